Context: an optimization exercise on an open-source flow, tuned for small area. The choices shown serve that exercise and are no tape-out recipe.
The RTL was checked by simulation tests, not by an equivalence proof against the original design.
Order is by start time. A run may have started before the one above it ended, and the first run may already hold edits.
Not every run is shown, and edits may drop behaviour that the tests do not exercise.
Power is estimated from default activity; no workload was simulated. The flow treats the clock pin as an ideal source, which a real chip does not have.

`constraint.sdc`:
```
create_clock -name core_clock -period 6.0 [get_ports {clk}]
set_input_delay 1.2000 -clock core_clock [delete_from_list [all_inputs] [get_ports {clk}]]
set_output_delay 1.2000 -clock core_clock [all_outputs]
set_load 0.01 [all_outputs]
```
`config.mk`:
```
export PLATFORM = sky130hd
export DESIGN_NAME = Top
export DESIGN_NICKNAME = Top
export VERILOG_FILES = /design/flow/design.v
export SDC_FILE = /design/flow/constraint.sdc
export NUM_CORES = 4
export LEC_CHECK = 0
export CAP_MARGIN = 20
export CORE_MARGIN = 2
export CORE_UTILIZATION = 40
export SLEW_MARGIN = 20
```
`run.sh`:
```
#!/bin/bash
# synth_recipe.tcl (not shown) runs the flow's synth.tcl, then flattens the netlist and writes it again
# the make line also repeats each setting of config.mk as NAME=value (left out here)
make -C /OpenROAD-flow-scripts/flow DESIGN_CONFIG=/design/flow/config.mk WORK_HOME=/design/flow/orfs CLKGATE_MAP_FILE= SYNTH_SCRIPT=/design/flow/synth_recipe.tcl finish
```
`design.v`:
```
`timescale 1ns / 1ns
module counter(
	clk,
	reset,
	counter
);
input clk, reset;
output reg [5:0] counter;
always @(posedge clk) begin
	if(reset)
		counter <= 6'd0;
	else
		counter <= counter + 6'd1;
end
endmodule
`timescale 1ns / 1ns
module sobel(
	a,
	b,
	out
);
input  [10:0] a, b;	 
output [7:0] out;
wire sat_a = a[10] ? (~&a[9:7] | ~|a[6:0]) : |a[9:7];
wire sat_b = b[10] ? (~&b[9:7] | ~|b[6:0]) : |b[9:7];
wire [6:0] mag_a = a[10] ? 7'd0 - a[6:0] : a[6:0];
wire [6:0] mag_b = b[10] ? 7'd0 - b[6:0] : b[6:0];
wire [6:0] mx = (mag_a > mag_b) ? mag_a : mag_b;
assign out = (sat_a | sat_b) ? 8'hff : {mx, 1'b0};
endmodule
`timescale 1ns / 1ns
module Top(
	clk,
	data_in,
	data_out,
	element,
	outmatrix
);
input clk, data_in, data_out;
input [7:0] element;
output reg [7:0] outmatrix;
wire [5:0] Wadr, Radr;
counter countin(
	.clk(clk),
	.reset(!data_in),
	.counter(Wadr)
);
counter countout(
	.clk(clk),
	.reset(!data_out),
	.counter(Radr)
);
reg [7:0] px [1:9];
wire [9:0] q0 = element + px[1] + px[8] + px[9];
reg [9:0] qs [1:9];
integer k;
always @(posedge clk) begin
	px[1] <= element;
	qs[1] <= q0;
	for (k = 2; k <= 9; k = k + 1) begin
		px[k] <= px[k-1];
		qs[k] <= qs[k-1];
	end
end
wire [10:0] a = {1'b0, qs[8]} - {1'b0, qs[1]};
wire [10:0] b = {1'b0, q0} - {1'b0, qs[9]};
wire [7:0] res;
sobel Sobel(
	.a(a),
	.b(b),
	.out(res)
);
wire ins = data_in & (|Wadr[5:4]) & (|Wadr[2:1]);
wire [2:0] wrow = Wadr[5:3];
reg [7:0] ring [0:35];
always @(posedge clk) begin
	ring[0] <= ring[35];
	for (k = 1; k < 36; k = k + 1)
		if (ins && k[0] == 1'b0 && k[5:1] == wrow - 3'd1)
			ring[k] <= res;
		else
			ring[k] <= ring[k-1];
end
reg [2:0] ph_hi, ph_lo;
always @(posedge clk) begin
	if (data_in) begin
		ph_hi <= 3'd1;
		ph_lo <= 3'd5;
	end else if (ph_lo >= 3'd5) begin
		ph_lo <= 3'd0;
		ph_hi <= (ph_hi >= 3'd5) ? 3'd0 : ph_hi + 3'd1;
	end else
		ph_lo <= ph_lo + 3'd1;
end
wire [2:0] rrow = Radr[5:3];
wire [2:0] rcol = Radr[2:0];
wire border = (rrow == 3'd0) | (rrow == 3'd7) | (rcol == 3'd0) | (rcol == 3'd7);
wire [3:0] lo_d = {1'b0, ph_lo} - {1'b0, rcol - 3'd1};
wire borrow = lo_d[3];
wire [2:0] pos_lo = borrow ? lo_d[2:0] + 3'd6 : lo_d[2:0];
wire [3:0] hi_d = {1'b0, ph_hi} - {1'b0, rrow - 3'd1} - {3'd0, borrow};
wire [2:0] pos_hi = hi_d[3] ? hi_d[2:0] + 3'd6 : hi_d[2:0];
reg [7:0] col_sel [0:5];
integer g;
always @(*) begin
	for (g = 0; g < 6; g = g + 1)
		case (pos_lo)
			3'd0: col_sel[g] = ring[6*g];
			3'd1: col_sel[g] = ring[6*g+1];
			3'd2: col_sel[g] = ring[6*g+2];
			3'd3: col_sel[g] = ring[6*g+3];
			3'd4: col_sel[g] = ring[6*g+4];
			default: col_sel[g] = ring[6*g+5];
		endcase
end
reg [7:0] rd;
always @(*) begin
	case (pos_hi)
		3'd0: rd = col_sel[0];
		3'd1: rd = col_sel[1];
		3'd2: rd = col_sel[2];
		3'd3: rd = col_sel[3];
		3'd4: rd = col_sel[4];
		default: rd = col_sel[5];
	endcase
end
always @(posedge clk)
	if (data_out)
		outmatrix <= border ? 8'd0 : rd;
endmodule
```
==> metrics.md, run 1 <==
| Metric | Value |
|---|---|
| Status | `finished with violations` |
| Failing Checks | `negative setup slack` |
| CP max stage delay | `0.56 ns` |
| DIE HEIGHT | `207 microns` |
| Layout Skew | `0.0277 ns` |
| Synth top area share | `57.1%` |
| CP max FO | `6` |
| Detailed Routing Iterations Pass 1 | `6` |
| Final WL | `37100 microns` |
| TritonCTS clock tree | `done` |
| Root buf cell | `clkbuf_16` |
| WL/cell | `17.4 microns` |
| Register area share after synthesis | `58.6%` |
| Yosys top cell by area | `dfxtp_1` |
| Io pins | `19` |
| Residual DRC count | `0` |
| Crit Path Class | `in2reg` |
| Num CTS Buffers | `49` |
| Largest family of logic cells by synthesized area | `compound AO/OA/AOI/OAI gates` |
| FFs w/ async S/R, synth | `0%` |
| Final hold violation count | `0` |
| Setup TNS | `-3.45 ns` |
| Yosys warns | `6` |
| Maxcap violations | `0` |
| H-tree levels | `2` |
| Max-slew violations | `0` |
| Initial Util | `40.4%` |
| Area share of fa/ha/maj cells after synthesis | `6.97%` |
| Slowest cell on crit path | `fa_1` |
| Synthesized area | `16400 sq um` |
| Core ar. | `40600 sq um` |
| Antenna Nets Post-Route | `0` |
| Post-synthesis mux area share | `3.40%` |
| Worst hold slack | `0.317 ns` |
| Critical path data required time | `6.42 ns` |
| Count of endpoints failing setup in the final report | `30` |
| First-pass GRT wire length | `60400 microns` |
| Slack of the critical path | `-0.178 ns` |
| Tightest Pin Transition | `0.997 ns` |
| Vias in the first global route | `11.4k` |
| Vias per std cell | `5.22` |
| Worst slew margin relative to its limit | `33.0%` |
| CP Depth | `28` |
| Antenna cells | `0` |
| Clock-pin slew on the worst setup and hold paths | `0.07 ns` |
| CP Capture Type | `register` |
| Share of layout cells above drive strength 1 | `15.5%` |
| Synth Area in XOR/XNOR | `2.03%` |
| # placed instances | `2038` |
| Row Count | `74` |
| Area fraction in compound gates after synthesis | `17.1%` |
| Unrepaired setup endpoints after global routing | `true` |
| Area grow syn2layout | `20.7%` |
| Fmax | `162 MHz` |
| Initial antenna violation count | `0` |
| Gate Count Post-Synth | `1461` |
| Placer Congestion | `0.852` |
| Part of the cycle the worst path needs | `103%` |
| Die area | `42700 sq um` |
| DPL Wire Length | `25200 microns` |
| Clk sinks | `476` |
| Nets | `1652` |
| GRT overflow | `0` |
| Largest net degree at the start of global routing | `40` |
| DR iter-0 viols | `645` |
| Startpoint types | `input port` |
| Post-synth EDFFs | `8` |
| Synth cell types | `85` |
| Fill count | `3639` |
| Main flop type after synthesis | `dfxtp_1` |
| R2r worst-path depth | `30` |
| Worst Path Buf+Inv | `4` |
| Die width | `207 microns` |
| Post-Synth Simple-Gate Area | `8.30%` |
| Post-Syn Area per Cell | `11.2 sq um` |
| Max clock buf depth | `3` |
| Critical path arrival | `6.60 ns` |
| Clock latency (worst-skew pair) | `0.60 ns` |
| Worst Hold Depth | `0` |
| Vias | `11.1k` |
| Layout Cells excl Fill | `2134` |
| CP delay by family, top | `adder cells` |
| Min Tclk post-route | `6.18 ns` |
| Worst Hold Class | `reg2reg` |
| Layout Utilization | `48.7%` |
| GR Util All Layers | `18.1%` |
| PortBufs | `18` |
| Synth Register Bits | `476` |
| Ranking of synthesized cells by area | `dfxtp_1 57%, ha_1 4.3%, fa_1 2.6%, mux2i_1 2.1%, inv_1 2.1%` |
-- state kept, by name, indices dropped and copies added (netlist names) --
register          count
px                   72
ph_hi                 3
ring                288
qs                   90
countout.counter      6
outmatrix             8
countin.counter       6
ph_lo                 3
-- routing by layer --
metal  wire, microns  GRT usage, %  vias up  share of wire, %
li1                -             -     5427                 -
met1           16700          22.6     5370                45
met2           17300          30.5      254                47
met3            1770          3.19       86               4.8
met4            1280          8.16        0               3.5
met5               0             0        -                 0
-- metrics by stage --
stage	area [sq um]	setup WS (ns)
after floorplan	16500	-0.610
after global placement	17900	-1.42
after detailed placement	17900	-1.51
after CTS	19700	-0.221
after global routing	19800	-0.506
final	19800	-0.178
-- synthesized netlist by cell type (21+ instances only) --
library cell / instances
dfxtp_1: 468
inv_1: 93
nand2_1: 93
nor2_1: 60
ha_1: 57
a21oi_1: 49
o21ai_0: 44
a31oi_1: 40
clkbuf_1: 37
mux2i_1: 35
a211oi_1: 29
o2bb2ai_1: 25
a22oi_1: 24
a22o_1: 23
nand3_1: 23
o22ai_1: 22
fa_1: 21
xnor2_1: 21
-- worst paths after layout --
path                        endpoint  slack [ns]             start
setup / recovery  ring[2][6]$_DFF_P_       -0.18        element[3]
hold / removal      qs[7][6]$_DFF_P_        0.32  qs[6][6]$_DFF_P_
setup reg to reg  ring[2][6]$_DFF_P_        0.15  px[8][1]$_DFF_P_
hold reg to reg     qs[7][6]$_DFF_P_        0.32  qs[6][6]$_DFF_P_
-- logic make-up (layout without fill, tap and decap cells) --
| kind of cell | Yosys count | count (layout) |
|---|---|---|
| buffers and inverters | 153 | 294 |
| AND/OR/NAND/NOR | 276 | 276 |
| adder cells (fa/ha/maj) | 79 | 79 |
| AO/OA/AOI/OAI | 390 | 390 |
| multiplexers | 49 | 49 |
| XOR/XNOR | 38 | 38 |
| flip-flops | 476 | 476 |
-- area by class of cell --
class                   count  area [sq um]  share of cell area (%)
inverters                  94           360                    1.82
repair buffers            110           903                    4.56
well taps                 532           666                    3.36
clock buffers              70          1430                    7.21
clock inverters            20           298                    1.50
flip-flops and latches    476          9610                    48.5
multi-input cells         832          6530                    33.0
-- what timing repair did --
action | in CTS | in global routing
hold buffers | 0 | 0
gates resized for setup | 30 | 8
pin swaps | 42 | 10
setup buffers | 3 | 2
endpoints found under the setup margin | 42 | 42
gates cloned | 0 | 0
-- cell usage in the layout (no fill, tap or decap), drive strengths merged, types with 8 or more instances in the layout --
master / netlist / layout
a211oi: 30 / 30
a21o: 14 / 14
a21oi: 49 / 49
a222oi: 9 / 9
a22o: 23 / 23
a22oi: 24 / 24
a2bb2oi: 10 / 10
a31oi: 40 / 40
and2: 14 / 14
buf: 22 / 93
clkbuf: 37 / 71
clkdlybuf4s50: 0 / 13
clkinv: 1 / 8
dfxtp: 468 / 468
edfxtp: 8 / 8
fa: 21 / 21
ha: 57 / 57
inv: 93 / 99
mux2i: 40 / 40
nand2: 94 / 94
nand3: 23 / 23
nor2: 61 / 61
nor2b: 14 / 14
nor3: 17 / 17
o211ai: 19 / 19
o21ai: 55 / 55
o22ai: 22 / 22
o2bb2ai: 25 / 25
o31a: 8 / 8
or2: 8 / 8
xnor2: 21 / 21
xor2: 17 / 17
Power of run 1 is not shown: the default activity estimate is doubtful for this run.
==> inputs of run 2 (changes only) <==
==> design.v (replaced) <==
`timescale 1ns / 1ns
module counter(
	clk,
	reset,
	counter
);
input clk, reset;
output reg [5:0] counter;
always @(posedge clk) begin
	if(reset)
		counter <= 6'd0;
	else
		counter <= counter + 6'd1;
end
endmodule
`timescale 1ns / 1ns
module sobel(
	a,
	b,
	out
);
input  [10:0] a, b;	 
output [7:0] out;
wire sat_a = a[10] ? (~&a[9:7] | ~|a[6:0]) : |a[9:7];
wire sat_b = b[10] ? (~&b[9:7] | ~|b[6:0]) : |b[9:7];
wire [6:0] mag_a = a[10] ? 7'd0 - a[6:0] : a[6:0];
wire [6:0] mag_b = b[10] ? 7'd0 - b[6:0] : b[6:0];
wire [6:0] mx = (mag_a > mag_b) ? mag_a : mag_b;
assign out = (sat_a | sat_b) ? 8'hff : {mx, 1'b0};
endmodule
`timescale 1ns / 1ns
module Top(
	clk,
	data_in,
	data_out,
	element,
	outmatrix
);
input clk, data_in, data_out;
input [7:0] element;
output reg [7:0] outmatrix;
wire [5:0] Wadr, Radr;
reg loading;	 
always @(posedge clk)
	loading <= data_in;
counter countin(
	.clk(clk),
	.reset(!loading),
	.counter(Wadr)
);
counter countout(
	.clk(clk),
	.reset(!data_out),
	.counter(Radr)
);
reg [7:0] px [1:9];
reg [9:0] qs [1:10];
integer k;
always @(posedge clk) begin
	px[1] <= element;
	qs[1] <= element + px[1] + px[8] + px[9];
	for (k = 2; k <= 9; k = k + 1)
		px[k] <= px[k-1];
	for (k = 2; k <= 10; k = k + 1)
		qs[k] <= qs[k-1];
end
wire [10:0] a = {1'b0, qs[9]} - {1'b0, qs[2]};
wire [10:0] b = {1'b0, qs[1]} - {1'b0, qs[10]};
wire [7:0] res;
sobel Sobel(
	.a(a),
	.b(b),
	.out(res)
);
wire ins = loading & (|Wadr[5:4]) & (|Wadr[2:1]);
wire [2:0] wrow = Wadr[5:3];
reg [7:0] ring [0:35];
integer r;
always @(posedge clk)
	for (r = 0; r < 6; r = r + 1) begin
		ring[6*r] <= (ins && wrow == r + 2) ? res : ring[6*r+5];
		for (k = 1; k < 6; k = k + 1)
			ring[6*r+k] <= ring[6*r+k-1];
	end
reg [2:0] ph, burst_ph;
wire [2:0] ph_next = data_in ? 3'd5 : (ph == 3'd5) ? 3'd0 : ph + 3'd1;
always @(posedge clk) begin
	ph <= ph_next;
	if (!data_out)
		burst_ph <= ph_next;
end
wire [2:0] rrow = Radr[5:3];
wire [2:0] rcol = Radr[2:0];
wire border = (rrow == 3'd0) | (rrow == 3'd7) | (rcol == 3'd0) | (rcol == 3'd7);
reg [7:0] rd;
integer g;
always @(*) begin
	rd = 8'd0;
	for (g = 0; g < 36; g = g + 1)
		if (rrow == g / 6 + 1 && burst_ph == g % 6)
			rd = ring[g];
end
always @(posedge clk)
	if (data_out)
		outmatrix <= border ? 8'd0 : rd;
endmodule
==> run 2 against run 1 <==
  * Now clean on timing, DRC and antenna
  * Worst setup slack better by 1.4 ns
  * Count of clock-buffer cells in the layout is 9 lower
  * Global-route usage is 1.7 points higher
  * Routed wire length up 11%
  * Die area shrank 0.81%
  * Cell area is 5.1% lower
  * Largest cell class unchanged
  * Non-clock buffer count fell by 62
==> metrics.md, run 2 <==
| Metric | Value |
|---|---|
| Ranking of synthesized cells by area | `dfxtp_1 59%, nor2_1 3.3%, ha_1 3.2%, a21oi_1 3.1%, o21ai_0 2.3% (was dfxtp_1 57%, ha_1 4.3%, fa_1 2.6%, mux2i_1 2.1%, inv_1 2.1%)` |
| Unrepaired setup endpoints after global routing | `false (was true)` |
| Fmax | `207 MHz (was 162 MHz)` |
| Root buf cell | `clkbuf_16 (unchanged)` |
| Number of flip-flops under the largest register name | `288 (unchanged)` |
| Worst Hold Class | `reg2reg (unchanged)` |
| Synthesized area | `16300 sq um (was 16400 sq um)` |
| Setup TNS | `0 ns (was -3.45 ns)` |
| Total design power | `10.6 mW` |
| Cell chain of the critical path | `inv_1 -> ha_1 -> fa_1 -> nand2b_1 -> a2111oi_2 -> o22a_2 -> a21o_1 -> a21oi_1 -> xnor2_1 -> inv_1 -> ha_1 -> nor2b_1 -> o21ai_0 -> o21ai_0 -> o22ai_1 -> mux2i_1 -> nor3_4 -> a21oi_1` |
| Post-CTS setup buffer count | `0 (was 3)` |
| Top reg by flops | `ring (unchanged)` |
| Min-Delay Startpoint | `qs[8][7]$_DFF_P_ (was qs[6][6]$_DFF_P_)` |
| CP max stage delay | `0.68 ns (was 0.56 ns)` |
| Most common cell in the netlist | `dfxtp_1 (unchanged)` |
| Startpoint types | `register (was input port)` |
| Synth top area share | `58.6% (was 57.1%)` |
| Yosys warns | `5 (was 6)` |
| Biggest regs | `ring (288), qs (100), px (72) (was ring (288), qs (90), px (72))` |
| Detailed Routing Iterations Pass 1 | `5 (was 6)` |
| Crit Path Class | `reg2reg (was in2reg)` |
| Clock-pin slew on the worst setup and hold paths | `0.07 ns (about the same)` |
| Clk sinks | `487 (was 476)` |
| GRT overflow | `0 (unchanged)` |
| Area grow syn2layout | `15.5% (was 20.7%)` |
| Tightest Pin Transition | `0.983 ns (was 0.997 ns)` |
| Yosys top cell by area | `dfxtp_1 (unchanged)` |
| PortBufs | `18 (unchanged)` |
| Layout Skew | `0.0288 ns (was 0.0277 ns)` |
| Commonest non-fill, non-tap cells in the layout | `476 x dfxtp_1, 143 x nor2_1, 100 x a21oi_1, 79 x nand2_1, 75 x o21ai_0 (was 468 x dfxtp_1, 93 x nand2_1, 89 x inv_1, 88 x buf_4, 58 x nor2_1)` |
| Main flop type after synthesis | `dfxtp_1 (unchanged)` |
| First-pass GRT wire length | `63900 microns (was 60400 microns)` |
| Max-slew violations | `0 (unchanged)` |
| Largest net degree at the start of global routing | `33 (was 40)` |
| Maxcap violations | `0 (unchanged)` |
| DPL Wire Length | `27800 microns (was 25200 microns)` |
| Vias in the first global route | `11.1k (was 11.4k)` |
| Residual DRC count | `0 (unchanged)` |
| Synth Register Bits | `487 (was 476)` |
| Critical path arrival | `5.26 ns (was 6.60 ns)` |
| Antenna cells | `0 (unchanged)` |
| Initial Util | `40.8% (was 40.4%)` |
| Num CTS Buffers | `48 (was 49)` |
| Count of endpoints failing setup in the final report | `0 (was 30)` |
| DR iter-0 viols | `948 (was 645)` |
| Setup crit start | `qs[1][0]$_DFF_P_ (was element[3])` |
| Hold_buf cts | `0 (unchanged)` |
| Part of the cycle the worst path needs | `80.4% (was 103%)` |
| Die width | `206 microns (was 207 microns)` |
| Initial antenna violation count | `0 (unchanged)` |
| Min Tclk post-route | `4.83 ns (was 6.18 ns)` |
| H-tree levels | `2 (unchanged)` |
| Post-synth EDFFs | `11 (was 8)` |
| GR Util All Layers | `19.8% (was 18.1%)` |
| CP Capture Type | `register (unchanged)` |
| Worst reg2reg path startpoint | `qs[1][0]$_DFF_P_ (was px[8][1]$_DFF_P_)` |
| PostCTS Resize Cnt | `0 (was 30)` |
| Most common cell after layout, fill and taps aside | `dfxtp_1 (unchanged)` |
| Critical path data required time | `6.44 ns (was 6.42 ns)` |
| Pleak | `7.40 nW` |
| Power per Cell Area | `566 nW/um^2` |
| Synth cell types | `91 (was 85)` |
| Top post-synthesis cells by count | `476 x dfxtp_1, 144 x nor2_1, 100 x a21oi_1 (was 468 x dfxtp_1, 93 x inv_1, 93 x nand2_1)` |
| Vias | `11.1k (about the same)` |
| Io pins | `19 (unchanged)` |
| Register area share after synthesis | `60.6% (was 58.6%)` |
| TritonCTS clock tree | `done (unchanged)` |
| Row Count | `73 (was 74)` |
| Clock latency (worst-skew pair) | `0.58 ns (was 0.60 ns)` |
| Worst slew margin relative to its limit | `34.5% (was 33.0%)` |
| Vias per std cell | `5.35 (was 5.22)` |
| Final WL | `41200 microns (was 37100 microns)` |
| Max clock buf depth | `3 (unchanged)` |
| WL/cell | `19.9 microns (was 17.4 microns)` |
| CP max FO | `10 (was 6)` |
| Antenna Nets Post-Route | `0 (unchanged)` |
| Status | `complete, no violations (was finished with violations)` |
| Core ar. | `39900 sq um (was 40600 sq um)` |
| Die area | `42300 sq um (was 42700 sq um)` |
| R2R Setup Slk | `1.17 ns (was 0.15 ns)` |
| Nets | `1582 (was 1652)` |
| Peak supply drop | `0.454 mV` |
| Placer Congestion | `0.874 (was 0.852)` |
| Gate Count Post-Synth | `1472 (was 1461)` |
| FFs w/ async S/R, synth | `0% (unchanged)` |
| Post-Syn Area per Cell | `11.1 sq um (was 11.2 sq um)` |
| DIE HEIGHT | `206 microns (was 207 microns)` |
| Slowest cell on crit path | `o22ai_1 (was fa_1)` |
| Share of layout cells above drive strength 1 | `10.0% (was 15.5%)` |
| Final hold violation count | `0 (unchanged)` |
run 2: cell count changes after synthesis, moves of 14 or more:
cell | before | now
nor2_1 | 60 | 144
a21oi_1 | 49 | 100
inv_1 | 93 | 48
o21ai_0 | 44 | 75
o2bb2ai_1 | 25 | 3
a31oi_1 | 40 | 21
a22o_1 | 23 | 5
a211oi_1 | 29 | 14
ha_1 | 57 | 42
nand2_1 | 93 | 79
run 2: metal layers:
metal	up-vias	global-route usage, %	part of all wire, %
met1	5286	25.8	43
met2	407	31.8	46
met4	0	9.22	4.1
met5	-	0	0
met3	98	3.63	6.9
li1	5300	-	-
run 2: cell type report:
| class | instances | area, sq um |
|---|---|---|
| clock inverter | 26 | 338 |
| timing repair buffer | 48 | 405 |
| tap | 525 | 657 |
| inverter | 50 | 188 |
| sequential | 487 | 9860 |
| multi-input combinational | 876 | 5990 |
| fill | 3640 | 21100 |
| clock buffer | 61 | 1350 |
run 2: worst max-delay path, delay by kind of cell (launching register included):
kind / cells / cell delay [ns]
AO/OA/AOI/OAI: 8 / 1.99
XOR/XNOR: 1 / 0.21
adder cells (fa/ha/maj): 3 / 0.90
buffers and inverters: 2 / 0.12
flip-flops: 1 / 0.32
multiplexers: 1 / 0.25
AND/OR/NAND/NOR: 3 / 0.89
run 2: kinds of logic after synthesis:
logic type	Yosys count	synth area share (%)
AOI/OAI and AO/OA	370	15.5
xor gates and xnor gates	36	1.94
muxes	33	2.46
buffers and inverters	109	2.69
adders and majority gates	60	5.44
and+or+nand+nor	377	11.4
DFF	487	60.6
run 2: worst paths after layout:
| check | to | cells past startpoint |
|---|---|---|
| worst max register to register | ring[30][1]$_DFF_P_ | 18 |
| worst min register to register | qs[9][7]$_DFF_P_ | 0 |
| worst min-delay path | qs[9][7]$_DFF_P_ | 0 |
| worst max-delay path | ring[30][1]$_DFF_P_ | 18 |
run 2: report_power, final:
group          internal [mW]  switching [mW]  leakage (nW)  total (mW)
sequential              3.60           0.131          4.01        3.73
combinational           1.39            2.33          2.56        3.72
clock                   1.90            1.28         0.829        3.18
run 2: per-stage QoR:
step	instances	util [%]	instance area, sq um	hold slack [ns]	setup slack (ns)
3_5_place_dp	1986	42.8	17100	0.312	1.29
3_3_place_gp	1986	42.8	17100	0.310	1.35
2_1_floorplan	1472	-	16300	0.310	2.00
6_report	2073	47.1	18800	0.306	1.17
5_1_grt	2073	47.1	18800	0.312	0.749
4_1_cts	2073	47.0	18800	0.297	1.24
==> inputs of run 3 (changes only) <==
--- a/config.mk
+++ b/config.mk
@@ -5,7 +5,8 @@
 export SDC_FILE = /design/flow/constraint.sdc
 export NUM_CORES = 4
 export LEC_CHECK = 0
+export ABC_AREA = 1
 export CAP_MARGIN = 20
 export CORE_MARGIN = 2
-export CORE_UTILIZATION = 40
+export CORE_UTILIZATION = 65
 export SLEW_MARGIN = 20
==> run 3 against run 2 <==
  * Still clean on timing, DRC and antenna
  * Combinational power fell by about 20%
  * Cell count fell by 6.8%
  * Worst setup slack improved by 0.14 ns
  * Sequential cell count did not move
  * First-iteration DRC count fell by 42%
  * Sequential power barely moved
  * Power fell by 9.0%
  * Area after synthesis fell by 5.3%
  * Fmax rose by 3.1%
  * Routed wire length fell by 26%
  * Non-clock buffer count fell by 24
  * Critical endpoint unchanged
  * Largest power group unchanged
==> metrics.md, run 3 <==
| Metric | Value |
|---|---|
| Status | `complete, no violations (unchanged)` |
| Synth Register Bits | `487 (unchanged)` |
| Commonest non-fill, non-tap cells in the layout | `476 x dfxtp_1, 321 x nand2_1, 167 x inv_1, 114 x nor2_1, 60 x a21oi_1 (was 476 x dfxtp_1, 143 x nor2_1, 100 x a21oi_1, 79 x nand2_1, 75 x o21ai_0)` |
| Placer Congestion | `0.857 (was 0.874)` |
| Ranking of synthesized cells by area | `dfxtp_1 62%, nand2_1 7.8%, inv_1 4.1%, ha_1 3.4%, nor2_1 2.8% (was dfxtp_1 59%, nor2_1 3.3%, ha_1 3.2%, a21oi_1 3.1%, o21ai_0 2.3%)` |
| Most common cell after layout, fill and taps aside | `dfxtp_1 (unchanged)` |
| Max-slew violations | `0 (unchanged)` |
| GR Util All Layers | `25.7% (was 19.8%)` |
| Clock latency (worst-skew pair) | `0.54 ns (was 0.58 ns)` |
| PostCTS Resize Cnt | `0 (unchanged)` |
| Fmax | `214 MHz (was 207 MHz)` |
| Setup crit start | `qs[1][0]$_DFF_P_ (unchanged)` |
| Num CTS Buffers | `46 (was 48)` |
| Io pins | `19 (unchanged)` |
| Unrepaired setup endpoints after global routing | `false (unchanged)` |
| Synth Area in XOR/XNOR | `1.65% (was 1.94%)` |
| Post-Syn Area per Cell | `10.2 sq um (was 11.1 sq um)` |
| DR iter-0 viols | `546 (was 948)` |
| Core ar. | `23300 sq um (was 39900 sq um)` |
| Maxcap violations | `0 (unchanged)` |
| Vias per std cell | `5.06 (was 5.35)` |
| Top reg by flops | `ring (unchanged)` |
| Vias in the first global route | `9874 (was 11.1k)` |
| Antenna Nets Post-Route | `0 (unchanged)` |
| Initial antenna violation count | `0 (unchanged)` |
| Pleak | `7.59 nW (was 7.40 nW)` |
| Hold_buf cts | `0 (unchanged)` |
| Critical path data required time | `6.43 ns (was 6.44 ns)` |
| Register area share after synthesis | `64.0% (was 60.6%)` |
| Top post-synthesis cells by count | `476 x dfxtp_1, 321 x nand2_1, 167 x inv_1 (was 476 x dfxtp_1, 144 x nor2_1, 100 x a21oi_1)` |
| Synthesized area | `15400 sq um (was 16300 sq um)` |
| Min Tclk post-route | `4.68 ns (was 4.83 ns)` |
| Vias | `9769 (was 11.1k)` |
| Post-CTS setup buffer count | `0 (unchanged)` |
| Die area | `24900 sq um (was 42300 sq um)` |
| GRT overflow | `0 (unchanged)` |
| PortBufs | `18 (unchanged)` |
| Post-synthesis mux area share | `2.00% (was 2.46%)` |
| Antenna cells | `0 (unchanged)` |
| Largest net degree at the start of global routing | `17 (was 33)` |
| Worst reg2reg path startpoint | `qs[1][0]$_DFF_P_ (unchanged)` |
| Initial Util | `66.0% (was 40.8%)` |
| Count of endpoints failing setup in the final report | `0 (unchanged)` |
| Max clock buf depth | `3 (unchanged)` |
| DIE HEIGHT | `158 microns (was 206 microns)` |
| Number of flip-flops under the largest register name | `288 (unchanged)` |
| WL/cell | `15.8 microns (was 19.9 microns)` |
| Share of layout cells above drive strength 1 | `10.2% (was 10.0%)` |
| Area grow syn2layout | `14.1% (was 15.5%)` |
| FFs w/ async S/R, synth | `0% (unchanged)` |
| Nets | `1646 (was 1582)` |
| Clock-pin slew on the worst setup and hold paths | `0.06 ns (was 0.07 ns)` |
| Synth top area share | `61.9% (was 58.6%)` |
| Final WL | `30600 microns (was 41200 microns)` |
| Peak supply drop | `0.736 mV (was 0.454 mV)` |
| CP Capture Type | `register (unchanged)` |
| Crit Path Class | `reg2reg (unchanged)` |
| Layout Skew | `0.0143 ns (was 0.0288 ns)` |
| Row Count | `56 (was 73)` |
| Biggest regs | `ring (288), qs (100), px (72) (unchanged)` |
| Synth cell types | `48 (was 91)` |
| Layout Cells excl Fill | `1931 (was 2073)` |
| First-pass GRT wire length | `49700 microns (was 63900 microns)` |
| Detailed Routing Iterations Pass 1 | `5 (unchanged)` |
| Yosys warns | `5 (unchanged)` |
| Most common cell in the netlist | `dfxtp_1 (unchanged)` |
| Main flop type after synthesis | `dfxtp_1 (unchanged)` |
| Yosys top cell by area | `dfxtp_1 (unchanged)` |
| Setup TNS | `0 ns (unchanged)` |
| Clk sinks | `487 (unchanged)` |
| Area post-placement | `16000 sq um (was 17100 sq um)` |
| Critical path arrival | `5.11 ns (was 5.26 ns)` |
| Power per Cell Area | `551 nW/um^2 (was 566 nW/um^2)` |
| Area fraction in compound gates after synthesis | `5.93% (was 15.5%)` |
| # placed instances | `1846 (was 1986)` |
| Min-Delay Startpoint | `px[7][2]$_DFF_P_ (was qs[8][7]$_DFF_P_)` |
| Gate Count Post-Synth | `1514 (was 1472)` |
| Root buf cell | `clkbuf_16 (unchanged)` |
| Part of the cycle the worst path needs | `78.0% (was 80.4%)` |
| H-tree levels | `2 (unchanged)` |
| Final instance area | `17600 sq um (was 18800 sq um)` |
| TritonCTS clock tree | `done (unchanged)` |
| Final hold violation count | `0 (unchanged)` |
| Layout Utilization | `75.3% (was 47.1%)` |
| Post-synth EDFFs | `11 (unchanged)` |
| Residual DRC count | `0 (unchanged)` |
| Tightest Pin Transition | `1.14 ns (was 0.983 ns)` |
| DPL Wire Length | `20300 microns (was 27800 microns)` |
| Startpoint types | `register (unchanged)` |
| Area share of fa/ha/maj cells after synthesis | `5.75% (was 5.44%)` |
| Worst Hold Class | `reg2reg (unchanged)` |
| Die width | `158 microns (was 206 microns)` |
| Largest family of logic cells by synthesized area | `simple AND/OR/NAND/NOR gates (was compound AO/OA/AOI/OAI gates)` |
| CP max FO | `9 (was 10)` |
| Worst slew margin relative to its limit | `23.2% (was 34.5%)` |
| Total design power | `9.67 mW (was 10.6 mW)` |
| Post-Synth Simple-Gate Area | `16.0% (was 11.4%)` |
## run 3: area by class of cell
class,instances,area [sq um]
Tap cell,319,399
Clock inverter,15,199
Timing Repair Buffer,24,225
Sequential cell,487,9860
Inverter,177,666
Fill cell,1635,5770
Clock buffer,70,1400
Multi-Input combinational cell,839,4820
## run 3: cell families after synthesis
| logic type | Yosys count |
|---|---|
| AO/OA/AOI/OAI | 148 |
| buffers and inverters | 188 |
| XOR/XNOR | 29 |
| adder cells (fa/ha/maj) | 60 |
| multiplexers | 27 |
| AND/OR/NAND/NOR | 575 |
| flip-flops | 487 |
## run 3: routing by layer
| layer | global-route usage [%] | vias to the layer above | routed length, microns |
|---|---|---|---|
| met2 | 44.5 | 171 | 14800 |
| met4 | 8.62 | 0 | 780 |
| met3 | 3.78 | 58 | 1070 |
| met5 | 0 | - | 0 |
| li1 | - | 4975 | - |
| met1 | 33.3 | 4565 | 13900 |
## run 3: metrics by stage
stage | hold WS [ns] | worst slack (ns)
after floorplan | 0.310 | 2.18
after global placement | 0.310 | 1.47
after detailed placement | 0.312 | 1.38
after CTS | 0.326 | 1.31
after global routing | 0.327 | 0.878
final | 0.325 | 1.32
## run 3: where the power goes
part	internal (mW)	switching, mW
Sequential	3.61	0.137
Combinational	1.01	1.95
Clock	1.78	1.19
Total	6.40	3.27
## run 3: critical path: stages, from the launching register on
cell and delay [ns]:
dfxtp_1 0.32, inv_1 0.04, ha_1 0.21, fa_1 0.42, o31ai_2 0.34, a21o_1 0.17
a21oi_2 0.06, nor2_1 0.11, o21ai_2 0.07, nand2_1 0.06, nand2_1 0.06, nand2_1 0.10
a21oi_4 0.09, inv_2 0.08, or2_1 0.11, xor2_1 0.14, inv_1 0.08, ha_1 0.29
nand2_1 0.07, nor2_1 0.16, nand2_1 0.08, a32oi_1 0.47, buf_4 0.29, nand2_1 0.07
o21ai_0 0.19, nand2_1 0.20, mux2_2 0.30
## run 3: path summary, 6_finish.rpt
kind / to / slack (ns) / cells after the start
setup reg to reg: ring[30][1]$_DFF_P_ / 1.32 / 26
hold / removal: px[8][2]$_DFF_P_ / 0.33 / 0
hold reg to reg: px[8][2]$_DFF_P_ / 0.33 / 0
setup / recovery: ring[30][1]$_DFF_P_ / 1.32 / 26
==> inputs of run 4 (changes only) <==
--- a/config.mk
+++ b/config.mk
@@ -9,4 +9,6 @@
 export CAP_MARGIN = 20
 export CORE_MARGIN = 2
 export CORE_UTILIZATION = 65
+export CTS_BUF_LIST = sky130_fd_sc_hd__clkbuf_8
+export CTS_CLUSTER_SIZE = 32
 export SLEW_MARGIN = 20
==> run 4 against run 3 <==
  * Still clean on timing, DRC and antenna
  * Register-to-register slack improved by 0.04 ns
  * Via count rose by 2.6%
  * Area after synthesis did not move
  * Clock skew rose by 0.0080 ns
  * Sequential cell count did not move
  * Hold slack got worse by 0.0030 ns
  * Synthesized cell count did not move
  * Sequential share of layout area rose by 0.29 points
  * Critical path type unchanged
==> metrics.md, run 4 <==
| Metric | Value |
|---|---|
| Initial antenna violation count | `0 (unchanged)` |
| Peak supply drop | `0.735 mV (was 0.736 mV)` |
| Main flop type after synthesis | `dfxtp_1 (unchanged)` |
| Synthesized area | `15400 sq um (unchanged)` |
| Worst Hold Class | `reg2reg (unchanged)` |
| Fmax | `215 MHz (was 214 MHz)` |
| Critical path arrival | `5.10 ns (was 5.11 ns)` |
| TritonCTS clock tree | `done (unchanged)` |
| GRT overflow | `0 (unchanged)` |
| Detailed Routing Iterations Pass 1 | `5 (unchanged)` |
| Post-CTS setup buffer count | `0 (unchanged)` |
| Status | `complete, no violations (unchanged)` |
| Max-slew violations | `0 (unchanged)` |
| Yosys top cell by area | `dfxtp_1 (unchanged)` |
| Vias per std cell | `5.08 (was 5.06)` |
| Antenna Nets Post-Route | `0 (unchanged)` |
| Initial Util | `66.0% (unchanged)` |
| Register area share after synthesis | `64.0% (unchanged)` |
| DIE HEIGHT | `158 microns (unchanged)` |
| Most common cell in the netlist | `dfxtp_1 (unchanged)` |
| WL/cell | `15.5 microns (was 15.8 microns)` |
| Area grow syn2layout | `13.5% (was 14.1%)` |
| Largest net degree at the start of global routing | `16 (was 17)` |
| Layout Skew | `0.0223 ns (was 0.0143 ns)` |
| Startpoint types | `register (unchanged)` |
| H-tree levels | `3 (was 2)` |
| Gate power share | `31.4% (was 30.6%)` |
| CP max FO | `9 (unchanged)` |
| Final hold violation count | `0 (unchanged)` |
| Clk sinks | `487 (unchanged)` |
| PostCTS Resize Cnt | `0 (unchanged)` |
| Clock-pin slew on the worst setup and hold paths | `0.07 ns (was 0.06 ns)` |
| Final instance area | `17500 sq um (was 17600 sq um)` |
| Hold_buf cts | `0 (unchanged)` |
| Antenna cells | `0 (unchanged)` |
| Setup WS pre-CTS | `1.38 ns (unchanged)` |
| PortBufs | `18 (unchanged)` |
| Post-synth EDFFs | `11 (unchanged)` |
| Crit-path most repeated cell | `nand2_1 (unchanged)` |
| DR iter-0 viols | `596 (was 546)` |
| Die width | `158 microns (unchanged)` |
| Most common cell after layout, fill and taps aside | `dfxtp_1 (unchanged)` |
| Yosys warns | `5 (unchanged)` |
| Biggest regs | `ring (288), qs (100), px (72) (unchanged)` |
| Num CTS Buffers | `73 (was 46)` |
| Nets | `1673 (was 1646)` |
| Top post-synthesis cells by count | `476 x dfxtp_1, 321 x nand2_1, 167 x inv_1 (unchanged)` |
| Clk network pwr share | `28.7% (was 30.7%)` |
| Critical path data required time | `6.46 ns (was 6.43 ns)` |
| Switching share of total power | `35.1% (was 33.8%)` |
| NetSw | `3.29 mW (was 3.27 mW)` |
| Power per Cell Area | `537 nW/um^2 (was 551 nW/um^2)` |
| Io pins | `19 (unchanged)` |
| Gate Count Post-Synth | `1514 (unchanged)` |
| Vias in the first global route | `10.3k (was 9874)` |
| Top reg by flops | `ring (unchanged)` |
| First-pass GRT wire length | `49800 microns (was 49700 microns)` |
| Ranking of synthesized cells by area | `dfxtp_1 62%, nand2_1 7.8%, inv_1 4.1%, ha_1 3.4%, nor2_1 2.8% (unchanged)` |
| Unrepaired setup endpoints after global routing | `false (unchanged)` |
| Pleak | `7.66 nW (was 7.59 nW)` |
| Final WL | `30600 microns (about the same)` |
| Post-Syn Area per Cell | `10.2 sq um (unchanged)` |
| Core ar. | `23300 sq um (unchanged)` |
| Commonest non-fill, non-tap cells in the layout | `476 x dfxtp_1, 321 x nand2_1, 188 x inv_1, 114 x nor2_1, 89 x clkbuf_8 (was 476 x dfxtp_1, 321 x nand2_1, 167 x inv_1, 114 x nor2_1, 60 x a21oi_1)` |
| DPL Wire Length | `20300 microns (unchanged)` |
| Slowest cell on crit path | `a32oi_1 (unchanged)` |
| CP Capture Type | `register (unchanged)` |
| Sequential share of power | `39.9% (was 38.7%)` |
| Maxcap violations | `0 (unchanged)` |
| CP delay by family, top | `compound AO/OA/AOI/OAI gates (unchanged)` |
| Max clock buf depth | `3 (unchanged)` |
| Worst Path Buf+Inv | `4 (unchanged)` |
| Area post-placement | `16000 sq um (unchanged)` |
| Row Count | `56 (unchanged)` |
| Tightest Pin Transition | `0.935 ns (was 1.14 ns)` |
| Part of the cycle the worst path needs | `77.4% (was 78.0%)` |
| Slack of the critical path | `1.36 ns (was 1.32 ns)` |
| Crit Path Class | `reg2reg (unchanged)` |
| Share of layout cells above drive strength 1 | `12.1% (was 10.2%)` |
| Min Tclk post-route | `4.64 ns (was 4.68 ns)` |
| Synth top area share | `61.9% (unchanged)` |
| Count of endpoints failing setup in the final report | `0 (unchanged)` |
| Number of flip-flops under the largest register name | `288 (unchanged)` |
| Placer Congestion | `0.857 (unchanged)` |
| FFs w/ async S/R, synth | `0% (unchanged)` |
| Die area | `24900 sq um (unchanged)` |
| Root buf cell | `clkbuf_8 (was clkbuf_16)` |
| Total internal power | `6.10 mW (was 6.40 mW)` |
| GR Util All Layers | `25.7% (about the same)` |
| Setup TNS | `0 ns (unchanged)` |
| Vias | `10.0k (was 9769)` |
| CP max stage delay | `0.45 ns (was 0.47 ns)` |
| Residual DRC count | `0 (unchanged)` |
| Synth Register Bits | `487 (unchanged)` |
| Worst slew margin relative to its limit | `37.5% (was 23.2%)` |
| Synth cell types | `48 (unchanged)` |
| Clock latency (worst-skew pair) | `0.58 ns (was 0.54 ns)` |
## run 4: cell counts after synthesis
No cell type changed its count.
## run 4: area by class of cell
class	instances	area (sq um)
clock buffer	89	1220
clock inverter	40	272
fill	1676	5860
inverter	177	666
multi-input combinational	839	4830
sequential	487	9860
tap	319	399
timing repair buffer	24	225
## run 4: path summary, 6_finish.rpt
kind | from | endpoint | slack (ns) | cells after the start
min | qs[7][6]$_DFF_P_ | qs[8][6]$_DFF_P_ | 0.32 | 0
min reg2reg | qs[7][6]$_DFF_P_ | qs[8][6]$_DFF_P_ | 0.32 | 0
max | qs[1][0]$_DFF_P_ | ring[6][1]$_DFF_P_ | 1.36 | 26
max reg2reg | qs[1][0]$_DFF_P_ | ring[6][1]$_DFF_P_ | 1.36 | 26
## run 4: kinds of logic after synthesis
| logic type | count (synthesis) | share of synthesized area, % |
|---|---|---|
| and+or+nand+nor | 575 | 16.0 |
| DFF | 487 | 64.0 |
| buffers and inverters | 188 | 4.67 |
| AOI/OAI and AO/OA | 148 | 5.93 |
| adders and majority gates | 60 | 5.75 |
| xor gates and xnor gates | 29 | 1.65 |
| muxes | 27 | 2.00 |
## run 4: routing by layer
metal	share of wire, %	GRT usage [%]	vias to the layer above
met5	0	0	-
met3	4.3	4.54	72
li1	-	-	5031
met2	49	43.7	199
met4	2.9	10.5	0
met1	44	32.5	4722
## run 4: metrics by stage
step                cells  power (mW)  util (%)  hold slack (ns)
floorplan            1514        6.08         -            0.310
global placement     1846        6.63      68.5            0.310
detailed placement   1846        6.72      68.5            0.312
CTS                  1975        9.45      74.9            0.322
global route         1975        9.92      74.9            0.326
finish               1975        9.39      74.9            0.322
## run 4: power by group through the flow
stage                     registers, mW  logic [mW]  clock network [mW]
final                              3.74        2.95                2.70
after global routing               3.78        3.26                2.88
after detailed placement           3.81        2.91                   0
after global placement             3.80        2.83                   0
after CTS                          3.75        2.95                2.75
after floorplan                    3.76        2.32                   0
==> inputs of run 5 (changes only) <==
--- a/config.mk
+++ b/config.mk
@@ -9,6 +9,7 @@
 export CAP_MARGIN = 20
 export CORE_MARGIN = 2
 export CORE_UTILIZATION = 65
-export CTS_BUF_LIST = sky130_fd_sc_hd__clkbuf_8
-export CTS_CLUSTER_SIZE = 32
+export CTS_BUF_LIST = sky130_fd_sc_hd__clkbuf_16
+export CTS_CLUSTER_DIAMETER = 100
+export CTS_CLUSTER_SIZE = 24
 export SLEW_MARGIN = 20
==> run 5 against run 4 <==
  * Area after synthesis did not move
  * Critical endpoint is now ring[30][1]$_DFF_P_
  * Die area did not move
  * Cell area fell by 4.8%
  * Fmax rose by 0.35%
  * Worst setup slack improved by 0.016 ns
  * Clock power fell by 36%
  * Sequential cell count did not move
  * Global-route usage fell by 0.94 points
  * Register-to-register slack improved by 0.02 ns
  * Utilization fell by 3.6 points
  * Cell count fell by 5.0%
==> metrics.md, run 5 <==
| Metric | Value |
|---|---|
| Final WL | `29400 microns (was 30600 microns)` |
| Post-Syn Area per Cell | `10.2 sq um (unchanged)` |
| Setup TNS | `0 ns (unchanged)` |
| Min-Delay Startpoint | `qs[8][5]$_DFF_P_ (was qs[7][6]$_DFF_P_)` |
| Antenna cells | `0 (unchanged)` |
| Maxcap violations | `0 (unchanged)` |
| DPL Wire Length | `20300 microns (unchanged)` |
| Peak supply drop | `0.728 mV (was 0.735 mV)` |
| Register area share after synthesis | `64.0% (unchanged)` |
| PortBufs | `18 (unchanged)` |
| Total internal power | `5.37 mW (was 6.10 mW)` |
| Synth Register Bits | `487 (unchanged)` |
| Vias in the first global route | `9578 (was 10.3k)` |
| Power per Cell Area | `504 nW/um^2 (was 537 nW/um^2)` |
| Critical path arrival | `5.06 ns (was 5.10 ns)` |
| Io pins | `19 (unchanged)` |
| Fill count | `1759 (was 1676)` |
| Tightest Pin Transition | `1.12 ns (was 0.935 ns)` |
| Fmax | `216 MHz (was 215 MHz)` |
| Synth top area share | `61.9% (unchanged)` |
| Most common cell after layout, fill and taps aside | `dfxtp_1 (unchanged)` |
| Num CTS Buffers | `24 (was 73)` |
| Max-slew violations | `0 (unchanged)` |
| Main flop type after synthesis | `dfxtp_1 (unchanged)` |
| Gate power share | `34.9% (was 31.4%)` |
| DR iter-0 viols | `543 (was 596)` |
| Core ar. | `23300 sq um (unchanged)` |
| WL/cell | `15.7 microns (was 15.5 microns)` |
| Setup WS pre-CTS | `1.38 ns (unchanged)` |
| Root buf cell | `clkbuf_16 (was clkbuf_8)` |
| Top post-synthesis cells by count | `476 x dfxtp_1, 321 x nand2_1, 167 x inv_1 (unchanged)` |
| First-pass GRT wire length | `48200 microns (was 49800 microns)` |
| GR Util All Layers | `24.7% (was 25.7%)` |
| NetSw | `3.02 mW (was 3.29 mW)` |
| Worst reg2reg path startpoint | `qs[1][0]$_DFF_P_ (unchanged)` |
| Residual DRC count | `0 (unchanged)` |
| CP max FO | `9 (unchanged)` |
| Clock-pin slew on the worst setup and hold paths | `0.10 ns (was 0.07 ns)` |
| Status | `complete, no violations (unchanged)` |
| Antenna Nets Post-Route | `0 (unchanged)` |
| H-tree levels | `1 (was 3)` |
| Count of endpoints failing setup in the final report | `0 (unchanged)` |
| TritonCTS clock tree | `done (unchanged)` |
| Slack of the critical path | `1.37 ns (was 1.36 ns)` |
| Initial Util | `66.0% (unchanged)` |
| Synth cell types | `48 (unchanged)` |
| Yosys warns | `5 (unchanged)` |
| Clk network pwr share | `20.5% (was 28.7%)` |
| Detailed Routing Iterations Pass 1 | `5 (unchanged)` |
| Post-CTS setup buffer count | `0 (unchanged)` |
| Startpoint types | `register (unchanged)` |
| Vias | `9578 (was 10.0k)` |
| Die width | `158 microns (unchanged)` |
| Vias per std cell | `5.10 (was 5.08)` |
| GRT overflow | `0 (unchanged)` |
| Layout Skew | `0.0224 ns (was 0.0223 ns)` |
| DIE HEIGHT | `158 microns (unchanged)` |
| Layout Utilization | `71.3% (was 74.9%)` |
| Part of the cycle the worst path needs | `77.1% (was 77.4%)` |
| Clk sinks | `487 (unchanged)` |
| Biggest regs | `ring (288), qs (100), px (72) (unchanged)` |
| Reg area | `9860 sq um (unchanged)` |
| Die area | `24900 sq um (unchanged)` |
| Synthesized area | `15400 sq um (unchanged)` |
| Yosys top cell by area | `dfxtp_1 (unchanged)` |
| Unrepaired setup endpoints after global routing | `false (unchanged)` |
| R2r worst-path depth | `26 (unchanged)` |
| Worst Hold Depth | `0 (unchanged)` |
| Nets | `1624 (was 1673)` |
| Worst Hold Class | `reg2reg (unchanged)` |
| FFs w/ async S/R, synth | `0% (unchanged)` |
| Footprint of the multi-input gates | `4820 sq um (was 4830 sq um)` |
| Ranking of synthesized cells by area | `dfxtp_1 62%, nand2_1 7.8%, inv_1 4.1%, ha_1 3.4%, nor2_1 2.8% (unchanged)` |
| Commonest non-fill, non-tap cells in the layout | `476 x dfxtp_1, 321 x nand2_1, 172 x inv_1, 114 x nor2_1, 60 x a21oi_1 (was 476 x dfxtp_1, 321 x nand2_1, 188 x inv_1, 114 x nor2_1, 89 x clkbuf_8)` |
| Area grow syn2layout | `8.02% (was 13.5%)` |
| Max clock buf depth | `3 (unchanged)` |
| Worst slew margin relative to its limit | `25.1% (was 37.5%)` |
| Clock latency (worst-skew pair) | `0.55 ns (was 0.58 ns)` |
| CP Capture Type | `register (unchanged)` |
| Crit Path Class | `reg2reg (unchanged)` |
| Largest net degree at the start of global routing | `26 (was 16)` |
| Critical path data required time | `6.44 ns (was 6.46 ns)` |
| Number of flip-flops under the largest register name | `288 (unchanged)` |
| Row Count | `56 (unchanged)` |
| Hold_buf cts | `0 (unchanged)` |
| Min Tclk post-route | `4.63 ns (was 4.64 ns)` |
| Setup crit start | `qs[1][0]$_DFF_P_ (unchanged)` |
| Gate Count Post-Synth | `1514 (unchanged)` |
| PostCTS Resize Cnt | `0 (unchanged)` |
| Switching share of total power | `36.0% (was 35.1%)` |
| Placer Congestion | `0.857 (unchanged)` |
| Initial antenna violation count | `0 (unchanged)` |
| Top reg by flops | `ring (unchanged)` |
| Post-synth EDFFs | `11 (unchanged)` |
| Share of layout cells above drive strength 1 | `7.57% (was 12.1%)` |
| Most common cell in the netlist | `dfxtp_1 (unchanged)` |
| Final hold violation count | `0 (unchanged)` |
| Sequential share of power | `44.6% (was 39.9%)` |
| Pleak | `7.16 nW (was 7.66 nW)` |
run 5: cell types whose count changed in the layout (fill, tap and decap cells not counted):
| cell | change |
|---|---|
| clkbuf_8 | -89 |
| clkbuf_16 | +25 |
| inv_1 | -16 |
| clkinv_2 | -9 |
| bufinv_16 | -3 |
| clkinvlp_4 | -3 |
| inv_6 | -3 |
| a311oi_1 | +1 |
| a311oi_2 | -1 |
| clkinv_4 | -1 |
| inv_16 | +1 |
run 5: path summary, 6_finish.rpt:
kind,slack [ns],end
setup reg to reg,1.37,ring[30][1]$_DFF_P_
hold reg to reg,0.32,qs[9][5]$_DFF_P_
hold / removal,0.32,qs[9][5]$_DFF_P_
setup / recovery,1.37,ring[30][1]$_DFF_P_
run 5: cells by family after synthesis:
kind of cell             after synthesis  share of synthesized area, %
flip-flops                           487                          64.0
AND/OR/NAND/NOR                      575                          16.0
buffers and inverters                188                          4.67
adder cells (fa/ha/maj)               60                          5.75
XOR/XNOR                              29                          1.65
multiplexers                          27                          2.00
AO/OA/AOI/OAI                        148                          5.93
run 5: layout make-up:
| type | count | area share, % |
|---|---|---|
| inverters | 177 | 4.00 |
| clock inverters | 6 | 0.233 |
| multi-input cells | 839 | 29.0 |
| repair buffers | 24 | 1.35 |
| clock buffers | 25 | 3.76 |
| well taps | 319 | 2.40 |
| flip-flops and latches | 487 | 59.3 |
run 5: power groups by stage:
stage | Combinational [mW] | Clock, mW | Sequential [mW]
after global routing | 3.26 | 1.86 | 3.78
final | 2.93 | 1.72 | 3.74
after floorplan | 2.32 | 0 | 3.76
after global placement | 2.83 | 0 | 3.80
after detailed placement | 2.91 | 0 | 3.81
after CTS | 2.94 | 1.75 | 3.75
run 5: layer usage:
| layer | GRT usage, % | vias to the layer above | routed length [microns] |
|---|---|---|---|
| met4 | 6.86 | 0 | 830 |
| met1 | 32.9 | 4471 | 13600 |
| met2 | 42.8 | 152 | 14000 |
| met5 | 0 | - | 0 |
| li1 | - | 4898 | - |
| met3 | 3.20 | 57 | 1050 |
run 5: critical path, stage by stage, from the launching register on:
cell and delay (ns):
dfxtp_1 0.33, inv_1 0.04, ha_1 0.21, fa_1 0.42, o31ai_2 0.33, a21o_1 0.17, a21oi_2 0.06, nor2_1 0.11
o21ai_2 0.07, nand2_1 0.06, nand2_1 0.06, nand2_1 0.10, a21oi_4 0.09, inv_2 0.08, or2_1 0.11, xor2_1 0.14
inv_1 0.08, ha_1 0.29, nand2_1 0.08, nor2_1 0.14, nand2_1 0.07, a32oi_1 0.45, buf_4 0.28, nand2_1 0.07
o21ai_0 0.19, nand2_1 0.20, mux2_2 0.30
run 5: metrics by stage:
stage | instance area [sq um] | hold WS (ns) | cells | total power [mW]
3_3_place_gp | 16000 | 0.310 | 1846 | 6.63
5_1_grt | 16600 | 0.317 | 1877 | 8.90
2_1_floorplan | 15400 | 0.310 | 1514 | 6.08
4_1_cts | 16600 | 0.313 | 1877 | 8.44
6_report | 16600 | 0.316 | 1877 | 8.39
3_5_place_dp | 16000 | 0.312 | 1846 | 6.72
==> inputs of run 6 (changes only) <==
==> design.v (replaced) <==
`timescale 1ns / 1ns
module counter(
	reset,
	count,
	next
);
input reset;
input [5:0] count;
output [5:0] next;
assign next = reset ? 6'd0 : count + 6'd1;
endmodule
`timescale 1ns / 1ns
module sobel(
	pa,
	na,
	pb,
	nb,
	code
);
input  [9:0] pa, na, pb, nb;
output [7:0] code;
wire [6:0] alo, blo;	 
wire sa, sb;		 
wire wa, wb;		 
diff Da(.p(pa), .n(na), .lo(alo), .sign(sa), .wide(wa));
diff Db(.p(pb), .n(nb), .lo(blo), .sign(sb), .wide(wb));
wire ge, cy;
ripple_carry #(7) Cge(.a(alo), .b(~blo), .ci(1'b1), .co(ge));
ripple_carry #(7) Ccy(.a(alo), .b(blo), .ci(1'b0), .co(cy));
wire a_big = sa ^ ((sa ^ sb) ? cy : ge);
wire [7:0] ca = {alo ^ {7{sa}}, sa};
wire [7:0] cb = {blo ^ {7{sb}}, sb};
assign code = (wa | wb) ? 8'hff : (a_big ? ca : cb);
endmodule
module diff(
	p,
	n,
	lo,
	sign,
	wide
);
input [9:0] p, n;
output [6:0] lo;
output sign, wide;
wire c7;
ripple_add #(7) Lo(.a(p[6:0]), .b(~n[6:0]), .ci(1'b1), .s(lo), .co(c7));
wire [3:0] h0 = {1'b0, p[9:7]} + {1'b1, ~n[9:7]};
wire [3:0] h1 = {1'b0, p[9:7]} + {1'b1, ~n[9:7]} + 4'd1;
wire [3:0] h = c7 ? h1 : h0;
assign sign = h[3];
assign wide = ~(&h | ~|h);
endmodule
module ripple_add #(parameter N = 8) (
	input [N-1:0] a,
	input [N-1:0] b,
	input ci,
	output [N-1:0] s,
	output co
);
wire [N:0] c;
assign c[0] = ci;
genvar i;
generate for (i = 0; i < N; i = i + 1) begin : fa
	assign s[i] = a[i] ^ b[i] ^ c[i];
	assign c[i+1] = (a[i] & b[i]) | (c[i] & (a[i] ^ b[i]));
end endgenerate
assign co = c[N];
endmodule
module ripple_carry #(parameter N = 8) (
	input [N-1:0] a,
	input [N-1:0] b,
	input ci,
	output co
);
wire [N:0] c;
assign c[0] = ci;
genvar i;
generate for (i = 0; i < N; i = i + 1) begin : fa
	assign c[i+1] = (a[i] & b[i]) | (c[i] & (a[i] | b[i]));
end endgenerate
assign co = c[N];
endmodule
module sobel_decode(
	code,
	out
);
input [7:0] code;
output [7:0] out;
wire [7:0] v = {1'b0, code[7:1]} + {7'd0, code[0]};
assign out = v[7] ? 8'hff : {v[6:0], 1'b0};
endmodule
`timescale 1ns / 1ns
module Top(
	clk,
	data_in,
	data_out,
	element,
	outmatrix
);
input clk, data_in, data_out;
input [7:0] element;
output reg [7:0] outmatrix;
reg loading;		 
reg [5:0] Wadr;		 
reg [5:0] Radr;		 
wire [5:0] Wadr_next, Radr_next;
counter countin(
	.reset(!loading),
	.count(Wadr),
	.next(Wadr_next)
);
counter countout(
	.reset(!data_out),
	.count(Radr),
	.next(Radr_next)
);
always @(posedge clk) begin
	loading <= data_in;
	Wadr <= Wadr_next;
	Radr <= Radr_next;
end
reg [71:0] px;
reg [99:0] qs;
wire [7:0] px1 = px[7:0], px8 = px[63:56], px9 = px[71:64];
wire [7:0] s1 = element ^ px1 ^ px8;
wire [7:0] c1 = (element & px1) | (px8 & (element ^ px1));
wire [8:0] s2 = {c1[7], s1[7:1] ^ c1[6:0] ^ px9[7:1], s1[0] ^ px9[0]};
wire [8:0] c2 = {1'b0, (s1[7:1] & c1[6:0]) | (px9[7:1] & (s1[7:1] ^ c1[6:0])), s1[0] & px9[0]};
wire [9:0] q0;
wire q0_co;
ripple_add #(10) Q(.a({1'b0, s2}), .b({c2, 1'b0}), .ci(1'b0), .s(q0), .co(q0_co));
always @(posedge clk) begin
	px <= {px[63:0], element};
	qs <= {qs[89:0], q0};
end
wire [7:0] code;
sobel Sobel(
	.pa(qs[89:80]),
	.na(qs[19:10]),
	.pb(qs[9:0]),
	.nb(qs[99:90]),
	.code(code)
);
wire ins = loading & (|Wadr[5:4]) & (|Wadr[2:1]);
wire [2:0] wrow = Wadr[5:3];
reg [287:0] ring;
genvar r, i, b;
generate for (r = 0; r < 6; r = r + 1) begin : rows
	always @(posedge clk)
		ring[48*r +: 48] <= {ring[48*r +: 40],
			(ins && wrow == r + 2) ? code : ring[48*r+40 +: 8]};
end endgenerate
reg [2:0] ph, burst_ph;
wire [2:0] ph_next = data_in ? 3'd5 : (ph == 3'd5) ? 3'd0 : ph + 3'd1;
always @(posedge clk) begin
	ph <= ph_next;
	if (!data_out)
		burst_ph <= ph_next;
end
wire [2:0] rrow = Radr[5:3];
wire [2:0] rcol = Radr[2:0];
wire inner_col = (rcol != 3'd0) & (rcol != 3'd7);
wire [5:0] sel_pos, sel_row;
generate for (i = 0; i < 6; i = i + 1) begin : dec
	assign sel_pos[i] = burst_ph == i;
	assign sel_row[i] = inner_col & (rrow == i + 1);
end endgenerate
wire [7:0] rd;
generate for (b = 0; b < 8; b = b + 1) begin : rdbit
	wire [5:0] at_row;
	for (r = 0; r < 6; r = r + 1) begin : row
		sel6 Pos(
			.s(sel_pos),
			.d({ring[48*r+40+b], ring[48*r+32+b], ring[48*r+24+b],
			    ring[48*r+16+b], ring[48*r+8+b], ring[48*r+b]}),
			.y(at_row[r])
		);
	end
	sel6 Row(.s(sel_row), .d(at_row), .y(rd[b]));
end endgenerate
wire [7:0] result;
sobel_decode Dec(
	.code(rd),
	.out(result)
);
always @(posedge clk)
	if (data_out)
		outmatrix <= result;
endmodule
module sel6(
	s,
	d,
	y
);
input [5:0] s, d;
output y;
wire n0, n1;
sel3n Lo(.s(s[2:0]), .d(d[2:0]), .y(n0));
sel3n Hi(.s(s[5:3]), .d(d[5:3]), .y(n1));
assign y = ~(n0 & n1);
endmodule
module sel3n(
	s,
	d,
	y
);
input [2:0] s, d;
output y;
assign y = ~|(s & d);
endmodule
--- a/config.mk
+++ b/config.mk
@@ -5,7 +5,6 @@
 export SDC_FILE = /design/flow/constraint.sdc
 export NUM_CORES = 4
 export LEC_CHECK = 0
-export ABC_AREA = 1
 export CAP_MARGIN = 20
 export CORE_MARGIN = 2
 export CORE_UTILIZATION = 65
@@ -13,3 +12,4 @@
 export CTS_CLUSTER_DIAMETER = 100
 export CTS_CLUSTER_SIZE = 24
 export SLEW_MARGIN = 20
+export SYNTH_HIERARCHICAL = 1
==> run 6 against run 5 <==
  * Still clean
  * Hold slack improved by 0.0081 ns
  * Combinational power rose by 5%
  * Worst setup slack worse by 1.0 ns
  * Utilization increased by 1.2 points
  * Routed wire length is 8.6% lower
  * Non-clock buffer count up 6
  * Count of clock-buffer cells in the layout stayed put
  * Synthesized cell count down 29%
  * Clock skew shrank 0.0035 ns
  * Clock power barely moved
  * Sequential power is 1% higher
  * Cell count down 25%
  * Largest power group unchanged
  * Highest routed layer unchanged
==> metrics.md, run 6 <==
| Metric | Value |
|---|---|
| Status | `complete, no violations (unchanged)` |
| Most common cell after layout, fill and taps aside | `dfxtp_1 (unchanged)` |
| Max clock buf depth | `3 (unchanged)` |
| Setup TNS | `0 ns (unchanged)` |
| Peak supply drop | `0.382 mV (was 0.728 mV)` |
| Worst Path Buf+Inv | `7 (was 4)` |
| Slowest cell on crit path | `fa_1 (was a32oi_1)` |
| Post-Syn Area per Cell | `13.6 sq um (was 10.2 sq um)` |
| Worst Hold Class | `reg2reg (unchanged)` |
| Critical path data required time | `6.45 ns (was 6.44 ns)` |
| Layout Cells excl Fill | `1412 (was 1877)` |
| Met3 wire len | `1760 microns (was 1050 microns)` |
| Gate Count Post-Synth | `1076 (was 1514)` |
| Worst Hold Depth | `0 (unchanged)` |
| # placed instances | `1383 (was 1846)` |
| Worst reg2reg path startpoint | `qs[10]$_DFF_P_ (was qs[1][0]$_DFF_P_)` |
| Row Count | `54 (was 56)` |
| Cell chain of the critical path | `clkdlybuf4s50_1 -> inv_1 -> fa_1 -> fa_1 -> inv_1 -> fa_1 -> fa_1 -> fa_1 -> fa_1 -> fa_1 -> fa_1 -> inv_1 -> fa_1 -> inv_1 -> fa_1 -> inv_1 -> fa_1 -> inv_1` |
| Layout Utilization | `72.5% (was 71.3%)` |
| GR Util All Layers | `23.0% (was 24.7%)` |
| Initial Util | `66.7% (was 66.0%)` |
| Die width | `154 microns (was 158 microns)` |
| Part of the cycle the worst path needs | `94.4% (was 77.1%)` |
| Unrepaired setup endpoints after global routing | `false (unchanged)` |
| Reg2reg end | `ring[195]$_DFF_P_ (was ring[30][1]$_DFF_P_)` |
| Residual DRC count | `0 (unchanged)` |
| Largest net degree at the start of global routing | `49 (was 26)` |
| Min Tclk post-route | `5.66 ns (was 4.63 ns)` |
| Antenna Nets Post-Route | `0 (unchanged)` |
| Detailed Routing Iterations Pass 1 | `9 (was 5)` |
| M1 WL | `12800 microns (was 13600 microns)` |
| Initial antenna violation count | `0 (unchanged)` |
| TritonCTS clock tree | `done (unchanged)` |
| Clock-pin slew on the worst setup and hold paths | `0.09 ns (was 0.10 ns)` |
| Fmax | `177 MHz (was 216 MHz)` |
| CP Capture Type | `register (unchanged)` |
| Top Layer Used | `met4 (unchanged)` |
| Share of layout cells above drive strength 1 | `12.0% (was 7.57%)` |
| Count of endpoints failing setup in the final report | `0 (unchanged)` |
| Worst hold slack | `0.324 ns (was 0.316 ns)` |
| Maxcap violations | `0 (unchanged)` |
| Top reg by flops | `ring (unchanged)` |
| WL/cell | `19.0 microns (was 15.7 microns)` |
| DIE HEIGHT | `154 microns (was 158 microns)` |
| CP max FO | `2 (was 9)` |
| DR WL met2 | `11800 microns (was 14000 microns)` |
| GRT overflow | `0 (unchanged)` |
| Io pins | `19 (unchanged)` |
| CP max stage delay | `0.51 ns (was 0.45 ns)` |
| Fill count | `1515 (was 1759)` |
| Hold_buf cts | `0 (unchanged)` |
| Crit Path Class | `in2reg (was reg2reg)` |
| Startpoint types | `input port (was register)` |
| Die area | `23800 sq um (was 24900 sq um)` |
| Crit-path most repeated cell | `fa_1 (was nand2_1)` |
| Setup WS pre-CTS | `-0.232 ns (was 1.38 ns)` |
| H-tree levels | `1 (unchanged)` |
| Hold EP | `qs[44]$_DFF_P_ (was qs[9][5]$_DFF_P_)` |
| Max-slew violations | `0 (unchanged)` |
| Pleak | `6.78 nW (was 7.16 nW)` |
| Commonest non-fill, non-tap cells in the layout | `476 x dfxtp_1, 112 x a222oi_1, 103 x inv_1, 75 x nand2_1, 49 x mux2_2 (was 476 x dfxtp_1, 321 x nand2_1, 172 x inv_1, 114 x nor2_1, 60 x a21oi_1)` |
| Min-Delay Startpoint | `qs[34]$_DFF_P_ (was qs[8][5]$_DFF_P_)` |
| CP delay by family, top | `adder cells (was compound AO/OA/AOI/OAI gates)` |
| DR iter-0 viols | `966 (was 543)` |
| Num CTS Buffers | `24 (unchanged)` |
| R2R Setup Slk | `0.61 ns (was 1.37 ns)` |
| Tightest Pin Transition | `1.01 ns (was 1.12 ns)` |
| Biggest regs | `ring (288), qs (100), px (72) (unchanged)` |
| Critical path arrival | `6.11 ns (was 5.06 ns)` |
| Final WL | `26900 microns (was 29400 microns)` |
| Number of flip-flops under the largest register name | `288 (unchanged)` |
| Core ar. | `22000 sq um (was 23300 sq um)` |
| Placer Congestion | `0.790 (was 0.857)` |
| Power per Cell Area | `539 nW/um^2 (was 504 nW/um^2)` |
| Clk sinks | `487 (unchanged)` |
| Slack of the critical path | `0.336 ns (was 1.37 ns)` |
| PostCTS Resize Cnt | `0 (unchanged)` |
| PortBufs | `18 (unchanged)` |
| Vias per std cell | `5.78 (was 5.10)` |
| Final hold violation count | `0 (unchanged)` |
| Worst slew margin relative to its limit | `32.1% (was 25.1%)` |
| Nets | `1194 (was 1624)` |
| First-pass GRT wire length | `43700 microns (was 48200 microns)` |
| DPL Wire Length | `16200 microns (was 20300 microns)` |
| Layout Skew | `0.0190 ns (was 0.0224 ns)` |
| Post-CTS setup buffer count | `0 (unchanged)` |
| Area grow syn2layout | `8.60% (was 8.02%)` |
| Vias in the first global route | `8342 (was 9578)` |
| Antenna cells | `0 (unchanged)` |
| Root buf cell | `clkbuf_16 (unchanged)` |
| Setup crit start | `element[1] (was qs[1][0]$_DFF_P_)` |
| Yosys warns | `7 (was 5)` |
| R2r worst-path depth | `17 (was 26)` |
| Synthesized area | `14700 sq um (was 15400 sq um)` |
| Vias | `8160 (was 9578)` |
| Clock latency (worst-skew pair) | `0.55 ns (about the same)` |
## run 6: per-stage QoR
stage	instance area [sq um]	power [mW]
after CTS	15900	8.64
after global placement	15300	6.86
after detailed placement	15300	6.94
after global routing	15900	9.20
final	15900	8.58
after floorplan	14700	6.42
## run 6: how the worst max path moves through the flow
| stage | to | slack, ns | cells past startpoint |
|---|---|---|---|
| floorplan | qs[9]$_DFF_P_ | 0.47 | 17 |
| global placement | qs[9]$_DFF_P_ | -0.17 | 18 |
| detailed placement | qs[9]$_DFF_P_ | -0.23 | 18 |
| CTS | qs[9]$_DFF_P_ | 0.30 | 18 |
| global route | qs[9]$_DFF_P_ | 0.18 | 18 |
| finish | qs[9]$_DFF_P_ | 0.34 | 18 |
## run 6: worst reg2reg max path, cell delays in order, from the launching register on
cell	delay, ns
dfxtp_1	0.33
inv_1	0.05
fa_1	0.40
fa_1	0.39
fa_1	0.39
fa_1	0.37
inv_1	0.09
fa_1	0.17
inv_1	0.05
fa_1	0.57
a22o_1	0.24
o32a_1	0.34
maj3_2	0.40
inv_2	0.20
nor2_1	0.08
o311a_2	0.38
o21ai_1	0.58
mux2_2	0.31
## run 6: final cells by class
type                    count  area, sq um  share of cell area, %
inverters                 102          383                   2.41
repair buffers             30          270                   1.70
clock inverters             4         31.3                  0.197
clock buffers              25          626                   3.93
well taps                 280          350                   2.20
flip-flops and latches    487         9860                   61.9
multi-input cells         484         4400                   27.6
## run 6: layer usage
metal	up-vias	track usage [%]
met5	-	0
met4	0	5.74
met3	35	3.69
met2	235	35.7
met1	3956	34.2
li1	3934	-
## run 6: where the power goes
| group | internal, mW | switching [mW] |
|---|---|---|
| clock network | 0.754 | 0.944 |
| registers | 3.64 | 0.152 |
| logic | 1.41 | 1.68 |
==> inputs of run 7 (changes only) <==
--- a/config.mk
+++ b/config.mk
@@ -9,7 +9,7 @@
 export CORE_MARGIN = 2
 export CORE_UTILIZATION = 65
 export CTS_BUF_LIST = sky130_fd_sc_hd__clkbuf_16
-export CTS_CLUSTER_DIAMETER = 100
-export CTS_CLUSTER_SIZE = 24
+export CTS_CLUSTER_DIAMETER = 120
+export CTS_CLUSTER_SIZE = 32
 export SLEW_MARGIN = 20
 export SYNTH_HIERARCHICAL = 1
==> run 7 against run 6 <==
  * Still clean on timing, DRC and antenna
  * Fmax increased by 0.24%
  * Clock skew grew 0.0091 ns
  * Register-to-register slack improved by 0.05 ns
  * Utilization is 0.59 points lower
  * Non-clock buffer count unchanged
  * Hold slack worse by 0.020 ns
  * Sequential power is essentially flat
  * Cell area shrank 0.81%
  * First-iteration DRC count up 7.3%
  * Routed wire length down 0.43%
  * Sequential cell count unchanged
  * Sequential share of layout area up 0.51 points
  * Largest cell class unchanged
==> metrics.md, run 7 <==
| Metric | Value |
|---|---|
| Die width | `154 microns (unchanged)` |
| Worst slew margin relative to its limit | `29.8% (was 32.1%)` |
| Worst Hold Class | `reg2reg (unchanged)` |
| Root buf cell | `clkbuf_16 (unchanged)` |
| Core ar. | `22000 sq um (unchanged)` |
| CP Depth | `18 (unchanged)` |
| Row Count | `54 (unchanged)` |
| Setup TNS | `0 ns (unchanged)` |
| Final WL | `26800 microns (was 26900 microns)` |
| Power per Cell Area | `531 nW/um^2 (was 539 nW/um^2)` |
| Hold EP | `px[45]$_DFF_P_ (was qs[44]$_DFF_P_)` |
| Top reg by flops | `ring (unchanged)` |
| CP max FO | `2 (unchanged)` |
| Initial antenna violation count | `0 (unchanged)` |
| Pleak | `6.71 nW (was 6.78 nW)` |
| Setup WS pre-CTS | `-0.232 ns (unchanged)` |
| Placer Congestion | `0.790 (unchanged)` |
| Maxcap violations | `0 (unchanged)` |
| Slowest cell on crit path | `fa_1 (unchanged)` |
| Most common cell after layout, fill and taps aside | `dfxtp_1 (unchanged)` |
| Final instance area | `15800 sq um (was 15900 sq um)` |
| Clock-pin slew on the worst setup and hold paths | `0.11 ns (was 0.09 ns)` |
| CP max stage delay | `0.51 ns (about the same)` |
| Crit Path Class | `in2reg (unchanged)` |
| Worst reg2reg path startpoint | `qs[10]$_DFF_P_ (unchanged)` |
| Layout Skew | `0.0280 ns (was 0.0190 ns)` |
| Antenna Nets Post-Route | `0 (unchanged)` |
| GR Util All Layers | `23.0% (about the same)` |
| H-tree levels | `1 (unchanged)` |
| R2R Setup Slk | `0.66 ns (was 0.61 ns)` |
| Num CTS Buffers | `19 (was 24)` |
| Startpoint types | `input port (unchanged)` |
| Io pins | `19 (unchanged)` |
| Worst Path Buf+Inv | `7 (unchanged)` |
| Residual DRC count | `0 (unchanged)` |
| Count of endpoints failing setup in the final report | `0 (unchanged)` |
| Critical path arrival | `6.10 ns (was 6.11 ns)` |
| Crit-path most repeated cell | `fa_1 (unchanged)` |
| DR iter-0 viols | `1037 (was 966)` |
| GRT overflow | `0 (unchanged)` |
| Share of layout cells above drive strength 1 | `11.6% (was 12.0%)` |
| Number of flip-flops under the largest register name | `288 (unchanged)` |
| DIE HEIGHT | `154 microns (unchanged)` |
| Vias per std cell | `5.77 (was 5.78)` |
| Biggest regs | `ring (288), qs (100), px (72) (unchanged)` |
| Part of the cycle the worst path needs | `94.2% (was 94.4%)` |
| Total design power | `8.39 mW (was 8.58 mW)` |
| Max-slew violations | `0 (unchanged)` |
| Min Tclk post-route | `5.65 ns (was 5.66 ns)` |
| Cell chain of the critical path | `clkdlybuf4s50_1 -> inv_1 -> fa_1 -> fa_1 -> inv_1 -> fa_1 -> fa_1 -> fa_1 -> fa_1 -> fa_1 -> fa_1 -> inv_1 -> fa_1 -> inv_1 -> fa_1 -> inv_1 -> fa_1 -> inv_1 (unchanged)` |
| Worst hold slack | `0.305 ns (was 0.324 ns)` |
| Clock latency (worst-skew pair) | `0.53 ns (was 0.55 ns)` |
| Initial Util | `66.7% (unchanged)` |
| Gate Count Post-Synth | `1076 (unchanged)` |
| Clk sinks | `487 (unchanged)` |
| PostCTS Resize Cnt | `0 (unchanged)` |
| Unrepaired setup endpoints after global routing | `false (unchanged)` |
| Synthesized area | `14700 sq um (unchanged)` |
| Slack of the critical path | `0.350 ns (was 0.336 ns)` |
| Die area | `23800 sq um (unchanged)` |
| CP delay by family, top | `adder cells (unchanged)` |
| CP Capture Type | `register (unchanged)` |
| Commonest non-fill, non-tap cells in the layout | `476 x dfxtp_1, 112 x a222oi_1, 103 x inv_1, 75 x nand2_1, 49 x mux2_2 (unchanged)` |
| Status | `complete, no violations (unchanged)` |
| Layout Utilization | `71.9% (was 72.5%)` |
| Critical path data required time | `6.45 ns (about the same)` |
| Vias | `8119 (was 8160)` |
| Yosys warns | `7 (unchanged)` |
| WL/cell | `19.0 microns (about the same)` |
| Post-Syn Area per Cell | `13.6 sq um (unchanged)` |
| First-pass GRT wire length | `43500 microns (was 43700 microns)` |
| Hold_buf cts | `0 (unchanged)` |
| Largest net degree at the start of global routing | `49 (unchanged)` |
| Peak supply drop | `0.376 mV (was 0.382 mV)` |
| PortBufs | `18 (unchanged)` |
| R2r worst-path depth | `17 (unchanged)` |
| Nets | `1189 (was 1194)` |
| Reg2reg end | `ring[195]$_DFF_P_ (unchanged)` |
| Post-CTS setup buffer count | `0 (unchanged)` |
| Final hold violation count | `0 (unchanged)` |
| # placed instances | `1383 (unchanged)` |
| Area grow syn2layout | `7.72% (was 8.60%)` |
| DPL Wire Length | `16200 microns (unchanged)` |
| Max clock buf depth | `3 (unchanged)` |
| Vias in the first global route | `8314 (was 8342)` |
| Worst Hold Depth | `0 (unchanged)` |
| Detailed Routing Iterations Pass 1 | `9 (unchanged)` |
| TritonCTS clock tree | `done (unchanged)` |
| Layout Cells excl Fill | `1408 (was 1412)` |
| Area post-placement | `15300 sq um (unchanged)` |
| Min-Delay Startpoint | `px[37]$_DFF_P_ (was qs[34]$_DFF_P_)` |
| Fmax | `177 MHz (about the same)` |
| Tightest Pin Transition | `1.05 ns (was 1.01 ns)` |
run 7: worst max-delay path by stage:
stage,from,end,slack (ns)
after floorplan,element[1],qs[9]$_DFF_P_,0.47
after CTS,element[1],qs[9]$_DFF_P_,0.30
after global placement,element[1],qs[9]$_DFF_P_,-0.17
final,element[1],qs[9]$_DFF_P_,0.35
after global routing,element[1],qs[9]$_DFF_P_,0.16
after detailed placement,element[1],qs[9]$_DFF_P_,-0.23
run 7: layout make-up:
type,instances,area [sq um]
Sequential cell,487,9860
Fill cell,1543,6170
Multi-Input combinational cell,484,4400
Clock buffer,19,475
Inverter,102,383
Tap cell,280,350
Timing Repair Buffer,30,270
Clock inverter,5,50.0
Antenna cell,1,2.50
run 7: power by group:
part	leakage, nW	internal (mW)	total [mW]	switching (mW)
combinational	2.40	1.41	3.09	1.67
clock	0.266	0.592	1.51	0.916
sequential	4.04	3.64	3.79	0.156
total	6.71	5.64	8.39	2.75
run 7: layer usage:
layer	share of wire [%]	track usage, %
met1	48	34.5
met2	44	35.6
met5	0	0
met4	1.8	5.16
met3	5.9	3.55
==> inputs of run 8 (changes only) <==
--- a/design.v
+++ b/design.v
@@ -28,9 +28,25 @@
 ripple_carry #(7) Cge(.a(alo), .b(~blo), .ci(1'b1), .co(ge));
 ripple_carry #(7) Ccy(.a(alo), .b(blo), .ci(1'b0), .co(cy));
 wire a_big = sa ^ ((sa ^ sb) ? cy : ge);
-wire [7:0] ca = {alo ^ {7{sa}}, sa};
-wire [7:0] cb = {blo ^ {7{sb}}, sb};
-assign code = (wa | wb) ? 8'hff : (a_big ? ca : cb);
+wire s = a_big ? sa : sb;
+wire sat = wa | wb;
+genvar i;
+generate for (i = 0; i < 7; i = i + 1) begin : mag
+	code_bit M(.a(alo[i]), .b(blo[i]), .a_big(a_big), .s(s), .sat(sat), .m(code[i+1]));
+end endgenerate
+assign code[0] = s | sat;
+endmodule
+module code_bit(
+	a,
+	b,
+	a_big,
+	s,
+	sat,
+	m
+);
+input a, b, a_big, s, sat;
+output m;
+assign m = ((a_big ? a : b) ^ s) | sat;
 endmodule
 module diff(
 	p,
@@ -50,6 +66,37 @@
 assign sign = h[3];
 assign wide = ~(&h | ~|h);
 endmodule
+module fa(
+	a,
+	b,
+	c,
+	s,
+	co
+);
+input a, b, c;
+output s, co;
+assign {co, s} = a + b + c;
+endmodule
+module ha(
+	a,
+	b,
+	s,
+	co
+);
+input a, b;
+output s, co;
+assign {co, s} = a + b;
+endmodule
+module carry(
+	a,
+	b,
+	c,
+	co
+);
+input a, b, c;
+output co;
+assign co = (a & b) | (a & c) | (b & c);
+endmodule
 module ripple_add #(parameter N = 8) (
 	input [N-1:0] a,
 	input [N-1:0] b,
@@ -60,9 +107,8 @@
 wire [N:0] c;
 assign c[0] = ci;
 genvar i;
-generate for (i = 0; i < N; i = i + 1) begin : fa
-	assign s[i] = a[i] ^ b[i] ^ c[i];
-	assign c[i+1] = (a[i] & b[i]) | (c[i] & (a[i] ^ b[i]));
+generate for (i = 0; i < N; i = i + 1) begin : add
+	fa F(.a(a[i]), .b(b[i]), .c(c[i]), .s(s[i]), .co(c[i+1]));
 end endgenerate
 assign co = c[N];
 endmodule
@@ -75,8 +121,8 @@
 wire [N:0] c;
 assign c[0] = ci;
 genvar i;
-generate for (i = 0; i < N; i = i + 1) begin : fa
-	assign c[i+1] = (a[i] & b[i]) | (c[i] & (a[i] | b[i]));
+generate for (i = 0; i < N; i = i + 1) begin : add
+	carry C(.a(a[i]), .b(b[i]), .c(c[i]), .co(c[i+1]));
 end endgenerate
 assign co = c[N];
 endmodule
@@ -122,13 +168,26 @@
 reg [71:0] px;
 reg [99:0] qs;
 wire [7:0] px1 = px[7:0], px8 = px[63:56], px9 = px[71:64];
-wire [7:0] s1 = element ^ px1 ^ px8;
-wire [7:0] c1 = (element & px1) | (px8 & (element ^ px1));
-wire [8:0] s2 = {c1[7], s1[7:1] ^ c1[6:0] ^ px9[7:1], s1[0] ^ px9[0]};
-wire [8:0] c2 = {1'b0, (s1[7:1] & c1[6:0]) | (px9[7:1] & (s1[7:1] ^ c1[6:0])), s1[0] & px9[0]};
+wire [7:0] s1, c1;	 
+wire [8:0] s2;
+wire [7:0] c2;		 
+wire [9:0] k;		 
 wire [9:0] q0;
-wire q0_co;
-ripple_add #(10) Q(.a({1'b0, s2}), .b({c2, 1'b0}), .ci(1'b0), .s(q0), .co(q0_co));
+genvar i, r, b;
+generate for (i = 0; i < 8; i = i + 1) begin : csa
+	fa F1(.a(px1[i]), .b(px8[i]), .c(px9[i]), .s(s1[i]), .co(c1[i]));
+	if (i > 0)
+		fa F2(.a(s1[i]), .b(c1[i-1]), .c(element[i]), .s(s2[i]), .co(c2[i]));
+	else
+		ha H2(.a(s1[0]), .b(element[0]), .s(s2[0]), .co(c2[0]));
+end endgenerate
+assign s2[8] = c1[7];
+assign q0[0] = s2[0];
+ha H(.a(s2[1]), .b(c2[0]), .s(q0[1]), .co(k[2]));
+generate for (i = 2; i < 9; i = i + 1) begin : add
+	fa F(.a(s2[i]), .b(c2[i-1]), .c(k[i]), .s(q0[i]), .co(k[i+1]));
+end endgenerate
+assign q0[9] = k[9];
 always @(posedge clk) begin
 	px <= {px[63:0], element};
 	qs <= {qs[89:0], q0};
@@ -144,7 +203,6 @@
 wire ins = loading & (|Wadr[5:4]) & (|Wadr[2:1]);
 wire [2:0] wrow = Wadr[5:3];
 reg [287:0] ring;
-genvar r, i, b;
 generate for (r = 0; r < 6; r = r + 1) begin : rows
 	always @(posedge clk)
 		ring[48*r +: 48] <= {ring[48*r +: 40],
==> run 8 against run 7 <==
  * First-iteration DRC count grew 14%
  * Non-clock buffer count grew 3
  * Global-route usage grew 1.4 points
  * Clock skew shrank 0.0035 ns
  * Largest power group unchanged
  * Fmax shrank 0.29%
  * Critical path type is now reg2reg
  * Critical endpoint is now ring[50]$_DFF_P_
  * Largest cell class unchanged
  * Worst setup slack lost 0.017 ns
==> metrics.md, run 8 <==
| Metric | Value |
|---|---|
| Status | `complete, no violations (unchanged)` |
| Critical path arrival | `6.14 ns (was 6.10 ns)` |
| R2R Setup Slk | `0.33 ns (was 0.66 ns)` |
| Synth top area share | `67.8%` |
| Layout Utilization | `72.0% (was 71.9%)` |
| Initial antenna violation count | `0 (unchanged)` |
| Worst reg2reg path startpoint | `qs[90]$_DFF_P_ (was qs[10]$_DFF_P_)` |
| Antenna Nets Post-Route | `0 (unchanged)` |
| Clk sinks | `487 (unchanged)` |
| Startpoint types | `register (was input port)` |
| Clk network pwr share | `20.3% (was 18.0%)` |
| Post-synth EDFFs | `11` |
| Num CTS Buffers | `19 (unchanged)` |
| Sequential share of power | `51.1% (was 45.2%)` |
| Vias per std cell | `6.06 (was 5.77)` |
| Power per Cell Area | `485 nW/um^2 (was 531 nW/um^2)` |
| Total internal power | `5.24 mW (was 5.64 mW)` |
| Detailed Routing Iterations Pass 1 | `8 (was 9)` |
| Yosys top cell by area | `dfxtp_1` |
| Pleak | `6.23 nW (was 6.71 nW)` |
| Vias in the first global route | `8373 (was 8314)` |
| Register area share after synthesis | `70.1%` |
| TritonCTS clock tree | `done (unchanged)` |
| Ranking of synthesized cells by area | `dfxtp_1 68%, a222oi_1 8.0%, fa_1 5.4%, mux2_2 3.4%, edfxtp_1 2.3%` |
| Row Count | `53 (was 54)` |
| Top post-synthesis cells by count | `476 x dfxtp_1, 112 x a222oi_1, 68 x nand2_1` |
| Die area | `22800 sq um (was 23800 sq um)` |
| Residual DRC count | `0 (unchanged)` |
| DIE HEIGHT | `151 microns (was 154 microns)` |
| Biggest regs | `ring (288), qs (100), px (72) (unchanged)` |
| Most common cell after layout, fill and taps aside | `dfxtp_1 (unchanged)` |
| PortBufs | `18 (unchanged)` |
| GRT overflow | `0 (unchanged)` |
| Clock-pin slew on the worst setup and hold paths | `0.11 ns (about the same)` |
| Yosys warns | `7 (unchanged)` |
| Maxcap violations | `0 (unchanged)` |
| NetSw | `2.14 mW (was 2.75 mW)` |
| Die width | `151 microns (was 154 microns)` |
| Count of endpoints failing setup in the final report | `0 (unchanged)` |
| Top reg by flops | `ring (unchanged)` |
| Gate power share | `28.7% (was 36.8%)` |
| DR iter-0 viols | `1187 (was 1037)` |
| CP max FO | `7 (was 2)` |
| Largest net degree at the start of global routing | `49 (unchanged)` |
| Tightest Pin Transition | `1.09 ns (was 1.05 ns)` |
| Antenna cells | `0 (was 1)` |
| Critical path data required time | `6.47 ns (was 6.45 ns)` |
| Io pins | `19 (unchanged)` |
| Fill count | `1373 (was 1543)` |
| FFs w/ async S/R, synth | `0%` |
| Final hold violation count | `0 (unchanged)` |
| Area grow syn2layout | `8.28% (was 7.72%)` |
| Min-Delay Startpoint | `px[22]$_DFF_P_ (was px[37]$_DFF_P_)` |
| Reg2reg end | `ring[50]$_DFF_P_ (was ring[195]$_DFF_P_)` |
| Nets | `1075 (was 1189)` |
| Crit Path Class | `reg2reg (was in2reg)` |
| GR Util All Layers | `24.4% (was 23.0%)` |
| Part of the cycle the worst path needs | `94.4% (was 94.2%)` |
| Synth cell types | `50` |
| Max clock buf depth | `3 (unchanged)` |
| Worst Hold Class | `reg2reg (unchanged)` |
| Peak supply drop | `0.562 mV (was 0.376 mV)` |
| Initial Util | `66.5% (was 66.7%)` |
| CP Capture Type | `register (unchanged)` |
| Min Tclk post-route | `5.67 ns (was 5.65 ns)` |
| WL/cell | `21.1 microns (was 19.0 microns)` |
| Synthesized area | `14100 sq um (was 14700 sq um)` |
| Most common cell in the netlist | `dfxtp_1` |
| Core ar. | `21200 sq um (was 22000 sq um)` |
| Fmax | `176 MHz (was 177 MHz)` |
| Worst slew margin relative to its limit | `26.9% (was 29.8%)` |
| Placer Congestion | `0.765 (was 0.790)` |
| Commonest non-fill, non-tap cells in the layout | `476 x dfxtp_1, 112 x a222oi_1, 68 x nand2_1, 42 x mux2_2, 38 x fa_1 (was 476 x dfxtp_1, 112 x a222oi_1, 103 x inv_1, 75 x nand2_1, 49 x mux2_2)` |
| Gate Count Post-Synth | `959 (was 1076)` |
| Number of flip-flops under the largest register name | `288 (unchanged)` |
| Post-Syn Area per Cell | `14.7 sq um (was 13.6 sq um)` |
| Share of layout cells above drive strength 1 | `11.9% (was 11.6%)` |
| Worst Hold Depth | `0 (unchanged)` |
| Clock latency (worst-skew pair) | `0.52 ns (was 0.53 ns)` |
| DPL Wire Length | `16200 microns (about the same)` |
| Main flop type after synthesis | `dfxtp_1` |
| H-tree levels | `1 (unchanged)` |
| Layout Skew | `0.0245 ns (was 0.0280 ns)` |
| Hold_buf cts | `0 (unchanged)` |
| Vias | `7801 (was 8119)` |
| Unrepaired setup endpoints after global routing | `false (unchanged)` |
| Hold EP | `px[30]$_DFF_P_ (was px[45]$_DFF_P_)` |
| R2r worst-path depth | `18 (was 17)` |
| Switching share of total power | `29.0% (was 32.7%)` |
| Synth Register Bits | `487` |
| Setup TNS | `0 ns (unchanged)` |
| Final WL | `27100 microns (was 26800 microns)` |
| Post-CTS setup buffer count | `0 (unchanged)` |
| Root buf cell | `clkbuf_16 (unchanged)` |
| PostCTS Resize Cnt | `0 (unchanged)` |
| First-pass GRT wire length | `43400 microns (was 43500 microns)` |
| Max-slew violations | `0 (unchanged)` |
==> run 8: worst max-delay path by stage <==
stage / start / end / cells past startpoint / slack [ns]
global placement: qs[90]$_DFF_P_ / ring[245]$_DFF_P_ / 18 / 0.59
CTS: qs[90]$_DFF_P_ / ring[50]$_DFF_P_ / 18 / 0.33
finish: qs[90]$_DFF_P_ / ring[50]$_DFF_P_ / 18 / 0.33
global route: qs[90]$_DFF_P_ / ring[54]$_DFF_P_ / 18 / 0.04
floorplan: qs[0]$_DFF_P_ / ring[100]$_DFF_P_ / 15 / 0.68
detailed placement: qs[90]$_DFF_P_ / ring[194]$_DFF_P_ / 18 / 0.36
==> run 8: cell families (layout without fill, tap and decap cells) <==
group | after synthesis | in the layout | share of synthesized area, %
AOI/OAI and AO/OA | 134 | 134 | 8.93
xor gates and xnor gates | 14 | 14 | 0.872
adders and majority gates | 66 | 66 | 7.78
buffers and inverters | 31 | 85 | 0.881
DFF | 487 | 487 | 70.1
muxes | 68 | 68 | 5.52
other | 4 | 4 | 0.107
and+or+nand+nor | 155 | 155 | 5.78
==> run 8: Yosys stat by module (local to each module, per instance), excerpt <==
module | copies in the design | flops+latches
fa | 36 | 0
code_bit | 7 | 0
counter | 2 | 0
sel6 | 56 | 0
sobel | 1 | 0
carry | 14 | 0
sel3n | 112 | 0
diff | 2 | 0
Top | 1 | 487
ha | 2 | 0
sobel_decode | 1 | 0
==> run 8: area by class of cell <==
type | count | area, sq um | area share (%)
Clock buffer | 19 | 475 | 3.12
Clock inverter | 3 | 37.5 | 0.247
Inverter | 30 | 113 | 0.740
Multi-Input combinational cell | 441 | 4100 | 26.9
Sequential cell | 487 | 9860 | 64.8
Tap cell | 275 | 344 | 2.26
Timing Repair Buffer | 33 | 293 | 1.92
==> run 8: critical path, stage by stage (launching register included) <==
cell	delay [ns]
dfxtp_1	0.33
inv_1	0.06
fa_1	0.41
fa_1	0.38
fa_1	0.39
fa_1	0.40
fa_1	0.41
fa_1	0.40
fa_1	0.45
nand2_1	0.14
nor3b_2	0.05
xor2_1	0.15
buf_4	0.16
mux2_1	0.30
mux2i_1	0.15
buf_4	0.21
mux2i_1	0.28
mux2i_1	0.66
mux2_2	0.29
==> run 8: power by group through the flow <==
| stage | sequential (mW) | combinational, mW | clock, mW |
|---|---|---|---|
| floorplan | 3.78 | 1.66 | 0 |
| global placement | 3.83 | 2.00 | 0 |
| detailed placement | 3.84 | 2.10 | 0 |
| CTS | 3.78 | 2.13 | 1.53 |
| global route | 3.82 | 2.38 | 1.65 |
| finish | 3.77 | 2.12 | 1.50 |
==> run 8: through the flow <==
step	hold slack (ns)	instances	power (mW)	setup WS [ns]	instance area (sq um)
4_1_cts	0.320	1287	7.44	0.329	15200
3_5_place_dp	0.312	1265	5.95	0.360	14700
2_1_floorplan	0.310	959	5.44	0.682	14100
5_1_grt	0.313	1288	7.85	0.0378	15200
6_report	0.317	1288	7.39	0.333	15200
3_3_place_gp	0.310	1265	5.83	0.590	14700
==> run 8: routing by layer <==
| layer | track usage [%] | vias up | share of wire, % |
|---|---|---|---|
| met5 | 0 | - | 0 |
| li1 | - | 3589 | - |
| met4 | 8.83 | 0 | 2.9 |
| met3 | 3.61 | 53 | 6.4 |
| met1 | 32.0 | 3884 | 42 |
| met2 | 41.6 | 275 | 49 |
==> inputs of run 9 (changes only) <==
--- a/design.v
+++ b/design.v
@@ -60,11 +60,13 @@
 output sign, wide;
 wire c7;
 ripple_add #(7) Lo(.a(p[6:0]), .b(~n[6:0]), .ci(1'b1), .s(lo), .co(c7));
-wire [3:0] h0 = {1'b0, p[9:7]} + {1'b1, ~n[9:7]};
-wire [3:0] h1 = {1'b0, p[9:7]} + {1'b1, ~n[9:7]} + 4'd1;
-wire [3:0] h = c7 ? h1 : h0;
-assign sign = h[3];
-assign wide = ~(&h | ~|h);
+wire [3:0] d = {1'b0, p[9:7]} - {1'b0, n[9:7]};
+wire lt = d[3];				 
+wire le = d[3] | ~|d[2:0];		 
+wire m10 = &d | ~|d;			 
+wire z1 = ~d[3] & ~|d[2:1];		 
+assign sign = c7 ? lt : le;
+assign wide = c7 ? ~m10 : ~z1;
 endmodule
 module fa(
 	a,
@@ -204,9 +206,14 @@
 wire [2:0] wrow = Wadr[5:3];
 reg [287:0] ring;
 generate for (r = 0; r < 6; r = r + 1) begin : rows
+	wire put = ins & (wrow == r + 2);
+	wire keep = ~put;
+	wire [7:0] head;
+	for (b = 0; b < 8; b = b + 1) begin : hb
+		ao22 H(.a1(put), .a2(code[b]), .b1(keep), .b2(ring[48*r+40+b]), .y(head[b]));
+	end
 	always @(posedge clk)
-		ring[48*r +: 48] <= {ring[48*r +: 40],
-			(ins && wrow == r + 2) ? code : ring[48*r+40 +: 8]};
+		ring[48*r +: 48] <= {ring[48*r +: 40], head};
 end endgenerate
 reg [2:0] ph, burst_ph;
 wire [2:0] ph_next = data_in ? 3'd5 : (ph == 3'd5) ? 3'd0 : ph + 3'd1;
@@ -245,6 +252,17 @@
 	if (data_out)
 		outmatrix <= result;
 endmodule
+module ao22(
+	a1,
+	a2,
+	b1,
+	b2,
+	y
+);
+input a1, a2, b1, b2;
+output y;
+assign y = (a1 & a2) | (b1 & b2);
+endmodule
 module sel6(
 	s,
 	d,
--- a/config.mk
+++ b/config.mk
@@ -7,7 +7,7 @@
 export LEC_CHECK = 0
 export CAP_MARGIN = 20
 export CORE_MARGIN = 2
-export CORE_UTILIZATION = 65
+export CORE_UTILIZATION = 78
 export CTS_BUF_LIST = sky130_fd_sc_hd__clkbuf_16
 export CTS_CLUSTER_DIAMETER = 120
 export CTS_CLUSTER_SIZE = 32
==> run 9 against run 8 <==
  * Clock skew up 0.0019 ns
  * Count of clock-buffer cells in the layout unchanged
  * Largest power group unchanged
  * Hold slack better by 0.0012 ns
  * Combinational power up 9%
  * Highest routed layer unchanged
==> metrics.md, run 9 <==
| Metric | Value |
|---|---|
| Startpoint types | `register (unchanged)` |
| Commonest non-fill, non-tap cells in the layout | `476 x dfxtp_1, 112 x a222oi_1, 64 x nand2_1, 48 x a22o_1, 38 x fa_1 (was 476 x dfxtp_1, 112 x a222oi_1, 68 x nand2_1, 42 x mux2_2, 38 x fa_1)` |
| DR iter-0 viols | `1429 (was 1187)` |
| TritonCTS clock tree | `done (unchanged)` |
| Top post-synthesis cells by count | `476 x dfxtp_1, 112 x a222oi_1, 64 x nand2_1 (was 476 x dfxtp_1, 112 x a222oi_1, 68 x nand2_1)` |
| CP max FO | `7 (unchanged)` |
| Status | `complete, no violations (unchanged)` |
| Synth top area share | `68.8% (was 67.8%)` |
| Final hold violation count | `0 (unchanged)` |
| Tightest Pin Transition | `1.09 ns (about the same)` |
| Part of the cycle the worst path needs | `98.9% (was 94.4%)` |
| Peak supply drop | `0.574 mV (was 0.562 mV)` |
| Biggest regs | `ring (288), qs (100), px (72) (unchanged)` |
| Antenna Nets Post-Route | `0 (unchanged)` |
| Fmax | `169 MHz (was 176 MHz)` |
| Clk sinks | `487 (unchanged)` |
| WL/cell | `26.3 microns (was 21.1 microns)` |
| Io pins | `19 (unchanged)` |
| Layout Skew | `0.0264 ns (was 0.0245 ns)` |
| Root buf cell | `clkbuf_16 (unchanged)` |
| Vias in the first global route | `8922 (was 8373)` |
| Max-slew violations | `0 (unchanged)` |
| Synth cell types | `46 (was 50)` |
| Most common cell after layout, fill and taps aside | `dfxtp_1 (unchanged)` |
| Initial antenna violation count | `0 (unchanged)` |
| Largest net degree at the start of global routing | `49 (unchanged)` |
| Vias per std cell | `6.88 (was 6.06)` |
| Die area | `18800 sq um (was 22800 sq um)` |
| Pleak | `6.09 nW (was 6.23 nW)` |
| PostCTS Resize Cnt | `0 (unchanged)` |
| Post-CTS setup buffer count | `0 (unchanged)` |
| DIE HEIGHT | `137 microns (was 151 microns)` |
| Placer Congestion | `0.799 (was 0.765)` |
| CP Capture Type | `register (unchanged)` |
| Count of endpoints failing setup in the final report | `0 (unchanged)` |
| First-pass GRT wire length | `49400 microns (was 43400 microns)` |
| Hold_buf cts | `0 (unchanged)` |
| Top reg by flops | `ring (unchanged)` |
| Die width | `137 microns (was 151 microns)` |
| Critical path data required time | `6.48 ns (was 6.47 ns)` |
| Yosys top cell by area | `dfxtp_1 (unchanged)` |
| Synth Register Bits | `487 (unchanged)` |
| Residual DRC count | `0 (unchanged)` |
| Post-synth EDFFs | `11 (unchanged)` |
| Power per Cell Area | `509 nW/um^2 (was 485 nW/um^2)` |
| Register area share after synthesis | `71.2% (was 70.1%)` |
| Nets | `1069 (was 1075)` |
| Ranking of synthesized cells by area | `dfxtp_1 69%, a222oi_1 8.1%, fa_1 5.5%, a22o_1 3.0%, edfxtp_1 2.4% (was dfxtp_1 68%, a222oi_1 8.0%, fa_1 5.4%, mux2_2 3.4%, edfxtp_1 2.3%)` |
| Share of layout cells above drive strength 1 | `7.72% (was 11.9%)` |
| GR Util All Layers | `34.8% (was 24.4%)` |
| Vias | `8508 (was 7801)` |
| DPL Wire Length | `18900 microns (was 16200 microns)` |
| Row Count | `48 (was 53)` |
| Clock-pin slew on the worst setup and hold paths | `0.11 ns (about the same)` |
| Synthesized area | `13900 sq um (was 14100 sq um)` |
| Number of flip-flops under the largest register name | `288 (unchanged)` |
| PortBufs | `18 (unchanged)` |
| Layout Utilization | `86.6% (was 72.0%)` |
| Antenna cells | `0 (unchanged)` |
| Initial Util | `79.8% (was 66.5%)` |
| FFs w/ async S/R, synth | `0% (unchanged)` |
| R2R Setup Slk | `0.07 ns (was 0.33 ns)` |
| H-tree levels | `1 (unchanged)` |
| Worst slew margin relative to its limit | `26.6% (was 26.9%)` |
| Num CTS Buffers | `19 (unchanged)` |
| Post-Syn Area per Cell | `14.6 sq um (was 14.7 sq um)` |
| Detailed Routing Iterations Pass 1 | `9 (was 8)` |
| Clock latency (worst-skew pair) | `0.54 ns (was 0.52 ns)` |
| Total design power | `7.64 mW (was 7.39 mW)` |
| Crit Path Class | `reg2reg (unchanged)` |
| Critical path arrival | `6.41 ns (was 6.14 ns)` |
| Fill count | `736 (was 1373)` |
| Worst Hold Class | `reg2reg (unchanged)` |
| Max clock buf depth | `3 (unchanged)` |
| GRT overflow | `0 (unchanged)` |
| Worst hold slack | `0.318 ns (was 0.317 ns)` |
| Maxcap violations | `0 (unchanged)` |
| Gate Count Post-Synth | `952 (was 959)` |
| Yosys warns | `7 (unchanged)` |
| Final WL | `32500 microns (was 27100 microns)` |
| Area grow syn2layout | `8.46% (was 8.28%)` |
| Main flop type after synthesis | `dfxtp_1 (unchanged)` |
| Min Tclk post-route | `5.93 ns (was 5.67 ns)` |
| Core ar. | `17400 sq um (was 21200 sq um)` |
| Most common cell in the netlist | `dfxtp_1 (unchanged)` |
## run 9: cell count changes after synthesis, sizes merged, moves of 4 or more
cell,previous run,this run
nor2,30,22
or3b,0,4
inv,30,34
a22o,0,48
xnor2,7,3
mux2,52,2
nand2,69,64
## run 9: per-layer routing
layer  track usage [%]  up-vias  wire length (microns)
met4              16.2        0                   1660
met1              43.5     4200                  12100
li1                  -     3638                      -
met5                 0        -                      0
met2              59.5      537                  16100
met3              5.74      133                   2600
## run 9: power breakdown
part           switching, mW  internal [mW]  total [mW]
combinational           1.32          0.986        2.31
clock                  0.933          0.593        1.53
sequential             0.193           3.61        3.81
total                   2.45           5.19        7.64
## run 9: stage by stage
stage                     setup TNS, ns  setup WS (ns)  area (sq um)  instances
final                                 0         0.0672         15000       1236
after detailed placement              0          0.318         14500       1212
after floorplan                       0          0.577         13900        952
after CTS                             0         0.0403         15000       1236
after global routing            -0.0381        -0.0290         15000       1236
after global placement                0          0.605         14500       1211
## run 9: worst paths after layout
path | endpoint | start | cells after the start
hold reg to reg | qs[52]$_DFF_P_ | qs[42]$_DFF_P_ | 0
setup reg to reg | ring[241]$_DFF_P_ | qs[90]$_DFF_P_ | 16
hold / removal | qs[52]$_DFF_P_ | qs[42]$_DFF_P_ | 0
setup / recovery | ring[241]$_DFF_P_ | qs[90]$_DFF_P_ | 16
## run 9: kinds of logic (layout without fill, tap and decap cells)
| logic type | count (synthesis) | after routing | synth area share [%] |
|---|---|---|---|
| AO/OA/AOI/OAI | 179 | 179 | 12.0 |
| XOR/XNOR | 10 | 10 | 0.632 |
| adder cells (fa/ha/maj) | 64 | 64 | 7.71 |
| buffers and inverters | 35 | 94 | 1.00 |
| flip-flops | 487 | 487 | 71.2 |
| multiplexers | 20 | 20 | 1.46 |
| other | 4 | 4 | 0.108 |
| AND/OR/NAND/NOR | 153 | 153 | 5.89 |
## run 9: critical path, stage by stage (launching register included)
cell     delay, ns
dfxtp_1       0.33
inv_1         0.07
fa_1          0.43
fa_1          0.42
fa_1          0.41
fa_1          0.42
fa_1          0.40
fa_1          0.39
fa_1          0.45
o41ai_2       0.49
buf_4         0.23
mux2_1        0.33
mux2i_1       0.14
buf_4         0.23
mux2i_1       0.25
mux2i_1       0.60
a22o_1        0.28
## run 9: area by class of cell
type / instances / area (sq um) / area share [%]
Inverter: 34 / 128 / 0.849
Timing Repair Buffer: 36 / 313 / 2.08
Clock buffer: 19 / 475 / 3.16
Sequential cell: 487 / 9860 / 65.6
Clock inverter: 5 / 50.0 / 0.333
Tap cell: 225 / 282 / 1.87
Multi-Input combinational cell: 430 / 3920 / 26.1
## run 9: Yosys stat by module (local to each module, per instance), excerpt
module        flip-flops and latches  cells inside  times used
Top                              487           533           1
ao22                               0             1          48
carry                              0             1          14
code_bit                           0             4           7
counter                            0            16           2
diff                               0            26           2
fa                                 0             1          36
ha                                 0             1           2
sel3n                              0             1         112
sel6                               0             1          56
sobel                              0            17           1
sobel_decode                       0            22           1
==> inputs of run 10 (changes only) <==
==> config.mk (replaced) <==
export PLATFORM = sky130hd
export DESIGN_NAME = Top
export DESIGN_NICKNAME = Top
export VERILOG_FILES = /design/flow/design.v
export SDC_FILE = /design/flow/constraint.sdc
export NUM_CORES = 4
export LEC_CHECK = 0
export CAP_MARGIN = 0
export CORE_MARGIN = 2
export CORE_UTILIZATION = 70
export CTS_BUF_LIST = sky130_fd_sc_hd__clkbuf_16
export CTS_CLUSTER_DIAMETER = 120
export CTS_CLUSTER_SIZE = 32
export SLEW_MARGIN = 0
export SYNTH_HIERARCHICAL = 1
==> run 10 against run 9 <==
  * Utilization shrank 9.1 points
  * Sequential cell count did not move
  * Routed wire length down 9.9%
  * Critical path type unchanged
  * Cell area rose by 0.32%
==> metrics.md, run 10 <==
| Metric | Value |
|---|---|
| CP max FO | `7 (unchanged)` |
| Largest family of logic cells by synthesized area | `compound AO/OA/AOI/OAI gates (unchanged)` |
| Ranking of synthesized cells by area | `dfxtp_1 69%, a222oi_1 8.1%, fa_1 5.5%, a22o_1 3.0%, edfxtp_1 2.4% (unchanged)` |
| Tightest Pin Transition | `1.29 ns (was 1.09 ns)` |
| Largest net degree at the start of global routing | `49 (unchanged)` |
| Die area | `20900 sq um (was 18800 sq um)` |
| Vias in the first global route | `8450 (was 8922)` |
| Vias per std cell | `6.30 (was 6.88)` |
| Max clock buf depth | `3 (unchanged)` |
| Yosys top cell by area | `dfxtp_1 (unchanged)` |
| Final instance area | `15100 sq um (was 15000 sq um)` |
| Part of the cycle the worst path needs | `96.7% (was 98.9%)` |
| GRT overflow | `0 (unchanged)` |
| Layout Skew | `0.0291 ns (was 0.0264 ns)` |
| Worst hold slack | `0.313 ns (was 0.318 ns)` |
| WL/cell | `22.9 microns (was 26.3 microns)` |
| Biggest regs | `ring (288), qs (100), px (72) (unchanged)` |
| Commonest non-fill, non-tap cells in the layout | `476 x dfxtp_1, 112 x a222oi_1, 64 x nand2_1, 48 x a22o_1, 38 x fa_1 (unchanged)` |
| DR iter-0 viols | `1007 (was 1429)` |
| Main flop type after synthesis | `dfxtp_1 (unchanged)` |
| Unrepaired setup endpoints after global routing | `false` |
| Most common cell in the netlist | `dfxtp_1 (unchanged)` |
| Num CTS Buffers | `19 (unchanged)` |
| Maxcap violations | `0 (unchanged)` |
| Most common cell after layout, fill and taps aside | `dfxtp_1 (unchanged)` |
| Crit Path Class | `reg2reg (unchanged)` |
| Startpoint types | `register (unchanged)` |
| Post-Syn Area per Cell | `14.6 sq um (unchanged)` |
| Residual DRC count | `0 (unchanged)` |
| Final hold violation count | `0 (unchanged)` |
| R2r worst-path depth | `16 (unchanged)` |
| Synthesized area | `13900 sq um (unchanged)` |
| Area grow syn2layout | `8.81% (was 8.46%)` |
| Worst reg2reg path startpoint | `qs[90]$_DFF_P_ (unchanged)` |
| Total design power | `7.37 mW (was 7.64 mW)` |
| Row Count | `51 (was 48)` |
| Antenna cells | `0 (unchanged)` |
| Top Layer Used | `met4 (unchanged)` |
| Core ar. | `19500 sq um (was 17400 sq um)` |
| Io pins | `19 (unchanged)` |
| CP Capture Type | `register (unchanged)` |
| Detailed Routing Iterations Pass 1 | `6 (was 9)` |
| Number of flip-flops under the largest register name | `288 (unchanged)` |
| Clock-pin slew on the worst setup and hold paths | `0.11 ns (about the same)` |
| Clk sinks | `487 (unchanged)` |
| Area share of fa/ha/maj cells after synthesis | `7.71% (unchanged)` |
| Synth Area in XOR/XNOR | `0.632% (unchanged)` |
| Antenna Nets Post-Route | `0 (unchanged)` |
| Initial antenna violation count | `0 (unchanged)` |
| Vias | `8043 (was 8508)` |
| Power per Cell Area | `489 nW/um^2 (was 509 nW/um^2)` |
| Placer Congestion | `0.799 (about the same)` |
| Area fraction in compound gates after synthesis | `12.0% (unchanged)` |
| Max-slew violations | `0 (unchanged)` |
| Peak supply drop | `0.449 mV (was 0.574 mV)` |
| Status | `complete, no violations (unchanged)` |
| Final WL | `29300 microns (was 32500 microns)` |
| Top post-synthesis cells by count | `476 x dfxtp_1, 112 x a222oi_1, 64 x nand2_1 (unchanged)` |
| First-pass GRT wire length | `45800 microns (was 49400 microns)` |
| M1 WL | `11700 microns (was 12100 microns)` |
| Register area share after synthesis | `71.2% (unchanged)` |
| TritonCTS clock tree | `done (unchanged)` |
| Critical path arrival | `6.28 ns (was 6.41 ns)` |
| Setup TNS | `0 ns (unchanged)` |
| Layout Utilization | `77.5% (was 86.6%)` |
| Share of layout cells above drive strength 1 | `7.61% (was 7.72%)` |
| DR WL met2 | `15000 microns (was 16100 microns)` |
| DIE HEIGHT | `145 microns (was 137 microns)` |
| Critical path data required time | `6.48 ns (about the same)` |
| R2R Setup Slk | `0.20 ns (was 0.07 ns)` |
| Gate Count Post-Synth | `952 (unchanged)` |
| Root buf cell | `clkbuf_16 (unchanged)` |
| Synth top area share | `68.8% (unchanged)` |
| Yosys warns | `7 (unchanged)` |
| Post-synthesis mux area share | `1.46% (unchanged)` |
| Synth Register Bits | `487 (unchanged)` |
| Setup crit start | `qs[90]$_DFF_P_ (unchanged)` |
| Setup crit end | `ring[199]$_DFF_P_ (was ring[241]$_DFF_P_)` |
| Die width | `145 microns (was 137 microns)` |
| Worst slew margin relative to its limit | `13.5% (was 26.6%)` |
| Initial Util | `71.2% (was 79.8%)` |
| Post-synth EDFFs | `11 (unchanged)` |
| Fmax | `172 MHz (was 169 MHz)` |
| PostCTS Resize Cnt | `0 (unchanged)` |
| GR Util All Layers | `28.4% (was 34.8%)` |
| Nets | `1070 (was 1069)` |
| Area post-placement | `14500 sq um (about the same)` |
| Post-Synth Simple-Gate Area | `5.89% (unchanged)` |
| Hold_buf cts | `0 (unchanged)` |
| Worst Hold Class | `reg2reg (unchanged)` |
| Count of endpoints failing setup in the final report | `0 (unchanged)` |
| H-tree levels | `1 (unchanged)` |
| Post-CTS setup buffer count | `0 (unchanged)` |
| DPL Wire Length | `17700 microns (was 18900 microns)` |
| Reg2reg end | `ring[199]$_DFF_P_ (was ring[241]$_DFF_P_)` |
| Top reg by flops | `ring (unchanged)` |
| Clock latency (worst-skew pair) | `0.54 ns (about the same)` |
| PortBufs | `18 (unchanged)` |
| Met3 wire len | `1910 microns (was 2600 microns)` |
| FFs w/ async S/R, synth | `0% (unchanged)` |
| Pleak | `6.10 nW (was 6.09 nW)` |
| Synth cell types | `46 (unchanged)` |
| Min Tclk post-route | `5.80 ns (was 5.93 ns)` |
## run 10: cell count changes in the layout (fill, tap and decap cells not counted)
cell	change
buf_2	-1
buf_4	+2
nor3b_1	+1
nor3b_2	-1
o41ai_1	+1
o41ai_2	-1
## run 10: final cells by class
class,instances,area [sq um]
Multi-Input combinational cell,430,3910
Fill cell,1135,4390
Timing Repair Buffer,37,323
Sequential cell,487,9860
Clock inverter,5,50.0
Tap cell,265,332
Clock buffer,19,475
Inverter,34,128
## run 10: worst max-delay path, stage by stage (launching register included)
cell     delay, ns
dfxtp_1       0.33
inv_1         0.05
fa_1          0.40
fa_1          0.42
fa_1          0.39
fa_1          0.39
fa_1          0.42
fa_1          0.41
fa_1          0.41
o41ai_1       0.38
buf_4         0.21
mux2_1        0.36
mux2i_1       0.23
buf_4         0.23
mux2i_1       0.24
mux2i_1       0.59
a22o_1        0.26
## run 10: worst min path at each step
stage,start,endpoint,slack (ns),depth (start not counted)
floorplan,px[8]$_DFF_P_,px[16]$_DFF_P_,0.31,0
global placement,qs[45]$_DFF_P_,qs[55]$_DFF_P_,0.31,0
detailed placement,px[29]$_DFF_P_,px[37]$_DFF_P_,0.31,0
CTS,qs[72]$_DFF_P_,qs[82]$_DFF_P_,0.32,0
global route,qs[72]$_DFF_P_,qs[82]$_DFF_P_,0.32,0
finish,qs[72]$_DFF_P_,qs[82]$_DFF_P_,0.31,0
## run 10: per-layer routing
layer / up-vias / GRT usage (%)
met5: - / 0
met1: 4004 / 36.4
met3: 68 / 4.18
met2: 332 / 50.5
met4: 0 / 8.64
li1: 3639 / -
## run 10: logic make-up after synthesis
group / after synthesis
flip-flops: 487
XOR/XNOR: 10
multiplexers: 20
buffers and inverters: 35
other: 4
AND/OR/NAND/NOR: 153
adder cells (fa/ha/maj): 64
AO/OA/AOI/OAI: 179
## run 10: power by group
group          switching (mW)  internal, mW  total (mW)
clock                   0.937         0.593        1.53
sequential              0.173          3.61        3.79
combinational            1.09         0.964        2.05
total                    2.20          5.17        7.37
## run 10: modules after synthesis (local to each module, per instance), a selection
| module | cell area, sq um | flops+latches | times used | cells |
|---|---|---|---|---|
| sel3n | 10.0 | 0 | 112 | 1 |
| sobel_decode | 154 | 0 | 1 | 22 |
| Top | 10200 | 487 | 1 | 533 |
| fa | 20.0 | 0 | 36 | 1 |
| sobel | 103 | 0 | 1 | 17 |
| code_bit | 30.0 | 0 | 7 | 4 |
## run 10: stage by stage
stage	cells	setup WS (ns)
finish	1277	0.198
global route	1277	0.00268
CTS	1277	0.284
detailed placement	1253	0.407
global placement	1253	0.651
floorplan	952	0.577
==> inputs of run 11 (changes only) <==
==> config.mk (replaced) <==
export PLATFORM = sky130hd
export DESIGN_NAME = Top
export DESIGN_NICKNAME = Top
export VERILOG_FILES = /design/flow/design.v
export SDC_FILE = /design/flow/constraint.sdc
export NUM_CORES = 4
export LEC_CHECK = 0
export CAP_MARGIN = 20
export CORE_MARGIN = 2
export CORE_UTILIZATION = 70
export CTS_BUF_LIST = sky130_fd_sc_hd__clkbuf_16
export CTS_CLUSTER_DIAMETER = 110
export CTS_CLUSTER_SIZE = 36
export SLEW_MARGIN = 20
export SYNTH_HIERARCHICAL = 1
==> run 11 against run 10 <==
  * Area after synthesis unchanged
  * Routed wire length down 3.0%
  * Cell count down 0.16%
  * Power down 2.2%
  * Sequential share of layout area up 0.25 points
  * Hold slack better by 0.012 ns
  * Sequential power about the same
  * Via count about the same
  * Global-route usage down 0.75 points
  * First-iteration DRC count up 9.4%
  * Clock skew down 0.0043 ns
==> metrics.md, run 11 <==
| Metric | Value |
|---|---|
| DR WL met2 | `14600 microns (was 15000 microns)` |
| Yosys warns | `7 (unchanged)` |
| Maxcap violations | `0 (unchanged)` |
| Max-slew violations | `0 (unchanged)` |
| Root buf cell | `clkbuf_16 (unchanged)` |
| Yosys top cell by area | `dfxtp_1 (unchanged)` |
| Count of endpoints failing setup in the final report | `0 (unchanged)` |
| TritonCTS clock tree | `done (unchanged)` |
| Antenna Nets Post-Route | `0 (unchanged)` |
| Top post-synthesis cells by count | `476 x dfxtp_1, 112 x a222oi_1, 64 x nand2_1 (unchanged)` |
| Slack of the critical path | `0.218 ns (was 0.198 ns)` |
| Antenna cells | `0 (unchanged)` |
| Most common cell after layout, fill and taps aside | `dfxtp_1 (unchanged)` |
| Max clock buf depth | `3 (unchanged)` |
| Worst Hold Class | `reg2reg (unchanged)` |
| Layout Utilization | `77.2% (was 77.5%)` |
| Vias in the first global route | `8443 (was 8450)` |
| Io pins | `19 (unchanged)` |
| Tightest Pin Transition | `1.01 ns (was 1.29 ns)` |
| Placer Congestion | `0.799 (unchanged)` |
| Hold EP | `qs[46]$_DFF_P_ (was qs[82]$_DFF_P_)` |
| Row Count | `51 (unchanged)` |
| Initial antenna violation count | `0 (unchanged)` |
| Clock latency (worst-skew pair) | `0.54 ns (about the same)` |
| H-tree levels | `1 (unchanged)` |
| Final WL | `28400 microns (was 29300 microns)` |
| PostCTS Resize Cnt | `0 (unchanged)` |
| Synth cell types | `46 (unchanged)` |
| GR Util All Layers | `27.7% (was 28.4%)` |
| Post-synth EDFFs | `11 (unchanged)` |
| Fmax | `173 MHz (was 172 MHz)` |
| Critical path arrival | `6.26 ns (was 6.28 ns)` |
| Critical path data required time | `6.48 ns (about the same)` |
| Final hold violation count | `0 (unchanged)` |
| Layout Cells excl Fill | `1275 (was 1277)` |
| First-pass GRT wire length | `44700 microns (was 45800 microns)` |
| Main flop type after synthesis | `dfxtp_1 (unchanged)` |
| Synth Register Bits | `487 (unchanged)` |
| Ranking of synthesized cells by area | `dfxtp_1 69%, a222oi_1 8.1%, fa_1 5.5%, a22o_1 3.0%, edfxtp_1 2.4% (unchanged)` |
| Area post-placement | `14600 sq um (was 14500 sq um)` |
| Die area | `20900 sq um (unchanged)` |
| Fill count | `1123 (was 1135)` |
| Num CTS Buffers | `17 (was 19)` |
| PortBufs | `18 (unchanged)` |
| R2r worst-path depth | `16 (unchanged)` |
| Final instance area | `15000 sq um (was 15100 sq um)` |
| Share of layout cells above drive strength 1 | `7.43% (was 7.61%)` |
| Peak supply drop | `0.414 mV (was 0.449 mV)` |
| Vias per std cell | `6.31 (was 6.30)` |
| DPL Wire Length | `17600 microns (was 17700 microns)` |
| Top Layer Used | `met4 (unchanged)` |
| Unrepaired setup endpoints after global routing | `false (unchanged)` |
| Status | `complete, no violations (unchanged)` |
| M1 WL | `11200 microns (was 11700 microns)` |
| DR iter-0 viols | `1102 (was 1007)` |
| Commonest non-fill, non-tap cells in the layout | `476 x dfxtp_1, 112 x a222oi_1, 64 x nand2_1, 48 x a22o_1, 38 x fa_1 (unchanged)` |
| GRT overflow | `0 (unchanged)` |
| Worst Hold Depth | `0 (unchanged)` |
| Nets | `1068 (was 1070)` |
| CP Capture Type | `register (unchanged)` |
| Top reg by flops | `ring (unchanged)` |
| # placed instances | `1253 (unchanged)` |
| Part of the cycle the worst path needs | `96.4% (was 96.7%)` |
| Met3 wire len | `1940 microns (was 1910 microns)` |
| CP max FO | `7 (unchanged)` |
| Clock-pin slew on the worst setup and hold paths | `0.12 ns (was 0.11 ns)` |
| Crit Path Class | `reg2reg (unchanged)` |
| Startpoint types | `register (unchanged)` |
| Biggest regs | `ring (288), qs (100), px (72) (unchanged)` |
| FFs w/ async S/R, synth | `0% (unchanged)` |
| Die width | `145 microns (unchanged)` |
| Register area share after synthesis | `71.2% (unchanged)` |
| Worst slew margin relative to its limit | `32.5% (was 13.5%)` |
| Synth top area share | `68.8% (unchanged)` |
| Post-CTS setup buffer count | `0 (unchanged)` |
| Hold_buf cts | `0 (unchanged)` |
| Min-Delay Startpoint | `qs[36]$_DFF_P_ (was qs[72]$_DFF_P_)` |
| Largest net degree at the start of global routing | `49 (unchanged)` |
| Residual DRC count | `0 (unchanged)` |
| Pleak | `6.08 nW (was 6.10 nW)` |
| R2R Setup Slk | `0.22 ns (was 0.20 ns)` |
| Number of flip-flops under the largest register name | `288 (unchanged)` |
| Most common cell in the netlist | `dfxtp_1 (unchanged)` |
| DIE HEIGHT | `145 microns (unchanged)` |
| Area grow syn2layout | `8.39% (was 8.81%)` |
| Core ar. | `19500 sq um (unchanged)` |
| Clk sinks | `487 (unchanged)` |
| Initial Util | `71.2% (unchanged)` |
| Post-Syn Area per Cell | `14.6 sq um (unchanged)` |
| Detailed Routing Iterations Pass 1 | `7 (was 6)` |
| Layout Skew | `0.0248 ns (was 0.0291 ns)` |
| Setup TNS | `0 ns (unchanged)` |
| Setup WS pre-CTS | `0.382 ns (was 0.407 ns)` |
| WL/cell | `22.3 microns (was 22.9 microns)` |
| Synthesized area | `13900 sq um (unchanged)` |
| Reg2reg end | `ring[49]$_DFF_P_ (was ring[199]$_DFF_P_)` |
| Gate Count Post-Synth | `952 (unchanged)` |
| Worst reg2reg path startpoint | `qs[90]$_DFF_P_ (unchanged)` |
| Vias | `8041 (was 8043)` |
| Power per Cell Area | `480 nW/um^2 (was 489 nW/um^2)` |
| Min Tclk post-route | `5.78 ns (was 5.80 ns)` |
-- run 11: cell counts after synthesis --
No cell type changed its count.
-- run 11: cells by family (layout without fill, tap and decap cells) --
family	after synthesis	after routing	share of synthesized area, %
and+or+nand+nor	153	153	5.89
adders and majority gates	64	64	7.71
AOI/OAI and AO/OA	179	179	12.0
other	4	4	0.108
xor gates and xnor gates	10	10	0.632
buffers and inverters	35	93	1.00
DFF	487	487	71.2
muxes	20	20	1.46
-- run 11: critical path, stage by stage (launching register included) --
cell and delay, ns:
dfxtp_1 0.34, inv_1 0.05, fa_1 0.40, fa_1 0.43
fa_1 0.40, fa_1 0.40, fa_1 0.41, fa_1 0.40
fa_1 0.41, o41ai_1 0.40, buf_4 0.21, mux2_1 0.33
mux2i_1 0.17, buf_4 0.21, mux2i_1 0.26, mux2i_1 0.64
a22o_1 0.26
-- run 11: layer usage --
metal | vias to the layer above | track usage [%]
met5 | - | 0
met4 | 0 | 8.38
met3 | 62 | 3.78
met2 | 361 | 49.5
met1 | 3982 | 35.3
li1 | 3636 | -
-- run 11: power by group --
group	internal (mW)	leakage, nW	switching (mW)
registers	3.61	4.03	0.169
clock network	0.535	0.240	0.899
logic	0.954	1.81	1.03
total	5.10	6.08	2.10
-- run 11: worst max path at each step --
stage                        start                end
floorplan            qs[0]$_DFF_P_  ring[100]$_DFF_P_
global placement    qs[90]$_DFF_P_  ring[241]$_DFF_P_
detailed placement   qs[0]$_DFF_P_    ring[1]$_DFF_P_
CTS                 qs[90]$_DFF_P_   ring[49]$_DFF_P_
global route        qs[90]$_DFF_P_  ring[193]$_DFF_P_
finish              qs[90]$_DFF_P_   ring[49]$_DFF_P_
-- run 11: metrics by stage --
stage	hold slack, ns	power, mW
CTS	0.324	7.22
finish	0.325	7.20
global route	0.331	7.52
detailed placement	0.312	5.77
global placement	0.311	5.63
floorplan	0.310	5.25
-- run 11: area by class of cell --
class	count	area [sq um]	area share, %
Tap cell	265	332	2.21
Clock buffer	17	425	2.83
Sequential cell	487	9860	65.7
Inverter	34	128	0.850
Timing Repair Buffer	37	323	2.15
Multi-Input combinational cell	430	3910	26.0
Clock inverter	5	40.0	0.267
-- run 11: modules after synthesis, one instance, submodules excluded, excerpt --
module / cells / cell area, sq um / copies in the design / flip-flops and latches
sobel_decode: 22 / 154 / 1 / 0
diff: 26 / 165 / 2 / 0
counter: 16 / 111 / 2 / 0
Top: 533 / 10200 / 1 / 487
sel3n: 1 / 10.0 / 112 / 0
ao22: 1 / 8.76 / 48 / 0
code_bit: 4 / 30.0 / 7 / 0
ha: 1 / 12.5 / 2 / 0
carry: 1 / 11.3 / 14 / 0
sel6: 1 / 3.75 / 56 / 0
fa: 1 / 20.0 / 36 / 0
sobel: 17 / 103 / 1 / 0
==> inputs of run 12 (changes only) <==
--- a/config.mk
+++ b/config.mk
@@ -7,9 +7,9 @@
 export LEC_CHECK = 0
 export CAP_MARGIN = 20
 export CORE_MARGIN = 2
-export CORE_UTILIZATION = 70
+export CORE_UTILIZATION = 65
 export CTS_BUF_LIST = sky130_fd_sc_hd__clkbuf_16
-export CTS_CLUSTER_DIAMETER = 110
-export CTS_CLUSTER_SIZE = 36
+export CTS_CLUSTER_DIAMETER = 120
+export CTS_CLUSTER_SIZE = 32
 export SLEW_MARGIN = 20
 export SYNTH_HIERARCHICAL = 1
==> run 12 against run 11 <==
  * Still clean on timing, DRC and antenna
  * Register-to-register slack better by 0.17 ns
  * First-iteration DRC count decreased by 13%
  * Synthesized cell count unchanged
  * Fmax up 3.1%
  * Non-clock buffer count up 3
  * Combinational power down 2%
  * Critical path depth is the same
  * Utilization down 5.1 points
  * Hold slack lost 0.015 ns
  * Sequential share of layout area is 0.34 points lower
  * Area after synthesis is the same
  * Highest routed layer unchanged
==> metrics.md, run 12 <==
| Metric | Value |
|---|---|
| Synth cell types | `46 (unchanged)` |
| First-pass GRT wire length | `44700 microns (about the same)` |
| Die area | `22500 sq um (was 20900 sq um)` |
| Commonest non-fill, non-tap cells in the layout | `476 x dfxtp_1, 112 x a222oi_1, 64 x nand2_1, 48 x a22o_1, 38 x fa_1 (unchanged)` |
| Layout Skew | `0.0298 ns (was 0.0248 ns)` |
| CP Capture Type | `register (unchanged)` |
| Final WL | `28100 microns (was 28400 microns)` |
| Post-CTS setup buffer count | `0 (unchanged)` |
| Ranking of synthesized cells by area | `dfxtp_1 69%, a222oi_1 8.1%, fa_1 5.5%, a22o_1 3.0%, edfxtp_1 2.4% (unchanged)` |
| Root buf cell | `clkbuf_16 (unchanged)` |
| Nets | `1073 (was 1068)` |
| WL/cell | `21.8 microns (was 22.3 microns)` |
| Yosys warns | `7 (unchanged)` |
| DPL Wire Length | `16700 microns (was 17600 microns)` |
| Critical path data required time | `6.48 ns (about the same)` |
| Worst Hold Class | `reg2reg (unchanged)` |
| Register area share after synthesis | `71.2% (unchanged)` |
| Pleak | `6.11 nW (was 6.08 nW)` |
| Post-synth EDFFs | `11 (unchanged)` |
| Detailed Routing Iterations Pass 1 | `7 (unchanged)` |
| Core ar. | `21000 sq um (was 19500 sq um)` |
| Final hold violation count | `0 (unchanged)` |
| R2r worst-path depth | `16 (unchanged)` |
| Share of layout cells above drive strength 1 | `7.59% (was 7.43%)` |
| Area grow syn2layout | `8.96% (was 8.39%)` |
| Hold_buf cts | `0 (unchanged)` |
| Most common cell in the netlist | `dfxtp_1 (unchanged)` |
| Num CTS Buffers | `19 (was 17)` |
| Biggest regs | `ring (288), qs (100), px (72) (unchanged)` |
| Vias per std cell | `6.11 (was 6.31)` |
| Synth Register Bits | `487 (unchanged)` |
| Worst Hold Depth | `0 (unchanged)` |
| Max clock buf depth | `3 (unchanged)` |
| Post-Syn Area per Cell | `14.6 sq um (unchanged)` |
| Number of flip-flops under the largest register name | `288 (unchanged)` |
| Row Count | `53 (was 51)` |
| Tightest Pin Transition | `1.21 ns (was 1.01 ns)` |
| Power per Cell Area | `479 nW/um^2 (was 480 nW/um^2)` |
| Clock latency (worst-skew pair) | `0.54 ns (about the same)` |
| Antenna Nets Post-Route | `0 (unchanged)` |
| FFs w/ async S/R, synth | `0% (unchanged)` |
| PortBufs | `18 (unchanged)` |
| Maxcap violations | `0 (unchanged)` |
| Vias | `7887 (was 8041)` |
| Initial Util | `66.1% (was 71.2%)` |
| Peak supply drop | `0.472 mV (was 0.414 mV)` |
| Synthesized area | `13900 sq um (unchanged)` |
| Slack of the critical path | `0.393 ns (was 0.218 ns)` |
| Residual DRC count | `0 (unchanged)` |
| Count of endpoints failing setup in the final report | `0 (unchanged)` |
| Clock-pin slew on the worst setup and hold paths | `0.11 ns (was 0.12 ns)` |
| Vias in the first global route | `8218 (was 8443)` |
| Layout Utilization | `72.0% (was 77.2%)` |
| H-tree levels | `1 (unchanged)` |
| GRT overflow | `0 (unchanged)` |
| DR iter-0 viols | `957 (was 1102)` |
| TritonCTS clock tree | `done (unchanged)` |
| Yosys top cell by area | `dfxtp_1 (unchanged)` |
| Most common cell after layout, fill and taps aside | `dfxtp_1 (unchanged)` |
| Io pins | `19 (unchanged)` |
| PostCTS Resize Cnt | `0 (unchanged)` |
| Initial antenna violation count | `0 (unchanged)` |
| Startpoint types | `register (unchanged)` |
| Clk sinks | `487 (unchanged)` |
| Largest net degree at the start of global routing | `49 (unchanged)` |
| Fmax | `178 MHz (was 173 MHz)` |
| Worst slew margin relative to its limit | `18.9% (was 32.5%)` |
| Crit Path Class | `reg2reg (unchanged)` |
| Layout Cells excl Fill | `1290 (was 1275)` |
| Critical path arrival | `6.08 ns (was 6.26 ns)` |
| Status | `complete, no violations (unchanged)` |
| Max-slew violations | `0 (unchanged)` |
| # placed instances | `1266 (was 1253)` |
| Placer Congestion | `0.771 (was 0.799)` |
| Setup WS pre-CTS | `0.577 ns (was 0.382 ns)` |
| Unrepaired setup endpoints after global routing | `false (unchanged)` |
| Synth top area share | `68.8% (unchanged)` |
| Gate Count Post-Synth | `952 (unchanged)` |
| Top post-synthesis cells by count | `476 x dfxtp_1, 112 x a222oi_1, 64 x nand2_1 (unchanged)` |
| GR Util All Layers | `25.6% (was 27.7%)` |
| CP max FO | `7 (unchanged)` |
| DIE HEIGHT | `150 microns (was 145 microns)` |
| Antenna cells | `0 (unchanged)` |
| Part of the cycle the worst path needs | `93.5% (was 96.4%)` |
| Top reg by flops | `ring (unchanged)` |
| Min Tclk post-route | `5.61 ns (was 5.78 ns)` |
| Setup TNS | `0 ns (unchanged)` |
| Main flop type after synthesis | `dfxtp_1 (unchanged)` |
| Die width | `150 microns (was 145 microns)` |
run 12: Yosys stat by module, one instance, submodules excluded, excerpt:
module	copies in the design	area [sq um]
Top	1	10200
diff	2	165
sel6	56	3.75
code_bit	7	30.0
sobel	1	103
ao22	48	8.76
fa	36	20.0
ha	2	12.5
run 12: critical path: stages, from the launching register on:
cell,delay [ns]
dfxtp_1,0.33
inv_1,0.05
fa_1,0.42
fa_1,0.44
fa_1,0.44
fa_1,0.41
fa_1,0.40
fa_1,0.39
fa_1,0.40
o41ai_1,0.34
buf_4,0.20
mux2_1,0.35
mux2i_1,0.16
buf_4,0.20
mux2i_1,0.25
mux2i_1,0.53
a22o_1,0.23
run 12: path summary, 6_finish.rpt:
kind                       endpoint           start  slack, ns
setup / recovery  ring[196]$_DFF_P_  qs[90]$_DFF_P_       0.39
setup reg to reg  ring[196]$_DFF_P_  qs[90]$_DFF_P_       0.39
hold reg to reg      qs[40]$_DFF_P_  qs[30]$_DFF_P_       0.31
hold / removal       qs[40]$_DFF_P_  qs[30]$_DFF_P_       0.31
run 12: stage by stage:
stage                     instance area, sq um  hold WS, ns  power, mW
final                                    15100        0.310       7.23
after detailed placement                 14600        0.312       5.73
after global routing                     15100        0.305       7.62
after global placement                   14600        0.311       5.64
after CTS                                15100        0.309       7.27
after floorplan                          13900        0.310       5.25
run 12: layout make-up:
class | count | area (sq um)
flip-flops and latches | 487 | 9860
fillers | 1374 | 5860
multi-input cells | 430 | 3890
clock buffers | 19 | 475
repair buffers | 40 | 345
well taps | 275 | 344
inverters | 34 | 128
clock inverters | 5 | 50.0
run 12: cell families after synthesis:
kind of cell	after synthesis	share of synthesized area [%]
buf+inv	35	1.00
other cells	4	0.108
simple gates	153	5.89
xor+xnor	10	0.632
compound gates	179	12.0
flops	487	71.2
mux	20	1.46
fa+ha+maj	64	7.71
run 12: metal layers:
layer | vias up | part of all wire [%] | track usage, %
met5 | - | 0 | 0
met4 | 0 | 2.3 | 6.70
met3 | 51 | 6.2 | 3.60
met2 | 289 | 49 | 44.3
met1 | 3908 | 42 | 34.1
li1 | 3639 | - | -
run 12: power breakdown:
group          internal (mW)  switching (mW)
combinational          0.944            1.00
clock                  0.592           0.913
sequential              3.61           0.169
==> inputs of run 13 (changes only) <==
--- a/config.mk
+++ b/config.mk
@@ -7,7 +7,7 @@
 export LEC_CHECK = 0
 export CAP_MARGIN = 20
 export CORE_MARGIN = 2
-export CORE_UTILIZATION = 65
+export CORE_UTILIZATION = 70
 export CTS_BUF_LIST = sky130_fd_sc_hd__clkbuf_16
 export CTS_CLUSTER_DIAMETER = 120
 export CTS_CLUSTER_SIZE = 32
==> run 13 against run 12 <==
  * Still clean
  * Count of clock-buffer cells in the layout stayed put
  * Global-route usage is 2.9 points higher
  * Sequential power hardly changed
  * Fmax is 1.4% lower
  * First-iteration DRC count is 4.8% lower
  * Largest power group unchanged
==> metrics.md, run 13 <==
| Metric | Value |
|---|---|
| DIE HEIGHT | `145 microns (was 150 microns)` |
| Top post-synthesis cells by count | `476 x dfxtp_1, 112 x a222oi_1, 64 x nand2_1 (unchanged)` |
| Core ar. | `19500 sq um (was 21000 sq um)` |
| Yosys warns | `7 (unchanged)` |
| Clock-pin slew on the worst setup and hold paths | `0.11 ns (about the same)` |
| First-pass GRT wire length | `45800 microns (was 44700 microns)` |
| Startpoint types | `register (unchanged)` |
| Clk network pwr share | `20.7% (was 20.8%)` |
| FFs w/ async S/R, synth | `0% (unchanged)` |
| Sequential share of power | `51.9% (was 52.3%)` |
| Main flop type after synthesis | `dfxtp_1 (unchanged)` |
| Gate Count Post-Synth | `952 (unchanged)` |
| Maxcap violations | `0 (unchanged)` |
| Max clock buf depth | `3 (unchanged)` |
| Synthesized area | `13900 sq um (unchanged)` |
| Placer Congestion | `0.799 (was 0.771)` |
| Die width | `145 microns (was 150 microns)` |
| Worst Hold Class | `reg2reg (unchanged)` |
| H-tree levels | `1 (unchanged)` |
| Synth Register Bits | `487 (unchanged)` |
| Setup TNS | `0 ns (unchanged)` |
| Worst slew margin relative to its limit | `31.8% (was 18.9%)` |
| R2r worst-path depth | `16 (unchanged)` |
| WL/cell | `22.6 microns (was 21.8 microns)` |
| Hold_buf cts | `0 (unchanged)` |
| Most common cell after layout, fill and taps aside | `dfxtp_1 (unchanged)` |
| Footprint of the multi-input gates | `3910 sq um (was 3890 sq um)` |
| TritonCTS clock tree | `done (unchanged)` |
| Antenna Nets Post-Route | `0 (unchanged)` |
| NetSw | `2.14 mW (was 2.08 mW)` |
| Layout Skew | `0.0271 ns (was 0.0298 ns)` |
| GRT overflow | `0 (unchanged)` |
| Post-Syn Area per Cell | `14.6 sq um (unchanged)` |
| Worst Hold Depth | `0 (unchanged)` |
| Power per Cell Area | `484 nW/um^2 (was 479 nW/um^2)` |
| Die area | `20900 sq um (was 22500 sq um)` |
| Number of flip-flops under the largest register name | `288 (unchanged)` |
| Worst hold slack | `0.306 ns (was 0.310 ns)` |
| Share of layout cells above drive strength 1 | `7.61% (was 7.59%)` |
| Min Tclk post-route | `5.69 ns (was 5.61 ns)` |
| Ranking of synthesized cells by area | `dfxtp_1 69%, a222oi_1 8.1%, fa_1 5.5%, a22o_1 3.0%, edfxtp_1 2.4% (unchanged)` |
| Post-CTS setup buffer count | `0 (unchanged)` |
| Commonest non-fill, non-tap cells in the layout | `476 x dfxtp_1, 112 x a222oi_1, 64 x nand2_1, 48 x a22o_1, 38 x fa_1 (unchanged)` |
| Pleak | `6.10 nW (was 6.11 nW)` |
| DR WL met2 | `14900 microns (was 13900 microns)` |
| Fmax | `176 MHz (was 178 MHz)` |
| CP max FO | `7 (unchanged)` |
| Vias | `8041 (was 7887)` |
| Area grow syn2layout | `8.82% (was 8.96%)` |
| Crit Path Class | `reg2reg (unchanged)` |
| Part of the cycle the worst path needs | `94.8% (was 93.5%)` |
| Gate power share | `27.3% (was 26.9%)` |
| Total internal power | `5.16 mW (was 5.15 mW)` |
| Vias per std cell | `6.30 (was 6.11)` |
| Initial antenna violation count | `0 (unchanged)` |
| Clk sinks | `487 (unchanged)` |
| Detailed Routing Iterations Pass 1 | `8 (was 7)` |
| Count of endpoints failing setup in the final report | `0 (unchanged)` |
| Initial Util | `71.2% (was 66.1%)` |
| Max-slew violations | `0 (unchanged)` |
| Vias in the first global route | `8647 (was 8218)` |
| Yosys top cell by area | `dfxtp_1 (unchanged)` |
| Register area share after synthesis | `71.2% (unchanged)` |
| Final instance area | `15100 sq um (about the same)` |
| Synth cell types | `46 (unchanged)` |
| Critical path arrival | `6.18 ns (was 6.08 ns)` |
| Area post-placement | `14600 sq um (about the same)` |
| PostCTS Resize Cnt | `0 (unchanged)` |
| Top Layer Used | `met4 (unchanged)` |
| DPL Wire Length | `17600 microns (was 16700 microns)` |
| Final WL | `28900 microns (was 28100 microns)` |
| Io pins | `19 (unchanged)` |
| Largest net degree at the start of global routing | `49 (unchanged)` |
| Met3 wire len | `1830 microns (was 1750 microns)` |
| Unrepaired setup endpoints after global routing | `false (unchanged)` |
| DR iter-0 viols | `911 (was 957)` |
| Synth top area share | `68.8% (unchanged)` |
| Peak supply drop | `0.441 mV (was 0.472 mV)` |
| Reg area | `9860 sq um (unchanged)` |
| PortBufs | `18 (unchanged)` |
| Residual DRC count | `0 (unchanged)` |
| Num CTS Buffers | `19 (unchanged)` |
| Layout Cells excl Fill | `1277 (was 1290)` |
| Tightest Pin Transition | `1.02 ns (was 1.21 ns)` |
| Top reg by flops | `ring (unchanged)` |
| Row Count | `51 (was 53)` |
| Most common cell in the netlist | `dfxtp_1 (unchanged)` |
| M1 WL | `11400 microns (was 11800 microns)` |
| Status | `complete, no violations (unchanged)` |
| Switching share of total power | `29.4% (was 28.8%)` |
| Critical path data required time | `6.49 ns (was 6.48 ns)` |
| CP Capture Type | `register (unchanged)` |
| # placed instances | `1253 (was 1266)` |
| Biggest regs | `ring (288), qs (100), px (72) (unchanged)` |
| Fill count | `1128 (was 1374)` |
| Root buf cell | `clkbuf_16 (unchanged)` |
| Final hold violation count | `0 (unchanged)` |
| Antenna cells | `0 (unchanged)` |
| Post-synth EDFFs | `11 (unchanged)` |
| Clock latency (worst-skew pair) | `0.54 ns (about the same)` |
| GR Util All Layers | `28.5% (was 25.6%)` |
| Nets | `1070 (was 1073)` |
run 13: cell counts after synthesis:
No cell type changed its count.
run 13: cells by family after synthesis:
family | share of synthesized area (%)
compound gates | 12.0
xor+xnor | 0.632
fa+ha+maj | 7.71
buf+inv | 1.00
flops | 71.2
mux | 1.46
other cells | 0.108
simple gates | 5.89
run 13: routing by layer:
metal | up-vias | GRT usage, %
met2 | 314 | 51.0
met4 | 0 | 9.91
met5 | - | 0
met3 | 64 | 3.62
li1 | 3641 | -
met1 | 4022 | 36.0
run 13: worst paths after layout:
kind,from,to,slack (ns)
setup / recovery,qs[90]$_DFF_P_,ring[49]$_DFF_P_,0.31
hold / removal,qs[72]$_DFF_P_,qs[82]$_DFF_P_,0.31
setup reg to reg,qs[90]$_DFF_P_,ring[49]$_DFF_P_,0.31
hold reg to reg,qs[72]$_DFF_P_,qs[82]$_DFF_P_,0.31
run 13: metrics by stage:
step / setup WS (ns) / power (mW) / utilization, %
global placement: 0.651 / 5.63 / 74.7
floorplan: 0.577 / 5.25 / -
CTS: 0.309 / 7.33 / 77.5
global route: 0.0576 / 7.63 / 77.5
detailed placement: 0.382 / 5.77 / 74.8
finish: 0.310 / 7.30 / 77.5
run 13: power by group through the flow:
stage | clock network [mW] | logic (mW) | registers (mW)
floorplan | 0 | 1.46 | 3.78
global placement | 0 | 1.80 | 3.83
detailed placement | 0 | 1.92 | 3.85
CTS | 1.54 | 1.99 | 3.80
global route | 1.64 | 2.16 | 3.83
finish | 1.51 | 2.00 | 3.79
run 13: per-module statistics from Yosys, one instance, submodules excluded, excerpt:
module	flip-flops and latches	cells inside	cell area (sq um)	copies in the design
Top	487	533	10200	1
ao22	0	1	8.76	48
carry	0	1	11.3	14
code_bit	0	4	30.0	7
counter	0	16	111	2
diff	0	26	165	2
fa	0	1	20.0	36
ha	0	1	12.5	2
sel3n	0	1	10.0	112
sel6	0	1	3.75	56
sobel	0	17	103	1
sobel_decode	0	22	154	1
run 13: area by class of cell:
class	count	area share, %
inverter	34	0.846
clock inverter	5	0.332
multi-input combinational	430	25.9
timing repair buffer	37	2.14
clock buffer	19	3.15
tap	265	2.20
sequential	487	65.4
run 13: worst max-delay path, cell delays in order, from the launching register on:
cell	delay [ns]
dfxtp_1	0.33
inv_1	0.05
fa_1	0.40
fa_1	0.42
fa_1	0.39
fa_1	0.39
fa_1	0.41
fa_1	0.41
fa_1	0.40
o41ai_1	0.39
buf_4	0.21
mux2_1	0.33
mux2i_1	0.17
buf_4	0.21
mux2i_1	0.26
mux2i_1	0.59
a22o_1	0.26
==> inputs of run 14 (changes only) <==
--- a/design.v
+++ b/design.v
@@ -32,7 +32,7 @@
 wire sat = wa | wb;
 genvar i;
 generate for (i = 0; i < 7; i = i + 1) begin : mag
-	code_bit M(.a(alo[i]), .b(blo[i]), .a_big(a_big), .s(s), .sat(sat), .m(code[i+1]));
+	code_bit M(.a(alo[i]), .b(blo[i]), .a_big(a_big), .sat(sat), .m(code[i+1]));
 end endgenerate
 assign code[0] = s | sat;
 endmodule
@@ -40,13 +40,12 @@
 	a,
 	b,
 	a_big,
-	s,
 	sat,
 	m
 );
-input a, b, a_big, s, sat;
+input a, b, a_big, sat;
 output m;
-assign m = ((a_big ? a : b) ^ s) | sat;
+assign m = (a_big ? a : b) & ~sat;
 endmodule
 module diff(
 	p,
@@ -134,8 +133,29 @@
 );
 input [7:0] code;
 output [7:0] out;
-wire [7:0] v = {1'b0, code[7:1]} + {7'd0, code[0]};
-assign out = v[7] ? 8'hff : {v[6:0], 1'b0};
+wire [6:0] m = code[7:1];
+wire s = code[0];
+wire [6:0] lower;	 
+assign lower[0] = 1'b0;
+genvar i;
+generate for (i = 1; i < 7; i = i + 1) begin : low
+	assign lower[i] = lower[i-1] | m[i-1];
+end endgenerate
+wire sat = s & ~(lower[6] | m[6]);	 
+generate for (i = 0; i < 7; i = i + 1) begin : bits
+	decode_bit D(.m(m[i]), .flip(s & lower[i]), .sat(sat), .y(out[i+1]));
+end endgenerate
+assign out[0] = sat;
+endmodule
+module decode_bit(
+	m,
+	flip,
+	sat,
+	y
+);
+input m, flip, sat;
+output y;
+assign y = (m ^ flip) | sat;
 endmodule
 `timescale 1ns / 1ns
 module Top(
--- a/config.mk
+++ b/config.mk
@@ -7,7 +7,7 @@
 export LEC_CHECK = 0
 export CAP_MARGIN = 20
 export CORE_MARGIN = 2
-export CORE_UTILIZATION = 70
+export CORE_UTILIZATION = 65
 export CTS_BUF_LIST = sky130_fd_sc_hd__clkbuf_16
 export CTS_CLUSTER_DIAMETER = 120
 export CTS_CLUSTER_SIZE = 32
==> run 14 against run 13 <==
  * Clock power about the same
  * Die area up 6.8%
  * Via count down 3.7%
  * Sequential cell count unchanged
  * Register-to-register slack better by 0.06 ns
  * Hold slack better by 0.0015 ns
  * Sequential share of layout area up 0.59 points
  * Count of clock-buffer cells in the layout unchanged
  * Cell area down 0.90%
  * Worst setup slack better by 0.064 ns
  * Still clean
==> metrics.md, run 14 <==
| Metric | Value |
|---|---|
| Status | `complete, no violations (unchanged)` |
| Hold_buf cts | `0 (unchanged)` |
| Synth cell types | `50 (was 46)` |
| DR iter-0 viols | `955 (was 911)` |
| Vias per std cell | `6.10 (was 6.30)` |
| Pleak | `5.98 nW (was 6.10 nW)` |
| Clk sinks | `487 (unchanged)` |
| Share of layout cells above drive strength 1 | `7.14% (was 7.61%)` |
| Top post-synthesis cells by count | `476 x dfxtp_1, 112 x a222oi_1, 63 x nand2_1 (was 476 x dfxtp_1, 112 x a222oi_1, 64 x nand2_1)` |
| Commonest non-fill, non-tap cells in the layout | `476 x dfxtp_1, 112 x a222oi_1, 63 x nand2_1, 48 x a22o_1 (was 476 x dfxtp_1, 112 x a222oi_1, 64 x nand2_1, 48 x a22o_1, 38 x fa_1)` |
| Critical path data required time | `6.48 ns (was 6.49 ns)` |
| Min Tclk post-route | `5.63 ns (was 5.69 ns)` |
| Synthesized area | `13800 sq um (was 13900 sq um)` |
| Max-slew violations | `0 (unchanged)` |
| Core ar. | `20900 sq um (was 19500 sq um)` |
| CP Capture Type | `register (unchanged)` |
| R2r worst-path depth | `15 (was 16)` |
| Post-CTS setup buffer count | `0 (unchanged)` |
| Detailed Routing Iterations Pass 1 | `8 (unchanged)` |
| Initial antenna violation count | `0 (unchanged)` |
| GRT overflow | `0 (unchanged)` |
| Yosys top cell by area | `dfxtp_1 (unchanged)` |
| DIE HEIGHT | `150 microns (was 145 microns)` |
| Tightest Pin Transition | `1.20 ns (was 1.02 ns)` |
| Final WL | `26300 microns (was 28900 microns)` |
| Main flop type after synthesis | `dfxtp_1 (unchanged)` |
| Residual DRC count | `0 (unchanged)` |
| Post-Syn Area per Cell | `14.6 sq um (about the same)` |
| Register area share after synthesis | `71.6% (was 71.2%)` |
| Max clock buf depth | `3 (unchanged)` |
| Slack of the critical path | `0.375 ns (was 0.310 ns)` |
| Worst Hold Class | `reg2reg (unchanged)` |
| Part of the cycle the worst path needs | `93.8% (was 94.8%)` |
| Antenna cells | `0 (unchanged)` |
| Largest net degree at the start of global routing | `49 (unchanged)` |
| Count of endpoints failing setup in the final report | `0 (unchanged)` |
| Initial Util | `65.9% (was 71.2%)` |
| R2R Setup Slk | `0.37 ns (was 0.31 ns)` |
| Setup TNS | `0 ns (unchanged)` |
| Clock latency (worst-skew pair) | `0.54 ns (about the same)` |
| Post-synth EDFFs | `11 (unchanged)` |
| DPL Wire Length | `16300 microns (was 17600 microns)` |
| Number of flip-flops under the largest register name | `288 (unchanged)` |
| Nets | `1050 (was 1070)` |
| Fill count | `1354 (was 1128)` |
| Placer Congestion | `0.800 (was 0.799)` |
| Row Count | `53 (was 51)` |
| Area grow syn2layout | `8.52% (was 8.82%)` |
| First-pass GRT wire length | `42600 microns (was 45800 microns)` |
| Crit Path Class | `reg2reg (unchanged)` |
| H-tree levels | `1 (unchanged)` |
| Vias in the first global route | `7981 (was 8647)` |
| Die area | `22400 sq um (was 20900 sq um)` |
| Reg area | `9860 sq um (unchanged)` |
| Most common cell after layout, fill and taps aside | `dfxtp_1 (unchanged)` |
| Setup WS pre-CTS | `0.449 ns (was 0.382 ns)` |
| Worst hold slack | `0.308 ns (was 0.306 ns)` |
| Power per Cell Area | `449 nW/um^2 (was 484 nW/um^2)` |
| Min-Delay Startpoint | `qs[79]$_DFF_P_ (was qs[72]$_DFF_P_)` |
| Clock-pin slew on the worst setup and hold paths | `0.11 ns (about the same)` |
| Critical path arrival | `6.10 ns (was 6.18 ns)` |
| PostCTS Resize Cnt | `0 (unchanged)` |
| Most common cell in the netlist | `dfxtp_1 (unchanged)` |
| Total design power | `6.70 mW (was 7.30 mW)` |
| Layout Skew | `0.0271 ns (unchanged)` |
| PortBufs | `18 (unchanged)` |
| Ranking of synthesized cells by area | `dfxtp_1 69%, a222oi_1 8.1%, fa_1 5.5%, a22o_1 3.1%, edfxtp_1 2.4% (was dfxtp_1 69%, a222oi_1 8.1%, fa_1 5.5%, a22o_1 3.0%, edfxtp_1 2.4%)` |
| Biggest regs | `ring (288), qs (100), px (72) (unchanged)` |
| Startpoint types | `register (unchanged)` |
| Fmax | `178 MHz (was 176 MHz)` |
| Peak supply drop | `0.316 mV (was 0.441 mV)` |
| Num CTS Buffers | `19 (unchanged)` |
| Footprint of the multi-input gates | `3810 sq um (was 3910 sq um)` |
| FFs w/ async S/R, synth | `0% (unchanged)` |
| GR Util All Layers | `24.0% (was 28.5%)` |
| Worst Hold Depth | `0 (unchanged)` |
| Hold EP | `qs[89]$_DFF_P_ (was qs[82]$_DFF_P_)` |
| Root buf cell | `clkbuf_16 (unchanged)` |
| Synth top area share | `69.2% (was 68.8%)` |
| WL/cell | `20.7 microns (was 22.6 microns)` |
| Top reg by flops | `ring (unchanged)` |
| Layout Utilization | `71.5% (was 77.5%)` |
| Worst slew margin relative to its limit | `19.5% (was 31.8%)` |
| Maxcap violations | `0 (unchanged)` |
| Yosys warns | `7 (unchanged)` |
| Unrepaired setup endpoints after global routing | `false (unchanged)` |
| Vias | `7744 (was 8041)` |
| Reg2reg end | `ring[198]$_DFF_P_ (was ring[49]$_DFF_P_)` |
| TritonCTS clock tree | `done (unchanged)` |
| Antenna Nets Post-Route | `0 (unchanged)` |
| Worst reg2reg path startpoint | `qs[10]$_DFF_P_ (was qs[90]$_DFF_P_)` |
| Synth Register Bits | `487 (unchanged)` |
| Final hold violation count | `0 (unchanged)` |
| Die width | `150 microns (was 145 microns)` |
| Gate Count Post-Synth | `942 (was 952)` |
| CP max FO | `7 (unchanged)` |
| Io pins | `19 (unchanged)` |
[run 14: cell types whose count changed in the layout (fill, tap and decap cells not counted), moves of 3 or more]
cell and change:
nand3_1 -3, nand2b_1 +6, mux2i_1 -9, xnor2_1 +6, buf_4 -7, nor3_1 +3, nor2b_1 -6
[run 14: worst max path at each step]
stage | cells after the start | end | slack (ns) | from
global route | 15 | ring[102]$_DFF_P_ | 0.09 | qs[10]$_DFF_P_
detailed placement | 15 | ring[198]$_DFF_P_ | 0.45 | qs[10]$_DFF_P_
floorplan | 13 | ring[100]$_DFF_P_ | 0.98 | qs[0]$_DFF_P_
CTS | 15 | ring[102]$_DFF_P_ | 0.41 | qs[10]$_DFF_P_
global placement | 15 | ring[150]$_DFF_P_ | 0.61 | qs[0]$_DFF_P_
finish | 15 | ring[198]$_DFF_P_ | 0.37 | qs[10]$_DFF_P_
[run 14: where the power goes]
part / internal [mW] / total (mW) / switching (mW)
Sequential: 3.60 / 3.75 / 0.149
Combinational: 0.719 / 1.46 / 0.739
Clock: 0.592 / 1.50 / 0.907
[run 14: per-stage QoR]
step,area [sq um],cells
after floorplan,13800,942
final,14900,1269
after CTS,14900,1269
after global placement,14400,1245
after global routing,14900,1269
after detailed placement,14400,1245
[run 14: cells by family after synthesis]
kind of cell / after synthesis / share of synthesized area (%)
DFF: 487 / 71.6
AOI/OAI and AO/OA: 179 / 12.2
and+or+nand+nor: 147 / 5.73
adders and majority gates: 63 / 7.66
buffers and inverters: 37 / 1.09
xor gates and xnor gates: 15 / 0.954
muxes: 9 / 0.654
other: 5 / 0.136
[run 14: worst max-delay path, stage by stage (launching register included)]
cell and delay [ns]:
dfxtp_1 0.36, inv_1 0.07, fa_1 0.42, fa_1 0.42, fa_1 0.43, fa_1 0.40
fa_1 0.38, fa_1 0.42, fa_1 0.50, maj3_2 0.32, inv_1 0.08, o21ai_0 0.07
a21oi_1 0.71, mux2i_1 0.18, nor2_1 0.54, a22o_1 0.27
[run 14: final cells by class]
cell class	instances	share of cell area, %
Sequential cell	487	66.0
Clock buffer	19	3.18
Inverter	35	0.879
Multi-Input combinational cell	418	25.5
Timing Repair Buffer	30	1.81
Clock inverter	5	0.335
Tap cell	275	2.30
[run 14: layer usage]
layer | track usage, % | share of wire (%) | vias to the layer above
li1 | - | - | 3570
met1 | 32.4 | 42 | 3854
met2 | 41.8 | 50 | 277
met3 | 2.99 | 6.3 | 43
met4 | 5.57 | 1.8 | 0
met5 | 0 | 0 | -
[run 14: Yosys stat by module (local to each module, per instance), excerpt]
module / times used / cells inside
decode_bit: 7 / 2
Top: 1 / 533
sel6: 56 / 1
fa: 36 / 1
code_bit: 7 / 2
carry: 14 / 1
ha: 2 / 1
sel3n: 112 / 1
sobel: 1 / 18
==> inputs of run 15 (changes only) <==
--- a/config.mk
+++ b/config.mk
@@ -7,7 +7,7 @@
 export LEC_CHECK = 0
 export CAP_MARGIN = 20
 export CORE_MARGIN = 2
-export CORE_UTILIZATION = 65
+export CORE_UTILIZATION = 70
 export CTS_BUF_LIST = sky130_fd_sc_hd__clkbuf_16
 export CTS_CLUSTER_DIAMETER = 120
 export CTS_CLUSTER_SIZE = 32
==> run 15 against run 14 <==
  * Largest cell class unchanged
  * Worst setup slack got worse by 0.054 ns
  * Cell count decreased by 0.87%
  * Global-route usage increased by 3.0 points
  * Critical endpoint is now ring[102]$_DFF_P_
  * Routed wire length increased by 5.1%
  * Power increased by 1.3%
  * Die area decreased by 7.0%
  * Via count increased by 0.94%
  * Synthesized cell count unchanged
  * Clock power about the same
==> metrics.md, run 15 <==
| Metric | Value |
|---|---|
| Status | `complete, no violations (unchanged)` |
| Tightest Pin Transition | `1.14 ns (was 1.20 ns)` |
| Layout Utilization | `76.9% (was 71.5%)` |
| Share of layout cells above drive strength 1 | `7.05% (was 7.14%)` |
| TritonCTS clock tree | `done (unchanged)` |
| Main flop type after synthesis | `dfxtp_1 (unchanged)` |
| Vias in the first global route | `8109 (was 7981)` |
| # placed instances | `1236 (was 1245)` |
| Pleak | `5.98 nW (about the same)` |
| CP Capture Type | `register (unchanged)` |
| Worst Hold Class | `reg2reg (unchanged)` |
| R2r worst-path depth | `14 (was 15)` |
| Synthesized area | `13800 sq um (unchanged)` |
| Die width | `144 microns (was 150 microns)` |
| H-tree levels | `1 (unchanged)` |
| Yosys top cell by area | `dfxtp_1 (unchanged)` |
| Core ar. | `19400 sq um (was 20900 sq um)` |
| Residual DRC count | `0 (unchanged)` |
| Fill count | `1201 (was 1354)` |
| Synth top area share | `69.2% (unchanged)` |
| Antenna cells | `0 (unchanged)` |
| DR iter-0 viols | `1135 (was 955)` |
| Footprint of the multi-input gates | `3810 sq um (about the same)` |
| Area post-placement | `14400 sq um (about the same)` |
| Count of endpoints failing setup in the final report | `0 (unchanged)` |
| Biggest regs | `ring (288), qs (100), px (72) (unchanged)` |
| CP max FO | `7 (unchanged)` |
| PostCTS Resize Cnt | `0 (unchanged)` |
| GRT overflow | `0 (unchanged)` |
| Fmax | `176 MHz (was 178 MHz)` |
| Vias | `7817 (was 7744)` |
| Area grow syn2layout | `8.36% (was 8.52%)` |
| Hold_buf cts | `0 (unchanged)` |
| Layout Skew | `0.0280 ns (was 0.0271 ns)` |
| Commonest non-fill, non-tap cells in the layout | `476 x dfxtp_1, 112 x a222oi_1, 63 x nand2_1, 48 x a22o_1, 38 x fa_1 (was 476 x dfxtp_1, 112 x a222oi_1, 63 x nand2_1, 48 x a22o_1)` |
| Unrepaired setup endpoints after global routing | `false (unchanged)` |
| Most common cell in the netlist | `dfxtp_1 (unchanged)` |
| Synth Register Bits | `487 (unchanged)` |
| Yosys warns | `7 (unchanged)` |
| Critical path data required time | `6.47 ns (was 6.48 ns)` |
| Die area | `20800 sq um (was 22400 sq um)` |
| Peak supply drop | `0.433 mV (was 0.316 mV)` |
| Setup TNS | `0 ns (unchanged)` |
| Part of the cycle the worst path needs | `94.7% (was 93.8%)` |
| Gate Count Post-Synth | `942 (unchanged)` |
| First-pass GRT wire length | `43400 microns (was 42600 microns)` |
| Worst hold slack | `0.314 ns (was 0.308 ns)` |
| R2R Setup Slk | `0.32 ns (was 0.37 ns)` |
| Post-CTS setup buffer count | `0 (unchanged)` |
| DPL Wire Length | `16700 microns (was 16300 microns)` |
| Startpoint types | `register (unchanged)` |
| Maxcap violations | `0 (unchanged)` |
| Ranking of synthesized cells by area | `dfxtp_1 69%, a222oi_1 8.1%, fa_1 5.5%, a22o_1 3.1%, edfxtp_1 2.4% (unchanged)` |
| Num CTS Buffers | `19 (unchanged)` |
| Post-Syn Area per Cell | `14.6 sq um (unchanged)` |
| Clk sinks | `487 (unchanged)` |
| Row Count | `51 (was 53)` |
| Max-slew violations | `0 (unchanged)` |
| Detailed Routing Iterations Pass 1 | `6 (was 8)` |
| FFs w/ async S/R, synth | `0% (unchanged)` |
| Worst Hold Depth | `0 (unchanged)` |
| Top post-synthesis cells by count | `476 x dfxtp_1, 112 x a222oi_1, 63 x nand2_1 (unchanged)` |
| Initial antenna violation count | `0 (unchanged)` |
| Initial Util | `71.0% (was 65.9%)` |
| Worst slew margin relative to its limit | `23.3% (was 19.5%)` |
| Power per Cell Area | `455 nW/um^2 (was 449 nW/um^2)` |
| Final instance area | `14900 sq um (about the same)` |
| Root buf cell | `clkbuf_16 (unchanged)` |
| Nets | `1051 (was 1050)` |
| GR Util All Layers | `27.0% (was 24.0%)` |
| Register area share after synthesis | `71.6% (unchanged)` |
| Min Tclk post-route | `5.68 ns (was 5.63 ns)` |
| Clock-pin slew on the worst setup and hold paths | `0.11 ns (about the same)` |
| Clock latency (worst-skew pair) | `0.52 ns (was 0.54 ns)` |
| Final WL | `27600 microns (was 26300 microns)` |
| Number of flip-flops under the largest register name | `288 (unchanged)` |
| Vias per std cell | `6.21 (was 6.10)` |
| Placer Congestion | `0.826 (was 0.800)` |
| Synth cell types | `50 (unchanged)` |
| Final hold violation count | `0 (unchanged)` |
| Layout Cells excl Fill | `1258 (was 1269)` |
| PortBufs | `18 (unchanged)` |
| Reg area | `9860 sq um (unchanged)` |
| Top reg by flops | `ring (unchanged)` |
| Post-synth EDFFs | `11 (unchanged)` |
| DIE HEIGHT | `144 microns (was 150 microns)` |
| Crit Path Class | `reg2reg (unchanged)` |
| Largest net degree at the start of global routing | `49 (unchanged)` |
| Most common cell after layout, fill and taps aside | `dfxtp_1 (unchanged)` |
| WL/cell | `22.0 microns (was 20.7 microns)` |
| Critical path arrival | `6.15 ns (was 6.10 ns)` |
| Max clock buf depth | `3 (unchanged)` |
| Io pins | `19 (unchanged)` |
| Antenna Nets Post-Route | `0 (unchanged)` |
## run 15: final timing paths
path             startpoint                 to
max reg2reg   qs[0]$_DFF_P_  ring[102]$_DFF_P_
min          qs[46]$_DFF_P_     qs[56]$_DFF_P_
max           qs[0]$_DFF_P_  ring[102]$_DFF_P_
min reg2reg  qs[46]$_DFF_P_     qs[56]$_DFF_P_
## run 15: kinds of logic after synthesis
family / after synthesis / share of synthesized area (%)
AOI/OAI and AO/OA: 179 / 12.2
xor gates and xnor gates: 15 / 0.954
adders and majority gates: 63 / 7.66
buffers and inverters: 37 / 1.09
DFF: 487 / 71.6
muxes: 9 / 0.654
other: 5 / 0.136
and+or+nand+nor: 147 / 5.73
## run 15: area by class of cell
type                            count  area share [%]
Sequential cell                   487            66.1
Inverter                           35           0.881
Clock buffer                       19            3.19
Clock inverter                      3           0.252
Tap cell                          265            2.22
Multi-Input combinational cell    418            25.5
Timing Repair Buffer               31            1.86
## run 15: critical path: stages (launching register included)
cell	delay (ns)
dfxtp_1	0.35
fa_1	0.44
fa_1	0.41
fa_1	0.43
fa_1	0.41
fa_1	0.40
fa_1	0.40
fa_1	0.41
o41ai_1	0.45
buf_4	0.22
o21ai_0	0.08
a21oi_1	0.72
mux2i_1	0.18
nor2_1	0.47
a22o_1	0.26
## run 15: where the power goes
group | switching [mW] | internal, mW
Sequential | 0.158 | 3.60
Combinational | 0.807 | 0.730
Clock | 0.907 | 0.588
Total | 1.87 | 4.92
## run 15: metrics by stage
step	setup WS (ns)	power, mW
final	0.321	6.79
after global placement	0.625	5.23
after global routing	0.0852	7.12
after detailed placement	0.507	5.30
after floorplan	0.980	4.92
after CTS	0.314	6.83
## run 15: per-layer routing
| metal | vias to the layer above | GRT usage (%) | wire length [microns] |
|---|---|---|---|
| li1 | 3566 | - | - |
| met1 | 3851 | 36.3 | 11400 |
| met2 | 342 | 45.6 | 13600 |
| met3 | 58 | 3.97 | 1970 |
| met4 | 0 | 8.99 | 663 |
| met5 | - | 0 | 0 |
## run 15: per-module statistics from Yosys, one instance, submodules excluded, excerpt
module	cell area, sq um	flops+latches
Top	10200	487
fa	20.0	0
sobel_decode	90.1	0
code_bit	13.8	0
ha	12.5	0
counter	111	0
sel3n	10.0	0
decode_bit	15.0	0
sobel	88.8	0
==> inputs of run 16 (changes only) <==
--- a/design.v
+++ b/design.v
@@ -25,8 +25,8 @@
 diff Da(.p(pa), .n(na), .lo(alo), .sign(sa), .wide(wa));
 diff Db(.p(pb), .n(nb), .lo(blo), .sign(sb), .wide(wb));
 wire ge, cy;
-ripple_carry #(7) Cge(.a(alo), .b(~blo), .ci(1'b1), .co(ge));
-ripple_carry #(7) Ccy(.a(alo), .b(blo), .ci(1'b0), .co(cy));
+ripple_carry #(6) Cge(.a(alo[6:1]), .b(~blo[6:1]), .ci(alo[0] | ~blo[0]), .co(ge));
+ripple_carry #(6) Ccy(.a(alo[6:1]), .b(blo[6:1]), .ci(alo[0] & blo[0]), .co(cy));
 wire a_big = sa ^ ((sa ^ sb) ? cy : ge);
 wire s = a_big ? sa : sb;
 wire sat = wa | wb;
@@ -58,7 +58,8 @@
 output [6:0] lo;
 output sign, wide;
 wire c7;
-ripple_add #(7) Lo(.a(p[6:0]), .b(~n[6:0]), .ci(1'b1), .s(lo), .co(c7));
+assign lo[0] = p[0] ^ n[0];
+ripple_add #(6) Lo(.a(p[6:1]), .b(~n[6:1]), .ci(p[0] | ~n[0]), .s(lo[6:1]), .co(c7));
 wire [3:0] d = {1'b0, p[9:7]} - {1'b0, n[9:7]};
 wire lt = d[3];				 
 wire le = d[3] | ~|d[2:0];		 
--- a/config.mk
+++ b/config.mk
@@ -7,7 +7,7 @@
 export LEC_CHECK = 0
 export CAP_MARGIN = 20
 export CORE_MARGIN = 2
-export CORE_UTILIZATION = 70
+export CORE_UTILIZATION = 78
 export CTS_BUF_LIST = sky130_fd_sc_hd__clkbuf_16
 export CTS_CLUSTER_DIAMETER = 120
 export CTS_CLUSTER_SIZE = 32
==> run 16 against run 15 <==
  * Largest power group unchanged
  * Largest cell class unchanged
  * Sequential share of layout area is 0.31 points higher
  * Worst setup slack got worse by 0.24 ns
  * Synthesized cell count decreased by 0.11%
  * Routed wire length increased by 11%
==> metrics.md, run 16 <==
| Metric | Value |
|---|---|
| Status | `complete, no violations (unchanged)` |
| Hold EP | `qs[72]$_DFF_P_ (was qs[56]$_DFF_P_)` |
| CP Capture Type | `register (unchanged)` |
| Yosys top cell by area | `dfxtp_1 (unchanged)` |
| Most common cell in the netlist | `dfxtp_1 (unchanged)` |
| Detailed Routing Iterations Pass 1 | `7 (was 6)` |
| Die width | `137 microns (was 144 microns)` |
| Clock-pin slew on the worst setup and hold paths | `0.11 ns (about the same)` |
| Final hold violation count | `0 (unchanged)` |
| Vias | `8231 (was 7817)` |
| Worst Hold Class | `reg2reg (unchanged)` |
| Vias per std cell | `6.76 (was 6.21)` |
| Setup WS pre-CTS | `0.538 ns (was 0.507 ns)` |
| FFs w/ async S/R, synth | `0% (unchanged)` |
| Final instance area | `14800 sq um (was 14900 sq um)` |
| Min Tclk post-route | `5.92 ns (was 5.68 ns)` |
| Io pins | `19 (unchanged)` |
| CP max FO | `7 (unchanged)` |
| Crit Path Class | `reg2reg (unchanged)` |
| Setup TNS | `0 ns (unchanged)` |
| Initial Util | `79.7% (was 71.0%)` |
| Critical path data required time | `6.46 ns (was 6.47 ns)` |
| Post-Syn Area per Cell | `14.6 sq um (about the same)` |
| Worst Hold Depth | `0 (unchanged)` |
| Largest net degree at the start of global routing | `49 (unchanged)` |
| GRT overflow | `0 (unchanged)` |
| Unrepaired setup endpoints after global routing | `false (unchanged)` |
| Ranking of synthesized cells by area | `dfxtp_1 69%, a222oi_1 8.2%, fa_1 5.2%, a22o_1 3.1%, edfxtp_1 2.4% (was dfxtp_1 69%, a222oi_1 8.1%, fa_1 5.5%, a22o_1 3.1%, edfxtp_1 2.4%)` |
| Residual DRC count | `0 (unchanged)` |
| Vias in the first global route | `8489 (was 8109)` |
| Power per Cell Area | `476 nW/um^2 (was 455 nW/um^2)` |
| Nets | `1049 (was 1051)` |
| Tightest Pin Transition | `1.22 ns (was 1.14 ns)` |
| Antenna cells | `0 (unchanged)` |
| DPL Wire Length | `17900 microns (was 16700 microns)` |
| Placer Congestion | `0.833 (was 0.826)` |
| Num CTS Buffers | `19 (unchanged)` |
| Slack of the critical path | `0.0768 ns (was 0.321 ns)` |
| DR iter-0 viols | `1263 (was 1135)` |
| Final WL | `30800 microns (was 27600 microns)` |
| Synth cell types | `50 (unchanged)` |
| Hold_buf cts | `0 (unchanged)` |
| Die area | `18700 sq um (was 20800 sq um)` |
| Yosys warns | `7 (unchanged)` |
| Part of the cycle the worst path needs | `98.7% (was 94.7%)` |
| Clock latency (worst-skew pair) | `0.53 ns (was 0.52 ns)` |
| Startpoint types | `register (unchanged)` |
| Count of endpoints failing setup in the final report | `0 (unchanged)` |
| Post-CTS setup buffer count | `0 (unchanged)` |
| Worst reg2reg path startpoint | `qs[80]$_DFF_P_ (was qs[0]$_DFF_P_)` |
| GR Util All Layers | `33.1% (was 27.0%)` |
| Root buf cell | `clkbuf_16 (unchanged)` |
| Gate Count Post-Synth | `941 (was 942)` |
| Share of layout cells above drive strength 1 | `6.85% (was 7.05%)` |
| Commonest non-fill, non-tap cells in the layout | `476 x dfxtp_1, 112 x a222oi_1, 63 x nand2_1, 48 x a22o_1, 41 x inv_1 (was 476 x dfxtp_1, 112 x a222oi_1, 63 x nand2_1, 48 x a22o_1, 38 x fa_1)` |
| Area grow syn2layout | `8.08% (was 8.36%)` |
| Most common cell after layout, fill and taps aside | `dfxtp_1 (unchanged)` |
| First-pass GRT wire length | `47000 microns (was 43400 microns)` |
| Register area share after synthesis | `71.8% (was 71.6%)` |
| Synth top area share | `69.4% (was 69.2%)` |
| Min-Delay Startpoint | `qs[62]$_DFF_P_ (was qs[46]$_DFF_P_)` |
| Worst slew margin relative to its limit | `18.0% (was 23.3%)` |
| Max-slew violations | `0 (unchanged)` |
| Area post-placement | `14300 sq um (was 14400 sq um)` |
| Row Count | `48 (was 51)` |
| R2R Setup Slk | `0.08 ns (was 0.32 ns)` |
| H-tree levels | `1 (unchanged)` |
| Worst hold slack | `0.330 ns (was 0.314 ns)` |
| Reg2reg end | `ring[5]$_DFF_P_ (was ring[102]$_DFF_P_)` |
| Post-synth EDFFs | `11 (unchanged)` |
| Peak supply drop | `0.400 mV (was 0.433 mV)` |
| PortBufs | `18 (unchanged)` |
| Number of flip-flops under the largest register name | `288 (unchanged)` |
| Top reg by flops | `ring (unchanged)` |
| DIE HEIGHT | `137 microns (was 144 microns)` |
| Top post-synthesis cells by count | `476 x dfxtp_1, 112 x a222oi_1, 63 x nand2_1 (unchanged)` |
| Fill count | `703 (was 1201)` |
| Pleak | `5.98 nW (about the same)` |
| Antenna Nets Post-Route | `0 (unchanged)` |
| R2r worst-path depth | `15 (was 14)` |
| Layout Cells excl Fill | `1217 (was 1258)` |
| WL/cell | `25.3 microns (was 22.0 microns)` |
| # placed instances | `1194 (was 1236)` |
| Fmax | `169 MHz (was 176 MHz)` |
| Clk sinks | `487 (unchanged)` |
| Initial antenna violation count | `0 (unchanged)` |
| PostCTS Resize Cnt | `0 (unchanged)` |
| Max clock buf depth | `3 (unchanged)` |
| Layout Skew | `0.0247 ns (was 0.0280 ns)` |
| Synth Register Bits | `487 (unchanged)` |
| Main flop type after synthesis | `dfxtp_1 (unchanged)` |
| Critical path arrival | `6.39 ns (was 6.15 ns)` |
| Synthesized area | `13700 sq um (was 13800 sq um)` |
| Maxcap violations | `0 (unchanged)` |
| Core ar. | `17200 sq um (was 19400 sq um)` |
| TritonCTS clock tree | `done (unchanged)` |
| Biggest regs | `ring (288), qs (100), px (72) (unchanged)` |
[run 16: cell count changes in the layout (fill, tap and decap cells not counted), sizes merged]
cell,change
nand2b,+1
and2,+1
ha,+2
conb,-4
fa,-2
maj3,-2
buf,-1
inv,+4
[run 16: cell families (layout without fill, tap and decap cells)]
| group | after synthesis | count (layout) | share of synthesized area (%) |
|---|---|---|---|
| compound gates | 179 | 179 | 12.2 |
| buf+inv | 40 | 91 | 1.17 |
| other cells | 1 | 1 | 0.0273 |
| xor+xnor | 15 | 15 | 0.956 |
| simple gates | 149 | 149 | 5.84 |
| flops | 487 | 487 | 71.8 |
| fa+ha+maj | 61 | 61 | 7.40 |
| mux | 9 | 9 | 0.656 |
[run 16: cell type report]
cell class | instances | area [sq um] | share of cell area [%]
well taps | 225 | 282 | 1.90
clock inverters | 4 | 41.3 | 0.278
inverters | 38 | 143 | 0.961
flip-flops and latches | 487 | 9860 | 66.4
clock buffers | 19 | 475 | 3.20
repair buffers | 30 | 270 | 1.82
multi-input cells | 414 | 3780 | 25.4
[run 16: report_power, final]
group / leakage, nW / total (mW) / switching [mW] / internal [mW]
Sequential: 4.01 / 3.78 / 0.183 / 3.60
Clock: 0.262 / 1.51 / 0.916 / 0.589
Combinational: 1.70 / 1.78 / 1.04 / 0.739
Total: 5.98 / 7.07 / 2.14 / 4.93
[run 16: per-stage QoR]
step                      power [mW]  util (%)
after global placement          5.19      83.0
after global routing            7.28      86.1
after detailed placement        5.36      83.0
after CTS                       7.00      86.0
final                           7.07      86.1
after floorplan                 4.91         -
[run 16: worst max path at each step]
stage	startpoint	end	slack, ns
after global routing	qs[80]$_DFF_P_	ring[244]$_DFF_P_	0.002
final	qs[80]$_DFF_P_	ring[5]$_DFF_P_	0.08
after CTS	qs[0]$_DFF_P_	ring[5]$_DFF_P_	0.07
after global placement	element[1]	qs[8]$_DFF_P_	0.72
after floorplan	qs[0]$_DFF_P_	ring[100]$_DFF_P_	1.22
after detailed placement	qs[0]$_DFF_P_	ring[50]$_DFF_P_	0.54
[run 16: critical path: stages, from the launching register on]
cell	delay, ns
dfxtp_1	0.33
inv_1	0.08
ha_1	0.15
inv_1	0.05
fa_1	0.38
fa_1	0.42
fa_1	0.46
fa_1	0.45
fa_1	0.41
fa_1	0.43
o41ai_1	0.97
a211oi_1	0.21
a21oi_2	0.56
mux2i_1	0.24
nor2_1	0.46
a22o_1	0.27
[run 16: Yosys stat by module (local to each module, per instance), excerpt]
module	times used	area, sq um	flops+latches	cells inside
ao22	48	8.76	0	1
decode_bit	7	15.0	0	2
carry	12	11.3	0	1
fa	34	20.0	0	1
ha	2	12.5	0	1
counter	2	111	0	16
sobel_decode	1	90.1	0	11
diff	2	181	0	28
code_bit	7	13.8	0	2
sel6	56	3.75	0	1
sel3n	112	10.0	0	1
[run 16: per-layer routing]
metal  track usage (%)  up-vias  share of wire [%]
li1                  -     3586                  -
met1              42.1     4076                 38
met2              56.3      450                 50
met3              5.44      119                7.1
met4              14.5        0                4.7
met5                 0        -                  0
==> inputs of run 17 (changes only) <==
--- a/config.mk
+++ b/config.mk
@@ -7,7 +7,7 @@
 export LEC_CHECK = 0
 export CAP_MARGIN = 20
 export CORE_MARGIN = 2
-export CORE_UTILIZATION = 78
+export CORE_UTILIZATION = 70
 export CTS_BUF_LIST = sky130_fd_sc_hd__clkbuf_16
 export CTS_CLUSTER_DIAMETER = 120
 export CTS_CLUSTER_SIZE = 32
==> run 17 against run 16 <==
  * Still clean
  * Global-route usage down 5.7 points
  * Count of clock-buffer cells in the layout unchanged
  * Power down 4.3%
  * Area after synthesis unchanged
  * Die area up 11%
  * Cell count up 3.2%
  * Fmax up 10%
  * Cell area up 0.35%
  * Clock power about the same
  * Clock skew up 0.014 ns
  * Largest cell class unchanged
  * Highest routed layer unchanged
==> metrics.md, run 17 <==
| Metric | Value |
|---|---|
| Tightest Pin Transition | `1.22 ns (about the same)` |
| Maxcap violations | `0 (unchanged)` |
| DIE HEIGHT | `144 microns (was 137 microns)` |
| Initial antenna violation count | `0 (unchanged)` |
| Post-Syn Area per Cell | `14.6 sq um (unchanged)` |
| Antenna Nets Post-Route | `0 (unchanged)` |
| Cell chain of the critical path | `inv_1 -> ha_1 -> inv_1 -> fa_1 -> fa_1 -> fa_1 -> fa_1 -> fa_1 -> fa_1 -> inv_1 -> maj3_2 -> nand2_1 -> o21ai_0 -> a21oi_1 -> mux2i_1 -> nor2_1 -> a22o_1 (was inv_1 -> ha_1 -> inv_1 -> fa_1 -> fa_1 -> fa_1 -> fa_1 -> fa_1 -> fa_1 -> o41ai_1 -> a211oi_1 -> a21oi_2 -> mux2i_1 -> nor2_1 -> a22o_1)` |
| Crit Path Class | `reg2reg (unchanged)` |
| Vias in the first global route | `8187 (was 8489)` |
| Worst Hold Class | `reg2reg (unchanged)` |
| Final hold violation count | `0 (unchanged)` |
| Vias per std cell | `6.27 (was 6.76)` |
| Worst Path Buf+Inv | `3 (was 2)` |
| Max clock buf depth | `3 (unchanged)` |
| Ranking of synthesized cells by area | `dfxtp_1 69%, a222oi_1 8.2%, fa_1 5.2%, a22o_1 3.1%, edfxtp_1 2.4% (unchanged)` |
| Most common cell in the netlist | `dfxtp_1 (unchanged)` |
| Placer Congestion | `0.764 (was 0.833)` |
| Largest net degree at the start of global routing | `49 (unchanged)` |
| Yosys top cell by area | `dfxtp_1 (unchanged)` |
| Peak supply drop | `0.392 mV (was 0.400 mV)` |
| FFs w/ async S/R, synth | `0% (unchanged)` |
| Clock-pin slew on the worst setup and hold paths | `0.11 ns (about the same)` |
| Status | `complete, no violations (unchanged)` |
| Min Tclk post-route | `5.39 ns (was 5.92 ns)` |
| Commonest non-fill, non-tap cells in the layout | `476 x dfxtp_1, 112 x a222oi_1, 63 x nand2_1, 48 x a22o_1, 41 x inv_1 (unchanged)` |
| Io pins | `19 (unchanged)` |
| Area grow syn2layout | `8.46% (was 8.08%)` |
| Final WL | `27800 microns (was 30800 microns)` |
| Synth Register Bits | `487 (unchanged)` |
| H-tree levels | `1 (unchanged)` |
| Critical path arrival | `5.85 ns (was 6.39 ns)` |
| Row Count | `51 (was 48)` |
| Share of layout cells above drive strength 1 | `6.76% (was 6.85%)` |
| Startpoint types | `register (unchanged)` |
| CP max FO | `7 (unchanged)` |
| Part of the cycle the worst path needs | `89.8% (was 98.7%)` |
| Initial Util | `71.1% (was 79.7%)` |
| Synthesized area | `13700 sq um (unchanged)` |
| Main flop type after synthesis | `dfxtp_1 (unchanged)` |
| R2R Setup Slk | `0.61 ns (was 0.08 ns)` |
| TritonCTS clock tree | `done (unchanged)` |
| Vias | `7880 (was 8231)` |
| Post-synth EDFFs | `11 (unchanged)` |
| Antenna cells | `0 (unchanged)` |
| Root buf cell | `clkbuf_16 (unchanged)` |
| Die width | `144 microns (was 137 microns)` |
| DPL Wire Length | `17100 microns (was 17900 microns)` |
| Gate Count Post-Synth | `941 (unchanged)` |
| Setup TNS | `0 ns (unchanged)` |
| Die area | `20800 sq um (was 18700 sq um)` |
| Number of flip-flops under the largest register name | `288 (unchanged)` |
| Clock latency (worst-skew pair) | `0.53 ns (about the same)` |
| Nets | `1048 (was 1049)` |
| CP max stage delay | `0.71 ns (was 0.97 ns)` |
| GRT overflow | `0 (unchanged)` |
| Worst slew margin relative to its limit | `18.5% (was 18.0%)` |
| Power per Cell Area | `454 nW/um^2 (was 476 nW/um^2)` |
| Top post-synthesis cells by count | `476 x dfxtp_1, 112 x a222oi_1, 63 x nand2_1 (unchanged)` |
| # placed instances | `1233 (was 1194)` |
| Total design power | `6.77 mW (was 7.07 mW)` |
| Unrepaired setup endpoints after global routing | `false (unchanged)` |
| Crit-path most repeated cell | `fa_1 (unchanged)` |
| Layout Skew | `0.0383 ns (was 0.0247 ns)` |
| Top reg by flops | `ring (unchanged)` |
| Critical path data required time | `6.47 ns (was 6.46 ns)` |
| Fmax | `186 MHz (was 169 MHz)` |
| Pleak | `5.97 nW (was 5.98 nW)` |
| Hold_buf cts | `0 (unchanged)` |
| DR iter-0 viols | `1032 (was 1263)` |
| Clk sinks | `487 (unchanged)` |
| Slack of the critical path | `0.615 ns (was 0.0768 ns)` |
| Setup WS pre-CTS | `0.606 ns (was 0.538 ns)` |
| GR Util All Layers | `27.5% (was 33.1%)` |
| Max-slew violations | `0 (unchanged)` |
| WL/cell | `22.2 microns (was 25.3 microns)` |
| Synth cell types | `50 (unchanged)` |
| CP Capture Type | `register (unchanged)` |
| Count of endpoints failing setup in the final report | `0 (unchanged)` |
| Num CTS Buffers | `19 (unchanged)` |
| CP delay by family, top | `adder cells (unchanged)` |
| PortBufs | `18 (unchanged)` |
| Yosys warns | `7 (unchanged)` |
| Slowest cell on crit path | `a21oi_1 (was o41ai_1)` |
| Register area share after synthesis | `71.8% (unchanged)` |
| Detailed Routing Iterations Pass 1 | `7 (unchanged)` |
| Core ar. | `19300 sq um (was 17200 sq um)` |
| Post-CTS setup buffer count | `0 (unchanged)` |
| Residual DRC count | `0 (unchanged)` |
| Synth top area share | `69.4% (unchanged)` |
| Layout Cells excl Fill | `1256 (was 1217)` |
| Most common cell after layout, fill and taps aside | `dfxtp_1 (unchanged)` |
| Worst hold slack | `0.325 ns (was 0.330 ns)` |
| First-pass GRT wire length | `44100 microns (was 47000 microns)` |
| Biggest regs | `ring (288), qs (100), px (72) (unchanged)` |
| PostCTS Resize Cnt | `0 (unchanged)` |
-- run 17: cell types whose count changed in the layout (fill, tap and decap cells not counted), sizes merged --
cell | before | now
buf | 12 | 11
-- run 17: logic make-up after synthesis --
kind of cell | share of synthesized area [%]
muxes | 0.656
xor gates and xnor gates | 0.956
DFF | 71.8
buffers and inverters | 1.17
and+or+nand+nor | 5.84
AOI/OAI and AO/OA | 12.2
other | 0.0273
adders and majority gates | 7.40
-- run 17: final cells by class --
cell class | count | area (sq um)
flip-flops and latches | 487 | 9860
fillers | 1178 | 4430
multi-input cells | 414 | 3790
clock buffers | 19 | 475
well taps | 265 | 332
repair buffers | 29 | 263
inverters | 38 | 143
clock inverters | 4 | 41.3
-- run 17: worst paths after layout --
| check | from | to | cells past startpoint |
|---|---|---|---|
| max | qs[0]$_DFF_P_ | ring[102]$_DFF_P_ | 17 |
| min | qs[56]$_DFF_P_ | qs[66]$_DFF_P_ | 0 |
| max reg2reg | qs[0]$_DFF_P_ | ring[102]$_DFF_P_ | 17 |
| min reg2reg | qs[56]$_DFF_P_ | qs[66]$_DFF_P_ | 0 |
-- run 17: power breakdown --
group	switching, mW	internal, mW	total [mW]
Clock	0.910	0.589	1.50
Combinational	0.796	0.713	1.51
Sequential	0.160	3.60	3.76
Total	1.87	4.90	6.77
-- run 17: per-layer routing --
| layer | GRT usage [%] | up-vias | wire length, microns |
|---|---|---|---|
| met5 | 0 | - | 0 |
| met4 | 7.43 | 0 | 537 |
| met3 | 3.91 | 50 | 2090 |
| met2 | 48.3 | 365 | 14200 |
| met1 | 35.9 | 3884 | 11000 |
| li1 | - | 3581 | - |
-- run 17: Yosys stat by module, one instance, submodules excluded, excerpt --
module	cells	copies in the design	area (sq um)
sel6	1	56	3.75
carry	1	12	11.3
ao22	1	48	8.76
Top	533	1	10200
fa	1	34	20.0
diff	28	2	181
code_bit	2	7	13.8
decode_bit	2	7	15.0
sobel_decode	11	1	90.1
sel3n	1	112	10.0
ha	1	2	12.5
sobel	17	1	90.1
-- run 17: through the flow --
step	area, sq um	utilization (%)
detailed placement	14400	74.3
global route	14900	77.1
global placement	14400	74.3
floorplan	13700	-
finish	14900	77.1
CTS	14900	77.0
==> inputs of run 18 (changes only) <==
--- a/config.mk
+++ b/config.mk
@@ -11,5 +11,6 @@
 export CTS_BUF_LIST = sky130_fd_sc_hd__clkbuf_16
 export CTS_CLUSTER_DIAMETER = 120
 export CTS_CLUSTER_SIZE = 32
+export PLACE_DENSITY = 0.85
 export SLEW_MARGIN = 20
 export SYNTH_HIERARCHICAL = 1
==> run 18 against run 17 <==
  * Synthesized cell count stayed put
  * Combinational power hardly changed
  * Sequential power hardly changed
  * Die area stayed put
  * Largest cell class unchanged
==> metrics.md, run 18 <==
| Metric | Value |
|---|---|
| Gate power share | `22.7% (was 22.3%)` |
| NetSw | `1.90 mW (was 1.87 mW)` |
| Footprint of the multi-input gates | `3790 sq um (unchanged)` |
| Unrepaired setup endpoints after global routing | `false (unchanged)` |
| Residual DRC count | `0 (unchanged)` |
| Fmax | `181 MHz (was 186 MHz)` |
| Switching share of total power | `27.9% (was 27.6%)` |
| Post-Synth Simple-Gate Area | `5.84% (unchanged)` |
| WL/cell | `21.7 microns (was 22.2 microns)` |
| Max-slew violations | `0 (unchanged)` |
| Pleak | `5.98 nW (was 5.97 nW)` |
| Worst Hold Class | `reg2reg (unchanged)` |
| Top reg by flops | `ring (unchanged)` |
| Yosys warns | `7 (unchanged)` |
| Top post-synthesis cells by count | `476 x dfxtp_1, 112 x a222oi_1, 63 x nand2_1 (unchanged)` |
| Power per Cell Area | `456 nW/um^2 (was 454 nW/um^2)` |
| DPL Wire Length | `16800 microns (was 17100 microns)` |
| Clock latency (worst-skew pair) | `0.54 ns (was 0.53 ns)` |
| Fill count | `1131 (was 1178)` |
| Ranking of synthesized cells by area | `dfxtp_1 69%, a222oi_1 8.2%, fa_1 5.2%, a22o_1 3.1%, edfxtp_1 2.4% (unchanged)` |
| Number of flip-flops under the largest register name | `288 (unchanged)` |
| Final WL | `27300 microns (was 27800 microns)` |
| Part of the cycle the worst path needs | `91.9% (was 89.8%)` |
| Crit Path Class | `reg2reg (unchanged)` |
| Synth Area in XOR/XNOR | `0.956% (unchanged)` |
| Count of endpoints failing setup in the final report | `0 (unchanged)` |
| Nets | `1048 (unchanged)` |
| Most common cell in the netlist | `dfxtp_1 (unchanged)` |
| Main flop type after synthesis | `dfxtp_1 (unchanged)` |
| Sequential share of power | `55.2% (was 55.5%)` |
| Layout Skew | `0.0273 ns (was 0.0383 ns)` |
| Die area | `20800 sq um (unchanged)` |
| Synth top area share | `69.4% (unchanged)` |
| Share of layout cells above drive strength 1 | `6.85% (was 6.76%)` |
| Maxcap violations | `0 (unchanged)` |
| Largest family of logic cells by synthesized area | `compound AO/OA/AOI/OAI gates (unchanged)` |
| Area fraction in compound gates after synthesis | `12.2% (unchanged)` |
| First-pass GRT wire length | `43000 microns (was 44100 microns)` |
| Area share of fa/ha/maj cells after synthesis | `7.40% (unchanged)` |
| GR Util All Layers | `26.9% (was 27.5%)` |
| Synth cell types | `50 (unchanged)` |
| Vias per std cell | `6.20 (was 6.27)` |
| Hold EP | `px[63]$_DFF_P_ (was qs[66]$_DFF_P_)` |
| Synthesized area | `13700 sq um (unchanged)` |
| Layout Cells excl Fill | `1257 (was 1256)` |
| R2r worst-path depth | `15 (was 17)` |
| PostCTS Resize Cnt | `0 (unchanged)` |
| Commonest non-fill, non-tap cells in the layout | `476 x dfxtp_1, 112 x a222oi_1, 63 x nand2_1, 48 x a22o_1, 41 x inv_1 (unchanged)` |
| Setup WS pre-CTS | `0.467 ns (was 0.606 ns)` |
| Die width | `144 microns (unchanged)` |
| Post-Syn Area per Cell | `14.6 sq um (unchanged)` |
| Antenna cells | `0 (unchanged)` |
| DIE HEIGHT | `144 microns (unchanged)` |
| Critical path data required time | `6.47 ns (about the same)` |
| Gate Count Post-Synth | `941 (unchanged)` |
| Clk sinks | `487 (unchanged)` |
| Initial antenna violation count | `0 (unchanged)` |
| PortBufs | `18 (unchanged)` |
| FFs w/ async S/R, synth | `0% (unchanged)` |
| Post-synth EDFFs | `11 (unchanged)` |
| Worst slew margin relative to its limit | `24.8% (was 18.5%)` |
| Yosys top cell by area | `dfxtp_1 (unchanged)` |
| Core ar. | `19300 sq um (unchanged)` |
| Synth Register Bits | `487 (unchanged)` |
| Initial Util | `71.1% (unchanged)` |
| Max clock buf depth | `3 (unchanged)` |
| Reg area | `9860 sq um (unchanged)` |
| Status | `complete, no violations (unchanged)` |
| Worst Hold Depth | `0 (unchanged)` |
| Startpoint types | `register (unchanged)` |
| CP Capture Type | `register (unchanged)` |
| Reg2reg end | `ring[151]$_DFF_P_ (was ring[102]$_DFF_P_)` |
| Num CTS Buffers | `19 (unchanged)` |
| CP max FO | `7 (unchanged)` |
| Worst reg2reg path startpoint | `qs[80]$_DFF_P_ (was qs[0]$_DFF_P_)` |
| Slack of the critical path | `0.489 ns (was 0.615 ns)` |
| Min Tclk post-route | `5.51 ns (was 5.39 ns)` |
| Clk network pwr share | `22.1% (was 22.2%)` |
| Hold_buf cts | `0 (unchanged)` |
| Peak supply drop | `0.351 mV (was 0.392 mV)` |
| Post-synthesis mux area share | `0.656% (unchanged)` |
| Worst hold slack | `0.310 ns (was 0.325 ns)` |
| Root buf cell | `clkbuf_16 (unchanged)` |
| Placer Congestion | `0.756 (was 0.764)` |
| H-tree levels | `1 (unchanged)` |
| R2R Setup Slk | `0.49 ns (was 0.61 ns)` |
| Area grow syn2layout | `8.52% (was 8.46%)` |
| Io pins | `19 (unchanged)` |
| Post-CTS setup buffer count | `0 (unchanged)` |
| Register area share after synthesis | `71.8% (unchanged)` |
| DR iter-0 viols | `961 (was 1032)` |
| TritonCTS clock tree | `done (unchanged)` |
| Detailed Routing Iterations Pass 1 | `8 (was 7)` |
| Vias in the first global route | `8047 (was 8187)` |
| Setup TNS | `0 ns (unchanged)` |
| Final hold violation count | `0 (unchanged)` |
| Vias | `7790 (was 7880)` |
| GRT overflow | `0 (unchanged)` |
| Most common cell after layout, fill and taps aside | `dfxtp_1 (unchanged)` |
| Biggest regs | `ring (288), qs (100), px (72) (unchanged)` |
| Antenna Nets Post-Route | `0 (unchanged)` |
| Row Count | `51 (unchanged)` |
| # placed instances | `1233 (unchanged)` |
| Total internal power | `4.91 mW (was 4.90 mW)` |
| Largest net degree at the start of global routing | `49 (unchanged)` |
| Critical path arrival | `5.98 ns (was 5.85 ns)` |
| Tightest Pin Transition | `1.12 ns (was 1.22 ns)` |
| Clock-pin slew on the worst setup and hold paths | `0.10 ns (was 0.11 ns)` |
| Min-Delay Startpoint | `px[55]$_DFF_P_ (was qs[56]$_DFF_P_)` |
## run 18: cells by family after synthesis
kind of cell	count (synthesis)
compound gates	179
xor+xnor	15
fa+ha+maj	61
buf+inv	40
flops	487
mux	9
other cells	1
simple gates	149
## run 18: per-module statistics from Yosys (local to each module, per instance), a selection
module,cells,flip-flops and latches,times used
Top,533,487,1
counter,16,0,2
sobel_decode,11,0,1
sobel,17,0,1
fa,1,0,34
decode_bit,2,0,7
code_bit,2,0,7
ha,1,0,2
sel3n,1,0,112
ao22,1,0,48
sel6,1,0,56
## run 18: metrics by stage
stage | instance area [sq um] | util [%] | total power, mW
6_report | 14900 | 77.1 | 6.80
5_1_grt | 14900 | 77.1 | 7.10
4_1_cts | 14900 | 77.0 | 6.84
3_5_place_dp | 14400 | 74.3 | 5.31
3_3_place_gp | 14400 | 74.2 | 5.18
2_1_floorplan | 13700 | - | 4.91
## run 18: final cells by class
cell class	count	share of cell area, %
clock buffers	19	3.19
clock inverters	5	0.336
inverters	38	0.957
multi-input cells	414	25.4
flip-flops and latches	487	66.1
well taps	265	2.22
repair buffers	29	1.76
## run 18: worst max path at each step
stage / cells after the start / slack (ns) / start / endpoint
5_1_grt: 15 / 0.21 / qs[80]$_DFF_P_ / ring[52]$_DFF_P_
3_3_place_gp: 10 / 0.75 / element[1] / qs[8]$_DFF_P_
4_1_cts: 15 / 0.53 / qs[80]$_DFF_P_ / ring[199]$_DFF_P_
2_1_floorplan: 15 / 1.22 / qs[0]$_DFF_P_ / ring[100]$_DFF_P_
6_report: 15 / 0.49 / qs[80]$_DFF_P_ / ring[151]$_DFF_P_
3_5_place_dp: 10 / 0.47 / element[1] / qs[8]$_DFF_P_
## run 18: routing by layer
layer / vias to the layer above / track usage, % / part of all wire (%)
met5: - / 0 / 0
met4: 0 / 8.20 / 2.7
met3: 58 / 3.71 / 5.9
met2: 299 / 47.1 / 51
met1: 3864 / 35.0 / 41
li1: 3569 / - / -
## run 18: power groups by stage
stage               clock, mW  combinational [mW]  sequential (mW)
CTS                      1.53                1.54             3.76
floorplan                   0                1.15             3.76
global route             1.64                1.67             3.79
global placement            0                1.38             3.80
finish                   1.51                1.54             3.75
detailed placement          0                1.48             3.83
## run 18: critical path, stage by stage (launching register included)
cell and delay, ns:
dfxtp_1 0.33, inv_1 0.07, ha_1 0.16, inv_1 0.05
fa_1 0.38, fa_1 0.40, fa_1 0.43, fa_1 0.41
fa_1 0.39, fa_1 0.41, o41ai_1 0.60, a211oi_1 0.10
a21oi_1 0.75, mux2i_1 0.21, nor2_1 0.51, a22o_1 0.24
==> inputs of run 19 (changes only) <==
==> flow/run.sh (new file) <==
#!/bin/bash
# The standard layout, with the port buffers that global placement inserts
# made from the smallest buffer cell instead of the default delay buffer.
# Every input and output port still gets its own buffer.
set -euo pipefail
export BUFFER_PORTS_ARGS="-buffer_cell sky130_fd_sc_hd__buf_1"
bash standard.sh > standard.log 2>&1
==> standard.sh (new file) <==
#!/bin/bash
# synth_recipe.tcl (not shown) runs the flow's synth.tcl, then flattens the netlist and writes it again
# the make line also repeats each setting of config.mk as NAME=value (left out here)
make -C /OpenROAD-flow-scripts/flow DESIGN_CONFIG=/design/flow/config.mk WORK_HOME=/design/flow/orfs CLKGATE_MAP_FILE= SYNTH_SCRIPT=/design/flow/synth_recipe.tcl "${@:-finish}"
--- a/config.mk
+++ b/config.mk
@@ -11,6 +11,5 @@
 export CTS_BUF_LIST = sky130_fd_sc_hd__clkbuf_16
 export CTS_CLUSTER_DIAMETER = 120
 export CTS_CLUSTER_SIZE = 32
-export PLACE_DENSITY = 0.85
 export SLEW_MARGIN = 20
 export SYNTH_HIERARCHICAL = 1
removed: run.sh
==> run 19 against run 18 <==
  * Register-to-register slack improved by 0.13 ns
  * Cell count is 0.24% lower
  * Sequential share of layout area increased by 0.57 points
  * Via count increased by 1.9%
  * Worst setup slack improved by 0.13 ns
  * Non-clock buffer count is 1 lower
  * Still clean on timing, DRC and antenna
  * Combinational power barely moved
  * Highest routed layer unchanged
  * Cell area is 0.85% lower
  * First-iteration DRC count up 20%
  * Die area unchanged
==> metrics.md, run 19 <==
| Metric | Value |
|---|---|
| TritonCTS clock tree | `done (unchanged)` |
| Row Count | `51 (unchanged)` |
| Crit Path Class | `reg2reg (unchanged)` |
| Slack of the critical path | `0.618 ns (was 0.489 ns)` |
| Synth Register Bits | `487 (unchanged)` |
| WL/cell | `23.2 microns (was 21.7 microns)` |
| Biggest regs | `ring (288), qs (100), px (72) (unchanged)` |
| CP delay by family, top | `adder cells (unchanged)` |
| Layout Utilization | `76.5% (was 77.1%)` |
| Critical path arrival | `5.85 ns (was 5.98 ns)` |
| Most common cell after layout, fill and taps aside | `dfxtp_1 (unchanged)` |
| Placer Congestion | `0.799 (was 0.756)` |
| R2r worst-path depth | `15 (unchanged)` |
| Worst slew margin relative to its limit | `18.3% (was 24.8%)` |
| Share of layout cells above drive strength 1 | `7.18% (was 6.85%)` |
| Die width | `144 microns (unchanged)` |
| Synth cell types | `50 (unchanged)` |
| Setup crit start | `qs[0]$_DFF_P_ (was qs[80]$_DFF_P_)` |
| Crit-path most repeated cell | `fa_1 (unchanged)` |
| Tightest Pin Transition | `1.22 ns (was 1.12 ns)` |
| Number of flip-flops under the largest register name | `288 (unchanged)` |
| First-pass GRT wire length | `45200 microns (was 43000 microns)` |
| Vias in the first global route | `8283 (was 8047)` |
| Detailed Routing Iterations Pass 1 | `9 (was 8)` |
| CP max FO | `7 (unchanged)` |
| Die area | `20800 sq um (unchanged)` |
| CP Capture Type | `register (unchanged)` |
| Maxcap violations | `0 (unchanged)` |
| DPL Wire Length | `17200 microns (was 16800 microns)` |
| Reg2reg end | `ring[55]$_DFF_P_ (was ring[151]$_DFF_P_)` |
| Worst Hold Class | `reg2reg (unchanged)` |
| Peak supply drop | `0.317 mV (was 0.351 mV)` |
| Initial antenna violation count | `0 (unchanged)` |
| Top post-synthesis cells by count | `476 x dfxtp_1, 112 x a222oi_1, 63 x nand2_1 (unchanged)` |
| Clk sinks | `487 (unchanged)` |
| Yosys top cell by area | `dfxtp_1 (unchanged)` |
| Vias per std cell | `6.33 (was 6.20)` |
| Layout Skew | `0.0359 ns (was 0.0273 ns)` |
| Setup crit end | `ring[55]$_DFF_P_ (was ring[151]$_DFF_P_)` |
| Synth top area share | `69.4% (unchanged)` |
| Nets | `1047 (was 1048)` |
| Core ar. | `19300 sq um (unchanged)` |
| Post-synth EDFFs | `11 (unchanged)` |
| Cell chain of the critical path | `inv_1 -> ha_1 -> inv_1 -> fa_1 -> fa_1 -> fa_1 -> fa_1 -> fa_1 -> fa_1 -> o41ai_1 -> o21ai_0 -> a21oi_2 -> mux2i_1 -> nor2_1 -> a22o_1 (was inv_1 -> ha_1 -> inv_1 -> fa_1 -> fa_1 -> fa_1 -> fa_1 -> fa_1 -> fa_1 -> o41ai_1 -> a211oi_1 -> a21oi_1 -> mux2i_1 -> nor2_1 -> a22o_1)` |
| DR iter-0 viols | `1154 (was 961)` |
| Critical path data required time | `6.47 ns (about the same)` |
| Setup WS pre-CTS | `0.419 ns (was 0.467 ns)` |
| Clock latency (worst-skew pair) | `0.53 ns (was 0.54 ns)` |
| Commonest non-fill, non-tap cells in the layout | `476 x dfxtp_1, 112 x a222oi_1, 63 x nand2_1, 48 x a22o_1, 40 x inv_1 (was 476 x dfxtp_1, 112 x a222oi_1, 63 x nand2_1, 48 x a22o_1, 41 x inv_1)` |
| Top reg by flops | `ring (unchanged)` |
| Worst hold slack | `0.308 ns (was 0.310 ns)` |
| GRT overflow | `0 (unchanged)` |
| Power per Cell Area | `461 nW/um^2 (was 456 nW/um^2)` |
| Setup TNS | `0 ns (unchanged)` |
| Register area share after synthesis | `71.8% (unchanged)` |
| Startpoint types | `register (unchanged)` |
| FFs w/ async S/R, synth | `0% (unchanged)` |
| Worst reg2reg path startpoint | `qs[0]$_DFF_P_ (was qs[80]$_DFF_P_)` |
| Max-slew violations | `0 (unchanged)` |
| Synthesized area | `13700 sq um (unchanged)` |
| Most common cell in the netlist | `dfxtp_1 (unchanged)` |
| Yosys warns | `7 (unchanged)` |
| Clock-pin slew on the worst setup and hold paths | `0.11 ns (was 0.10 ns)` |
| Slowest cell on crit path | `o41ai_1 (was a21oi_1)` |
| H-tree levels | `1 (unchanged)` |
| Io pins | `19 (unchanged)` |
| Largest net degree at the start of global routing | `49 (unchanged)` |
| Main flop type after synthesis | `dfxtp_1 (unchanged)` |
| Antenna cells | `0 (unchanged)` |
| Part of the cycle the worst path needs | `89.7% (was 91.9%)` |
| Vias | `7940 (was 7790)` |
| Min Tclk post-route | `5.38 ns (was 5.51 ns)` |
| CP Depth | `15 (unchanged)` |
| Pleak | `5.92 nW (was 5.98 nW)` |
| Ranking of synthesized cells by area | `dfxtp_1 69%, a222oi_1 8.2%, fa_1 5.2%, a22o_1 3.1%, edfxtp_1 2.4% (unchanged)` |
| Count of endpoints failing setup in the final report | `0 (unchanged)` |
| Initial Util | `71.1% (unchanged)` |
| Final hold violation count | `0 (unchanged)` |
| Final WL | `29200 microns (was 27300 microns)` |
| Worst Path Buf+Inv | `2 (unchanged)` |
| DIE HEIGHT | `144 microns (unchanged)` |
| Num CTS Buffers | `19 (unchanged)` |
| Antenna Nets Post-Route | `0 (unchanged)` |
| CP max stage delay | `0.72 ns (was 0.75 ns)` |
| Unrepaired setup endpoints after global routing | `false (unchanged)` |
| Fmax | `186 MHz (was 181 MHz)` |
| Area grow syn2layout | `7.60% (was 8.52%)` |
| Hold_buf cts | `0 (unchanged)` |
| GR Util All Layers | `28.6% (was 26.9%)` |
| Total design power | `6.81 mW (was 6.80 mW)` |
| Post-Syn Area per Cell | `14.6 sq um (unchanged)` |
| Max clock buf depth | `3 (unchanged)` |
| PortBufs | `18 (unchanged)` |
| Gate Count Post-Synth | `941 (unchanged)` |
| Residual DRC count | `0 (unchanged)` |
| Status | `complete, no violations (unchanged)` |
| Root buf cell | `clkbuf_16 (unchanged)` |
| R2R Setup Slk | `0.62 ns (was 0.49 ns)` |
## run 19: cell counts after synthesis
No cell type changed its count.
## run 19: per-layer routing
layer / up-vias / GRT usage [%] / routed length (microns)
met5: - / 0 / 0
met4: 0 / 11.6 / 1130
met3: 75 / 5.07 / 2410
met2: 353 / 47.8 / 14000
met1: 3937 / 37.2 / 11600
li1: 3575 / - / -
## run 19: stage by stage
stage / instances / instance area [sq um]
after global placement: 1232 / 14300
final: 1254 / 14800
after CTS: 1254 / 14800
after detailed placement: 1232 / 14300
after global routing: 1254 / 14800
after floorplan: 941 / 13700
## run 19: worst min-delay path by stage
stage,from,endpoint,slack [ns],cells past startpoint
2_1_floorplan,px[8]$_DFF_P_,px[16]$_DFF_P_,0.31,0
3_3_place_gp,qs[52]$_DFF_P_,qs[62]$_DFF_P_,0.31,0
3_5_place_dp,px[19]$_DFF_P_,px[27]$_DFF_P_,0.31,0
4_1_cts,qs[36]$_DFF_P_,qs[46]$_DFF_P_,0.31,0
5_1_grt,qs[56]$_DFF_P_,qs[66]$_DFF_P_,0.31,0
6_report,qs[36]$_DFF_P_,qs[46]$_DFF_P_,0.31,0
## run 19: layout make-up
type                       count  area (sq um)
sequential                   487          9860
fill                        1153          4550
multi-input combinational    414          3790
clock buffer                  19           475
tap                          265           332
timing repair buffer          28           143
inverter                      38           143
clock inverter                 3          37.5
## run 19: worst register-to-register path, delay by kind of cell (launching register included)
kind	cells	cell delay (ns)
fa+ha+maj	7	2.51
compound gates	4	1.80
mux	1	0.16
flops	1	0.33
buf+inv	2	0.12
simple gates	1	0.40
## run 19: repair_timing
| action | in CTS | in global routing |
|---|---|---|
| setup endpoints to repair | 0 | 1 |
| gates resized for setup | 0 | 1 |
| buffers inserted | 0 | 0 |
| hold endpoints to repair | 0 | 0 |
## run 19: report_power, final
part           internal (mW)  switching, mW
sequential              3.60          0.164
clock                  0.588          0.915
combinational          0.705          0.841
## run 19: modules after synthesis (local to each module, per instance), excerpt
| module | flops+latches | area, sq um | times used |
|---|---|---|---|
| Top | 487 | 10200 | 1 |
| diff | 0 | 181 | 2 |
| counter | 0 | 111 | 2 |
| sobel | 0 | 90.1 | 1 |
| sobel_decode | 0 | 90.1 | 1 |
| fa | 0 | 20.0 | 34 |
| decode_bit | 0 | 15.0 | 7 |
| code_bit | 0 | 13.8 | 7 |
| ha | 0 | 12.5 | 2 |
| carry | 0 | 11.3 | 12 |
| sel3n | 0 | 10.0 | 112 |
| ao22 | 0 | 8.76 | 48 |
| sel6 | 0 | 3.75 | 56 |
## run 19: kinds of logic (layout without fill, tap and decap cells)
group / Yosys count / in the layout / synth area share, %
AND/OR/NAND/NOR: 149 / 149 / 5.84
flip-flops: 487 / 487 / 71.8
XOR/XNOR: 15 / 15 / 0.956
buffers and inverters: 40 / 88 / 1.17
AO/OA/AOI/OAI: 179 / 179 / 12.2
adder cells (fa/ha/maj): 61 / 61 / 7.40
multiplexers: 9 / 9 / 0.656
other: 1 / 1 / 0.0273
==> inputs of run 20 (changes only) <==
==> flow/run.sh (replaced) <==
#!/bin/bash
# The standard layout with three changes that only pick smaller cells:
# - the port buffers that global placement inserts are the smallest buffer
#   cell instead of the default delay buffer (every input and output port
#   still gets its own buffer);
# - the clock tree's root and inner buffers are clkbuf_8 (its leaf buffers
#   stay clkbuf_16, as config.mk's CTS_BUF_LIST gives);
# - clock tree synthesis adds no dummy loads.
set -euo pipefail
export BUFFER_PORTS_ARGS="-buffer_cell sky130_fd_sc_hd__buf_1"
export CTS_ARGS="-sink_clustering_enable -repair_clock_nets -sink_clustering_size 32 -sink_clustering_max_diameter 120 -buf_list sky130_fd_sc_hd__clkbuf_16 -root_buf sky130_fd_sc_hd__clkbuf_8 -tree_buf sky130_fd_sc_hd__clkbuf_8 -dont_use_dummy_load"
bash standard.sh > standard.log 2>&1
==> run 20 against run 19 <==
  * Clock power shrank 5%
  * Largest cell class unchanged
  * Area after synthesis is the same
  * Synthesized cell count did not move
  * Highest routed layer unchanged
  * Sequential power barely moved
  * Critical path type unchanged
  * Fmax shrank 0.33%
  * Worst setup slack got worse by 0.018 ns
  * Still clean on timing, DRC and antenna
  * Via count fell by 0.89%
  * Combinational power barely moved
==> metrics.md, run 20 <==
| Metric | Value |
|---|---|
| Vias per std cell | `6.29 (was 6.33)` |
| Reg2reg end | `ring[53]$_DFF_P_ (was ring[55]$_DFF_P_)` |
| Routing usage on met1 | `36.0% (was 37.2%)` |
| Synth Register Bits | `487 (unchanged)` |
| Min-Delay Startpoint | `qs[36]$_DFF_P_ (unchanged)` |
| Clk network pwr share | `21.1% (was 22.1%)` |
| Synth top area share | `69.4% (unchanged)` |
| Setup crit start | `qs[0]$_DFF_P_ (unchanged)` |
| Crit Path Class | `reg2reg (unchanged)` |
| GRT overflow | `0 (unchanged)` |
| Most common cell after layout, fill and taps aside | `dfxtp_1 (unchanged)` |
| Layout Utilization | `76.1% (was 76.5%)` |
| CP max stage delay | `0.72 ns (about the same)` |
| Post-CTS setup buffer count | `0 (unchanged)` |
| Number of flip-flops under the largest register name | `288 (unchanged)` |
| Io pins | `19 (unchanged)` |
| Fmax | `185 MHz (was 186 MHz)` |
| DPL Wire Length | `17200 microns (unchanged)` |
| GR Util met3 | `4.74% (was 5.07%)` |
| Unrepaired setup endpoints after global routing | `false (unchanged)` |
| Top reg by flops | `ring (unchanged)` |
| PortBufs | `18 (unchanged)` |
| Residual DRC count | `0 (unchanged)` |
| Layout Skew | `0.0711 ns (was 0.0359 ns)` |
| Slowest cell on crit path | `o41ai_1 (unchanged)` |
| R2r worst-path depth | `15 (unchanged)` |
| Yosys top cell by area | `dfxtp_1 (unchanged)` |
| DIE HEIGHT | `144 microns (unchanged)` |
| Synth cell types | `50 (unchanged)` |
| Antenna Nets Post-Route | `0 (unchanged)` |
| Status | `complete, no violations (unchanged)` |
| Core ar. | `19300 sq um (unchanged)` |
| Initial Util | `71.1% (unchanged)` |
| Biggest regs | `ring (288), qs (100), px (72) (unchanged)` |
| Vias in the first global route | `8384 (was 8283)` |
| Startpoint types | `register (unchanged)` |
| Setup WS pre-CTS | `0.419 ns (unchanged)` |
| Most common cell in the netlist | `dfxtp_1 (unchanged)` |
| Cell chain of the critical path | `inv_1 -> ha_1 -> inv_1 -> fa_1 -> fa_1 -> fa_1 -> fa_1 -> fa_1 -> fa_1 -> o41ai_1 -> o21ai_0 -> a21oi_2 -> mux2i_1 -> nor2_1 -> a22o_1 (unchanged)` |
| Ranking of synthesized cells by area | `dfxtp_1 69%, a222oi_1 8.2%, fa_1 5.2%, a22o_1 3.1%, edfxtp_1 2.4% (unchanged)` |
| Min Tclk post-route | `5.40 ns (was 5.38 ns)` |
| Slack of the critical path | `0.601 ns (was 0.618 ns)` |
| Largest net degree at the start of global routing | `49 (unchanged)` |
| First-pass GRT wire length | `44700 microns (was 45200 microns)` |
| Max clock buf depth | `3 (unchanged)` |
| WL/cell | `23.0 microns (was 23.2 microns)` |
| R2R Setup Slk | `0.60 ns (was 0.62 ns)` |
| H-tree levels | `1 (unchanged)` |
| Clk sinks | `487 (unchanged)` |
| Root buf cell | `clkbuf_8 (was clkbuf_16)` |
| Power per Cell Area | `457 nW/um^2 (was 461 nW/um^2)` |
| Crit-path most repeated cell | `fa_1 (unchanged)` |
| FFs w/ async S/R, synth | `0% (unchanged)` |
| DR iter-0 viols | `1103 (was 1154)` |
| Worst reg2reg path startpoint | `qs[0]$_DFF_P_ (unchanged)` |
| Area grow syn2layout | `7.09% (was 7.60%)` |
| Pleak | `5.88 nW (was 5.92 nW)` |
| Critical path arrival | `5.94 ns (was 5.85 ns)` |
| PostCTS Resize Cnt | `0 (unchanged)` |
| Count of endpoints failing setup in the final report | `0 (unchanged)` |
| Detailed Routing Iterations Pass 1 | `7 (was 9)` |
| Gate Count Post-Synth | `941 (unchanged)` |
| Share of layout cells above drive strength 1 | `7.10% (was 7.18%)` |
| Antenna cells | `0 (unchanged)` |
| Yosys warns | `7 (unchanged)` |
| Nets | `1047 (unchanged)` |
| Switching share of total power | `28.2% (about the same)` |
| Vias | `7869 (was 7940)` |
| Worst slew margin relative to its limit | `21.1% (was 18.3%)` |
| Post-synth EDFFs | `11 (unchanged)` |
| Hold_buf cts | `0 (unchanged)` |
| Peak supply drop | `0.375 mV (was 0.317 mV)` |
| Clock latency (worst-skew pair) | `0.60 ns (was 0.53 ns)` |
| Post-Syn Area per Cell | `14.6 sq um (unchanged)` |
| Die area | `20800 sq um (unchanged)` |
| Final WL | `28800 microns (was 29200 microns)` |
| Critical path data required time | `6.54 ns (was 6.47 ns)` |
| Tightest Pin Transition | `1.18 ns (was 1.22 ns)` |
| Top post-synthesis cells by count | `476 x dfxtp_1, 112 x a222oi_1, 63 x nand2_1 (unchanged)` |
| Die width | `144 microns (unchanged)` |
| Gr busiest metal | `met2 (unchanged)` |
| Maxcap violations | `0 (unchanged)` |
| Setup TNS | `0 ns (unchanged)` |
| GR Util All Layers | `28.3% (was 28.6%)` |
| Row Count | `51 (unchanged)` |
| Met2 usage | `47.6% (was 47.8%)` |
| Total design power | `6.73 mW (was 6.81 mW)` |
| CP max FO | `7 (unchanged)` |
| Commonest non-fill, non-tap cells in the layout | `476 x dfxtp_1, 112 x a222oi_1, 63 x nand2_1, 48 x a22o_1, 38 x inv_1 (was 476 x dfxtp_1, 112 x a222oi_1, 63 x nand2_1, 48 x a22o_1, 40 x inv_1)` |
| CP Capture Type | `register (unchanged)` |
| Sequential share of power | `55.8% (was 55.2%)` |
| Num CTS Buffers | `19 (unchanged)` |
| Total internal power | `4.83 mW (was 4.89 mW)` |
| Clock-pin slew on the worst setup and hold paths | `0.11 ns (about the same)` |
| NetSw | `1.90 mW (was 1.92 mW)` |
| Worst Hold Class | `reg2reg (unchanged)` |
| Hold EP | `qs[46]$_DFF_P_ (unchanged)` |
| Max-slew violations | `0 (unchanged)` |
| Placer Congestion | `0.799 (unchanged)` |
| Final hold violation count | `0 (unchanged)` |
| TritonCTS clock tree | `done (unchanged)` |
| Part of the cycle the worst path needs | `90.0% (was 89.7%)` |
| Register area share after synthesis | `71.8% (unchanged)` |
| Initial antenna violation count | `0 (unchanged)` |
| Gate power share | `23.1% (was 22.7%)` |
| Main flop type after synthesis | `dfxtp_1 (unchanged)` |
| Worst Hold Depth | `0 (unchanged)` |
| Synthesized area | `13700 sq um (unchanged)` |
-- run 20: cell counts after synthesis --
No cell type changed its count.
-- run 20: per-layer routing --
| layer | vias up | part of all wire [%] |
|---|---|---|
| met5 | - | 0 |
| met4 | 0 | 4.6 |
| met3 | 87 | 7.9 |
| met2 | 350 | 48 |
| met1 | 3873 | 40 |
| li1 | 3559 | - |
-- run 20: critical path: cells and delay by family (launching register included) --
kind / cells / cell delay, ns
muxes: 1 / 0.16
DFF: 1 / 0.33
AOI/OAI and AO/OA: 4 / 1.83
buffers and inverters: 2 / 0.11
adders and majority gates: 7 / 2.53
and+or+nand+nor: 1 / 0.38
-- run 20: power by group through the flow --
stage                     Combinational [mW]  Sequential, mW  Clock [mW]
final                                   1.56            3.76        1.42
after floorplan                         1.15            3.76           0
after detailed placement                1.51            3.83           0
after global placement                  1.45            3.80           0
after CTS                               1.55            3.76        1.43
after global routing                    1.69            3.79        1.53
-- run 20: worst max path at each step --
stage                         to  cells past startpoint
2_1_floorplan  ring[100]$_DFF_P_                     15
3_3_place_gp   ring[150]$_DFF_P_                     15
3_5_place_dp    ring[98]$_DFF_P_                     15
4_1_cts          ring[5]$_DFF_P_                     15
5_1_grt          ring[5]$_DFF_P_                     15
6_report        ring[53]$_DFF_P_                     15
-- run 20: final cells by class --
class	count	area (sq um)
Fill cell	1173	4620
Clock buffer	19	442
Inverter	38	143
Tap cell	265	332
Multi-Input combinational cell	414	3790
Sequential cell	487	9860
Timing Repair Buffer	28	143
-- run 20: stage by stage --
stage	cell area [sq um]	cells	hold WS, ns
after global routing	14700	1251	0.278
after global placement	14300	1232	0.311
final	14700	1251	0.274
after floorplan	13700	941	0.310
after detailed placement	14300	1232	0.312
after CTS	14700	1251	0.279
-- run 20: kinds of logic (layout without fill, tap and decap cells) --
group,count (synthesis),in the layout,share of synthesized area (%)
AND/OR/NAND/NOR,149,149,5.84
flip-flops,487,487,71.8
buffers and inverters,40,85,1.17
adder cells (fa/ha/maj),61,61,7.40
AO/OA/AOI/OAI,179,179,12.2
other,1,1,0.0273
multiplexers,9,9,0.656
XOR/XNOR,15,15,0.956
-- run 20: per-module statistics from Yosys (local to each module, per instance), a selection --
module / copies in the design / flip-flops and latches / cells
counter: 2 / 0 / 16
ao22: 48 / 0 / 1
carry: 12 / 0 / 1
sobel_decode: 1 / 0 / 11
decode_bit: 7 / 0 / 2
fa: 34 / 0 / 1
sel3n: 112 / 0 / 1
Top: 1 / 487 / 533
code_bit: 7 / 0 / 2
==> inputs of run 21 (changes only) <==
--- a/flow/run.sh
+++ b/flow/run.sh
@@ -5,8 +5,11 @@
 #   still gets its own buffer);
 # - the clock tree's root and inner buffers are clkbuf_8 (its leaf buffers
 #   stay clkbuf_16, as config.mk's CTS_BUF_LIST gives);
-# - clock tree synthesis adds no dummy loads.
+# - clock tree synthesis adds no dummy loads;
+# - after global routing, gates off the critical paths are sized down
+#   (ORFS's power recovery, RECOVER_POWER).
 set -euo pipefail
 export BUFFER_PORTS_ARGS="-buffer_cell sky130_fd_sc_hd__buf_1"
 export CTS_ARGS="-sink_clustering_enable -repair_clock_nets -sink_clustering_size 32 -sink_clustering_max_diameter 120 -buf_list sky130_fd_sc_hd__clkbuf_16 -root_buf sky130_fd_sc_hd__clkbuf_8 -tree_buf sky130_fd_sc_hd__clkbuf_8 -dont_use_dummy_load"
+export RECOVER_POWER=100
 bash standard.sh > standard.log 2>&1
==> run 21 against run 20 <==
  * Now fails the layout checks on max-capacitance violations, max-slew violations
  * First-iteration DRC count is 1.9% higher
  * Register-to-register slack hardly changed
  * Clock power hardly changed
  * Routed wire length is 0.55% lower
  * Critical path depth stayed put
==> metrics.md, run 21 <==
| Metric | Value |
|---|---|
| Synthesized area | `13700 sq um (unchanged)` |
| DIE HEIGHT | `144 microns (unchanged)` |
| Part of the cycle the worst path needs | `89.7% (was 90.0%)` |
| Vias in the first global route | `8384 (unchanged)` |
| FFs w/ async S/R, synth | `0% (unchanged)` |
| Worst slew margin relative to its limit | `-82.2% (was 21.1%)` |
| Yosys top cell by area | `dfxtp_1 (unchanged)` |
| Layout Utilization | `76.0% (was 76.1%)` |
| Slack of the critical path | `0.616 ns (was 0.601 ns)` |
| Tightest Pin Transition | `2.73 ns (was 1.18 ns)` |
| Placer Congestion | `0.799 (unchanged)` |
| Final instance area | `14700 sq um (about the same)` |
| Initial antenna violation count | `0 (unchanged)` |
| Maxcap violations | `1 (was 0)` |
| GR Util All Layers | `28.3% (unchanged)` |
| Worst Hold Depth | `0 (unchanged)` |
| Area post-placement | `14300 sq um (unchanged)` |
| DPL Wire Length | `17200 microns (unchanged)` |
| Min Tclk post-route | `5.38 ns (was 5.40 ns)` |
| Pleak | `5.88 nW (about the same)` |
| Setup WS pre-CTS | `0.419 ns (unchanged)` |
| Die width | `144 microns (unchanged)` |
| Count of endpoints failing setup in the final report | `0 (unchanged)` |
| Yosys warns | `7 (unchanged)` |
| Power per Cell Area | `457 nW/um^2 (about the same)` |
| Core ar. | `19300 sq um (unchanged)` |
| Max clock buf depth | `3 (unchanged)` |
| Register area share after synthesis | `71.8% (unchanged)` |
| Failing Checks | `max-capacitance violations, max-slew violations` |
| Final WL | `28600 microns (was 28800 microns)` |
| Critical path data required time | `6.53 ns (was 6.54 ns)` |
| Gate Count Post-Synth | `941 (unchanged)` |
| Antenna cells | `0 (unchanged)` |
| GRT overflow | `0 (unchanged)` |
| Clock-pin slew on the worst setup and hold paths | `0.11 ns (about the same)` |
| Critical path arrival | `5.92 ns (was 5.94 ns)` |
| Clock latency (worst-skew pair) | `0.60 ns (about the same)` |
| Crit Path Class | `reg2reg (unchanged)` |
| Die area | `20800 sq um (unchanged)` |
| Num CTS Buffers | `19 (unchanged)` |
| Most common cell in the netlist | `dfxtp_1 (unchanged)` |
| CP max FO | `7 (unchanged)` |
| H-tree levels | `1 (unchanged)` |
| Vias per std cell | `6.32 (was 6.29)` |
| Detailed Routing Iterations Pass 1 | `7 (unchanged)` |
| Nets | `1047 (unchanged)` |
| Worst Hold Class | `reg2reg (unchanged)` |
| Hold EP | `qs[46]$_DFF_P_ (unchanged)` |
| Largest net degree at the start of global routing | `49 (unchanged)` |
| Initial Util | `71.1% (unchanged)` |
| R2R Setup Slk | `0.62 ns (was 0.60 ns)` |
| Synth cell types | `50 (unchanged)` |
| CP Capture Type | `register (unchanged)` |
| Status | `finished with violations (was complete, no violations)` |
| Max-slew violations | `49 (was 0)` |
| Reg2reg end | `ring[53]$_DFF_P_ (unchanged)` |
| Cell chain of the critical path | `inv_1 -> ha_1 -> inv_1 -> fa_1 -> fa_1 -> fa_1 -> fa_1 -> fa_1 -> fa_1 -> o41ai_1 -> o21ai_0 -> a21oi_2 -> mux2i_1 -> nor2_1 -> a22o_1 (unchanged)` |
| Vias | `7903 (was 7869)` |
| Main flop type after synthesis | `dfxtp_1 (unchanged)` |
| Layout Cells excl Fill | `1251 (unchanged)` |
| Area grow syn2layout | `6.88% (was 7.09%)` |
| Post-Syn Area per Cell | `14.6 sq um (unchanged)` |
| Unrepaired setup endpoints after global routing | `false (unchanged)` |
| Slowest cell on crit path | `o41ai_1 (unchanged)` |
| Residual DRC count | `0 (unchanged)` |
| Hold_buf cts | `0 (unchanged)` |
| First-pass GRT wire length | `44700 microns (unchanged)` |
| # placed instances | `1232 (unchanged)` |
| DR iter-0 viols | `1124 (was 1103)` |
| Peak supply drop | `0.372 mV (was 0.375 mV)` |
| Layout Skew | `0.0733 ns (was 0.0711 ns)` |
| Clk sinks | `487 (unchanged)` |
| R2r worst-path depth | `15 (unchanged)` |
| Most common cell after layout, fill and taps aside | `dfxtp_1 (unchanged)` |
| CP max stage delay | `0.70 ns (was 0.72 ns)` |
| Synth top area share | `69.4% (unchanged)` |
| Min-Delay Startpoint | `qs[36]$_DFF_P_ (unchanged)` |
| Post-synth EDFFs | `11 (unchanged)` |
| Final hold violation count | `0 (unchanged)` |
| Startpoint types | `register (unchanged)` |
| Antenna Nets Post-Route | `0 (unchanged)` |
| Fill count | `1180 (was 1173)` |
| Top post-synthesis cells by count | `476 x dfxtp_1, 112 x a222oi_1, 63 x nand2_1 (unchanged)` |
| WL/cell | `22.9 microns (was 23.0 microns)` |
| Fmax | `186 MHz (was 185 MHz)` |
| TritonCTS clock tree | `done (unchanged)` |
| Top reg by flops | `ring (unchanged)` |
| Commonest non-fill, non-tap cells in the layout | `476 x dfxtp_1, 112 x a222oi_1, 63 x nand2_1, 48 x a22o_1, 38 x inv_1 (unchanged)` |
| Worst reg2reg path startpoint | `qs[0]$_DFF_P_ (unchanged)` |
| Row Count | `51 (unchanged)` |
| Crit-path most repeated cell | `fa_1 (unchanged)` |
| Synth Register Bits | `487 (unchanged)` |
| Root buf cell | `clkbuf_8 (unchanged)` |
| PortBufs | `18 (unchanged)` |
| Setup TNS | `0 ns (unchanged)` |
| Number of flip-flops under the largest register name | `288 (unchanged)` |
| Share of layout cells above drive strength 1 | `6.39% (was 7.10%)` |
| Biggest regs | `ring (288), qs (100), px (72) (unchanged)` |
| Ranking of synthesized cells by area | `dfxtp_1 69%, a222oi_1 8.2%, fa_1 5.2%, a22o_1 3.1%, edfxtp_1 2.4% (unchanged)` |
| Io pins | `19 (unchanged)` |
-- run 21: cell types whose count changed in the layout (fill, tap and decap cells not counted), sizes merged --
cell / before / now
buf: 28 / 26
clkbuf: 19 / 21
-- run 21: modules after synthesis (local to each module, per instance), excerpt --
module,cells inside,flip-flops and latches,copies in the design
sobel_decode,11,0,1
ao22,1,0,48
carry,1,0,12
ha,1,0,2
Top,533,487,1
counter,16,0,2
diff,28,0,2
sel6,1,0,56
-- run 21: critical path: cells and delay by family, from the launching register on --
kind                       cells  cell delay, ns
AOI/OAI and AO/OA              4            1.79
and+or+nand+nor                1            0.39
buffers and inverters          2            0.11
DFF                            1            0.33
adders and majority gates      7            2.52
muxes                          1            0.16
-- run 21: worst max-delay path by stage --
stage	start	end	slack, ns	cells past startpoint
after floorplan	qs[0]$_DFF_P_	ring[100]$_DFF_P_	1.22	15
after global placement	qs[0]$_DFF_P_	ring[150]$_DFF_P_	0.55	15
after detailed placement	qs[0]$_DFF_P_	ring[98]$_DFF_P_	0.42	15
after CTS	qs[0]$_DFF_P_	ring[5]$_DFF_P_	0.34	15
after global routing	qs[0]$_DFF_P_	ring[5]$_DFF_P_	0.31	15
final	qs[0]$_DFF_P_	ring[53]$_DFF_P_	0.62	15
-- run 21: final cells by class --
class,instances,area (sq um),share of cell area (%)
sequential,487,9860,67.1
multi-input combinational,414,3770,25.7
clock buffer,19,442,3.01
tap,265,332,2.26
inverter,38,143,0.971
timing repair buffer,28,139,0.946
-- run 21: repair_timing --
item / in CTS / in global routing
resized for setup: 0 / 1
buffers inserted: 0 / 0
setup endpoints to repair: 0 / 6
-- run 21: routing by layer --
layer | GRT usage (%) | wire, microns | up-vias
li1 | - | - | 3559
met3 | 4.74 | 2360 | 79
met2 | 47.6 | 13800 | 370
met5 | 0 | 0 | -
met1 | 36.0 | 11300 | 3895
met4 | 13.3 | 1170 | 0
-- run 21: cell families (layout without fill, tap and decap cells) --
family / after synthesis / after routing / share of synthesized area [%]
flops: 487 / 487 / 71.8
compound gates: 179 / 179 / 12.2
simple gates: 149 / 149 / 5.84
fa+ha+maj: 61 / 61 / 7.40
buf+inv: 40 / 85 / 1.17
xor+xnor: 15 / 15 / 0.956
mux: 9 / 9 / 0.656
other cells: 1 / 1 / 0.0273
-- run 21: power breakdown --
group          internal (mW)  total, mW  switching [mW]
sequential              3.60       3.76           0.158
combinational          0.702       1.55           0.847
clock                  0.526       1.41           0.885
-- run 21: through the flow --
step,power (mW),hold WS [ns]
after CTS,6.74,0.279
after global routing,7.00,0.278
after floorplan,4.91,0.310
after detailed placement,5.34,0.312
final,6.72,0.275
after global placement,5.25,0.311
==> inputs of run 22 (changes only) <==
==> flow/run.sh (replaced) <==
#!/bin/bash
# The standard layout with three changes that only pick smaller cells:
# - the port buffers that global placement inserts are the smallest buffer
#   cell instead of the default delay buffer (every input and output port
#   still gets its own buffer);
# - the clock tree's root and inner buffers are clkbuf_4 (its leaf buffers
#   stay clkbuf_16, as config.mk's CTS_BUF_LIST gives);
# - clock tree synthesis adds no dummy loads.
set -euo pipefail
export BUFFER_PORTS_ARGS="-buffer_cell sky130_fd_sc_hd__buf_1"
export CTS_ARGS="-sink_clustering_enable -repair_clock_nets -sink_clustering_size 32 -sink_clustering_max_diameter 120 -buf_list sky130_fd_sc_hd__clkbuf_16 -root_buf sky130_fd_sc_hd__clkbuf_4 -tree_buf sky130_fd_sc_hd__clkbuf_4 -dont_use_dummy_load"
bash standard.sh > standard.log 2>&1
--- a/config.mk
+++ b/config.mk
@@ -7,7 +7,7 @@
 export LEC_CHECK = 0
 export CAP_MARGIN = 20
 export CORE_MARGIN = 2
-export CORE_UTILIZATION = 70
+export CORE_UTILIZATION = 74
 export CTS_BUF_LIST = sky130_fd_sc_hd__clkbuf_16
 export CTS_CLUSTER_DIAMETER = 120
 export CTS_CLUSTER_SIZE = 32
==> run 22 against run 21 <==
  * Now clean on timing, DRC and antenna
  * Worst setup slack worse by 0.17 ns
  * Register-to-register slack worse by 0.17 ns
  * Die area is 5.3% lower
  * Critical path type unchanged
==> metrics.md, run 22 <==
| Metric | Value |
|---|---|
| Placer Congestion | `0.851 (was 0.799)` |
| DPL Wire Length | `17400 microns (was 17200 microns)` |
| Nets | `1050 (was 1047)` |
| Slack of the critical path | `0.450 ns (was 0.616 ns)` |
| Power per Cell Area | `457 nW/um^2 (about the same)` |
| Core ar. | `18100 sq um (was 19300 sq um)` |
| Crit Path Class | `reg2reg (unchanged)` |
| Detailed Routing Iterations Pass 1 | `10 (was 7)` |
| Tightest Pin Transition | `1.19 ns (was 2.73 ns)` |
| Worst Hold Class | `reg2reg (unchanged)` |
| Setup WS pre-CTS | `0.326 ns (was 0.419 ns)` |
| Slowest cell on crit path | `o41ai_1 (unchanged)` |
| Maxcap violations | `0 (was 1)` |
| Synth cell types | `50 (unchanged)` |
| Yosys warns | `7 (unchanged)` |
| Startpoint types | `register (unchanged)` |
| CP max stage delay | `0.71 ns (was 0.70 ns)` |
| Clock-pin slew on the worst setup and hold paths | `0.11 ns (about the same)` |
| Count of endpoints failing setup in the final report | `0 (unchanged)` |
| DIE HEIGHT | `140 microns (was 144 microns)` |
| Cell chain of the critical path | `inv_1 -> ha_1 -> inv_1 -> fa_1 -> fa_1 -> fa_1 -> fa_1 -> fa_1 -> fa_1 -> o41ai_1 -> o21ai_0 -> a21oi_2 -> mux2i_1 -> nor2_1 -> a22o_1 (unchanged)` |
| Total design power | `6.70 mW (was 6.72 mW)` |
| Row Count | `49 (was 51)` |
| Share of layout cells above drive strength 1 | `7.28% (was 6.39%)` |
| Ranking of synthesized cells by area | `dfxtp_1 69%, a222oi_1 8.2%, fa_1 5.2%, a22o_1 3.1%, edfxtp_1 2.4% (unchanged)` |
| Fmax | `180 MHz (was 186 MHz)` |
| Setup TNS | `0 ns (unchanged)` |
| Met3 wire len | `2500 microns (was 2360 microns)` |
| Synth Register Bits | `487 (unchanged)` |
| Gate Count Post-Synth | `941 (unchanged)` |
| Main flop type after synthesis | `dfxtp_1 (unchanged)` |
| Top reg by flops | `ring (unchanged)` |
| Root buf cell | `clkbuf_4 (was clkbuf_8)` |
| Layout Skew | `0.0576 ns (was 0.0733 ns)` |
| Area grow syn2layout | `6.70% (was 6.88%)` |
| Clock latency (worst-skew pair) | `0.76 ns (was 0.60 ns)` |
| Status | `complete, no violations (was finished with violations)` |
| Vias per std cell | `6.65 (was 6.32)` |
| Unrepaired setup endpoints after global routing | `false (unchanged)` |
| CP max FO | `7 (unchanged)` |
| DR iter-0 viols | `1161 (was 1124)` |
| Worst slew margin relative to its limit | `20.2% (was -82.2%)` |
| Vias | `8103 (was 7903)` |
| Most common cell after layout, fill and taps aside | `dfxtp_1 (unchanged)` |
| Vias in the first global route | `8476 (was 8384)` |
| Pleak | `5.89 nW (was 5.88 nW)` |
| Max-slew violations | `0 (was 49)` |
| Footprint of the multi-input gates | `3780 sq um (was 3770 sq um)` |
| TritonCTS clock tree | `done (unchanged)` |
| Initial Util | `76.0% (was 71.1%)` |
| PortBufs | `18 (unchanged)` |
| Critical path arrival | `6.22 ns (was 5.92 ns)` |
| CP Capture Type | `register (unchanged)` |
| Commonest non-fill, non-tap cells in the layout | `476 x dfxtp_1, 112 x a222oi_1, 63 x nand2_1, 48 x a22o_1, 38 x inv_1 (unchanged)` |
| Biggest regs | `ring (288), qs (100), px (72) (unchanged)` |
| Fill count | `950 (was 1180)` |
| Max clock buf depth | `3 (unchanged)` |
| First-pass GRT wire length | `46600 microns (was 44700 microns)` |
| Die width | `140 microns (was 144 microns)` |
| Layout Utilization | `81.1% (was 76.0%)` |
| Die area | `19700 sq um (was 20800 sq um)` |
| Register area share after synthesis | `71.8% (unchanged)` |
| FFs w/ async S/R, synth | `0% (unchanged)` |
| Post-synth EDFFs | `11 (unchanged)` |
| GRT overflow | `0 (unchanged)` |
| Crit-path most repeated cell | `fa_1 (unchanged)` |
| Residual DRC count | `0 (unchanged)` |
| Peak supply drop | `0.467 mV (was 0.372 mV)` |
| Most common cell in the netlist | `dfxtp_1 (unchanged)` |
| Post-CTS setup buffer count | `0 (unchanged)` |
| Min Tclk post-route | `5.55 ns (was 5.38 ns)` |
| Yosys top cell by area | `dfxtp_1 (unchanged)` |
| Top post-synthesis cells by count | `476 x dfxtp_1, 112 x a222oi_1, 63 x nand2_1 (unchanged)` |
| Synthesized area | `13700 sq um (unchanged)` |
| Clk sinks | `487 (unchanged)` |
| GR Util All Layers | `30.5% (was 28.3%)` |
| M1 WL | `11400 microns (was 11300 microns)` |
| Final hold violation count | `0 (unchanged)` |
| Io pins | `19 (unchanged)` |
| WL/cell | `24.2 microns (was 22.9 microns)` |
| Critical path data required time | `6.67 ns (was 6.53 ns)` |
| Top Layer Used | `met4 (unchanged)` |
| H-tree levels | `1 (unchanged)` |
| Initial antenna violation count | `1 (was 0)` |
| Part of the cycle the worst path needs | `92.5% (was 89.7%)` |
| DR WL met2 | `14300 microns (was 13800 microns)` |
| Num CTS Buffers | `19 (unchanged)` |
| Post-Syn Area per Cell | `14.6 sq um (unchanged)` |
| Antenna Nets Post-Route | `0 (unchanged)` |
| Worst hold slack | `0.279 ns (was 0.275 ns)` |
| Reg area | `9860 sq um (unchanged)` |
| Synth top area share | `69.4% (unchanged)` |
| Largest net degree at the start of global routing | `49 (unchanged)` |
| Final WL | `29600 microns (was 28600 microns)` |
| Number of flip-flops under the largest register name | `288 (unchanged)` |
run 22: final cells by class:
| class | count | share of cell area (%) |
|---|---|---|
| timing repair buffer | 31 | 1.13 |
| sequential | 487 | 67.3 |
| clock buffer | 19 | 2.88 |
| multi-input combinational | 414 | 25.8 |
| antenna | 1 | 0.0171 |
| tap | 229 | 1.95 |
| inverter | 38 | 0.973 |
run 22: logic make-up after synthesis:
kind of cell | after synthesis | share of synthesized area, %
and+or+nand+nor | 149 | 5.84
adders and majority gates | 61 | 7.40
muxes | 9 | 0.656
DFF | 487 | 71.8
buffers and inverters | 40 | 1.17
other | 1 | 0.0273
AOI/OAI and AO/OA | 179 | 12.2
xor gates and xnor gates | 15 | 0.956
run 22: power by group:
group / total, mW / switching [mW] / internal [mW]
Sequential: 3.76 / 0.164 / 3.60
Clock: 1.37 / 0.875 / 0.496
Combinational: 1.56 / 0.858 / 0.706
run 22: per-layer routing:
metal | vias up | track usage (%)
li1 | 3574 | -
met1 | 3973 | 39.3
met2 | 438 | 51.0
met3 | 118 | 4.24
met4 | 0 | 15.7
met5 | - | 0
run 22: repair_timing:
action / CTS / global route
hold buffers: 0 / 0
gates resized for setup: 0 / 1
endpoints found under the setup margin: 0 / 21
run 22: per-stage QoR:
step                cell area [sq um]  std cells
floorplan                       13700        941
global placement                14200       1198
detailed placement              14200       1198
CTS                             14600       1217
global route                    14700       1219
finish                          14700       1219
run 22: Yosys stat by module, one instance, submodules excluded, a selection:
module | cells | flip-flops and latches | copies in the design | area, sq um
decode_bit | 2 | 0 | 7 | 15.0
diff | 28 | 0 | 2 | 181
sobel_decode | 11 | 0 | 1 | 90.1
sel6 | 1 | 0 | 56 | 3.75
carry | 1 | 0 | 12 | 11.3
counter | 16 | 0 | 2 | 111
fa | 1 | 0 | 34 | 20.0
Top | 533 | 487 | 1 | 10200
ao22 | 1 | 0 | 48 | 8.76
sobel | 17 | 0 | 1 | 90.1
sel3n | 1 | 0 | 112 | 10.0
run 22: critical path, delay by kind of cell (launching register included):
family | cells | cell delay (ns)
DFF | 1 | 0.34
buffers and inverters | 2 | 0.12
adders and majority gates | 7 | 2.59
muxes | 1 | 0.14
and+or+nand+nor | 1 | 0.54
AOI/OAI and AO/OA | 4 | 1.73
run 22: path summary, 6_finish.rpt:
| kind | from | endpoint | slack (ns) | cells after the start |
|---|---|---|---|---|
| max | qs[0]$_DFF_P_ | ring[199]$_DFF_P_ | 0.45 | 15 |
| min reg2reg | qs[39]$_DFF_P_ | qs[49]$_DFF_P_ | 0.28 | 0 |
| max reg2reg | qs[0]$_DFF_P_ | ring[199]$_DFF_P_ | 0.45 | 15 |
| min | qs[39]$_DFF_P_ | qs[49]$_DFF_P_ | 0.28 | 0 |

## what the ideal ports hide
No port has a modelled driver above. Below, the same layouts with a new extraction and two added sets of constraints.
Step 1: set_driving_cell puts a clkbuf_16 on clk and a buf_2 on each other input, an assumption about the parent block.
Step 2 adds t to the input delays and takes it off the output delays; t is the mean of the earliest and latest rising clock arrival at the registers after step 1. Input paths then give back, and output paths get back, about the clock's delay inside the block.
a / b / c = ideal / step 1 / step 2; a / b = the first two.
| run | shift t [ns] | slack for setup (ns) | worst slew at a driven data input, ns |
|---|---|---|---|
| run 1 | 0.639 | -0.178 / -0.148 / -0.787 | 0.05 |
| run 2 | 0.623 | 1.175 / 1.175 / 1.175 | 0.03 |
| run 3 | 0.585 | 1.320 / 1.320 / 1.320 | 0.05 |
| run 4 | 0.613 | 1.357 / 1.357 / 1.357 | 0.05 |
| run 5 | 0.586 | 1.374 / 1.374 / 1.374 | 0.05 |
| run 6 | 0.586 | 0.336 / 0.361 / -0.225 | 0.03 |
| run 7 | 0.570 | 0.350 / 0.375 / -0.194 | 0.03 |
| run 8 | 0.559 | 0.333 / 0.333 / 0.333 | 0.04 |
| run 9 | 0.576 | 0.067 / 0.067 / 0.067 | 0.04 |
| run 10 | 0.572 | 0.198 / 0.198 / 0.198 | 0.03 |
| run 11 | 0.571 | 0.218 / 0.218 / 0.218 | 0.03 |
| run 12 | 0.574 | 0.393 / 0.393 / 0.393 | 0.03 |
| run 13 | 0.573 | 0.310 / 0.310 / 0.310 | 0.03 |
| run 14 | 0.571 | 0.375 / 0.375 / 0.375 | 0.04 |
| run 15 | 0.555 | 0.321 / 0.321 / 0.321 | 0.04 |
| run 16 | 0.563 | 0.077 / 0.077 / 0.077 | 0.04 |
| run 17 | 0.558 | 0.615 / 0.615 / 0.442 | 0.04 |
| run 18 | 0.571 | 0.489 / 0.489 / 0.489 | 0.03 |
| run 19 | 0.564 | 0.618 / 0.618 / 0.618 | 0.03 |
| run 20 | 0.612 | 0.601 / 0.601 / 0.601 | 0.03 |
| run 21 | 0.609 | 0.616 / 0.616 / 0.616 | 0.03 |
| run 22 | 0.770 | 0.450 / 0.450 / 0.450 | 0.03 |
Met with ideal ports but missed after step 2: setup timing in run 6 and run 7. The setup slack of run 1, which loses most, moves by +0.030 ns with the drivers and by -0.609 ns with both steps.
